Source: an optimization exercise on an open RTL-to-GDS flow (aim: small area and a short achievable clock period). Production flows keep margins and buffers that such runs may drop.
At most, simulation tests tie the RTL to the original design; equivalence was not proved.
Order is by start time. A run may have started before the one above it ended, and the first run may already hold edits.
Not every run is shown, and edits may drop behaviour that the tests do not exercise.
Function not checked in runs 2 to 5: the RTL went through the layout flow alone.
Power is estimated from default activity; no workload was simulated.

--- design/flow/run.sh ---
#!/bin/bash
# synth_recipe.tcl (not shown) runs the flow's synth.tcl, then flattens the netlist and writes it again
# the make line also repeats each setting of config.mk as NAME=value (left out here)
make -C /OpenROAD-flow-scripts/flow DESIGN_CONFIG=/design/flow/config.mk WORK_HOME=/design/flow/orfs CLKGATE_MAP_FILE= SYNTH_SCRIPT=/design/flow/synth_recipe.tcl finish
--- design/flow/config.mk ---
export PLATFORM = sky130hd
export DESIGN_NAME = MIPS
export DESIGN_NICKNAME = MIPS
export VERILOG_FILES = /design/flow/design.v
export SDC_FILE = /design/flow/constraint.sdc
export NUM_CORES = 4
export LEC_CHECK = 0
export CAP_MARGIN = 20
export CORE_MARGIN = 2
export CORE_UTILIZATION = 40
export SLEW_MARGIN = 20
--- design/flow/constraint.sdc ---
create_clock -name core_clock -period 6.0 [get_ports {clk}]
set_input_delay 1.2000 -clock core_clock [delete_from_list [all_inputs] [get_ports {clk}]]
set_output_delay 1.2000 -clock core_clock [all_outputs]
set_load 0.01 [all_outputs]
--- design/flow/design.v ---
module MIPS (
    input  clk,
    input  rst_n,
    input  in_valid,
    input  [31:0] instruction,
    input  [19:0] output_reg,
    output reg          out_valid,
    output reg  [31:0]  out_1,
    output reg  [31:0]  out_2,
    output reg  [31:0]  out_3,
    output reg  [31:0]  out_4,
    output reg          instruction_fail
);
wire  [5:0]  Opcode;
wire  [4:0]  rs, rt, rd_w;
wire  [15:0] immd_w;
wire         Format_w;           
reg          legal;
reg          rs_legal, rt_legal, rd_legal;
wire         legalAddress;
wire         instruction_fail_w;
reg  [31:0]  instrn_reg;
reg  [19:0]  output_reg_1, output_reg_2, output_reg_3;
reg          out_valid_1, out_valid_2, out_valid_3;
reg          instruction_fail_1, instruction_fail_2;
reg  [31:0]  rf0, rf1, rf2, rf3, rf4, rf5;
reg  [31:0]  rf0_n, rf1_n, rf2_n, rf3_n, rf4_n, rf5_n;
reg  [31:0]  x_rs, x_rt;
reg  [31:0]  alu_result;
always @(posedge clk or negedge rst_n) begin
    if (!rst_n) begin
        instrn_reg    <= 32'd0;
        output_reg_1  <= 20'd0;
        out_valid_1   <= 1'b0;
    end else begin
        instrn_reg    <= (in_valid) ? instruction  : 32'd0;
        output_reg_1  <= (in_valid) ? output_reg   : 20'd0;
        out_valid_1   <=  in_valid;
    end
end
assign Opcode     = instrn_reg[31:26];
assign rs         = instrn_reg[25:21];
assign rt         = instrn_reg[20:16];
assign rd_w       = (Format_w) ? instrn_reg[15:11] : rt;  
assign immd_w     = instrn_reg[15:0];
assign Format_w   = ~Opcode[3];                         
always @* begin
    if (Opcode == 6'b000000) begin
        case (instrn_reg[5:0])
            6'b100000, 6'b100100, 6'b100101,
            6'b100111, 6'b000000, 6'b000010: legal = 1'b1;
            default :                         legal = 1'b0;
        endcase
    end
    else if (Opcode == 6'b001000) begin
        legal = 1'b1;         
    end
    else begin
        legal = 1'b0;
    end
end
always @* begin
    case (rs_q)
        5'b10001: x_rs = rf5;
        5'b10010: x_rs = rf4;
        5'b01000: x_rs = rf3;
        5'b10111: x_rs = rf2;
        5'b11111: x_rs = rf1;
        5'b10000: x_rs = rf0;
        default : x_rs = 32'd0;
    endcase
    case (rt_q)
        5'b10001: x_rt = rf5;
        5'b10010: x_rt = rf4;
        5'b01000: x_rt = rf3;
        5'b10111: x_rt = rf2;
        5'b11111: x_rt = rf1;
        5'b10000: x_rt = rf0;
        default : x_rt = 32'd0;
    endcase
end
always @* begin
    case (rs)
        5'b10001,5'b10010,5'b01000,5'b10111,5'b11111,5'b10000: rs_legal = 1'b1;
        default:                                              rs_legal = 1'b0;
    endcase
    case (rt)
        5'b10001,5'b10010,5'b01000,5'b10111,5'b11111,5'b10000: rt_legal = 1'b1;
        default:                                              rt_legal = 1'b0;
    endcase
    case (rd_w)
        5'b10001,5'b10010,5'b01000,5'b10111,5'b11111,5'b10000: rd_legal = 1'b1;
        default:                                              rd_legal = 1'b0;
    endcase
end
assign legalAddress        = rs_legal & rt_legal & rd_legal;
assign instruction_fail_w  = (out_valid_1) ? ~(legal & legalAddress) : 1'b0;
reg  [4:0] rd;
reg  [4:0] rs_q, rt_q;
reg  [15:0] immd;
reg         Format;
always @(posedge clk or negedge rst_n) begin
    if (!rst_n) begin
        output_reg_2      <= 20'd0;
        out_valid_2       <= 1'b0;
        instruction_fail_1<= 1'b0;
        rd                <= 5'd0;
        rs_q              <= 5'd0;
        rt_q              <= 5'd0;
        immd              <= 16'd0;
        Format            <= 1'b0;
    end else begin
        output_reg_2      <= output_reg_1;
        out_valid_2       <= out_valid_1;
        instruction_fail_1<= instruction_fail_w;
        rd                <= rd_w;
        rs_q              <= rs;
        rt_q              <= rt;
        immd              <= immd_w;
        Format            <= Format_w;
    end
end
always @* begin
    if (!Format) begin               
        alu_result = x_rs + {{16{immd[15]}}, immd};  
    end else begin                   
        case (immd[5:0])             
            6'b100000: alu_result = x_rs + x_rt;                
            6'b100100: alu_result = x_rs & x_rt;                
            6'b100101: alu_result = x_rs | x_rt;                
            6'b100111: alu_result = ~(x_rs | x_rt);             
            6'b000000: alu_result = x_rt << immd[10:6];         
            6'b000010: alu_result = x_rt >> immd[10:6];         
            default  : alu_result = 32'd0;
        endcase
    end
end
always @* begin
    {rf5_n, rf4_n, rf3_n, rf2_n, rf1_n, rf0_n} =
        {rf5,  rf4,  rf3,  rf2,  rf1,  rf0};       
    if (!instruction_fail_1) begin
        case (rd)
            5'b10001: rf5_n = alu_result;
            5'b10010: rf4_n = alu_result;
            5'b01000: rf3_n = alu_result;
            5'b10111: rf2_n = alu_result;
            5'b11111: rf1_n = alu_result;
            5'b10000: rf0_n = alu_result;
        endcase
    end
end
always @(posedge clk or negedge rst_n) begin
    if (!rst_n) begin
        {rf5, rf4, rf3, rf2, rf1, rf0} <= 192'd0;
        output_reg_3      <= 20'd0;
        out_valid_3       <= 1'b0;
        instruction_fail_2<= 1'b0;
    end else begin
        {rf5, rf4, rf3, rf2, rf1, rf0} <=
            {rf5_n, rf4_n, rf3_n, rf2_n, rf1_n, rf0_n};
        output_reg_3      <= output_reg_2;
        out_valid_3       <= out_valid_2;
        instruction_fail_2<= instruction_fail_1;
    end
end
always @* begin
    if (instruction_fail_2) begin
        {out_1, out_2, out_3, out_4} = 128'd0;
    end else begin
        {out_1, out_2, out_3, out_4} = 128'd0;
        case (output_reg_3[19:15])    
            5'b10001: out_4 = rf5;
            5'b10010: out_4 = rf4;
            5'b01000: out_4 = rf3;
            5'b10111: out_4 = rf2;
            5'b11111: out_4 = rf1;
            5'b10000: out_4 = rf0;
        endcase
        case (output_reg_3[14:10])    
            5'b10001: out_3 = rf5;
            5'b10010: out_3 = rf4;
            5'b01000: out_3 = rf3;
            5'b10111: out_3 = rf2;
            5'b11111: out_3 = rf1;
            5'b10000: out_3 = rf0;
        endcase
        case (output_reg_3[9:5])      
            5'b10001: out_2 = rf5;
            5'b10010: out_2 = rf4;
            5'b01000: out_2 = rf3;
            5'b10111: out_2 = rf2;
            5'b11111: out_2 = rf1;
            5'b10000: out_2 = rf0;
        endcase
        case (output_reg_3[4:0])      
            5'b10001: out_1 = rf5;
            5'b10010: out_1 = rf4;
            5'b01000: out_1 = rf3;
            5'b10111: out_1 = rf2;
            5'b11111: out_1 = rf1;
            5'b10000: out_1 = rf0;
        endcase
    end
end
always @* begin
    out_valid        = out_valid_3;
    instruction_fail = instruction_fail_2;
end
endmodule
==> results of run 1 <==
power by group through the flow:
stage               clock network (mW)  registers [mW]  logic (mW)
floorplan                            0            2.40       0.526
global placement                     0            2.50       0.927
detailed placement                   0            2.50       0.932
CTS                               2.59            2.47       0.936
global route                      2.68            2.49        1.01
finish                            2.58            2.49       0.975
Yosys cell counts (70+ instances only):
master      n  area (um^2)
a21oi_1   172          861
a222oi_1   83          831
a22oi_1   341         2560
a31oi_1   107          669
clkbuf_1  224          841
dfrtp_1   321         8030
ha_1       95         1190
inv_1      85          319
mux2_2    150         1690
mux2i_1    70          701
nand2_1   261          980
nor2_1    219          822
o21ai_0   133          666
per-stage QoR:
step,setup WS [ns],power (mW)
after floorplan,1.28,2.93
after global routing,0.0324,6.18
after CTS,0.431,6.00
after detailed placement,0.481,3.44
after global placement,0.519,3.43
final,0.168,6.04
what timing repair did:
action	in CTS	in global routing
hold buffers	0	0
endpoints found under the setup margin	0	5
gates resized for setup	0	1
setup buffers	0	0
worst max path at each step:
stage,start,endpoint,cells past startpoint
2_1_floorplan,rt_q[0],rf5[18],21
3_3_place_gp,rt_q[3],rf2[31],19
3_5_place_dp,rt_q[3],rf3[31],19
4_1_cts,rt_q[3],rf3[31],19
5_1_grt,rt_q[0],rf2[31],17
6_report,rt_q[3],rf3[31],18
final cells by class:
type / count / area [um^2]
well taps: 873 / 1090
inverters: 92 / 345
flip-flops and latches: 321 / 8040
clock buffers: 52 / 1090
multi-input cells: 2473 / 18000
clock inverters: 19 / 290
repair buffers: 368 / 3320
fillers: 6481 / 35200
diodes: 1 / 2.50
layer usage:
layer / GRT usage / vias up / wire (um)
met5: 0 / - / 27
li1: - / 12600 / -
met2: 0.671 / 3016 / 68000
met4: 0.223 / 4 / 10600
met1: 0.587 / 15300 / 60400
met3: 0.139 / 723 / 22900
worst reg2reg max path, cell delays in order, from the launching register on:
cell and delay [ns]:
dfrtp_1 0.49, buf_4 0.25, or4b_1 0.52, nor2_4 0.32, buf_4 0.31, a22o_1 0.18
a211o_1 0.24, ha_1 0.31, and3_1 0.28, and3_1 0.21, nand3_1 0.38, a211o_1 0.45
a2111oi_0 0.58, o32a_1 0.35, xnor2_1 0.14, o2111a_1 0.21, a2bb2oi_1 0.18, buf_4 0.20
o21ai_1 0.09
cells by family (layout without fill, tap and decap cells):
kind of cell	Yosys count	in the layout	synth area share
AOI/OAI and AO/OA	1220	1220	0.319
xor gates and xnor gates	77	77	0.0247
adders and majority gates	97	97	0.0450
buffers and inverters	360	531	0.0526
DFF	321	321	0.294
muxes	262	262	0.122
other	0	1	0
and+or+nand+nor	817	817	0.142
layout by cell type (no fill, tap or decap), types with 13 or more instances in the layout:
master	synthesis	layout
a211o_1	15	15
a211oi_1	30	30
a21o_1	23	23
a21oi_1	172	172
a221o_1	46	46
a221oi_1	16	16
a222oi_1	83	83
a22o_1	15	15
a22oi_1	341	341
a31oi_1	107	106
and2_1	64	62
and3_1	15	15
buf_4	9	177
clkbuf_16	0	39
clkdlybuf4s50_1	0	183
dfrtp_1	321	314
ha_1	95	95
inv_1	85	84
mux2_2	150	150
mux2i_1	70	70
mux4_2	42	42
nand2_1	261	258
nand3_1	62	62
nand4_1	19	19
nor2_1	219	212
nor2b_1	16	14
nor3_1	54	51
nor4_1	21	13
o211ai_1	19	19
o21a_1	15	15
o21ai_0	133	133
o21ai_1	37	37
o21bai_1	13	13
o22ai_1	34	34
o31ai_1	14	14
xnor2_1	55	55
xor2_1	22	22
==> impl_results.md, run 1 <==
- # DRC: 0
- Register share of total power: 0.412
- Element type at the critical path end: register
- Routability cong.: roughly 1.1
- Worst Hold Depth: 0
- Routed WL: 162000 um
- Placed instance area: 30800 um^2
- Clk_skew: ~0.036 ns
- Final period utilization: 0.972
- Worst Path Required: about 6.4 ns
- Non-filler instance count after layout: about 4200
- Hold EP: output_reg_3[7]
- Setup violators final: 0
- CP bufs+invs: 3
- Tot GR Track Use: 0.449
- Worst Hold Slack: 0.347 ns
- Synth Instances: 3154
- CP Max Fanout: 15
- Avg Cell Area, Syn: between 8 and 9 um^2
- Clock buffer count from CTS: 39
- Count of different cell masters after synthesis: 97
- Post-route antenna net violation count: 0
- Rows: 95
- Starting Density: 0.405
- Final Critical Period: roughly 5.8 ns
- Min-Delay Startpoint: output_reg_2[7]
- FFs w/ async S/R, synth: 1.00
- Die width: around 270 um
- I/O pin total: 185
- Synthesis-to-layout area growth: 17.9%
- CP delay by family, top: compound AO/OA/AOI/OAI gates
- Pin count of the biggest net entering global routing: 134
- Static leakage: 12.4 nW
- Detail Placement HPWL: between 100000 and 150000 um
- Worst VDD drop: approximately 0.00024 V
- Status: complete, no violations
- Yosys synthesis warning count: 1
- Sw frac: 0.315
- H-tree depth: 2
- Most common flop cell mapped by yosys: dfrtp_1
- Final core utilization: 0.477
- First-pass GRT wire length: ~230000 um
- EDFF count, synth: 0
- P_sw: ~1.9 mW
- Placed instance count: 4127
- Synth Cell Area: approximately 27000 um^2
- Cell Int Power: 4.14 mW
- Slowest cell delay on critical path: 0.58 ns
- Pre-antenna DRT Iters: 14
- Routed len/inst: between 30 and 40 um
- R2r startpoint: rt_q[3]
- Clock sink count: between 300 and 400
- Logic gate share of total power: 0.161
- Nets: between 3000 and 4000
- Crit path launch type: register
- Vias in the first global route: between 30000 and 40000
- Power per cell area: ~190 nW/um^2
- Clock root buffer master: clkbuf_16
- Port Buf Inserts: between 150 and 200
- Starting DRT DRC Count: slightly below 7000
- Max_slew headroom: 0.251
- CTS tree: done
- Share of cells above drive strength 1: 0.159
- Final Hold Vio Count: 0
- Core box area: about 67000 um^2
- Die Span Y: roughly 270 um
- Via count: 31600
- RSZ-0062 raised after global routing: no
- Critical path's slowest cell: a2111oi_0
- Number of cells on the worst reg-to-reg path: 18
- Critical path class: register to register
- Global route overflow: 0
- R2R Setup Slk: around 0.17 ns
- Max-cap viol count: 0
- Worst skew pair latency: around 0.58 ns
- Syn nets: between 3000 and 4000
- Total Die Area: between 70000 and 80000 um^2
- Most used cell, CP: buf_4
- Crit-path cells: buf_4 -> or4b_1 -> nor2_4 -> buf_4 -> a22o_1 -> a211o_1 -> ha_1 -> and3_1 -> and3_1 -> nand3_1 -> a211o_1 -> a2111oi_0 -> o32a_1 -> xnor2_1 -> o2111a_1 -> a2bb2oi_1 -> buf_4 -> o21ai_1
- Post-DR vias/cell: about 7.5
- Slew Limit Fails: 0
- Min-delay worst type: register to register
- Antenna violations before repair: 4
- Sequential-to-total area share from yosys stat: 0.294
- Clock slew at reported path FFs: roughly 0.07 ns
- Fmax: between 150 and 200 MHz
- Setup TNS: 0 ns
- Crit path arrival time: 6.25 ns
- Maximum clock path buffer count: 3
- Capturing point of the worst reg2reg path: rf3[31]
- Seq cells post-synth: around 320
- Post-route design area: about 32000 um^2
- Clock network fraction of design power: 0.427
- Worst-Margin Slew: approximately 1.1 ns
==> run 2, diff against run 1 <==
==> design/flow/design.v (replaced) <==
module MIPS (
    input             clk,
    input             rst_n,
    input             in_valid,
    input      [31:0] instruction,
    input      [19:0] output_reg,
    output            out_valid,
    output     [31:0] out_1,
    output     [31:0] out_2,
    output     [31:0] out_3,
    output     [31:0] out_4,
    output            instruction_fail
);
function [5:0] dec;
    input [4:0] a;
    begin
        dec[0] = (a == 5'b10000);
        dec[1] = (a == 5'b11111);
        dec[2] = (a == 5'b10111);
        dec[3] = (a == 5'b01000);
        dec[4] = (a == 5'b10010);
        dec[5] = (a == 5'b10001);
    end
endfunction
wire [5:0] op    = instruction[31:26];
wire [5:0] funct = instruction[5:0];
wire       is_r  = (op == 6'b000000);
wire       is_i  = (op == 6'b001000);
wire       f_add = is_r & (funct == 6'b100000);
wire       f_and = is_r & (funct == 6'b100100);
wire       f_or  = is_r & (funct == 6'b100101);
wire       f_nor = is_r & (funct == 6'b100111);
wire       f_sll = is_r & (funct == 6'b000000);
wire       f_srl = is_r & (funct == 6'b000010);
wire       legal = f_add | f_and | f_or | f_nor | f_sll | f_srl | is_i;
wire [5:0] rs_h  = dec(instruction[25:21]);
wire [5:0] rt_h  = dec(instruction[20:16]);
wire [5:0] rd_h  = dec(instruction[15:11]);
wire [5:0] dst_h = is_i ? rt_h : rd_h;
wire       fail  = ~(legal & (|rs_h) & (|rt_h) & (|dst_h));
reg        v1;
reg  [5:0] we1;
reg        f1;
reg  [5:0] ra1, rb1;
reg        add1, and1, or1, nor1, sll1, srl1, imm1;
reg [15:0] immd1;
reg [19:0] oreg1;
always @(posedge clk or negedge rst_n) begin
    if (!rst_n) begin
        v1  <= 1'b0;
        we1 <= 6'd0;
    end else begin
        v1  <= in_valid;
        we1 <= (in_valid & ~fail) ? dst_h : 6'd0;
    end
end
always @(posedge clk) begin
    f1    <= fail;
    ra1   <= rs_h;
    rb1   <= is_i ? 6'd0 : rt_h;
    add1  <= f_add | is_i;
    and1  <= f_and;
    or1   <= f_or;
    nor1  <= f_nor;
    sll1  <= f_sll;
    srl1  <= f_srl;
    imm1  <= is_i;
    immd1 <= instruction[15:0];
    oreg1 <= output_reg;
end
reg [31:0] rf0, rf1, rf2, rf3, rf4, rf5;
wire [31:0] a = ({32{ra1[0]}} & rf0) | ({32{ra1[1]}} & rf1) | ({32{ra1[2]}} & rf2)
              | ({32{ra1[3]}} & rf3) | ({32{ra1[4]}} & rf4) | ({32{ra1[5]}} & rf5);
wire [31:0] b = ({32{rb1[0]}} & rf0) | ({32{rb1[1]}} & rf1) | ({32{rb1[2]}} & rf2)
              | ({32{rb1[3]}} & rf3) | ({32{rb1[4]}} & rf4) | ({32{rb1[5]}} & rf5)
              | ({32{imm1}} & {{16{immd1[15]}}, immd1});
wire [4:0]  sh = immd1[10:6];
wire [31:0] sum = a + b;
wire [31:0] res = ({32{add1}} & sum)
                | ({32{and1}} & (a & b))
                | ({32{or1}}  & (a | b))
                | ({32{nor1}} & ~(a | b))
                | ({32{sll1}} & (b << sh))
                | ({32{srl1}} & (b >> sh));
always @(posedge clk or negedge rst_n) begin
    if (!rst_n) begin
        rf0 <= 32'd0; rf1 <= 32'd0; rf2 <= 32'd0;
        rf3 <= 32'd0; rf4 <= 32'd0; rf5 <= 32'd0;
    end else begin
        if (we1[0]) rf0 <= res;
        if (we1[1]) rf1 <= res;
        if (we1[2]) rf2 <= res;
        if (we1[3]) rf3 <= res;
        if (we1[4]) rf4 <= res;
        if (we1[5]) rf5 <= res;
    end
end
reg        v2;
reg        f2;
reg  [5:0] s1, s2, s3, s4;
always @(posedge clk or negedge rst_n) begin
    if (!rst_n) v2 <= 1'b0;
    else        v2 <= v1;
end
always @(posedge clk) begin
    f2 <= f1;
    s1 <= f1 ? 6'd0 : dec(oreg1[4:0]);
    s2 <= f1 ? 6'd0 : dec(oreg1[9:5]);
    s3 <= f1 ? 6'd0 : dec(oreg1[14:10]);
    s4 <= f1 ? 6'd0 : dec(oreg1[19:15]);
end
function [31:0] rd6;
    input [5:0] s;
    input [31:0] r0, r1, r2, r3, r4, r5;
    rd6 = ({32{s[0]}} & r0) | ({32{s[1]}} & r1) | ({32{s[2]}} & r2)
        | ({32{s[3]}} & r3) | ({32{s[4]}} & r4) | ({32{s[5]}} & r5);
endfunction
assign out_valid        = v2;
assign instruction_fail = f2;
assign out_1 = rd6(s1, rf0, rf1, rf2, rf3, rf4, rf5);
assign out_2 = rd6(s2, rf0, rf1, rf2, rf3, rf4, rf5);
assign out_3 = rd6(s3, rf0, rf1, rf2, rf3, rf4, rf5);
assign out_4 = rd6(s4, rf0, rf1, rf2, rf3, rf4, rf5);
endmodule
==> impl_results.md, run 2 <==
- Min-delay worst type: register to register
- Placed instance count: 3431 (-17%)
- Routed len/inst: 33.9 um (-12%)
- Count of different cell masters after synthesis: 84 (-13%)
- Pre-antenna DRT Iters: 11 (-3)
- CP startpoint: rb1[0]
- Clock sink count: 281 (-12%)
- Worst Hold Depth: 0 (unchanged)
- Pin count of the biggest net entering global routing: 113 (-16%)
- Cell Int Power: 3.08 mW (-26%)
- Port Buf Inserts: 184 (unchanged)
- Routability cong.: 0.965 (-8.9%)
- Seq cells post-synth: 281 (-12%)
- Critical path class: register to register
- Detail Placement HPWL: 81400 um (-30%)
- Commonest cells after routing, fill and taps aside: a22oi_1, nor2_1, a21oi_1
- Share of the synthesized area in the top cell type: 0.227 (-0.0673)
- Worst skew pair latency: 0.61 ns (+0.03 ns)
- Clk_skew: 0.0322 ns (-0.00376 ns)
- Core box area: 54800 um^2 (-19%)
- Final Hold Vio Count: 0 (unchanged)
- Hold Buf Count CTS: 0 (unchanged)
- Avg Cell Area, Syn: 8.16 um^2 (-5.7%)
- Maximum clock path buffer count: 3 (unchanged)
- Routed WL: 118000 um (-27%)
- Setup violators final: 0 (unchanged)
- Top cells by count, synth: a22oi_1, nor2_1, a21oi_1
- Max_slew headroom: 0.172 (-0.0792)
- Yosys synthesis warning count: 1 (unchanged)
- Via count: 26300 (-17%)
- Post-Place Worst Slack: 1.36 ns (+0.874 ns)
- R2R Setup Slk: 1.13 ns (+0.96 ns)
- Yosys top cell by area: dfrtp_1
- Crit path launch type: register
- Count leader, synth: a22oi_1
- Tot GR Track Use: 0.399 (-0.0498)
- Synth Instances: 2700 (-14%)
- Die Span Y: 239 um (-10%)
- P_sw: 1.07 mW (-44%)
- CTS tree: done
- Syn nets: 2820 (-15%)
- Clock root buffer master: clkbuf_16
- Placed instance area: 24400 um^2 (-21%)
- Total Die Area: 57000 um^2 (-19%)
- Share of cells above drive strength 1: 0.0801 (-0.0790)
- EDFF count, synth: 0 (unchanged)
- Worst VDD drop: 0.000201 V (-16%)
- Post-route antenna net violation count: 0 (unchanged)
- Final Critical Period: 4.87 ns (-0.959 ns)
- Die width: 239 um (-10%)
- Starting DRT DRC Count: 4913 (-28%)
- Most common flop cell mapped by yosys: dfrtp_1
- Register share of total power: 0.466 (+0.054)
- RSZ-0062 raised after global routing: no
- Element type at the critical path end: register
- Hold EP: v2
- Setup TNS: 0 ns (unchanged)
- Sw frac: 0.258 (-0.0561)
- Sequential-to-total area share from yosys stat: 0.301 (+0.00634)
- Vias in the first global route: 24300 (-19%)
- Post-DR vias/cell: 7.54 (+0.14%)
- I/O pin total: 185 (unchanged)
- Clock slew at reported path FFs: 0.06 ns (about the same)
- Global route overflow: 0 (unchanged)
- Power per cell area: 163 nW/um^2 (-13%)
- Slew Limit Fails: 0 (unchanged)
- Worst Hold Slack: 0.359 ns (+0.0121 ns)
- Synthesis-to-layout area growth: 15.4%
- Capturing point of the worst reg2reg path: rf2[27]
- Worst-Margin Slew: 1.24 ns (+0.121 ns)
- Rows: 86 (-9.5%)
- Antenna violations before repair: 4 (unchanged)
- Non-filler instance count after layout: 3490 (-17%)
- Fmax: 205 MHz (+20%)
- Clock network fraction of design power: 0.463 (+0.036)
- CP Max Fanout: 17 (+2)
- CTS resizes: 0 (unchanged)
- Number of cells on the worst reg-to-reg path: 12 (-6)
- H-tree depth: 1 (-1)
- Max-cap viol count: 0 (unchanged)
- Clock buffer count from CTS: 31 (-21%)
- Commonest non-fill, non-tap cell in the layout: a22oi_1
- Worst Path Required: 6.43 ns (+0.02 ns)
- Status: complete, no violations
- Logic gate share of total power: 0.071 (-0.090)
- First-pass GRT wire length: 169000 um (-26%)
- Setup slack after layout: 1.13 ns (+0.959 ns)
- FFs w/ async S/R, synth: 0.712 (-0.288)
- # DRC: 0 (unchanged)
- Min-Delay Startpoint: v1
- Starting Density: 0.402 (-0.00255)
- Nets: 2880 (-16%)
- Final period utilization: 0.812 (-0.160)
- Top cells by area, synth: dfrtp_1, a22oi_1, dfxtp_1, a21oi_1, nand3_1
- Post-route design area: 25400 um^2 (-21%)
- Synth Cell Area: 22000 um^2 (-19%)
- R2r startpoint: rb1[0]
- Postcts setup bufs: 0 (unchanged)
- Crit path arrival time: 5.30 ns (-0.95 ns)
- Static leakage: 9.84 nW (-21%)
-- run 2: worst max-delay path, cell delays in order, from the launching register on --
cell	delay [ns]
dfxtp_1	0.86
buf_4	0.40
a22oi_1	0.20
nand3_1	0.23
ha_1	0.28
a211oi_1	0.37
o211ai_1	0.24
a32o_1	0.35
or4_1	0.57
and2_1	0.17
a21oi_1	0.16
xor2_1	0.66
o211ai_1	0.19
-- run 2: cells by family (layout without fill, tap and decap cells) --
logic type / count (synthesis) / count (layout) / share of synthesized area
buffers and inverters: 313 / 398 / 0.0564
other: 0 / 1 / 0
adder cells (fa/ha/maj): 65 / 65 / 0.0373
AO/OA/AOI/OAI: 1133 / 1133 / 0.365
AND/OR/NAND/NOR: 801 / 801 / 0.177
multiplexers: 87 / 87 / 0.0555
XOR/XNOR: 20 / 20 / 0.00795
flip-flops: 281 / 281 / 0.301
-- run 2: layout make-up --
type | count | area [um^2]
antenna | 1 | 2.50
clock buffer | 46 | 935
clock inverter | 12 | 72.6
fill | 5332 | 29300
inverter | 87 | 327
multi-input combinational | 2106 | 14200
sequential | 281 | 6650
tap | 704 | 881
timing repair buffer | 253 | 2380
-- run 2: metal layers --
metal	track usage	up-vias	wire (um)
met5	0	-	56
met4	0.175	6	6160
met3	0.136	528	17600
met2	0.564	2324	48400
met1	0.549	12800	46200
li1	-	10700	-
-- run 2: how the worst max path moves through the flow --
stage | to | slack (ns)
after detailed placement | rf4[16] | 1.36
after global routing | rf0[27] | 1.01
after CTS | rf4[16] | 1.30
final | rf2[27] | 1.13
after global placement | rf4[16] | 1.43
after floorplan | rf0[28] | 2.47
-- run 2: per-stage QoR --
stage,utilization,power [mW]
2_1_floorplan,-,2.10
4_1_cts,0.464,4.15
5_1_grt,0.464,4.24
6_report,0.464,4.15
3_5_place_dp,0.446,2.25
3_3_place_gp,0.446,2.25
-- run 2: power by group through the flow --
stage               sequential, mW  combinational [mW]  clock, mW
floorplan                     1.95               0.149          0
global placement              1.97               0.285          0
detailed placement            1.97               0.284          0
CTS                           1.93               0.284       1.93
global route                  1.93               0.309       2.00
finish                        1.94               0.295       1.92
==> run 3, diff against run 2 <==
--- a/design/flow/design.v
+++ b/design/flow/design.v
@@ -38,6 +38,8 @@
 wire [5:0] rd_h  = dec(instruction[15:11]);
 wire [5:0] dst_h = is_i ? rt_h : rd_h;
 wire       fail  = ~(legal & (|rs_h) & (|rt_h) & (|dst_h));
+reg [31:0] rf0, rf1, rf2, rf3, rf4, rf5;
+reg  [5:0] rv;
 reg        v1;
 reg  [5:0] we1;
 reg        f1;
@@ -56,8 +58,8 @@
 end
 always @(posedge clk) begin
     f1    <= fail;
-    ra1   <= rs_h;
-    rb1   <= is_i ? 6'd0 : rt_h;
+    ra1   <= rs_h & (rv | we1);
+    rb1   <= is_i ? 6'd0 : (rt_h & (rv | we1));
     add1  <= f_add | is_i;
     and1  <= f_and;
     or1   <= f_or;
@@ -68,7 +70,6 @@
     immd1 <= instruction[15:0];
     oreg1 <= output_reg;
 end
-reg [31:0] rf0, rf1, rf2, rf3, rf4, rf5;
 wire [31:0] a = ({32{ra1[0]}} & rf0) | ({32{ra1[1]}} & rf1) | ({32{ra1[2]}} & rf2)
               | ({32{ra1[3]}} & rf3) | ({32{ra1[4]}} & rf4) | ({32{ra1[5]}} & rf5);
 wire [31:0] b = ({32{rb1[0]}} & rf0) | ({32{rb1[1]}} & rf1) | ({32{rb1[2]}} & rf2)
@@ -76,24 +77,29 @@
               | ({32{imm1}} & {{16{immd1[15]}}, immd1});
 wire [4:0]  sh = immd1[10:6];
 wire [31:0] sum = a + b;
+wire [4:0]  r  = srl1 ? sh : -sh;
+wire [31:0] r0 = r[0] ? {b[0], b[31:1]}      : b;
+wire [31:0] r1 = r[1] ? {r0[1:0], r0[31:2]}  : r0;
+wire [31:0] r2 = r[2] ? {r1[3:0], r1[31:4]}  : r1;
+wire [31:0] r3 = r[3] ? {r2[7:0], r2[31:8]}  : r2;
+wire [31:0] r4 = r[4] ? {r3[15:0], r3[31:16]} : r3;
+wire [31:0] msk = ({32{sll1}} & ({32{1'b1}} << sh)) | ({32{srl1}} & ({32{1'b1}} >> sh));
 wire [31:0] res = ({32{add1}} & sum)
                 | ({32{and1}} & (a & b))
                 | ({32{or1}}  & (a | b))
                 | ({32{nor1}} & ~(a | b))
-                | ({32{sll1}} & (b << sh))
-                | ({32{srl1}} & (b >> sh));
+                | (msk & r4);
 always @(posedge clk or negedge rst_n) begin
-    if (!rst_n) begin
-        rf0 <= 32'd0; rf1 <= 32'd0; rf2 <= 32'd0;
-        rf3 <= 32'd0; rf4 <= 32'd0; rf5 <= 32'd0;
-    end else begin
-        if (we1[0]) rf0 <= res;
-        if (we1[1]) rf1 <= res;
-        if (we1[2]) rf2 <= res;
-        if (we1[3]) rf3 <= res;
-        if (we1[4]) rf4 <= res;
-        if (we1[5]) rf5 <= res;
-    end
+    if (!rst_n) rv <= 6'd0;
+    else        rv <= rv | we1;
+end
+always @(posedge clk) begin
+    if (we1[0]) rf0 <= res;
+    if (we1[1]) rf1 <= res;
+    if (we1[2]) rf2 <= res;
+    if (we1[3]) rf3 <= res;
+    if (we1[4]) rf4 <= res;
+    if (we1[5]) rf5 <= res;
 end
 reg        v2;
 reg        f2;
@@ -104,10 +110,10 @@
 end
 always @(posedge clk) begin
     f2 <= f1;
-    s1 <= f1 ? 6'd0 : dec(oreg1[4:0]);
-    s2 <= f1 ? 6'd0 : dec(oreg1[9:5]);
-    s3 <= f1 ? 6'd0 : dec(oreg1[14:10]);
-    s4 <= f1 ? 6'd0 : dec(oreg1[19:15]);
+    s1 <= f1 ? 6'd0 : (dec(oreg1[4:0])   & (rv | we1));
+    s2 <= f1 ? 6'd0 : (dec(oreg1[9:5])   & (rv | we1));
+    s3 <= f1 ? 6'd0 : (dec(oreg1[14:10]) & (rv | we1));
+    s4 <= f1 ? 6'd0 : (dec(oreg1[19:15]) & (rv | we1));
 end
 function [31:0] rd6;
     input [5:0] s;
--- a/design/flow/config.mk
+++ b/design/flow/config.mk
@@ -5,7 +5,9 @@
 export SDC_FILE = /design/flow/constraint.sdc
 export NUM_CORES = 4
 export LEC_CHECK = 0
+export ABC_CLOCK_PERIOD_IN_PS = 3000
 export CAP_MARGIN = 20
 export CORE_MARGIN = 2
 export CORE_UTILIZATION = 40
+export SETUP_SLACK_MARGIN = 3.0
 export SLEW_MARGIN = 20
==> impl_results.md, run 3 <==
- Status: complete, no violations
- Static leakage: 10.7 nW (+8.6%)
- Maximum clock path buffer count: 3 (unchanged)
- Clock slew at reported path FFs: 0.06 ns (about the same)
- Share of the synthesized area in the top cell type: 0.285 (+0.0581)
- Synthesis-to-layout area growth: 43.9%
- Non-filler instance count after layout: 3167 (-9.3%)
- Tot GR Track Use: 0.436 (+0.0368)
- Core box area: 50000 um^2 (-8.8%)
- Synth Cell Area: 20200 um^2 (-8.3%)
- EDFF count, synth: 192 (+192)
- Detail Placement HPWL: 66700 um (-18%)
- Final Hold Vio Count: 0 (unchanged)
- Final Critical Period: 3.76 ns (-1.11 ns)
- CTS tree: done
- Share of cells above drive strength 1: 0.372 (+0.292)
- Seq cells post-synth: 287 (+2.1%)
- Die width: 229 um (-4.1%)
- Global route overflow: 0 (unchanged)
- Pre-antenna DRT Iters: 17 (+6)
- Commonest cells after routing, fill and taps aside: a22oi_1, edfxtp_1, buf_4
- Min-delay worst type: register to register
- Element type at the critical path end: register
- Vias in the first global route: 22900 (-5.6%)
- Worst Path Required: 6.37 ns (-0.06 ns)
- Clock sink count: 287 (+2.1%)
- Antenna violations before repair: 4 (unchanged)
- Port Buf Inserts: 184 (unchanged)
- Clock root buffer master: clkbuf_16
- Synth Instances: 2106 (-22%)
- Placed instance count: 2852 (-17%)
- Min-Delay Startpoint: v1
- Setup TNS: 0 ns (unchanged)
- Clk_skew: 0.0192 ns (-0.0130 ns)
- First-pass GRT wire length: 167000 um (-1.2%)
- Number of cells on the worst reg-to-reg path: 12 (unchanged)
- Hold Buf Count CTS: 0 (unchanged)
- I/O pin total: 185 (unchanged)
- Routed len/inst: 38.7 um (+14%)
- Most common flop cell mapped by yosys: edfxtp_1
- Capturing point of the worst reg2reg path: rf3[28]
- Post-route antenna net violation count: 0 (unchanged)
- Nets: 2593 (-10%)
- Top cells by area, synth: edfxtp_1, a22oi_1, dfxtp_1, nand3_1, ha_1
- Starting DRT DRC Count: 5743 (+17%)
- Power per cell area: 148 nW/um^2 (-9.4%)
- FFs w/ async S/R, synth: 0.0488 (-0.663)
- # DRC: 0 (unchanged)
- Max_slew headroom: 0.221 (+0.0487)
- Worst skew pair latency: 0.61 ns (about the same)
- Fill count: 4149 (-22%)
- Max-cap viol count: 0 (unchanged)
- Yosys synthesis warning count: 1 (unchanged)
- Die Span Y: 229 um (-4.1%)
- Worst VDD drop: 0.000247 V (+23%)
- Via count: 24800 (-6.0%)
- Count of different cell masters after synthesis: 65 (-23%)
- Setup violators final: 0 (unchanged)
- Hold EP: v2
- Slew Limit Fails: 0 (unchanged)
- Crit path arrival time: 4.13 ns (-1.17 ns)
- Routed WL: 122000 um (+3.4%)
- R2R Setup Slk: 2.24 ns (+1.11 ns)
- Worst Hold Depth: 0 (unchanged)
- R2r startpoint: rb1[2]
- Worst-Margin Slew: 1.17 ns (-0.0726 ns)
- CP startpoint: rb1[2]
- Rows: 82 (-4.7%)
- Yosys top cell by area: edfxtp_1
- Clock buffer count from CTS: 31 (unchanged)
- Top cells by count, synth: a22oi_1, nand3_1, edfxtp_1
- RSZ-0062 raised after global routing: yes
- Avg Cell Area, Syn: 9.60 um^2 (+18%)
- Sequential-to-total area share from yosys stat: 0.383 (+0.0821)
- Fmax: 266 MHz (+29%)
- Syn nets: 2230 (-21%)
- Commonest non-fill, non-tap cell in the layout: a22oi_1
- H-tree depth: 1 (unchanged)
- Starting Density: 0.404 (+0.00227)
- Crit path launch type: register
- Count leader, synth: a22oi_1
- Critical path class: register to register
- Post-DR vias/cell: 7.82 (+3.6%)
- Total Die Area: 52300 um^2 (-8.1%)
- Worst Hold Slack: 0.357 ns (-0.00131 ns)
- Pin count of the biggest net entering global routing: 42 (-63%)
- CP Max Fanout: 21 (+4)
- Routability cong.: 1.04 (+7.5%)
- Final period utilization: 0.627 (-0.185)
run 3: cell types whose count changed in the layout (fill, tap and decap cells not counted), moves of 57 or more:
cell	before	now
a21oi_1	251	61
a22oi_2	1	154
nand3_1	217	128
edfxtp_1	0	192
buf_2	0	77
a22oi_1	582	408
nor2_1	259	68
buf_4	68	180
buf_6	0	57
dfrtp_1	194	14
clkdlybuf4s50_1	183	56
run 3: cell families after synthesis:
kind of cell,synth area share
DFF,0.383
xor gates and xnor gates,0.0130
buffers and inverters,0.0505
and+or+nand+nor,0.123
muxes,0.0755
AOI/OAI and AO/OA,0.312
adders and majority gates,0.0431
run 3: metal layers:
metal	track usage	part of all wire	wire, um	vias up
li1	-	-	-	9311
met4	0.316	0.11	13000	6
met2	0.630	0.40	48900	2721
met5	0.00919	0.00074	91	-
met3	0.222	0.18	21400	992
met1	0.494	0.32	39000	11700
run 3: cell type report:
class | instances | area (um^2) | area share
multi-input combinational | 1558 | 13500 | 0.466
sequential | 287 | 7890 | 0.271
timing repair buffer | 502 | 5440 | 0.187
clock buffer | 45 | 858 | 0.0295
tap | 672 | 841 | 0.0289
inverter | 89 | 350 | 0.0120
clock inverter | 12 | 150 | 0.00516
antenna | 2 | 5.00 | 0.000172
run 3: what timing repair did:
| action | 4_1_cts | 5_1_grt |
|---|---|---|
| buffers inserted | 158 | 65 |
| setup endpoints to repair | 326 | 308 |
| gates resized for setup | 681 | 411 |
| pin swaps | 107 | 145 |
| gates cloned | 25 | 8 |
run 3: worst max-delay path by stage:
stage	cells past startpoint	slack, ns	endpoint
detailed placement	10	1.26	rf1[29]
global route	13	2.15	rf3[27]
global placement	10	1.27	rf1[29]
CTS	14	2.41	rf0[25]
floorplan	13	2.82	rf0[26]
finish	12	2.24	rf3[28]
run 3: report_power, final:
group	internal (mW)	leakage (nW)	switching (mW)
Combinational	0.109	7.97	0.142
Sequential	2.08	2.21	0.0188
Clock	1.12	0.493	0.832
Total	3.31	10.7	0.992
run 3: per-stage QoR:
stage	cell area [um^2]	setup slack [ns]	power, mW	util
finish	29100	2.24	4.30	0.582
global route	29100	2.15	4.38	0.582
CTS	27000	2.41	4.26	0.541
detailed placement	22900	1.26	2.37	0.458
global placement	22900	1.27	2.37	0.458
floorplan	20400	2.82	2.28	-
run 3: critical path, stage by stage (launching register included):
cell,delay (ns)
dfxtp_4,0.42
buf_12,0.18
a22oi_1,0.31
nand4_1,0.27
ha_4,0.40
nand3_2,0.14
o32a_1,0.43
a41oi_4,0.34
a31oi_4,0.18
o311ai_4,0.34
xnor2_4,0.22
o21ai_2,0.10
buf_6,0.18
==> run 4, diff against run 3 <==
==> design/flow/config.mk (replaced) <==
export PLATFORM = sky130hd
export DESIGN_NAME = MIPS
export DESIGN_NICKNAME = MIPS
export VERILOG_FILES = /design/flow/design.v
export SDC_FILE = /design/flow/constraint.sdc
export NUM_CORES = 4
export LEC_CHECK = 0
export ABC_CLOCK_PERIOD_IN_PS = 2400
export CAP_MARGIN = 20
export CORE_MARGIN = 2
export CORE_UTILIZATION = 40
export SETUP_SLACK_MARGIN = 3.6
export SLEW_MARGIN = 20
==> impl_results.md, run 4 <==
- Footprint of the multi-input gates: 14100 um^2 (+4.4%)
- Commonest cells after routing, fill and taps aside: a22oi_1, a22oi_2, buf_4
- Clk_skew: 0.0194 ns (+0.000202 ns)
- Min-Delay Startpoint: v1
- Pin count of the biggest net entering global routing: 43 (+2.4%)
- Most common flop cell mapped by yosys: edfxtp_1
- Max_slew headroom: 0.363 (+0.143)
- Nets: 2685 (+3.5%)
- Synthesis-to-layout area growth: 52.6%
- Post-route design area: 30800 um^2 (+6.0%)
- Yosys synthesis warning count: 1 (unchanged)
- FFs w/ async S/R, synth: 0.0488 (unchanged)
- Clock network fraction of design power: 0.485 (+0.032)
- Slowest cell delay on critical path: 0.59 ns (+0.16 ns)
- Rows: 82 (unchanged)
- Maximum clock path buffer count: 3 (unchanged)
- Final period utilization: 0.630 (+0.00292)
- Met3 wire len: 18200 um (-15%)
- Top cells by count, synth: a22oi_1, nand3_1, edfxtp_1
- Share of cells above drive strength 1: 0.448 (+0.0759)
- First-pass GRT wire length: 164000 um (-1.4%)
- RSZ-0062 raised after global routing: yes
- Clock slew at reported path FFs: 0.07 ns (about the same)
- Hold Buf Count CTS: 0 (unchanged)
- EDFF count, synth: 192 (unchanged)
- Most used cell, CP: o211ai_1
- Number of cells on the worst reg-to-reg path: 13 (+1)
- Clock buffer count from CTS: 31 (unchanged)
- Fill count: 3863 (-6.9%)
- Global route overflow: 0 (unchanged)
- Static leakage: 11.4 nW (+7.0%)
- Capturing point of the worst reg2reg path: rf2[27]
- Antenna violations before repair: 3 (-1)
- Commonest non-fill, non-tap cell in the layout: a22oi_1
- Post-route antenna net violation count: 0 (unchanged)
- Yosys top cell by area: edfxtp_1
- Count of different cell masters after synthesis: 65 (unchanged)
- Starting Density: 0.404 (unchanged)
- Synth Instances: 2106 (unchanged)
- Element type at the critical path end: register
- Critical path's slowest cell: a222oi_1
- R2r startpoint: rb1[0]
- Avg Cell Area, Syn: 9.60 um^2 (unchanged)
- Setup TNS: 0 ns (unchanged)
- Final core utilization: 0.617 (+0.0351)
- Hold EP: v2
- Share of the synthesized area in the top cell type: 0.285 (unchanged)
- Crit-path cells: buf_12 -> a222oi_1 -> nand3_2 -> ha_4 -> o211ai_1 -> o21ai_2 -> o211ai_1 -> buf_4 -> a211oi_4 -> o211ai_1 -> a21oi_1 -> xor2_1 -> a221o_1
- Post-DR vias/cell: 7.51 (-3.9%)
- Routed len/inst: 37.2 um (-3.8%)
- CTS tree: done
- Cell Int Power: 3.54 mW (+6.9%)
- Routability cong.: 1.02 (-1.5%)
- Worst skew pair latency: 0.63 ns (+0.02 ns)
- Post-Place Worst Slack: 1.43 ns (+0.167 ns)
- Critical path class: register to register
- Synth Cell Area: 20200 um^2 (unchanged)
- Starting DRT DRC Count: 4882 (-15%)
- Final Critical Period: 3.78 ns (+0.0175 ns)
- Logic gate share of total power: 0.057 (about the same)
- Met2 wire length: 51100 um (+4.5%)
- Wl on met1: 38700 um (-0.92%)
- Sequential-to-total area share from yosys stat: 0.383 (unchanged)
- Worst Path Required: 6.33 ns (-0.04 ns)
- Power per cell area: 149 nW/um^2 (+0.67%)
- # DRC: 0 (unchanged)
- Pre-antenna DRT Iters: 14 (-3)
- Detail Placement HPWL: 65100 um (-2.5%)
- Die width: 229 um (unchanged)
- DR top layer: met5
- P_sw: 1.05 mW (+6.3%)
- Syn nets: 2230 (unchanged)
- Clock root buffer master: clkbuf_16
- Clock sink count: 287 (unchanged)
- Placed instance area: 23000 um^2 (+0.36%)
- Min-delay worst type: register to register
- Worst VDD drop: 0.000243 V (-1.5%)
- Slew Limit Fails: 0 (unchanged)
- Max-cap viol count: 0 (unchanged)
- Sw frac: 0.230 (-0.00105)
- H-tree depth: 1 (unchanged)
- Top cells by area, synth: edfxtp_1, a22oi_1, dfxtp_1, nand3_1, ha_1
- Via count: 24500 (-1.1%)
- Final Hold Vio Count: 0 (unchanged)
- Fmax: 264 MHz (-0.46%)
- Setup slack after layout: 2.22 ns (-0.0175 ns)
- Core box area: 50000 um^2 (unchanged)
- Die Span Y: 229 um (unchanged)
- Vias in the first global route: 23000 (+0.61%)
- Worst-Margin Slew: 0.955 ns (-0.213 ns)
- Count leader, synth: a22oi_1
- R2R Setup Slk: 2.22 ns (-0.02 ns)
- Crit path arrival time: 4.12 ns (about the same)
- Port Buf Inserts: 184 (unchanged)
- Status: complete, no violations
- Total Die Area: 52300 um^2 (unchanged)
- Tot GR Track Use: 0.426 (-0.0103)
- Sequential cell area: 7880 um^2 (about the same)
- Routed WL: 121000 um (-0.98%)
- Seq cells post-synth: 287 (unchanged)
- Setup violators final: 0 (unchanged)
- Register share of total power: 0.459 (-0.029)
- Crit path launch type: register
- CP Max Fanout: 8 (-62%)
- I/O pin total: 185 (unchanged)
- Worst Hold Depth: 0 (unchanged)
-- run 4: logic make-up (layout without fill, tap and decap cells) --
family | after synthesis | count (layout) | share of synthesized area
AO/OA/AOI/OAI | 866 | 866 | 0.312
AND/OR/NAND/NOR | 490 | 491 | 0.123
flip-flops | 287 | 287 | 0.383
buffers and inverters | 261 | 740 | 0.0505
multiplexers | 103 | 103 | 0.0755
adder cells (fa/ha/maj) | 69 | 69 | 0.0431
XOR/XNOR | 30 | 30 | 0.0130
other | 0 | 1 | 0
-- run 4: timing repair --
item,in CTS,in global routing
buffers inserted,271,67
resized for setup,999,322
pin swaps,186,166
cloned,12,5
endpoints found under the setup margin,329,331
-- run 4: how the worst max path moves through the flow --
stage          startpoint       to  slack (ns)  depth (start not counted)
2_1_floorplan        imm1  rf0[26]        2.82                         13
3_3_place_gp     immd1[6]   rf4[4]        1.45                         10
3_5_place_dp     immd1[6]  rf0[29]        1.43                         10
4_1_cts           rf1[13]  rf2[26]        2.48                         10
5_1_grt            rb1[0]  rf5[27]        2.17                         13
6_report           rb1[0]  rf2[27]        2.22                         13
-- run 4: power by group through the flow --
stage          registers, mW  logic (mW)  clock network (mW)
3_5_place_dp            2.16       0.211                   0
2_1_floorplan           2.15       0.140                   0
5_1_grt                 2.10       0.275                2.30
6_report                2.11       0.261                2.23
3_3_place_gp            2.16       0.211                   0
4_1_cts                 2.10       0.248                2.20
-- run 4: area by class of cell --
cell class | instances | share of cell area
repair inverters | 1 | 0.000162
repair buffers | 592 | 0.208
flip-flops and latches | 287 | 0.256
clock buffers | 39 | 0.0295
inverters | 89 | 0.0114
diodes | 1 | 0.0000812
multi-input cells | 1559 | 0.459
clock inverters | 19 | 0.00881
well taps | 672 | 0.0273
-- run 4: worst max-delay path: cells and delay by family, from the launching register on --
kind            cells  cell delay [ns]
compound gates      8             2.15
fa+ha+maj           1             0.32
flops               1             0.38
xor+xnor            1             0.09
buf+inv             2             0.33
simple gates        1             0.22
-- run 4: stage by stage --
stage          power (mW)  hold slack [ns]  std cells
2_1_floorplan        2.29            0.331       2106
3_3_place_gp         2.37            0.344       2845
3_5_place_dp         2.37            0.337       2845
4_1_cts              4.55            0.359       3186
5_1_grt              4.68            0.373       3258
6_report             4.59            0.371       3259
-- run 4: metal layers --
metal / global-route usage / vias up
li1: - / 9481
met1: 0.475 / 11600
met2: 0.643 / 2515
met3: 0.167 / 900
met4: 0.351 / 4
met5: 0 / -
==> run 5, diff against run 4 <==
--- a/design/flow/design.v
+++ b/design/flow/design.v
@@ -46,6 +46,7 @@
 reg  [5:0] ra1, rb1;
 reg        add1, and1, or1, nor1, sll1, srl1, imm1;
 reg [15:0] immd1;
+reg  [4:0] rot1;
 reg [19:0] oreg1;
 always @(posedge clk or negedge rst_n) begin
     if (!rst_n) begin
@@ -68,6 +69,7 @@
     srl1  <= f_srl;
     imm1  <= is_i;
     immd1 <= instruction[15:0];
+    rot1  <= f_srl ? instruction[10:6] : -instruction[10:6];
     oreg1 <= output_reg;
 end
 wire [31:0] a = ({32{ra1[0]}} & rf0) | ({32{ra1[1]}} & rf1) | ({32{ra1[2]}} & rf2)
@@ -77,7 +79,7 @@
               | ({32{imm1}} & {{16{immd1[15]}}, immd1});
 wire [4:0]  sh = immd1[10:6];
 wire [31:0] sum = a + b;
-wire [4:0]  r  = srl1 ? sh : -sh;
+wire [4:0]  r  = rot1;
 wire [31:0] r0 = r[0] ? {b[0], b[31:1]}      : b;
 wire [31:0] r1 = r[1] ? {r0[1:0], r0[31:2]}  : r0;
 wire [31:0] r2 = r[2] ? {r1[3:0], r1[31:4]}  : r1;
==> design/flow/config.mk (replaced) <==
export PLATFORM = sky130hd
export DESIGN_NAME = MIPS
export DESIGN_NICKNAME = MIPS
export VERILOG_FILES = /design/flow/design.v
export SDC_FILE = /design/flow/constraint.sdc
export NUM_CORES = 4
export LEC_CHECK = 0
export CAP_MARGIN = 20
export CORE_MARGIN = 2
export CORE_UTILIZATION = 55
export SETUP_SLACK_MARGIN = 2.4
export SLEW_MARGIN = 20
==> impl_results.md, run 5 <==
- Pre-antenna DRT Iters: 17 (+3)
- Setup TNS: 0 ns (unchanged)
- EDFF count, synth: 192 (unchanged)
- Final Hold Vio Count: 0 (unchanged)
- Slowest cell delay on critical path: 0.65 ns (+0.06 ns)
- Routability cong.: 1.05 (+3.0%)
- Syn nets: 2334 (+4.7%)
- Seq cells post-synth: 291 (+1.4%)
- Worst Path Required: 6.34 ns (about the same)
- Commonest non-fill, non-tap cell in the layout: a22oi_1
- Yosys top cell by area: edfxtp_1
- Slew Limit Fails: 0 (unchanged)
- Post-route antenna net violation count: 0 (unchanged)
- Global route overflow: 0 (unchanged)
- Footprint of the multi-input gates: 12400 um^2 (-12%)
- Clock buffer count from CTS: 29 (-6.5%)
- Min-delay worst type: register to register
- Total Die Area: 38800 um^2 (-26%)
- Top cells by area, synth: edfxtp_1, a22oi_1, dfxtp_1, nand3_1, ha_1
- Count leader, synth: a22oi_1
- Max_slew headroom: 0.283 (-0.0801)
- Tot GR Track Use: 0.512 (+0.0865)
- Yosys synthesis warning count: 1 (unchanged)
- Fmax: 246 MHz (-6.9%)
- Detail Placement HPWL: 66500 um (+2.2%)
- Routed len/inst: 35.5 um (-4.6%)
- Synth Instances: 2213 (+5.1%)
- Port Buf Inserts: 184 (unchanged)
- Starting Density: 0.559 (+0.154)
- Commonest cells after routing, fill and taps aside: a22oi_1, edfxtp_1, clkdlybuf4s50_1
- Max-cap viol count: 0 (unchanged)
- Avg Cell Area, Syn: 9.26 um^2 (-3.5%)
- Crit path arrival time: 4.40 ns (+0.28 ns)
- Rows: 70 (-15%)
- Clk_skew: 0.0169 ns (-0.00251 ns)
- Most common flop cell mapped by yosys: edfxtp_1
- Routed WL: 103000 um (-15%)
- Worst VDD drop: 0.000221 V (-9.2%)
- Final Power: 4.37 mW (-4.8%)
- Static leakage: 8.64 nW (-24%)
- R2R Setup Slk: 1.94 ns (-0.28 ns)
- RSZ-0062 raised after global routing: yes
- Hold Buf Count CTS: 0 (unchanged)
- FFs w/ async S/R, synth: 0.0481 (-0.000671)
- Top cells by count, synth: a22oi_1, nand3_1, edfxtp_1
- Status: complete, no violations
- Critical path's slowest cell: dfxtp_2
- Sequential cell area: 7950 um^2 (+0.83%)
- Most used cell, CP: o211ai_1
- Die Span Y: 197 um (-14%)
- Starting DRT DRC Count: 5309 (+8.7%)
- Vias in the first global route: 22300 (-3.1%)
- CP startpoint: rot1[1]
- Fill count: 2812 (-27%)
- Critical path class: register to register
- Core box area: 36700 um^2 (-27%)
- Power per cell area: 171 nW/um^2 (+15%)
- Worst-Margin Slew: 1.07 ns (+0.119 ns)
- Antenna violations before repair: 7 (+4)
- H-tree depth: 1 (unchanged)
- Nets: 2538 (-5.5%)
- Clock root buffer master: clkbuf_16
- Pin count of the biggest net entering global routing: 41 (-4.7%)
- CTS tree: done
- Final period utilization: 0.677 (+0.0466)
- Element type at the critical path end: register
- Setup violators final: 0 (unchanged)
- Die width: 197 um (-14%)
- Crit-path cells: a21boi_4 -> nand4_1 -> nand2_1 -> a222oi_1 -> and2_1 -> o21ba_2 -> o211ai_1 -> o211ai_1 -> buf_4
- Synthesis-to-layout area growth: 24.9%
- Maximum clock path buffer count: 3 (unchanged)
- Sequential-to-total area share from yosys stat: 0.381 (-0.00154)
- Count of different cell masters after synthesis: 69 (+6.2%)
- # DRC: 0 (unchanged)
- Share of the synthesized area in the top cell type: 0.281 (-0.00406)
- Share of cells above drive strength 1: 0.170 (-0.278)
- Final Critical Period: 4.06 ns (+0.280 ns)
- Via count: 24100 (-1.4%)
- R2r startpoint: rot1[1]
- CP delay by family, top: compound AO/OA/AOI/OAI gates
- Min-Delay Startpoint: v1
- CP Max Fanout: 11 (+3)
- Clock sink count: 291 (+1.4%)
- Crit path launch type: register
- Post-DR vias/cell: 8.30 (+10%)
- CP bufs+invs: 1 (-1)
- Worst skew pair latency: 0.59 ns (-0.04 ns)
- Clock slew at reported path FFs: 0.07 ns (about the same)
- I/O pin total: 185 (unchanged)
- Synth Cell Area: 20500 um^2 (+1.4%)
- First-pass GRT wire length: 147000 um (-11%)
-- run 5: worst reg2reg max path, delay by kind of cell (launching register included) --
kind | cells | cell delay [ns]
buf+inv | 1 | 0.25
simple gates | 3 | 1.15
compound gates | 5 | 1.76
flops | 1 | 0.65
-- run 5: per-layer routing --
layer | up-vias | wire [um] | global-route usage
met5 | - | 70 | 0.0128
met4 | 10 | 11500 | 0.383
met3 | 981 | 17700 | 0.225
met2 | 2811 | 42400 | 0.756
met1 | 10900 | 31700 | 0.587
li1 | 9404 | - | -
-- run 5: worst paths after layout --
kind	end	cells past startpoint
max in group asynchronous	we1[0]	1
hold reg to reg	v2	0
min in group asynchronous	v2	1
hold / removal	v2	0
setup reg to reg	rf2[21]	9
setup / recovery	rf2[21]	9
-- run 5: logic make-up (layout without fill, tap and decap cells) --
group	Yosys count	count (layout)	share of synthesized area
compound gates	914	914	0.324
simple gates	569	569	0.140
flops	291	291	0.381
buf+inv	268	495	0.0521
mux	75	75	0.0494
fa+ha+maj	66	66	0.0406
xor+xnor	30	30	0.0128
other cells	0	2	0
-- run 5: report_power, final --
part           internal, mW  switching, mW
Combinational         0.160          0.252
Clock                  1.02          0.803
Sequential             2.11         0.0248
Total                  3.29           1.08
-- run 5: cell type report --
cell class,count,share of cell area
Antenna cell,2,0.000195
Clock buffer,41,0.0325
Clock inverter,13,0.00469
Inverter,95,0.0142
Multi-Input combinational cell,1654,0.485
Sequential cell,291,0.310
Tap cell,468,0.0229
Timing Repair Buffer,346,0.130
-- run 5: timing repair --
item / CTS / global route
gates resized for setup: 159 / 84
cloned: 3 / 1
buffers inserted: 53 / 65
setup endpoints to repair: 296 / 186
pin swaps: 47 / 65
-- run 5: per-stage QoR --
step / hold WS, ns / instance area [um^2] / cells / utilization / worst slack [ns]
6_report: 0.362 / 25600 / 2910 / 0.698 / 1.94
3_5_place_dp: 0.360 / 22500 / 2732 / 0.614 / 1.59
2_1_floorplan: 0.331 / 20500 / 2213 / - / 2.47
4_1_cts: 0.365 / 24600 / 2842 / 0.671 / 2.33
5_1_grt: 0.369 / 25600 / 2908 / 0.698 / 2.04
3_3_place_gp: 0.340 / 22500 / 2732 / 0.614 / 1.64
==> run 6, diff against run 5 <==
==> design/flow/design.v (replaced) <==
module MIPS (
    input             clk,
    input             rst_n,
    input             in_valid,
    input      [31:0] instruction,
    input      [19:0] output_reg,
    output            out_valid,
    output     [31:0] out_1,
    output     [31:0] out_2,
    output     [31:0] out_3,
    output     [31:0] out_4,
    output            instruction_fail
);
function [5:0] dec;
    input [4:0] a;
    begin
        dec[0] = (a == 5'b10000);
        dec[1] = (a == 5'b11111);
        dec[2] = (a == 5'b10111);
        dec[3] = (a == 5'b01000);
        dec[4] = (a == 5'b10010);
        dec[5] = (a == 5'b10001);
    end
endfunction
function [31:0] rd6;
    input [5:0]  s;
    input [31:0] r0, r1, r2, r3, r4, r5;
    rd6 = ({32{s[0]}} & r0) | ({32{s[1]}} & r1) | ({32{s[2]}} & r2)
        | ({32{s[3]}} & r3) | ({32{s[4]}} & r4) | ({32{s[5]}} & r5);
endfunction
reg [31:0] rf0, rf1, rf2, rf3, rf4, rf5;
reg  [5:0] rv;         
wire [31:0] res;       
wire [5:0] op    = instruction[31:26];
wire [5:0] funct = instruction[5:0];
wire       is_r  = (op == 6'b000000);
wire       is_i  = (op == 6'b001000);
wire       f_add = is_r & (funct == 6'b100000);
wire       f_and = is_r & (funct == 6'b100100);
wire       f_or  = is_r & (funct == 6'b100101);
wire       f_nor = is_r & (funct == 6'b100111);
wire       f_sll = is_r & (funct == 6'b000000);
wire       f_srl = is_r & (funct == 6'b000010);
wire       legal = f_add | f_and | f_or | f_nor | f_sll | f_srl | is_i;
wire [5:0] rs_h  = dec(instruction[25:21]);
wire [5:0] rt_h  = dec(instruction[20:16]);
wire [5:0] rd_h  = dec(instruction[15:11]);
wire [5:0] dst_h = is_i ? rt_h : rd_h;
reg         v1;
reg   [5:0] dst1;
reg         ok1;       
reg         f1n;
reg  [31:0] a1, b1;
reg         add1, and1, or1, nor1, sll1, srl1;
reg   [4:0] sh1, rot1;
reg  [19:0] oreg1;
wire        f1   = ~(ok1 & (|dst1));
wire  [5:0] we1  = (v1 & ok1) ? dst1 : 6'd0;
wire        fwd_a = |(rs_h & we1);
wire        fwd_b = ~is_i & (|(rt_h & we1));
wire [31:0] pre_a = rd6(rs_h & rv, rf0, rf1, rf2, rf3, rf4, rf5);
wire [31:0] pre_b = is_i ? {{16{instruction[15]}}, instruction[15:0]}
                         : rd6(rt_h & rv, rf0, rf1, rf2, rf3, rf4, rf5);
always @(posedge clk or negedge rst_n) begin
    if (!rst_n) v1 <= 1'b0;
    else        v1 <= in_valid;
end
always @(posedge clk) begin
    dst1  <= dst_h;
    ok1   <= legal & (|rs_h) & (|rt_h);
    a1    <= fwd_a ? res : pre_a;
    b1    <= fwd_b ? res : pre_b;
    add1  <= f_add | is_i;
    and1  <= f_and;
    or1   <= f_or;
    nor1  <= f_nor;
    sll1  <= f_sll;
    srl1  <= f_srl;
    sh1   <= instruction[10:6];
    rot1  <= f_srl ? instruction[10:6] : -instruction[10:6];
    oreg1 <= output_reg;
end
wire [31:0] sum = a1 + b1;
wire [31:0] r0 = rot1[0] ? {b1[0], b1[31:1]}    : b1;
wire [31:0] r1 = rot1[1] ? {r0[1:0], r0[31:2]}  : r0;
wire [31:0] r2 = rot1[2] ? {r1[3:0], r1[31:4]}  : r1;
wire [31:0] r3 = rot1[3] ? {r2[7:0], r2[31:8]}  : r2;
wire [31:0] r4 = rot1[4] ? {r3[15:0], r3[31:16]} : r3;
wire [31:0] msk = ({32{sll1}} & ({32{1'b1}} << sh1)) | ({32{srl1}} & ({32{1'b1}} >> sh1));
assign res = ({32{add1}} & sum)
           | ({32{and1}} & (a1 & b1))
           | ({32{or1}}  & (a1 | b1))
           | ({32{nor1}} & ~(a1 | b1))
           | (msk & r4);
always @(posedge clk or negedge rst_n) begin
    if (!rst_n) rv <= 6'd0;
    else        rv <= rv | we1;
end
always @(posedge clk) begin
    if (we1[0]) rf0 <= res;
    if (we1[1]) rf1 <= res;
    if (we1[2]) rf2 <= res;
    if (we1[3]) rf3 <= res;
    if (we1[4]) rf4 <= res;
    if (we1[5]) rf5 <= res;
end
reg        v2;
reg        f2;
reg  [5:0] s1, s2, s3, s4;
always @(posedge clk or negedge rst_n) begin
    if (!rst_n) v2 <= 1'b0;
    else        v2 <= v1;
end
always @(posedge clk) begin
    f2 <= f1;
    s1 <= f1 ? 6'd0 : (dec(oreg1[4:0])   & (rv | we1));
    s2 <= f1 ? 6'd0 : (dec(oreg1[9:5])   & (rv | we1));
    s3 <= f1 ? 6'd0 : (dec(oreg1[14:10]) & (rv | we1));
    s4 <= f1 ? 6'd0 : (dec(oreg1[19:15]) & (rv | we1));
end
assign out_valid        = v2;
assign instruction_fail = f2;
assign out_1 = rd6(s1, rf0, rf1, rf2, rf3, rf4, rf5);
assign out_2 = rd6(s2, rf0, rf1, rf2, rf3, rf4, rf5);
assign out_3 = rd6(s3, rf0, rf1, rf2, rf3, rf4, rf5);
assign out_4 = rd6(s4, rf0, rf1, rf2, rf3, rf4, rf5);
endmodule
--- a/design/flow/config.mk
+++ b/design/flow/config.mk
@@ -7,6 +7,6 @@
 export LEC_CHECK = 0
 export CAP_MARGIN = 20
 export CORE_MARGIN = 2
-export CORE_UTILIZATION = 55
-export SETUP_SLACK_MARGIN = 2.4
+export CORE_UTILIZATION = 45
+export SETUP_SLACK_MARGIN = 2.8
 export SLEW_MARGIN = 20
==> impl_results.md, run 6 <==
- Cell Int Power: 3.89 mW (+18%)
- Via count: 24900 (+3.0%)
- Max_slew headroom: 0.353 (+0.0696)
- Commonest cells after routing, fill and taps aside: a22oi_1, edfxtp_1, nand3_1
- Rows: 81 (+16%)
- Critical path class: register to primary output
- Final Hold Vio Count: 0 (unchanged)
- Non-filler instance count after layout: 3250 (+12%)
- Detail Placement HPWL: 68400 um (+2.9%)
- Global route overflow: 0 (unchanged)
- Sequential-to-total area share from yosys stat: 0.385 (+0.00336)
- Clock buffer count from CTS: 39 (+34%)
- Starting DRT DRC Count: 6126 (+15%)
- Yosys top cell by area: edfxtp_1
- Nets: 2676 (+5.4%)
- P_sw: 1.19 mW (+10%)
- Worst Path Required: 4.80 ns (-1.54 ns)
- M3 GR Usage: 0.173 (-0.0522)
- Clock root buffer master: clkbuf_16
- Routed WL: 118000 um (+14%)
- Crit path arrival time: 2.15 ns (-2.25 ns)
- Total Die Area: 51400 um^2 (+32%)
- Routed len/inst: 36.2 um (+1.9%)
- Worst VDD drop: 0.000241 V (+9.1%)
- Clock slew at reported path FFs: 0.07 ns (about the same)
- Clock network fraction of design power: 0.480 (+0.063)
- Pre-antenna DRT Iters: 13 (-4)
- EDFF count, synth: 192 (unchanged)
- Count of different cell masters after synthesis: 80 (+16%)
- I/O pin total: 185 (unchanged)
- Grt met1 use: 0.545 (-0.0423)
- Most common flop cell mapped by yosys: edfxtp_1
- Top cells by area, synth: edfxtp_1, a22oi_1, dfxtp_1, nand3_1, ha_1
- M2 GR Usage: 0.638 (-0.118)
- Synth Instances: 2329 (+5.2%)
- # DRC: 0 (unchanged)
- Slew Limit Fails: 0 (unchanged)
- Min-delay worst type: register to register
- Max-cap viol count: 0 (unchanged)
- Die width: 227 um (+15%)
- Status: complete, no violations
- Vias in the first global route: 23100 (+3.5%)
- Share of the synthesized area in the top cell type: 0.258 (-0.0230)
- FFs w/ async S/R, synth: 0.0242 (-0.0239)
- Static leakage: 11.2 nW (+29%)
- H-tree depth: 2 (+1)
- Top Usage Layer GRT: met2
- Clk_skew: 0.0283 ns (+0.0114 ns)
- Tot GR Track Use: 0.443 (-0.0690)
- Routability cong.: 0.996 (-5.4%)
- Yosys synthesis warning count: 1 (unchanged)
- First-pass GRT wire length: 164000 um (+12%)
- Element type at the critical path end: primary output
- Worst skew pair latency: 0.58 ns (about the same)
- Final Critical Period: 3.35 ns (-0.716 ns)
- Syn nets: 2450 (+5.0%)
- Crit path launch type: register
- Clock sink count: 331 (+14%)
- Starting Density: 0.456 (-0.103)
- Port Buf Inserts: 184 (unchanged)
- Logic gate share of total power: 0.045 (-0.049)
- Setup TNS: 0 ns (unchanged)
- Placed instance count: 3026 (+11%)
- Antenna violations before repair: 8 (+1)
- Setup violators final: 0 (unchanged)
- Register share of total power: 0.475 (-0.014)
- Core box area: 49000 um^2 (+33%)
- Commonest non-fill, non-tap cell in the layout: a22oi_1
- RSZ-0062 raised after global routing: yes
- Hold Buf Count CTS: 0 (unchanged)
- Count leader, synth: a22oi_1
- Fmax: 299 MHz (+21%)
- CTS tree: done
- Avg Cell Area, Syn: 9.59 um^2 (+3.5%)
- Post-DR vias/cell: 7.65 (-7.8%)
- Synth Cell Area: 22300 um^2 (+8.9%)
- Pin count of the biggest net entering global routing: 36 (-12%)
- Power per cell area: 177 nW/um^2 (+3.5%)
- CP Max Fanout: 16 (+5)
- Seq cells post-synth: 331 (+14%)
- Synthesis-to-layout area growth: 28.6%
- Post-route antenna net violation count: 0 (unchanged)
- Sw frac: 0.234 (-0.0128)
- Share of cells above drive strength 1: 0.217 (+0.0466)
- Maximum clock path buffer count: 3 (unchanged)
- Top cells by count, synth: a22oi_1, edfxtp_1, nand3_1
- Die Span Y: 227 um (+15%)
- Final period utilization: 0.558 (-0.119)
- Worst-Margin Slew: 0.971 ns (-0.103 ns)
-- run 6: cell count changes after synthesis, sizes merged, moves of 27 or more --
cell and change:
a222oi +44, mux2 +57, nand4 -42, nor2 +27, clkbuf +32, dfxtp +46
a22oi -72, o21ai +29
-- run 6: kinds of logic (layout without fill, tap and decap cells) --
kind of cell / after synthesis / after routing / synth area share
DFF: 331 / 331 / 0.385
and+or+nand+nor: 569 / 570 / 0.126
buffers and inverters: 296 / 551 / 0.0524
other: 0 / 1 / 0
muxes: 150 / 150 / 0.0943
adders and majority gates: 66 / 66 / 0.0373
xor gates and xnor gates: 18 / 18 / 0.00706
AOI/OAI and AO/OA: 899 / 899 / 0.298
-- run 6: timing repair --
item | 4_1_cts | 5_1_grt
endpoints found under the setup margin | 384 | 192
resized for setup | 235 | 157
gates cloned | 8 | 2
buffers inserted | 124 | 18
pin swaps | 14 | 25
-- run 6: metrics by stage --
stage	hold slack, ns	worst slack [ns]	cell area [um^2]	power [mW]	util
detailed placement	0.431	1.64	24600	2.67	0.503
finish	0.441	2.65	28700	5.08	0.587
floorplan	0.410	3.07	22300	2.59	-
CTS	0.435	2.68	28000	5.04	0.572
global route	0.467	2.66	28700	5.17	0.587
global placement	0.429	1.80	24600	2.67	0.503
-- run 6: path summary, 6_finish.rpt --
path / slack [ns] / to / startpoint / cells after the start
worst min register to register: 0.44 / s1[1] / oreg1[1] / 2
min in group asynchronous: 0.91 / rv[3] / rst_n / 1
max in group asynchronous: 4.79 / rv[0] / rst_n / 1
worst max-delay path: 2.65 / out_3[26] / s3[5] / 4
worst max register to register: 2.80 / b1[23] / rot1[2] / 10
worst min-delay path: 0.44 / s1[1] / oreg1[1] / 2
-- run 6: worst max-delay path: stages (launching register included) --
cell and delay, ns:
dfxtp_2 0.44, bufbuf_16 0.38, a22oi_1 0.09, nand3_1 0.10, clkdlybuf4s50_1 0.54
-- run 6: area by class of cell --
cell class / instances / area (um^2)
sequential: 331 / 8730
inverter: 100 / 378
clock buffer: 55 / 1080
fill: 4191 / 20200
timing repair buffer: 380 / 4210
antenna: 1 / 2.50
clock inverter: 16 / 185
tap: 664 / 831
multi-input combinational: 1703 / 13300
-- run 6: power by group through the flow --
stage / combinational (mW) / clock (mW) / sequential (mW)
floorplan: 0.140 / 0 / 2.45
global route: 0.240 / 2.52 / 2.41
finish: 0.228 / 2.44 / 2.41
CTS: 0.214 / 2.41 / 2.41
global placement: 0.187 / 0 / 2.48
detailed placement: 0.189 / 0 / 2.48
-- run 6: layer usage --
metal | vias to the layer above | share of wire
li1 | 9830 | -
met1 | 11700 | 0.35
met2 | 2538 | 0.41
met3 | 769 | 0.16
met4 | 6 | 0.093
met5 | - | 0.00029
==> run 7, diff against run 6 <==
--- a/design/flow/design.v
+++ b/design/flow/design.v
@@ -20,6 +20,17 @@
         dec[3] = (a == 5'b01000);
         dec[4] = (a == 5'b10010);
         dec[5] = (a == 5'b10001);
+    end
+endfunction
+function [5:0] dec_g;
+    input [4:0] a;
+    begin
+        dec_g[0] =  a[4] & ~a[3] & ~a[2] & ~a[1] & ~a[0];
+        dec_g[1] =  a[4] &  a[3] &  a[2] &  a[1] &  a[0];
+        dec_g[2] =  a[4] & ~a[3] &  a[2] &  a[1] &  a[0];
+        dec_g[3] = ~a[4] &  a[3] & ~a[2] & ~a[1] & ~a[0];
+        dec_g[4] =  a[4] & ~a[3] & ~a[2] &  a[1] & ~a[0];
+        dec_g[5] =  a[4] & ~a[3] & ~a[2] & ~a[1] &  a[0];
     end
 endfunction
 function [31:0] rd6;
@@ -106,7 +117,8 @@
 end
 reg        v2;
 reg        f2;
-reg  [5:0] s1, s2, s3, s4;
+reg  [5:0] s1, s2, s3, s4;       
+reg  [5:0] t1, t2, t3, t4;       
 always @(posedge clk or negedge rst_n) begin
     if (!rst_n) v2 <= 1'b0;
     else        v2 <= v1;
@@ -117,11 +129,23 @@
     s2 <= f1 ? 6'd0 : (dec(oreg1[9:5])   & (rv | we1));
     s3 <= f1 ? 6'd0 : (dec(oreg1[14:10]) & (rv | we1));
     s4 <= f1 ? 6'd0 : (dec(oreg1[19:15]) & (rv | we1));
+    t1 <= f1 ? 6'd0 : (dec_g(oreg1[4:0])   & (rv | we1));
+    t2 <= f1 ? 6'd0 : (dec_g(oreg1[9:5])   & (rv | we1));
+    t3 <= f1 ? 6'd0 : (dec_g(oreg1[14:10]) & (rv | we1));
+    t4 <= f1 ? 6'd0 : (dec_g(oreg1[19:15]) & (rv | we1));
 end
 assign out_valid        = v2;
 assign instruction_fail = f2;
-assign out_1 = rd6(s1, rf0, rf1, rf2, rf3, rf4, rf5);
-assign out_2 = rd6(s2, rf0, rf1, rf2, rf3, rf4, rf5);
-assign out_3 = rd6(s3, rf0, rf1, rf2, rf3, rf4, rf5);
-assign out_4 = rd6(s4, rf0, rf1, rf2, rf3, rf4, rf5);
+wire [31:0] o1l = rd6(s1, rf0, rf1, rf2, rf3, rf4, rf5);
+wire [31:0] o2l = rd6(s2, rf0, rf1, rf2, rf3, rf4, rf5);
+wire [31:0] o3l = rd6(s3, rf0, rf1, rf2, rf3, rf4, rf5);
+wire [31:0] o4l = rd6(s4, rf0, rf1, rf2, rf3, rf4, rf5);
+wire [31:0] o1h = rd6(t1, rf0, rf1, rf2, rf3, rf4, rf5);
+wire [31:0] o2h = rd6(t2, rf0, rf1, rf2, rf3, rf4, rf5);
+wire [31:0] o3h = rd6(t3, rf0, rf1, rf2, rf3, rf4, rf5);
+wire [31:0] o4h = rd6(t4, rf0, rf1, rf2, rf3, rf4, rf5);
+assign out_1 = {o1h[31:16], o1l[15:0]};
+assign out_2 = {o2h[31:16], o2l[15:0]};
+assign out_3 = {o3h[31:16], o3l[15:0]};
+assign out_4 = {o4h[31:16], o4l[15:0]};
 endmodule
==> design/flow/flow/run.sh (new file) <==
#!/bin/bash
# The standard layout, with every input and output port buffered by a
# sky130_fd_sc_hd__buf_2 instead of the cell buffer_ports picks by default.
set -euo pipefail
export BUFFER_PORTS_ARGS="-buffer_cell sky130_fd_sc_hd__buf_2"
bash standard.sh > standard_flow.log 2>&1
==> design/flow/standard.sh (new file) <==
#!/bin/bash
# synth_recipe.tcl (not shown) runs the flow's synth.tcl, then flattens the netlist and writes it again
# the make line also repeats each setting of config.mk as NAME=value (left out here)
make -C /OpenROAD-flow-scripts/flow DESIGN_CONFIG=/design/flow/config.mk WORK_HOME=/design/flow/orfs CLKGATE_MAP_FILE= SYNTH_SCRIPT=/design/flow/synth_recipe.tcl "${@:-finish}"
removed: design/flow/run.sh
==> impl_results.md, run 7 <==
- Max_slew headroom: 0.229 (-0.124)
- Via count: 24100 (-3.2%)
- # DRC: 0 (unchanged)
- Clock network fraction of design power: 0.472 (-0.008)
- Setup TNS: 0 ns (unchanged)
- Most common flop cell mapped by yosys: edfxtp_1
- Seq cells post-synth: 355 (+7.3%)
- P_sw: 1.23 mW (+3.6%)
- Starting DRT DRC Count: 4745 (-23%)
- Synth Cell Area: 22900 um^2 (+2.6%)
- Count of different cell masters after synthesis: 83 (+3.8%)
- Top cells by count, synth: a22oi_1, clkbuf_1, edfxtp_1
- RSZ-0062 raised after global routing: yes
- Critical path class: input port to register
- Clock slew at reported path FFs: 0.06 ns (about the same)
- Die width: 230 um (+1.3%)
- FFs w/ async S/R, synth: 0.0225 (-0.00163)
- Cell Int Power: 4.08 mW (+5.0%)
- Sw frac: 0.232 (-0.00239)
- Share of cells above drive strength 1: 0.209 (-0.00759)
- Post-DR vias/cell: 7.38 (-3.5%)
- Clk_skew: 0.0350 ns (+0.00673 ns)
- Capturing point of the worst reg2reg path: rf2[24]
- Yosys synthesis warning count: 1 (unchanged)
- H-tree depth: 2 (unchanged)
- Port Buf Inserts: 184 (unchanged)
- Worst VDD drop: 0.000261 V (+8.4%)
- Worst-Margin Slew: 1.16 ns (+0.186 ns)
- Antenna violations before repair: 5 (-3)
- Element type at the critical path end: register
- Crit path launch type: input port
- Static leakage: 10.1 nW (-9.5%)
- R2R Setup Slk: 2.84 ns (+0.04 ns)
- Synthesis-to-layout area growth: 14.4%
- Tot GR Track Use: 0.374 (-0.0691)
- Clock buffer count from CTS: 39 (unchanged)
- Pin count of the biggest net entering global routing: 53 (+47%)
- Post-route antenna net violation count: 0 (unchanged)
- Syn nets: 2616 (+6.8%)
- I/O pin total: 185 (unchanged)
- Starting Density: 0.457 (+0.000532)
- Final Hold Vio Count: 0 (unchanged)
- Logic gate share of total power: 0.041 (-0.004)
- Max-cap viol count: 0 (unchanged)
- Clock root buffer master: clkbuf_16
- EDFF count, synth: 192 (unchanged)
- Core box area: 50200 um^2 (+2.5%)
- Slew Limit Fails: 0 (unchanged)
- Crit path arrival time: 3.65 ns (+1.50 ns)
- Fmax: 309 MHz (+3.6%)
- Top cells by area, synth: edfxtp_1, a22oi_1, dfxtp_1, nand3_1, ha_1
- Worst skew pair latency: 0.59 ns (about the same)
- Vias in the first global route: 22100 (-4.2%)
- Global route overflow: 0 (unchanged)
- R2r startpoint: b1[13]
- CTS tree: done
- Sequential-to-total area share from yosys stat: 0.396 (+0.0112)
- Nets: 2679 (+0.11%)
- Fill count: 4554 (+8.7%)
- Detail Placement HPWL: 67800 um (-0.81%)
- Die Span Y: 230 um (+1.3%)
- Final Critical Period: 3.23 ns (-0.115 ns)
- Number of cells on the worst reg-to-reg path: 10 (unchanged)
- Synth Instances: 2495 (+7.1%)
- Avg Cell Area, Syn: 9.18 um^2 (-4.2%)
- Worst Hold Slack: 0.469 ns (+0.0279 ns)
- Routed len/inst: 31.5 um (-13%)
- Power per cell area: 203 nW/um^2 (+15%)
- Worst Hold Depth: 1 (-1)
- Min-delay worst type: register to register
- Worst Path Required: 6.42 ns (+1.62 ns)
- Min-Delay Startpoint: oreg1[13]
- Share of the synthesized area in the top cell type: 0.252 (-0.00657)
- Count leader, synth: a22oi_1
- Commonest cells after routing, fill and taps aside: a22oi_1, edfxtp_1, nand3_1, buf_2, nand2_1
- Clock sink count: 355 (+7.3%)
- Commonest non-fill, non-tap cell in the layout: a22oi_1
- Status: complete, no violations
- Setup violators final: 0 (unchanged)
- CP Max Fanout: 17 (+1)
- Final period utilization: 0.539 (-0.0192)
- Routability cong.: 1.03 (+3.1%)
- Routed WL: 103000 um (-13%)
- Hold EP: s3[2]
- Register share of total power: 0.487 (+0.012)
- Total Die Area: 52700 um^2 (+2.6%)
- First-pass GRT wire length: 149000 um (-9.4%)
- Maximum clock path buffer count: 3 (unchanged)
- Rows: 82 (+1.2%)
- Yosys top cell by area: edfxtp_1
- Pre-antenna DRT Iters: 11 (-2)
-- run 7: cell types whose count changed after synthesis, moves of 12 or more --
| cell | previous run | this run |
|---|---|---|
| a21oi_1 | 89 | 111 |
| a222oi_1 | 64 | 17 |
| a22oi_1 | 486 | 540 |
| a31oi_1 | 17 | 36 |
| a41oi_1 | 15 | 3 |
| clkbuf_1 | 178 | 197 |
| dfxtp_1 | 131 | 155 |
| mux2_2 | 60 | 28 |
| nand2_1 | 97 | 175 |
| nand4_1 | 17 | 30 |
| nor2_1 | 117 | 105 |
| o21ai_0 | 68 | 81 |
-- run 7: how the worst max path moves through the flow --
stage / from / end / slack, ns / cells past startpoint
after CTS: b1[13] / rf2[28] / 2.69 / 10
final: instruction[24] / a1[18] / 2.77 / 8
after detailed placement: instruction[19] / b1[25] / 1.80 / 9
after floorplan: instruction[26] / b1[2] / 2.95 / 7
after global placement: instruction[19] / b1[17] / 1.90 / 9
after global routing: b1[2] / rf0[16] / 2.74 / 11
-- run 7: kinds of logic after synthesis --
logic type / synth area share
XOR/XNOR: 0.00726
multiplexers: 0.0605
buffers and inverters: 0.0572
adder cells (fa/ha/maj): 0.0364
AND/OR/NAND/NOR: 0.146
AO/OA/AOI/OAI: 0.297
flip-flops: 0.396
-- run 7: metal layers --
| layer | up-vias | share of wire | global-route usage |
|---|---|---|---|
| met1 | 11500 | 0.37 | 0.495 |
| li1 | 9894 | - | - |
| met4 | 8 | 0.060 | 0.169 |
| met3 | 495 | 0.15 | 0.117 |
| met5 | - | 0.00047 | 0 |
| met2 | 2161 | 0.42 | 0.559 |
-- run 7: through the flow --
step	power, mW	util	worst slack, ns	cells	instance area, um^2
after global placement	2.83	0.481	1.90	3165	24100
final	5.31	0.522	2.77	3262	26200
after floorplan	2.76	-	2.95	2495	22900
after global routing	5.45	0.522	2.74	3260	26200
after CTS	5.32	0.514	2.69	3241	25800
after detailed placement	2.84	0.481	1.80	3165	24100
-- run 7: cell type report --
class | count | area [um^2] | area share
repair buffers | 243 | 1440 | 0.0548
diodes | 2 | 5.00 | 0.000191
well taps | 672 | 841 | 0.0321
clock buffers | 56 | 1220 | 0.0466
flip-flops and latches | 355 | 9180 | 0.350
multi-input cells | 1805 | 13000 | 0.494
inverters | 114 | 435 | 0.0166
clock inverters | 15 | 139 | 0.00530
-- run 7: repair_timing --
action,in CTS,in global routing
pin swaps,5,16
endpoints found under the setup margin,303,176
buffers inserted,4,19
hold buffers,0,0
cloned,1,0
resized for setup,91,62
-- run 7: power by group through the flow --
stage                     clock network (mW)  logic [mW]  registers [mW]
after floorplan                            0       0.146            2.61
after global placement                     0       0.183            2.65
after detailed placement                   0       0.186            2.65
after CTS                               2.53       0.198            2.59
after global routing                    2.63       0.232            2.59
final                                   2.51       0.218            2.59
-- run 7: critical path, cell delays in order --
cell and delay, ns:
buf_2 0.16, and3b_1 0.24, and3_1 0.93, buf_4 0.45, a22oi_1 0.11, nand3_1 0.11
nor2_1 0.06, a21oi_1 0.36
==> run 8, diff against run 7 <==
--- a/design/flow/design.v
+++ b/design/flow/design.v
@@ -20,17 +20,6 @@
         dec[3] = (a == 5'b01000);
         dec[4] = (a == 5'b10010);
         dec[5] = (a == 5'b10001);
-    end
-endfunction
-function [5:0] dec_g;
-    input [4:0] a;
-    begin
-        dec_g[0] =  a[4] & ~a[3] & ~a[2] & ~a[1] & ~a[0];
-        dec_g[1] =  a[4] &  a[3] &  a[2] &  a[1] &  a[0];
-        dec_g[2] =  a[4] & ~a[3] &  a[2] &  a[1] &  a[0];
-        dec_g[3] = ~a[4] &  a[3] & ~a[2] & ~a[1] & ~a[0];
-        dec_g[4] =  a[4] & ~a[3] & ~a[2] &  a[1] & ~a[0];
-        dec_g[5] =  a[4] & ~a[3] & ~a[2] & ~a[1] &  a[0];
     end
 endfunction
 function [31:0] rd6;
@@ -117,8 +106,7 @@
 end
 reg        v2;
 reg        f2;
-reg  [5:0] s1, s2, s3, s4;       
-reg  [5:0] t1, t2, t3, t4;       
+reg  [5:0] s1, s2, s3, s4;
 always @(posedge clk or negedge rst_n) begin
     if (!rst_n) v2 <= 1'b0;
     else        v2 <= v1;
@@ -129,23 +117,25 @@
     s2 <= f1 ? 6'd0 : (dec(oreg1[9:5])   & (rv | we1));
     s3 <= f1 ? 6'd0 : (dec(oreg1[14:10]) & (rv | we1));
     s4 <= f1 ? 6'd0 : (dec(oreg1[19:15]) & (rv | we1));
-    t1 <= f1 ? 6'd0 : (dec_g(oreg1[4:0])   & (rv | we1));
-    t2 <= f1 ? 6'd0 : (dec_g(oreg1[9:5])   & (rv | we1));
-    t3 <= f1 ? 6'd0 : (dec_g(oreg1[14:10]) & (rv | we1));
-    t4 <= f1 ? 6'd0 : (dec_g(oreg1[19:15]) & (rv | we1));
 end
-assign out_valid        = v2;
-assign instruction_fail = f2;
-wire [31:0] o1l = rd6(s1, rf0, rf1, rf2, rf3, rf4, rf5);
-wire [31:0] o2l = rd6(s2, rf0, rf1, rf2, rf3, rf4, rf5);
-wire [31:0] o3l = rd6(s3, rf0, rf1, rf2, rf3, rf4, rf5);
-wire [31:0] o4l = rd6(s4, rf0, rf1, rf2, rf3, rf4, rf5);
-wire [31:0] o1h = rd6(t1, rf0, rf1, rf2, rf3, rf4, rf5);
-wire [31:0] o2h = rd6(t2, rf0, rf1, rf2, rf3, rf4, rf5);
-wire [31:0] o3h = rd6(t3, rf0, rf1, rf2, rf3, rf4, rf5);
-wire [31:0] o4h = rd6(t4, rf0, rf1, rf2, rf3, rf4, rf5);
-assign out_1 = {o1h[31:16], o1l[15:0]};
-assign out_2 = {o2h[31:16], o2l[15:0]};
-assign out_3 = {o3h[31:16], o3l[15:0]};
-assign out_4 = {o4h[31:16], o4l[15:0]};
+reg         v3;
+reg         f3;
+reg  [31:0] o1, o2, o3, o4;
+always @(posedge clk or negedge rst_n) begin
+    if (!rst_n) v3 <= 1'b0;
+    else        v3 <= v2;
+end
+always @(posedge clk) begin
+    f3 <= f2;
+    o1 <= rd6(s1, rf0, rf1, rf2, rf3, rf4, rf5);
+    o2 <= rd6(s2, rf0, rf1, rf2, rf3, rf4, rf5);
+    o3 <= rd6(s3, rf0, rf1, rf2, rf3, rf4, rf5);
+    o4 <= rd6(s4, rf0, rf1, rf2, rf3, rf4, rf5);
+end
+assign out_valid        = v3;
+assign instruction_fail = f3;
+assign out_1 = o1;
+assign out_2 = o2;
+assign out_3 = o3;
+assign out_4 = o4;
 endmodule
--- a/design/flow/config.mk
+++ b/design/flow/config.mk
@@ -8,5 +8,5 @@
 export CAP_MARGIN = 20
 export CORE_MARGIN = 2
 export CORE_UTILIZATION = 45
-export SETUP_SLACK_MARGIN = 2.8
+export SETUP_SLACK_MARGIN = 3.1
 export SLEW_MARGIN = 20
==> impl_results.md, run 8 <==
- Status: complete, no violations
- CP bufs+invs: 4 (+2)
- Count of different cell masters after synthesis: 82 (-1.2%)
- H-tree depth: 2 (unchanged)
- Hold Buf Count CTS: 0 (unchanged)
- Crit path launch type: register
- Antenna violations before repair: 4 (-1)
- Worst Path Required: 6.35 ns (-0.07 ns)
- Core box area: 54000 um^2 (+7.7%)
- Final Hold Vio Count: 0 (unchanged)
- Static leakage: 11.5 nW (+14%)
- Pin count of the biggest net entering global routing: 59 (+11%)
- Synth Instances: 2477 (-0.72%)
- Share of the synthesized area in the top cell type: 0.234 (-0.0178)
- Element type at the critical path end: register
- Worst skew pair latency: 0.61 ns (+0.02 ns)
- Starting DRT DRC Count: 5017 (+5.7%)
- Commonest non-fill, non-tap cell in the layout: a22oi_1
- Clock sink count: 461 (+30%)
- Synth Cell Area: 24700 um^2 (+7.6%)
- Slew Limit Fails: 0 (unchanged)
- Crit-path cells: buf_12 -> clkbuf_16 -> mux4_2 -> nand2_1 -> nand2_1 -> mux2i_1 -> mux2i_1 -> a221oi_2 -> buf_4 -> inv_4
- Placed instance area: 26100 um^2 (+8.4%)
- I/O pin total: 185 (unchanged)
- Placed instance count: 3212 (+1.5%)
- Port Buf Inserts: 184 (unchanged)
- Number of cells on the worst reg-to-reg path: 10 (unchanged)
- Die Span Y: 238 um (+3.7%)
- Fmax: 337 MHz (+8.8%)
- Capturing point of the worst reg2reg path: rf3[23]
- # DRC: 0 (unchanged)
- CP startpoint: rot1[2]
- R2R Setup Slk: 3.03 ns (+0.19 ns)
- Post-DR vias/cell: 7.29 (-1.2%)
- FFs w/ async S/R, synth: 0.0195 (-0.00301)
- Avg Cell Area, Syn: 9.95 um^2 (+8.4%)
- Clock slew at reported path FFs: 0.06 ns (about the same)
- Routability cong.: 0.987 (-3.8%)
- Syn nets: 2598 (-0.69%)
- Count leader, synth: a22oi_1
- Total Die Area: 56700 um^2 (+7.5%)
- Top cells by count, synth: a22oi_1, dfxtp_1, nand3_1
- Post-route design area: 29400 um^2 (+12%)
- Clock root buffer master: clkbuf_16
- Starting Density: 0.456 (about the same)
- Setup violators final: 0 (unchanged)
- Via count: 24600 (+2.3%)
- Max_slew headroom: 0.146 (-0.0828)
- Routed len/inst: 31.9 um (+1.3%)
- Global route overflow: 0 (unchanged)
- Final Critical Period: 2.97 ns (-0.261 ns)
- Seq cells post-synth: 461 (+30%)
- Pre-antenna DRT Iters: 11 (unchanged)
- Vias in the first global route: 23300 (+5.3%)
- Rows: 85 (+3.7%)
- Top cells by area, synth: edfxtp_1, dfxtp_1, a22oi_1, nand3_1, ha_1
- Synthesis-to-layout area growth: 19.1%
- Setup TNS: 0 ns (unchanged)
- Nets: 2763 (+3.1%)
- Sequential-to-total area share from yosys stat: 0.454 (+0.0583)
- Yosys synthesis warning count: 1 (unchanged)
- Commonest cells after routing, fill and taps aside: a22oi_1, dfxtp_1, nand3_1
- Crit path arrival time: 3.32 ns (-0.33 ns)
- Non-filler instance count after layout: 3378 (+3.6%)
- Min-delay worst type: register to register
- Critical path class: register to register
- Power per cell area: 223 nW/um^2 (+10%)
- WP depth: 10 (+2)
- Fill count: 4692 (+3.0%)
- R2r startpoint: rot1[2]
- Die width: 238 um (+3.7%)
- Final period utilization: 0.495 (-0.0435)
- Yosys top cell by area: edfxtp_1
- CP delay by family, top: multiplexers
- Worst-Margin Slew: 1.28 ns (+0.124 ns)
- Detail Placement HPWL: 64600 um (-4.8%)
- CTS tree: done
- EDFF count, synth: 192 (unchanged)
- Tot GR Track Use: 0.362 (-0.0118)
- Post-route antenna net violation count: 0 (unchanged)
- Max-cap viol count: 0 (unchanged)
- Slowest cell delay on critical path: 0.51 ns (-0.42 ns)
- First-pass GRT wire length: 153000 um (+3.0%)
- Final Power: 6.56 mW (+23%)
- Maximum clock path buffer count: 3 (unchanged)
- Crit path to: rf3[23]
- Clock buffer count from CTS: 48 (+23%)
- Worst VDD drop: 0.000279 V (+6.8%)
- Most common flop cell mapped by yosys: dfxtp_1
- Share of cells above drive strength 1: 0.247 (+0.0375)
- Critical path's slowest cell: mux4_2
- Clk_skew: 0.0248 ns (-0.0103 ns)
- Routed WL: 108000 um (+4.9%)
- CP Max Fanout: 8 (-9)
- RSZ-0062 raised after global routing: yes
run 8: cell count changes in the layout (fill, tap and decap cells not counted), sizes merged, moves of 25 or more:
cell / previous run / this run
a21oi: 111 / 86
o21ai: 91 / 65
dfxtp: 155 / 260
a221oi: 26 / 52
nand2: 175 / 113
buf: 243 / 304
run 8: logic make-up (layout without fill, tap and decap cells):
family | after synthesis | after routing | synth area share
adder cells (fa/ha/maj) | 66 | 66 | 0.0338
buffers and inverters | 304 | 506 | 0.0479
AO/OA/AOI/OAI | 905 | 905 | 0.271
flip-flops | 461 | 461 | 0.454
AND/OR/NAND/NOR | 599 | 601 | 0.118
XOR/XNOR | 24 | 24 | 0.00853
other | 0 | 1 | 0
multiplexers | 118 | 118 | 0.0666
run 8: worst min path at each step:
stage | from | end | cells past startpoint
2_1_floorplan | f2 | f3 | 0
3_3_place_gp | f2 | f3 | 0
3_5_place_dp | f2 | f3 | 0
4_1_cts | f2 | f3 | 0
5_1_grt | f2 | f3 | 0
6_report | f2 | f3 | 0
run 8: metal layers:
layer  up-vias  wire length [um]  track usage
met5         -                79       0.0104
met4         4              7020        0.184
met3       627             16400        0.125
met2      2308             43800        0.520
met1     11600             40500        0.483
li1      10100                 -            -
run 8: metrics by stage:
step                      worst slack [ns]  hold slack [ns]   util
after global routing                  3.00            0.339  0.543
after global placement                1.95            0.312  0.484
after floorplan                       3.10            0.310      -
after detailed placement              1.92            0.319  0.484
after CTS                             3.06            0.334  0.532
final                                 3.03            0.330  0.543
run 8: cell type report:
| cell class | count | area (um^2) | area share |
|---|---|---|---|
| Clock buffer | 60 | 1350 | 0.0460 |
| Timing Repair Buffer | 307 | 2100 | 0.0716 |
| Clock inverter | 29 | 229 | 0.00780 |
| Antenna cell | 1 | 2.50 | 0.0000852 |
| Sequential cell | 461 | 11300 | 0.385 |
| Tap cell | 696 | 871 | 0.0297 |
| Timing Repair inverter | 1 | 7.51 | 0.000256 |
| Multi-Input combinational cell | 1714 | 13100 | 0.446 |
| Inverter | 109 | 420 | 0.0143 |
run 8: timing repair:
action / in CTS / in global routing
gates resized for setup: 140 / 92
buffers inserted: 43 / 28
setup endpoints to repair: 256 / 205
cloned: 3 / 2
pin swaps: 28 / 45
run 8: report_power, final:
| part | leakage [nW] | internal [mW] | total [mW] | switching (mW) |
|---|---|---|---|---|
| logic | 6.28 | 0.123 | 0.275 | 0.152 |
| registers | 4.48 | 3.25 | 3.27 | 0.0249 |
| clock network | 0.769 | 1.67 | 3.01 | 1.34 |
| total | 11.5 | 5.04 | 6.56 | 1.52 |
run 8: worst reg2reg max path, cell delays in order (launching register included):
cell and delay, ns:
dfxtp_4 0.39, buf_12 0.15, clkbuf_16 0.15, mux4_2 0.51, nand2_1 0.10, nand2_1 0.11, mux2i_1 0.37, mux2i_1 0.26
a221oi_2 0.37, buf_4 0.24, inv_4 0.07
==> run 9, diff against run 8 <==
==> design/flow/design.v: back to that of run 7 <==
==> impl_results.md, run 9 <==
- # DRC: 0 (unchanged)
- Crit path arrival time: 3.31 ns (about the same)
- Clock slew at reported path FFs: 0.06 ns (about the same)
- Worst Path Required: 6.31 ns (-0.04 ns)
- Commonest cells after routing, fill and taps aside: a22oi_1, edfxtp_1, buf_2
- Vias in the first global route: 22300 (-4.4%)
- Port Buf Inserts: 184 (unchanged)
- Detail Placement HPWL: 67800 um (+4.9%)
- FFs w/ async S/R, synth: 0.0225 (+0.00301)
- Max_slew headroom: 0.265 (+0.120)
- Final core utilization: 0.544 (about the same)
- Count leader, synth: a22oi_1
- Starting Density: 0.457 (about the same)
- Nets: 2735 (-1.0%)
- Final period utilization: 0.501 (+0.00561)
- Post-route antenna net violation count: 0 (unchanged)
- Min-delay worst type: register to register
- Slew Limit Fails: 0 (unchanged)
- Static leakage: 10.5 nW (-8.8%)
- Die width: 230 um (-3.5%)
- Capturing point of the worst reg2reg path: rf0[21]
- Fmax: 333 MHz (-1.1%)
- Worst skew pair latency: 0.57 ns (-0.04 ns)
- Fill count: 4462 (-4.9%)
- Seq cells post-synth: 355 (-23%)
- Rows: 82 (-3.5%)
- Yosys top cell by area: edfxtp_1
- R2R Setup Slk: 3.00 ns (-0.03 ns)
- Synth Instances: 2495 (+0.73%)
- Pin count of the biggest net entering global routing: 62 (+5.1%)
- Tot GR Track Use: 0.373 (+0.0108)
- Status: complete, no violations
- Total Die Area: 52700 um^2 (-7.0%)
- Setup TNS: 0 ns (unchanged)
- Routability cong.: 1.05 (+6.3%)
- Routed WL: 104000 um (-3.3%)
- Min-Delay Startpoint: oreg1[13]
- Element type at the critical path end: register
- Clk_skew: 0.0180 ns (-0.00671 ns)
- Most common flop cell mapped by yosys: edfxtp_1
- Commonest non-fill, non-tap cell in the layout: a22oi_1
- EDFF count, synth: 192 (unchanged)
- Top cells by count, synth: a22oi_1, clkbuf_1, edfxtp_1
- Global route overflow: 0 (unchanged)
- Avg Cell Area, Syn: 9.18 um^2 (-7.7%)
- Number of cells on the worst reg-to-reg path: 12 (+2)
- First-pass GRT wire length: 149000 um (-2.7%)
- CP Max Fanout: 6 (-2)
- Share of the synthesized area in the top cell type: 0.252 (+0.0178)
- Count of different cell masters after synthesis: 83 (+1.2%)
- Final Critical Period: 3.00 ns (+0.0337 ns)
- Share of cells above drive strength 1: 0.256 (+0.00960)
- Routed len/inst: 31.4 um (-1.5%)
- Max-cap viol count: 0 (unchanged)
- Hold Buf Count CTS: 0 (unchanged)
- Critical path class: register to register
- Power per cell area: 195 nW/um^2 (-13%)
- Footprint of the multi-input gates: 13400 um^2 (+2.3%)
- Die Span Y: 230 um (-3.5%)
- CTS tree: done
- Worst VDD drop: 0.000213 V (-23%)
- Worst Hold Depth: 1 (+1)
- Pre-antenna DRT Iters: 9 (-2)
- Setup violators final: 0 (unchanged)
- Synth Cell Area: 22900 um^2 (-7.1%)
- H-tree depth: 2 (unchanged)
- Starting DRT DRC Count: 4376 (-13%)
- Hold EP: s3[2]
- Top cells by area, synth: edfxtp_1, a22oi_1, dfxtp_1, nand3_1, ha_1
- Maximum clock path buffer count: 3 (unchanged)
- Via count: 24500 (-0.63%)
- Syn nets: 2616 (+0.69%)
- RSZ-0062 raised after global routing: yes
- Antenna violations before repair: 10 (+6)
- Worst-Margin Slew: 1.09 ns (-0.194 ns)
- I/O pin total: 185 (unchanged)
- Sequential cell area: 9330 um^2 (-17%)
- R2r startpoint: b1[6]
- Core box area: 50200 um^2 (-7.1%)
- Post-DR vias/cell: 7.38 (+1.2%)
- Clock buffer count from CTS: 39 (-19%)
- Clock root buffer master: clkbuf_16
- Crit path launch type: register
- Yosys synthesis warning count: 1 (unchanged)
- Sequential-to-total area share from yosys stat: 0.396 (-0.0583)
- Synthesis-to-layout area growth: 19.1% (about the same)
- Final Hold Vio Count: 0 (unchanged)
- Clock sink count: 355 (-23%)
run 9: cell types whose count changed after synthesis, moves of 13 or more:
cell	previous run	this run
a221oi_1	51	25
a222oi_1	30	17
mux2_2	42	28
a21oi_1	83	111
clkbuf_1	166	197
a22oi_1	523	540
o21ai_0	51	81
nand2_1	113	175
nand4_1	12	30
dfxtp_1	260	155
nand3_1	205	184
run 9: kinds of logic (layout without fill, tap and decap cells):
family	after synthesis	count (layout)	synth area share
compound gates	948	948	0.297
simple gates	676	677	0.146
flops	355	355	0.396
buf+inv	336	483	0.0572
mux	95	95	0.0605
fa+ha+maj	66	66	0.0364
xor+xnor	19	19	0.00726
other cells	0	2	0
run 9: repair_timing:
action	CTS	global route
cloned	0	2
buffers inserted	27	46
setup endpoints to repair	384	233
pin swaps	27	35
resized for setup	192	142
run 9: layout make-up:
class                      count  area share
multi-input combinational   1805       0.491
sequential                   355       0.342
timing repair buffer         299      0.0706
clock buffer                  55      0.0438
tap                          672      0.0308
inverter                     114      0.0162
clock inverter                15     0.00564
antenna                        2    0.000184
run 9: critical path, cell delays in order (launching register included):
cell	delay, ns
dfxtp_4	0.35
inv_2	0.04
ha_4	0.23
a21o_1	0.17
a21o_1	0.19
a2111oi_4	0.31
buf_4	0.20
a211oi_4	0.09
or3_4	0.38
a21o_1	0.17
a311oi_2	0.30
buf_4	0.25
inv_4	0.06
run 9: worst max path at each step:
stage                    startpoint       to  slack (ns)  cells past startpoint
finish                        b1[6]  rf0[21]        3.00                     12
global route                  b1[6]  rf0[21]        2.94                     12
detailed placement  instruction[19]    b1[9]        1.97                      9
global placement    instruction[19]    b1[9]        2.02                      9
floorplan           instruction[26]   b1[24]        3.10                      7
CTS                           b1[2]  rf1[16]        3.08                     12
run 9: power breakdown:
group	switching (mW)	internal (mW)	total (mW)
sequential	0.0294	2.53	2.55
clock	1.01	1.52	2.53
combinational	0.141	0.0963	0.237
total	1.18	4.14	5.32
run 9: stage by stage:
| stage | cell area, um^2 | worst slack, ns | total power [mW] | instances | hold slack (ns) |
|---|---|---|---|---|---|
| after floorplan | 22900 | 3.10 | 2.76 | 2495 | 0.415 |
| after detailed placement | 24100 | 1.97 | 2.84 | 3170 | 0.476 |
| after global routing | 27300 | 2.94 | 5.45 | 3315 | 0.498 |
| after CTS | 26300 | 3.08 | 5.33 | 3267 | 0.474 |
| after global placement | 24100 | 2.02 | 2.83 | 3170 | 0.474 |
| final | 27300 | 3.00 | 5.32 | 3317 | 0.474 |
run 9: metal layers:
metal  global-route usage  routed length (um)  vias up
li1                     -                   -    10000
met1                0.497               38200    11700
met2                0.564               44600     2245
met3                0.113               15500      499
met4                0.152                5900       14
met5                    0                  93        -
==> run 10, diff against run 9 <==
--- a/design/flow/design.v
+++ b/design/flow/design.v
@@ -20,17 +20,6 @@
         dec[3] = (a == 5'b01000);
         dec[4] = (a == 5'b10010);
         dec[5] = (a == 5'b10001);
-    end
-endfunction
-function [5:0] dec_g;
-    input [4:0] a;
-    begin
-        dec_g[0] =  a[4] & ~a[3] & ~a[2] & ~a[1] & ~a[0];
-        dec_g[1] =  a[4] &  a[3] &  a[2] &  a[1] &  a[0];
-        dec_g[2] =  a[4] & ~a[3] &  a[2] &  a[1] &  a[0];
-        dec_g[3] = ~a[4] &  a[3] & ~a[2] & ~a[1] & ~a[0];
-        dec_g[4] =  a[4] & ~a[3] & ~a[2] &  a[1] & ~a[0];
-        dec_g[5] =  a[4] & ~a[3] & ~a[2] & ~a[1] &  a[0];
     end
 endfunction
 function [31:0] rd6;
@@ -117,8 +106,7 @@
 end
 reg        v2;
 reg        f2;
-reg  [5:0] s1, s2, s3, s4;       
-reg  [5:0] t1, t2, t3, t4;       
+reg  [5:0] s1, s2, s3, s4;
 always @(posedge clk or negedge rst_n) begin
     if (!rst_n) v2 <= 1'b0;
     else        v2 <= v1;
@@ -129,23 +117,11 @@
     s2 <= f1 ? 6'd0 : (dec(oreg1[9:5])   & (rv | we1));
     s3 <= f1 ? 6'd0 : (dec(oreg1[14:10]) & (rv | we1));
     s4 <= f1 ? 6'd0 : (dec(oreg1[19:15]) & (rv | we1));
-    t1 <= f1 ? 6'd0 : (dec_g(oreg1[4:0])   & (rv | we1));
-    t2 <= f1 ? 6'd0 : (dec_g(oreg1[9:5])   & (rv | we1));
-    t3 <= f1 ? 6'd0 : (dec_g(oreg1[14:10]) & (rv | we1));
-    t4 <= f1 ? 6'd0 : (dec_g(oreg1[19:15]) & (rv | we1));
 end
 assign out_valid        = v2;
 assign instruction_fail = f2;
-wire [31:0] o1l = rd6(s1, rf0, rf1, rf2, rf3, rf4, rf5);
-wire [31:0] o2l = rd6(s2, rf0, rf1, rf2, rf3, rf4, rf5);
-wire [31:0] o3l = rd6(s3, rf0, rf1, rf2, rf3, rf4, rf5);
-wire [31:0] o4l = rd6(s4, rf0, rf1, rf2, rf3, rf4, rf5);
-wire [31:0] o1h = rd6(t1, rf0, rf1, rf2, rf3, rf4, rf5);
-wire [31:0] o2h = rd6(t2, rf0, rf1, rf2, rf3, rf4, rf5);
-wire [31:0] o3h = rd6(t3, rf0, rf1, rf2, rf3, rf4, rf5);
-wire [31:0] o4h = rd6(t4, rf0, rf1, rf2, rf3, rf4, rf5);
-assign out_1 = {o1h[31:16], o1l[15:0]};
-assign out_2 = {o2h[31:16], o2l[15:0]};
-assign out_3 = {o3h[31:16], o3l[15:0]};
-assign out_4 = {o4h[31:16], o4l[15:0]};
+assign out_1 = rd6(s1, rf0, rf1, rf2, rf3, rf4, rf5);
+assign out_2 = rd6(s2, rf0, rf1, rf2, rf3, rf4, rf5);
+assign out_3 = rd6(s3, rf0, rf1, rf2, rf3, rf4, rf5);
+assign out_4 = rd6(s4, rf0, rf1, rf2, rf3, rf4, rf5);
 endmodule
--- a/design/flow/config.mk
+++ b/design/flow/config.mk
@@ -8,5 +8,5 @@
 export CAP_MARGIN = 20
 export CORE_MARGIN = 2
 export CORE_UTILIZATION = 45
-export SETUP_SLACK_MARGIN = 3.1
+export SETUP_SLACK_MARGIN = 2.8
 export SLEW_MARGIN = 20
==> impl_results.md, run 10 <==
- Status: complete, no violations
- Placed instance count: 3041 (-4.1%)
- Cell Int Power: 3.86 mW (-6.8%)
- Logic gate share of total power: 0.039 (-0.006)
- Top cells by count, synth: a22oi_1, edfxtp_1, nand3_1
- Clock buffer count from CTS: 40 (+2.6%)
- Commonest cells after routing, fill and taps aside: a22oi_1, edfxtp_1, buf_2
- Critical path's slowest cell: a31oi_1
- Commonest non-fill, non-tap cell in the layout: a22oi_1
- Via count: 24000 (-1.9%)
- Min-delay worst type: input port to async pin
- Yosys top cell by area: edfxtp_1
- Share of the synthesized area in the top cell type: 0.258 (+0.00657)
- Final Critical Period: 3.23 ns (+0.229 ns)
- Most common flop cell mapped by yosys: edfxtp_1
- Clock root buffer master: clkbuf_16
- Worst-Margin Slew: 0.908 ns (-0.180 ns)
- Critical path class: input port to register
- Register share of total power: 0.479 (about the same)
- Detail Placement HPWL: 65400 um (-3.5%)
- Pre-antenna DRT Iters: 14 (+5)
- Tot GR Track Use: 0.407 (+0.0339)
- Vias in the first global route: 22900 (+2.7%)
- Crit path arrival time: 3.75 ns (+0.44 ns)
- Core box area: 49000 um^2 (-2.4%)
- Placed instance area: 23800 um^2 (-1.5%)
- FFs w/ async S/R, synth: 0.0242 (+0.00163)
- Post-route antenna net violation count: 0 (unchanged)
- Total Die Area: 51400 um^2 (-2.5%)
- Slew Limit Fails: 0 (unchanged)
- Synthesis-to-layout area growth: 16.2%
- Post-route design area: 25900 um^2 (-4.9%)
- Pin count of the biggest net entering global routing: 36 (-42%)
- RSZ-0062 raised after global routing: yes
- Worst Path Required: 6.52 ns (+0.21 ns)
- Fmax: 309 MHz (-7.1%)
- CTS tree: done
- Crit-path cells: buf_2 -> nor3b_1 -> and3_1 -> buf_4 -> a222oi_1 -> a31oi_1 -> a22o_1
- Final period utilization: 0.539 (+0.0381)
- P_sw: 1.20 mW (+1.8%)
- Post-Place Worst Slack: 2.05 ns (+0.0806 ns)
- # DRC: 0 (unchanged)
- Avg Cell Area, Syn: 9.59 um^2 (+4.4%)
- Global route overflow: 0 (unchanged)
- Rows: 81 (-1.2%)
- Synth Cell Area: 22300 um^2 (-2.5%)
- Routed WL: 108000 um (+3.3%)
- Top cells by area, synth: edfxtp_1, a22oi_1, dfxtp_1, nand3_1, ha_1
- Clk_skew: 0.0572 ns (+0.0392 ns)
- Share of cells above drive strength 1: 0.229 (-0.0269)
- Sequential-to-total area share from yosys stat: 0.385 (-0.0112)
- Nets: 2567 (-6.1%)
- Yosys synthesis warning count: 1 (unchanged)
- Clock network fraction of design power: 0.482 (+0.007)
- Element type at the critical path end: register
- Fill count: 4388 (-1.7%)
- EDFF count, synth: 192 (unchanged)
- Routed len/inst: 34.2 um (+8.9%)
- Static leakage: 9.61 nW (-8.6%)
- Maximum clock path buffer count: 3 (unchanged)
- Final Hold Vio Count: 0 (unchanged)
- Slowest cell delay on critical path: 0.71 ns (+0.33 ns)
- Sw frac: 0.238 (+0.0156)
- Post-DR vias/cell: 7.63 (+3.4%)
- Setup slack after layout: 2.77 ns (-0.229 ns)
- Count of different cell masters after synthesis: 80 (-3.6%)
- Worst skew pair latency: 0.60 ns (+0.03 ns)
- First-pass GRT wire length: 153000 um (+2.9%)
- Routability cong.: 0.996 (-5.1%)
- H-tree depth: 2 (unchanged)
- Non-filler instance count after layout: 3144 (-5.2%)
- Worst VDD drop: 0.000214 V (+0.32%)
- Setup violators final: 0 (unchanged)
- Power per cell area: 195 nW/um^2 (about the same)
- Antenna violations before repair: 3 (-7)
- Max_slew headroom: 0.394 (+0.129)
- Max-cap viol count: 0 (unchanged)
- R2R Setup Slk: 2.81 ns (-0.19 ns)
- Clock slew at reported path FFs: 0.06 ns (about the same)
- Syn nets: 2450 (-6.3%)
- Crit path launch type: input port
- Seq cells post-synth: 331 (-6.8%)
- I/O pin total: 185 (unchanged)
- Starting DRT DRC Count: 5728 (+31%)
- Setup TNS: 0 ns (unchanged)
- Starting Density: 0.456 (-0.000532)
- Clock sink count: 331 (-6.8%)
- Die width: 227 um (-1.3%)
- Port Buf Inserts: 184 (unchanged)
- Die Span Y: 227 um (-1.3%)
- CP Max Fanout: 32 (+26)
- Count leader, synth: a22oi_1
- Synth Instances: 2329 (-6.7%)
-- run 10: cell types whose count changed after synthesis, moves of 12 or more --
cell      before  now
nand2_1      175   97
a22oi_1      540  486
a222oi_1      17   64
mux2_2        28   60
dfxtp_1      155  131
a21oi_1      111   89
a31oi_1       36   17
clkbuf_1     197  178
nand4_1       30   17
o21ai_0       81   68
a41oi_1        3   15
nor2_1       105  117
-- run 10: power by group through the flow --
stage | clock (mW) | sequential (mW) | combinational (mW)
2_1_floorplan | 0 | 2.45 | 0.140
3_3_place_gp | 0 | 2.48 | 0.167
3_5_place_dp | 0 | 2.48 | 0.170
4_1_cts | 2.45 | 2.42 | 0.190
5_1_grt | 2.54 | 2.42 | 0.211
6_report | 2.44 | 2.42 | 0.200
-- run 10: stage by stage --
stage | total power, mW | hold slack, ns | utilization
global placement | 2.64 | 0.437 | 0.485
detailed placement | 2.65 | 0.441 | 0.486
CTS | 5.06 | 0.424 | 0.521
global route | 5.18 | 0.446 | 0.530
finish | 5.06 | 0.435 | 0.530
floorplan | 2.59 | 0.410 | -
-- run 10: per-layer routing --
metal	track usage	vias up	routed length, um	share of wire
li1	-	9625	-	-
met5	0	-	138	0.0013
met1	0.523	11400	38200	0.35
met2	0.579	2370	43900	0.41
met3	0.170	581	18400	0.17
met4	0.214	4	6970	0.065
-- run 10: kinds of logic after synthesis --
kind of cell,after synthesis,share of synthesized area
AOI/OAI and AO/OA,899,0.298
and+or+nand+nor,569,0.126
DFF,331,0.385
buffers and inverters,296,0.0524
muxes,150,0.0943
adders and majority gates,66,0.0373
xor gates and xnor gates,18,0.00706
-- run 10: what timing repair did --
item,in CTS,in global routing
resized for setup,60,87
endpoints found under the setup margin,270,180
hold buffers,0,0
pin swaps,9,13
setup buffers,16,10
gates cloned,0,1
-- run 10: worst max-delay path, delay by kind of cell --
kind	cells	cell delay, ns
AOI/OAI and AO/OA	3	1.14
buffers and inverters	2	0.66
and+or+nand+nor	2	0.72
-- run 10: path summary, 6_finish.rpt --
check	start	end	depth (start not counted)
min in group core_clock	oreg1[12]	s3[4]	1
worst max register to register	a1[6]	a1[9]	12
worst max-delay path	instruction[17]	b1[3]	7
worst min-delay path	rst_n	v2	1
max in group asynchronous	rst_n	rv[2]	1
worst min register to register	oreg1[12]	s3[4]	1
-- run 10: layout make-up --
type	count	area [um^2]	share of cell area
diodes	2	5.00	0.000193
clock buffers	47	1060	0.0408
clock inverters	27	253	0.00975
inverters	100	378	0.0146
multi-input cells	1702	13000	0.501
flip-flops and latches	331	8630	0.333
well taps	664	831	0.0320
repair buffers	271	1790	0.0688
==> run 11, diff against run 10 <==
--- a/design/flow/design.v
+++ b/design/flow/design.v
@@ -20,6 +20,17 @@
         dec[3] = (a == 5'b01000);
         dec[4] = (a == 5'b10010);
         dec[5] = (a == 5'b10001);
+    end
+endfunction
+function [5:0] dec_g;
+    input [4:0] a;
+    begin
+        dec_g[0] =  a[4] & ~a[3] & ~a[2] & ~a[1] & ~a[0];
+        dec_g[1] =  a[4] &  a[3] &  a[2] &  a[1] &  a[0];
+        dec_g[2] =  a[4] & ~a[3] &  a[2] &  a[1] &  a[0];
+        dec_g[3] = ~a[4] &  a[3] & ~a[2] & ~a[1] & ~a[0];
+        dec_g[4] =  a[4] & ~a[3] & ~a[2] &  a[1] & ~a[0];
+        dec_g[5] =  a[4] & ~a[3] & ~a[2] & ~a[1] &  a[0];
     end
 endfunction
 function [31:0] rd6;
@@ -106,7 +117,8 @@
 end
 reg        v2;
 reg        f2;
-reg  [5:0] s1, s2, s3, s4;
+reg  [5:0] s1, s2, s3, s4;       
+reg  [5:0] t1, t2, t3, t4;       
 always @(posedge clk or negedge rst_n) begin
     if (!rst_n) v2 <= 1'b0;
     else        v2 <= v1;
@@ -117,11 +129,23 @@
     s2 <= f1 ? 6'd0 : (dec(oreg1[9:5])   & (rv | we1));
     s3 <= f1 ? 6'd0 : (dec(oreg1[14:10]) & (rv | we1));
     s4 <= f1 ? 6'd0 : (dec(oreg1[19:15]) & (rv | we1));
+    t1 <= f1 ? 6'd0 : (dec_g(oreg1[4:0])   & (rv | we1));
+    t2 <= f1 ? 6'd0 : (dec_g(oreg1[9:5])   & (rv | we1));
+    t3 <= f1 ? 6'd0 : (dec_g(oreg1[14:10]) & (rv | we1));
+    t4 <= f1 ? 6'd0 : (dec_g(oreg1[19:15]) & (rv | we1));
 end
 assign out_valid        = v2;
 assign instruction_fail = f2;
-assign out_1 = rd6(s1, rf0, rf1, rf2, rf3, rf4, rf5);
-assign out_2 = rd6(s2, rf0, rf1, rf2, rf3, rf4, rf5);
-assign out_3 = rd6(s3, rf0, rf1, rf2, rf3, rf4, rf5);
-assign out_4 = rd6(s4, rf0, rf1, rf2, rf3, rf4, rf5);
+wire [31:0] o1l = rd6(s1, rf0, rf1, rf2, rf3, rf4, rf5);
+wire [31:0] o2l = rd6(s2, rf0, rf1, rf2, rf3, rf4, rf5);
+wire [31:0] o3l = rd6(s3, rf0, rf1, rf2, rf3, rf4, rf5);
+wire [31:0] o4l = rd6(s4, rf0, rf1, rf2, rf3, rf4, rf5);
+wire [31:0] o1h = rd6(t1, rf0, rf1, rf2, rf3, rf4, rf5);
+wire [31:0] o2h = rd6(t2, rf0, rf1, rf2, rf3, rf4, rf5);
+wire [31:0] o3h = rd6(t3, rf0, rf1, rf2, rf3, rf4, rf5);
+wire [31:0] o4h = rd6(t4, rf0, rf1, rf2, rf3, rf4, rf5);
+assign out_1 = {o1h[31:16], o1l[15:0]};
+assign out_2 = {o2h[31:16], o2l[15:0]};
+assign out_3 = {o3h[31:16], o3l[15:0]};
+assign out_4 = {o4h[31:16], o4l[15:0]};
 endmodule
==> design/flow/config.mk (replaced) <==
export PLATFORM = sky130hd
export DESIGN_NAME = MIPS
export DESIGN_NICKNAME = MIPS
export VERILOG_FILES = /design/flow/design.v
export SDC_FILE = /design/flow/constraint.sdc
export NUM_CORES = 4
export LEC_CHECK = 0
export CAP_MARGIN = 40
export CORE_MARGIN = 2
export CORE_UTILIZATION = 45
export SETUP_SLACK_MARGIN = 3.1
export SLEW_MARGIN = 60
==> impl_results.md, run 11 <==
- Status: complete, no violations
- Starting Density: 0.457 (+0.000532)
- Vias in the first global route: 22300 (-2.7%)
- # DRC: 0 (unchanged)
- Tot GR Track Use: 0.372 (-0.0351)
- Setup TNS: 0 ns (unchanged)
- Yosys synthesis warning count: 1 (unchanged)
- Post-Place Worst Slack: 2.43 ns (+0.383 ns)
- Pre-antenna DRT Iters: 9 (-5)
- CTS tree: done
- Register share of total power: 0.471 (-0.008)
- Non-filler instance count after layout: 3339 (+6.2%)
- Max_slew headroom: 0.569 (+0.175)
- Clock buffer count from CTS: 40 (unchanged)
- Top cells by area, synth: edfxtp_1, a22oi_1, dfxtp_1, nand3_1, ha_1
- Commonest cells after routing, fill and taps aside: a22oi_1, edfxtp_1, buf_2
- Post-DR vias/cell: 7.26 (-4.8%)
- Static leakage: 10.7 nW (+11%)
- Clock sink count: 355 (+7.3%)
- Footprint of the multi-input gates: 13400 um^2 (+2.9%)
- Cell Int Power: 4.17 mW (+8.0%)
- Logic gate share of total power: 0.045 (+0.006)
- Antenna violations before repair: 11 (+8)
- Total Die Area: 52700 um^2 (+2.6%)
- Max-cap viol count: 0 (unchanged)
- Clock root buffer master: clkbuf_16
- CP Max Fanout: 6 (-81%)
- Starting DRT DRC Count: 4587 (-20%)
- Pin count of the biggest net entering global routing: 62 (+72%)
- Crit path launch type: register
- Synth Instances: 2495 (+7.1%)
- Post-route design area: 27500 um^2 (+6.1%)
- First-pass GRT wire length: 149000 um (-2.9%)
- Synth Cell Area: 22900 um^2 (+2.6%)
- Placed instance area: 24400 um^2 (+2.6%)
- Worst VDD drop: 0.000199 V (-6.9%)
- Worst-Margin Slew: 0.643 ns (-0.265 ns)
- Yosys top cell by area: edfxtp_1
- Post-route antenna net violation count: 0 (unchanged)
- Seq cells post-synth: 355 (+7.3%)
- Fmax: 336 MHz (+8.5%)
- Routability cong.: 1.05 (+5.4%)
- Count leader, synth: a22oi_1
- Clock slew at reported path FFs: 0.06 ns (about the same)
- Die width: 230 um (+1.3%)
- Min-delay worst type: input port to async pin
- R2R Setup Slk: 3.02 ns (+0.21 ns)
- Final Power: 5.42 mW (+7.1%)
- Slew Limit Fails: 0 (unchanged)
- CP startpoint: b1[6]
- P_sw: 1.25 mW (+4.2%)
- Final period utilization: 0.497 (-0.0421)
- Rows: 82 (+1.2%)
- Routed len/inst: 31.0 um (-9.4%)
- Detail Placement HPWL: 68000 um (+4.1%)
- Worst skew pair latency: 0.59 ns (about the same)
- Nets: 2755 (+7.3%)
- Final Critical Period: 2.98 ns (-0.253 ns)
- Clk_skew: 0.0306 ns (-0.0266 ns)
- FFs w/ async S/R, synth: 0.0225 (-0.00163)
- I/O pin total: 185 (unchanged)
- Avg Cell Area, Syn: 9.18 um^2 (-4.2%)
- Number of cells on the worst reg-to-reg path: 12 (unchanged)
- Clock network fraction of design power: 0.484 (+0.002)
- EDFF count, synth: 192 (unchanged)
- Element type at the critical path end: register
- Global route overflow: 0 (unchanged)
- Power per cell area: 197 nW/um^2 (+0.92%)
- Setup slack after layout: 3.02 ns (+0.253 ns)
- Fill count: 4382 (-0.14%)
- Port Buf Inserts: 184 (unchanged)
- Share of the synthesized area in the top cell type: 0.252 (-0.00657)
- Commonest non-fill, non-tap cell in the layout: a22oi_1
- Critical path class: register to register
- Syn nets: 2616 (+6.8%)
- Sw frac: 0.231 (-0.00636)
- Worst Path Required: 6.33 ns (-0.19 ns)
- Synthesis-to-layout area growth: 20.1%
- Via count: 24200 (+1.1%)
- Maximum clock path buffer count: 3 (unchanged)
- Core box area: 50200 um^2 (+2.5%)
- Sequential-to-total area share from yosys stat: 0.396 (+0.0112)
- Final Hold Vio Count: 0 (unchanged)
- RSZ-0062 raised after global routing: yes
- Top cells by count, synth: a22oi_1, clkbuf_1, edfxtp_1
- Crit path arrival time: 3.31 ns (-0.44 ns)
- H-tree depth: 2 (unchanged)
- Sequential cell area: 9340 um^2 (+8.1%)
- Placed instance count: 3177 (+4.5%)
- Routed WL: 104000 um (-3.7%)
- R2r startpoint: b1[6]
- Setup violators final: 0 (unchanged)
- Die Span Y: 230 um (+1.3%)
- Share of cells above drive strength 1: 0.265 (+0.0361)
- Count of different cell masters after synthesis: 83 (+3.8%)
- Most common flop cell mapped by yosys: edfxtp_1
[run 11: changes by cell type in the layout (fill, tap and decap cells not counted), sizes merged, moves of 21 or more]
cell | before | now
nand2 | 97 | 175
a22oi | 486 | 540
a222oi | 64 | 17
buf | 269 | 317
mux2 | 71 | 28
dfxtp | 131 | 155
a21oi | 90 | 111
[run 11: routing by layer]
metal | track usage | up-vias | wire, um
met2 | 0.553 | 2252 | 44400
met3 | 0.127 | 443 | 15800
li1 | - | 10100 | -
met1 | 0.489 | 11500 | 37600
met4 | 0.163 | 14 | 5630
met5 | 0 | - | 86
[run 11: logic make-up (layout without fill, tap and decap cells)]
group,Yosys count,after routing,synth area share
fa+ha+maj,66,66,0.0364
mux,95,95,0.0605
buf+inv,336,506,0.0572
simple gates,676,676,0.146
other cells,0,2,0
xor+xnor,19,19,0.00726
compound gates,948,948,0.297
flops,355,355,0.396
[run 11: stage by stage]
stage | hold slack, ns | util
after global routing | 0.481 | 0.548
after CTS | 0.469 | 0.528
after detailed placement | 0.477 | 0.486
after global placement | 0.474 | 0.481
final | 0.472 | 0.548
after floorplan | 0.415 | -
[run 11: power groups by stage]
stage          Clock [mW]  Sequential (mW)  Combinational [mW]
2_1_floorplan           0             2.61               0.146
6_report             2.62             2.55               0.244
4_1_cts              2.63             2.56               0.225
3_5_place_dp            0             2.64               0.199
5_1_grt              2.73             2.55               0.258
3_3_place_gp            0             2.64               0.195
[run 11: critical path, stage by stage (launching register included)]
cell       delay (ns)
dfxtp_4          0.37
inv_2            0.05
ha_4             0.23
a21o_1           0.15
a21o_1           0.18
a2111oi_4        0.29
buf_4            0.19
a211oi_4         0.09
or3_4            0.40
a21o_1           0.17
a311oi_2         0.32
buf_4            0.25
inv_4            0.06
[run 11: layout make-up]
class	instances	area share
well taps	672	0.0306
diodes	2	0.000182
clock buffers	52	0.0429
repair buffers	319	0.0770
clock inverters	21	0.00828
flip-flops and latches	355	0.339
multi-input cells	1804	0.486
inverters	114	0.0159
[run 11: final timing paths]
kind | endpoint
min | rv[1]
min reg2reg | s3[3]
max | rf1[21]
min in group core_clock | s3[3]
max reg2reg | rf1[21]
max in group asynchronous | rv[4]
[run 11: repair_timing]
item | in CTS | in global routing
gates resized for setup | 125 | 121
hold buffers | 0 | 0
buffers inserted | 27 | 56
setup endpoints to repair | 220 | 222
gates cloned | 0 | 1
pin swaps | 20 | 28
==> run 12, diff against run 11 <==
--- a/design/flow/design.v
+++ b/design/flow/design.v
@@ -20,17 +20,6 @@
         dec[3] = (a == 5'b01000);
         dec[4] = (a == 5'b10010);
         dec[5] = (a == 5'b10001);
-    end
-endfunction
-function [5:0] dec_g;
-    input [4:0] a;
-    begin
-        dec_g[0] =  a[4] & ~a[3] & ~a[2] & ~a[1] & ~a[0];
-        dec_g[1] =  a[4] &  a[3] &  a[2] &  a[1] &  a[0];
-        dec_g[2] =  a[4] & ~a[3] &  a[2] &  a[1] &  a[0];
-        dec_g[3] = ~a[4] &  a[3] & ~a[2] & ~a[1] & ~a[0];
-        dec_g[4] =  a[4] & ~a[3] & ~a[2] &  a[1] & ~a[0];
-        dec_g[5] =  a[4] & ~a[3] & ~a[2] & ~a[1] &  a[0];
     end
 endfunction
 function [31:0] rd6;
@@ -117,8 +106,7 @@
 end
 reg        v2;
 reg        f2;
-reg  [5:0] s1, s2, s3, s4;       
-reg  [5:0] t1, t2, t3, t4;       
+reg  [5:0] s1, s2, s3, s4;
 always @(posedge clk or negedge rst_n) begin
     if (!rst_n) v2 <= 1'b0;
     else        v2 <= v1;
@@ -129,23 +117,11 @@
     s2 <= f1 ? 6'd0 : (dec(oreg1[9:5])   & (rv | we1));
     s3 <= f1 ? 6'd0 : (dec(oreg1[14:10]) & (rv | we1));
     s4 <= f1 ? 6'd0 : (dec(oreg1[19:15]) & (rv | we1));
-    t1 <= f1 ? 6'd0 : (dec_g(oreg1[4:0])   & (rv | we1));
-    t2 <= f1 ? 6'd0 : (dec_g(oreg1[9:5])   & (rv | we1));
-    t3 <= f1 ? 6'd0 : (dec_g(oreg1[14:10]) & (rv | we1));
-    t4 <= f1 ? 6'd0 : (dec_g(oreg1[19:15]) & (rv | we1));
 end
 assign out_valid        = v2;
 assign instruction_fail = f2;
-wire [31:0] o1l = rd6(s1, rf0, rf1, rf2, rf3, rf4, rf5);
-wire [31:0] o2l = rd6(s2, rf0, rf1, rf2, rf3, rf4, rf5);
-wire [31:0] o3l = rd6(s3, rf0, rf1, rf2, rf3, rf4, rf5);
-wire [31:0] o4l = rd6(s4, rf0, rf1, rf2, rf3, rf4, rf5);
-wire [31:0] o1h = rd6(t1, rf0, rf1, rf2, rf3, rf4, rf5);
-wire [31:0] o2h = rd6(t2, rf0, rf1, rf2, rf3, rf4, rf5);
-wire [31:0] o3h = rd6(t3, rf0, rf1, rf2, rf3, rf4, rf5);
-wire [31:0] o4h = rd6(t4, rf0, rf1, rf2, rf3, rf4, rf5);
-assign out_1 = {o1h[31:16], o1l[15:0]};
-assign out_2 = {o2h[31:16], o2l[15:0]};
-assign out_3 = {o3h[31:16], o3l[15:0]};
-assign out_4 = {o4h[31:16], o4l[15:0]};
+assign out_1 = rd6(s1, rf0, rf1, rf2, rf3, rf4, rf5);
+assign out_2 = rd6(s2, rf0, rf1, rf2, rf3, rf4, rf5);
+assign out_3 = rd6(s3, rf0, rf1, rf2, rf3, rf4, rf5);
+assign out_4 = rd6(s4, rf0, rf1, rf2, rf3, rf4, rf5);
 endmodule
==> design/flow/config.mk (replaced) <==
export PLATFORM = sky130hd
export DESIGN_NAME = MIPS
export DESIGN_NICKNAME = MIPS
export VERILOG_FILES = /design/flow/design.v
export SDC_FILE = /design/flow/constraint.sdc
export NUM_CORES = 4
export LEC_CHECK = 0
export CAP_MARGIN = 20
export CORE_MARGIN = 2
export CORE_UTILIZATION = 45
export SETUP_SLACK_MARGIN = 3.1
export SLEW_MARGIN = 20
==> impl_results.md, run 12 <==
- Crit-path cells: buf_2 -> and3_1 -> and3_4 -> buf_4 -> a222oi_1 -> a31oi_1 -> a22o_1
- Final Power: 5.22 mW (-3.6%)
- Clock root buffer master: clkbuf_16
- Footprint of the multi-input gates: 14300 um^2 (+7.2%)
- Starting Density: 0.456 (-0.000532)
- Number of cells on the worst reg-to-reg path: 9 (-3)
- Non-filler instance count after layout: 3208 (-3.9%)
- Final core utilization: 0.587 (+0.0384)
- Fmax: 332 MHz (-1.1%)
- Clock slew at reported path FFs: 0.06 ns (about the same)
- CP bufs+invs: 2 (-2)
- Detail Placement HPWL: 65100 um (-4.3%)
- Routed len/inst: 35.3 um (+14%)
- Maximum clock path buffer count: 3 (unchanged)
- Worst Path Required: 6.45 ns (+0.12 ns)
- FFs w/ async S/R, synth: 0.0242 (+0.00163)
- CTS tree: done
- Vias in the first global route: 22700 (+2.0%)
- Seq cells post-synth: 331 (-6.8%)
- Routed WL: 113000 um (+9.3%)
- Synthesis-to-layout area growth: 28.7%
- Final period utilization: 0.502 (+0.00562)
- I/O pin total: 185 (unchanged)
- Count of different cell masters after synthesis: 80 (-3.6%)
- Die Span Y: 227 um (-1.3%)
- Pre-antenna DRT Iters: 12 (+3)
- Post-DR vias/cell: 7.68 (+5.7%)
- Starting DRT DRC Count: 6060 (+32%)
- First-pass GRT wire length: 151000 um (+1.3%)
- Port Buf Inserts: 184 (unchanged)
- Synth Cell Area: 22300 um^2 (-2.5%)
- Global route overflow: 0 (unchanged)
- Worst Hold Depth: 1
- Most common flop cell mapped by yosys: edfxtp_1
- Power per cell area: 182 nW/um^2 (-7.7%)
- Total Die Area: 51400 um^2 (-2.5%)
- Sequential-to-total area share from yosys stat: 0.385 (-0.0112)
- Share of the synthesized area in the top cell type: 0.258 (+0.00657)
- Antenna violations before repair: 3 (-8)
- WP depth: 7 (-5)
- Slowest cell delay on critical path: 0.76 ns (+0.36 ns)
- Count leader, synth: a22oi_1
- EDFF count, synth: 192 (unchanged)
- Share of cells above drive strength 1: 0.345 (+0.0800)
- Placed instance count: 3042 (-4.2%)
- Commonest non-fill, non-tap cell in the layout: a22oi_1
- Rows: 81 (-1.2%)
- Clk_skew: 0.0334 ns (+0.00278 ns)
- Slew Limit Fails: 0 (unchanged)
- Sequential cell area: 8740 um^2 (-6.4%)
- Crit path launch type: input port
- Post-route antenna net violation count: 0 (unchanged)
- Routability cong.: 0.977 (-6.9%)
- Max_slew headroom: 0.297 (-0.272)
- Commonest cells after routing, fill and taps aside: a22oi_1, edfxtp_1, buf_2
- Clock buffer count from CTS: 39 (-2.5%)
- Clock sink count: 331 (-6.8%)
- Final Critical Period: 3.01 ns (+0.0337 ns)
- Final Hold Vio Count: 0 (unchanged)
- Core box area: 49000 um^2 (-2.4%)
- Status: complete, no violations
- Yosys top cell by area: edfxtp_1
- Worst skew pair latency: 0.59 ns (about the same)
- Yosys synthesis warning count: 1 (unchanged)
- Tot GR Track Use: 0.400 (+0.0285)
- Static leakage: 10.5 nW (-2.0%)
- Min-delay worst type: register to register
- Max-cap viol count: 0 (unchanged)
- Crit path arrival time: 3.47 ns (+0.16 ns)
- Worst-Margin Slew: 1.05 ns (+0.412 ns)
- CP delay by family, top: compound AO/OA/AOI/OAI gates
- Via count: 24600 (+1.6%)
- Hold Buf Count CTS: 0 (unchanged)
- Critical path's slowest cell: a222oi_1
- Element type at the critical path end: register
- Setup violators final: 0 (unchanged)
- Nets: 2634 (-4.4%)
- Top cells by area, synth: edfxtp_1, a22oi_1, dfxtp_1, nand3_1, ha_1
- Die width: 227 um (-1.3%)
- Top cells by count, synth: a22oi_1, edfxtp_1, nand3_1
- Critical path class: input port to register
- H-tree depth: 2 (unchanged)
- Syn nets: 2450 (-6.3%)
- Worst Hold Slack: 0.433 ns (-0.0393 ns)
- Fill count: 4107 (-6.3%)
- Synth Instances: 2329 (-6.7%)
- CP Max Fanout: 14 (+8)
- RSZ-0062 raised after global routing: yes
- Avg Cell Area, Syn: 9.59 um^2 (+4.4%)
- Setup TNS: 0 ns (unchanged)
- # DRC: 0 (unchanged)
- Worst VDD drop: 0.000245 V (+23%)
- Pin count of the biggest net entering global routing: 36 (-42%)
-- run 12: changes by cell type after synthesis, sizes merged, moves of 12 or more --
cell / previous run / this run
nand2: 175 / 97
a22oi: 540 / 486
a222oi: 17 / 64
mux2: 28 / 71
dfxtp: 155 / 131
a21oi: 111 / 90
a31oi: 36 / 17
clkbuf: 197 / 178
o21ai: 90 / 76
nand4: 30 / 17
a41oi: 3 / 15
nor2: 105 / 117
-- run 12: cell type report --
class,instances,share of cell area
multi-input combinational,1704,0.499
inverter,100,0.0135
clock buffer,58,0.0409
tap,664,0.0289
timing repair buffer,337,0.107
antenna,1,0.0000871
clock inverter,13,0.00671
sequential,331,0.304
-- run 12: repair_timing --
item / CTS / global route
pin swaps: 32 / 87
endpoints found under the setup margin: 384 / 245
buffers inserted: 40 / 33
gates cloned: 3 / 17
gates resized for setup: 253 / 301
-- run 12: worst paths after layout --
check                                 from      end  slack [ns]
max                        instruction[17]    b1[3]        2.99
min in group asynchronous            rst_n       v2        0.46
min                              oreg1[12]    s3[4]        0.43
min reg2reg                      oreg1[12]    s3[4]        0.43
max reg2reg                        rot1[2]  rf0[19]        3.03
max in group asynchronous            rst_n       v1        5.35
-- run 12: power breakdown --
part	internal, mW	switching (mW)
Combinational	0.114	0.127
Sequential	2.38	0.0270
Clock	1.54	1.04
Total	4.03	1.19
-- run 12: cell families after synthesis --
family	count (synthesis)	synth area share
AOI/OAI and AO/OA	899	0.298
xor gates and xnor gates	18	0.00706
adders and majority gates	66	0.0373
buffers and inverters	296	0.0524
DFF	331	0.385
muxes	150	0.0943
and+or+nand+nor	569	0.126
-- run 12: metrics by stage --
stage               setup WS (ns)  area, um^2
floorplan                    3.10       22300
global placement             1.94       23800
detailed placement           1.98       23800
CTS                          3.06       26700
global route                 3.02       28700
finish                       2.99       28700
-- run 12: metal layers --
| layer | GRT usage | wire length, um |
|---|---|---|
| met4 | 0.208 | 9050 |
| met3 | 0.144 | 18300 |
| met1 | 0.517 | 39500 |
| met5 | 0 | 158 |
| met2 | 0.587 | 46100 |
==> run 13, diff against run 12 <==
--- a/design/flow/design.v
+++ b/design/flow/design.v
@@ -22,6 +22,17 @@
         dec[5] = (a == 5'b10001);
     end
 endfunction
+function [5:0] dec_g;
+    input [4:0] a;
+    begin
+        dec_g[0] =  a[4] & ~a[3] & ~a[2] & ~a[1] & ~a[0];
+        dec_g[1] =  a[4] &  a[3] &  a[2] &  a[1] &  a[0];
+        dec_g[2] =  a[4] & ~a[3] &  a[2] &  a[1] &  a[0];
+        dec_g[3] = ~a[4] &  a[3] & ~a[2] & ~a[1] & ~a[0];
+        dec_g[4] =  a[4] & ~a[3] & ~a[2] &  a[1] & ~a[0];
+        dec_g[5] =  a[4] & ~a[3] & ~a[2] & ~a[1] &  a[0];
+    end
+endfunction
 function [31:0] rd6;
     input [5:0]  s;
     input [31:0] r0, r1, r2, r3, r4, r5;
@@ -31,8 +42,19 @@
 reg [31:0] rf0, rf1, rf2, rf3, rf4, rf5;
 reg  [5:0] rv;         
 wire [31:0] res;       
-wire [5:0] op    = instruction[31:26];
-wire [5:0] funct = instruction[5:0];
+reg         v0;
+reg  [31:0] ins0;
+reg  [19:0] oreg0;
+always @(posedge clk or negedge rst_n) begin
+    if (!rst_n) v0 <= 1'b0;
+    else        v0 <= in_valid;
+end
+always @(posedge clk) begin
+    ins0  <= instruction;
+    oreg0 <= output_reg;
+end
+wire [5:0] op    = ins0[31:26];
+wire [5:0] funct = ins0[5:0];
 wire       is_r  = (op == 6'b000000);
 wire       is_i  = (op == 6'b001000);
 wire       f_add = is_r & (funct == 6'b100000);
@@ -42,9 +64,9 @@
 wire       f_sll = is_r & (funct == 6'b000000);
 wire       f_srl = is_r & (funct == 6'b000010);
 wire       legal = f_add | f_and | f_or | f_nor | f_sll | f_srl | is_i;
-wire [5:0] rs_h  = dec(instruction[25:21]);
-wire [5:0] rt_h  = dec(instruction[20:16]);
-wire [5:0] rd_h  = dec(instruction[15:11]);
+wire [5:0] rs_h  = dec(ins0[25:21]);
+wire [5:0] rt_h  = dec(ins0[20:16]);
+wire [5:0] rd_h  = dec(ins0[15:11]);
 wire [5:0] dst_h = is_i ? rt_h : rd_h;
 reg         v1;
 reg   [5:0] dst1;
@@ -59,11 +81,11 @@
 wire        fwd_a = |(rs_h & we1);
 wire        fwd_b = ~is_i & (|(rt_h & we1));
 wire [31:0] pre_a = rd6(rs_h & rv, rf0, rf1, rf2, rf3, rf4, rf5);
-wire [31:0] pre_b = is_i ? {{16{instruction[15]}}, instruction[15:0]}
+wire [31:0] pre_b = is_i ? {{16{ins0[15]}}, ins0[15:0]}
                          : rd6(rt_h & rv, rf0, rf1, rf2, rf3, rf4, rf5);
 always @(posedge clk or negedge rst_n) begin
     if (!rst_n) v1 <= 1'b0;
-    else        v1 <= in_valid;
+    else        v1 <= v0;
 end
 always @(posedge clk) begin
     dst1  <= dst_h;
@@ -76,9 +98,9 @@
     nor1  <= f_nor;
     sll1  <= f_sll;
     srl1  <= f_srl;
-    sh1   <= instruction[10:6];
-    rot1  <= f_srl ? instruction[10:6] : -instruction[10:6];
-    oreg1 <= output_reg;
+    sh1   <= ins0[10:6];
+    rot1  <= f_srl ? ins0[10:6] : -ins0[10:6];
+    oreg1 <= oreg0;
 end
 wire [31:0] sum = a1 + b1;
 wire [31:0] r0 = rot1[0] ? {b1[0], b1[31:1]}    : b1;
@@ -106,7 +128,8 @@
 end
 reg        v2;
 reg        f2;
-reg  [5:0] s1, s2, s3, s4;
+reg  [5:0] s1, s2, s3, s4;       
+reg  [5:0] t1, t2, t3, t4;       
 always @(posedge clk or negedge rst_n) begin
     if (!rst_n) v2 <= 1'b0;
     else        v2 <= v1;
@@ -117,11 +140,23 @@
     s2 <= f1 ? 6'd0 : (dec(oreg1[9:5])   & (rv | we1));
     s3 <= f1 ? 6'd0 : (dec(oreg1[14:10]) & (rv | we1));
     s4 <= f1 ? 6'd0 : (dec(oreg1[19:15]) & (rv | we1));
+    t1 <= f1 ? 6'd0 : (dec_g(oreg1[4:0])   & (rv | we1));
+    t2 <= f1 ? 6'd0 : (dec_g(oreg1[9:5])   & (rv | we1));
+    t3 <= f1 ? 6'd0 : (dec_g(oreg1[14:10]) & (rv | we1));
+    t4 <= f1 ? 6'd0 : (dec_g(oreg1[19:15]) & (rv | we1));
 end
 assign out_valid        = v2;
 assign instruction_fail = f2;
-assign out_1 = rd6(s1, rf0, rf1, rf2, rf3, rf4, rf5);
-assign out_2 = rd6(s2, rf0, rf1, rf2, rf3, rf4, rf5);
-assign out_3 = rd6(s3, rf0, rf1, rf2, rf3, rf4, rf5);
-assign out_4 = rd6(s4, rf0, rf1, rf2, rf3, rf4, rf5);
+wire [31:0] o1l = rd6(s1, rf0, rf1, rf2, rf3, rf4, rf5);
+wire [31:0] o2l = rd6(s2, rf0, rf1, rf2, rf3, rf4, rf5);
+wire [31:0] o3l = rd6(s3, rf0, rf1, rf2, rf3, rf4, rf5);
+wire [31:0] o4l = rd6(s4, rf0, rf1, rf2, rf3, rf4, rf5);
+wire [31:0] o1h = rd6(t1, rf0, rf1, rf2, rf3, rf4, rf5);
+wire [31:0] o2h = rd6(t2, rf0, rf1, rf2, rf3, rf4, rf5);
+wire [31:0] o3h = rd6(t3, rf0, rf1, rf2, rf3, rf4, rf5);
+wire [31:0] o4h = rd6(t4, rf0, rf1, rf2, rf3, rf4, rf5);
+assign out_1 = {o1h[31:16], o1l[15:0]};
+assign out_2 = {o2h[31:16], o2l[15:0]};
+assign out_3 = {o3h[31:16], o3l[15:0]};
+assign out_4 = {o4h[31:16], o4l[15:0]};
 endmodule
==> impl_results.md, run 13 <==
- Post-route design area: 28600 um^2 (-0.42%)
- Starting DRT DRC Count: 4591 (-24%)
- Slowest cell delay on critical path: 0.50 ns (-0.26 ns)
- Critical path's slowest cell: edfxtp_1
- Static leakage: 11.1 nW (+5.4%)
- Post-route antenna net violation count: 0 (unchanged)
- Die width: 235 um (+3.7%)
- Count leader, synth: a22oi_1
- Hold Buf Count CTS: 0 (unchanged)
- CP Max Fanout: 5 (-9)
- WP depth: 3 (-4)
- Max-cap viol count: 0 (unchanged)
- Core box area: 52700 um^2 (+7.6%)
- Final Power: 5.76 mW (+10%)
- Sequential-to-total area share from yosys stat: 0.422 (+0.0369)
- Routed WL: 104000 um (-8.1%)
- Global route overflow: 0 (unchanged)
- Crit path to: out_4[29]
- Seq cells post-synth: 408 (+23%)
- Cell Int Power: 4.44 mW (+10%)
- Clock sink count: 408 (+23%)
- Final Critical Period: 2.94 ns (-0.0730 ns)
- Synthesis-to-layout area growth: 19.0%
- R2R Setup Slk: 3.12 ns (+0.09 ns)
- Port Buf Inserts: 184 (unchanged)
- CP startpoint: rf3[29]
- Rows: 84 (+3.7%)
- EDFF count, synth: 192 (unchanged)
- Pin count of the biggest net entering global routing: 60 (+67%)
- Yosys top cell by area: edfxtp_1
- Worst Path Required: 4.80 ns (-1.65 ns)
- Sequential cell area: 10400 um^2 (+19%)
- Fill count: 4520 (+10%)
- Commonest cells after routing, fill and taps aside: a22oi_1, edfxtp_1, buf_2
- CP bufs+invs: 1 (-1)
- Post-DR vias/cell: 7.37 (-3.9%)
- Capturing point of the worst reg2reg path: rf1[26]
- Worst Hold Slack: 0.320 ns (-0.113 ns)
- Share of the synthesized area in the top cell type: 0.240 (-0.0184)
- CTS tree: done
- Clock network fraction of design power: 0.453 (-0.040)
- First-pass GRT wire length: 150000 um (-0.74%)
- Worst VDD drop: 0.000265 V (+8.3%)
- RSZ-0062 raised after global routing: yes
- Final period utilization: 0.490 (-0.0122)
- Clk_skew: 0.0470 ns (+0.0136 ns)
- Total Die Area: 55300 um^2 (+7.5%)
- Detail Placement HPWL: 66000 um (+1.4%)
- CP delay by family, top: flip-flops
- Number of cells on the worst reg-to-reg path: 9 (unchanged)
- Power per cell area: 201 nW/um^2 (+11%)
- Clock buffer count from CTS: 43 (+10%)
- Most common flop cell mapped by yosys: dfxtp_1
- Worst skew pair latency: 0.61 ns (+0.02 ns)
- Logic gate share of total power: 0.034 (-0.012)
- Final Hold Vio Count: 0 (unchanged)
- Routability cong.: 0.960 (-1.8%)
- Tot GR Track Use: 0.353 (-0.0474)
- Worst-Margin Slew: 1.08 ns (+0.0217 ns)
- # DRC: 0 (unchanged)
- Antenna violations before repair: 3 (unchanged)
- Setup TNS: 0 ns (unchanged)
- FFs w/ async S/R, synth: 0.0221 (-0.00211)
- H-tree depth: 2 (unchanged)
- Via count: 24600 (-0.12%)
- Critical path class: register to primary output
- Share of cells above drive strength 1: 0.279 (-0.0661)
- Placed instance area: 25200 um^2 (+5.8%)
- I/O pin total: 185 (unchanged)
- Fmax: 340 MHz (+2.5%)
- Clock slew at reported path FFs: 0.08 ns (+0.02 ns)
- Clock root buffer master: clkbuf_16
- Pre-antenna DRT Iters: 8 (-4)
- Routed len/inst: 31.2 um (-12%)
- Register share of total power: 0.513 (+0.052)
- Max_slew headroom: 0.275 (-0.0223)
- Footprint of the multi-input gates: 13600 um^2 (-5.0%)
- Crit-path cells: a22oi_1 -> nand3_2 -> buf_2
- Setup violators final: 0 (unchanged)
- Synth Cell Area: 24000 um^2 (+7.7%)
- Crit path launch type: register
- Top cells by count, synth: a22oi_1, dfxtp_1, edfxtp_1
- Crit path arrival time: 1.74 ns (-1.73 ns)
- Count of different cell masters after synthesis: 87 (+8.8%)
- ANT cells: 0 (-1)
- P_sw: 1.32 mW (+11%)
- Maximum clock path buffer count: 3 (unchanged)
- Sw frac: 0.229 (+0.00104)
- Slew Limit Fails: 0 (unchanged)
- Syn nets: 2609 (+6.5%)
- Avg Cell Area, Syn: 9.66 um^2 (+0.80%)
- Yosys synthesis warning count: 1 (unchanged)
- Vias in the first global route: 23000 (+1.4%)
- Top cells by area, synth: edfxtp_1, dfxtp_1, a22oi_1, nand3_1, ha_1
- Element type at the critical path end: primary output
- R2r startpoint: rot1[2]
- Status: complete, no violations
- Final core utilization: 0.543 (-0.0436)
- Starting Density: 0.457 (+0.000465)
- Nets: 2734 (+3.8%)
- Min-delay worst type: register to register
- Die Span Y: 235 um (+3.7%)
- Commonest non-fill, non-tap cell in the layout: a22oi_1
- Synth Instances: 2488 (+6.8%)
-- run 13: cell count changes after synthesis, sizes merged, moves of 11 or more --
cell / change
dfxtp: +76
clkbuf: +12
nor2: -16
o21ai: +11
inv: +12
a222oi: -47
mux2: -22
a21oi: +21
a41oi: -11
a22oi: +56
mux2i: +27
buf: +18
-- run 13: worst min path at each step --
stage | slack [ns] | cells past startpoint | startpoint | endpoint
3_3_place_gp | 0.31 | 0 | oreg0[2] | oreg1[2]
2_1_floorplan | 0.31 | 0 | oreg0[0] | oreg1[0]
6_report | 0.32 | 0 | oreg0[18] | oreg1[18]
3_5_place_dp | 0.31 | 0 | oreg0[6] | oreg1[6]
4_1_cts | 0.32 | 0 | oreg0[18] | oreg1[18]
5_1_grt | 0.33 | 0 | oreg0[4] | oreg1[4]
-- run 13: power by group through the flow --
stage | Sequential (mW) | Clock (mW) | Combinational, mW
floorplan | 3.00 | 0 | 0.149
global placement | 3.06 | 0 | 0.145
detailed placement | 3.06 | 0 | 0.147
CTS | 2.96 | 2.62 | 0.182
global route | 2.96 | 2.74 | 0.209
finish | 2.95 | 2.61 | 0.197
-- run 13: metal layers --
layer	track usage	vias to the layer above	routed length [um]
li1	-	10000	-
met1	0.480	11800	38500
met2	0.521	2213	44700
met3	0.0945	520	15000
met4	0.170	6	5760
met5	0.00173	-	29
-- run 13: stage by stage --
stage	worst slack [ns]	cells
floorplan	3.17	2488
global placement	2.44	3161
detailed placement	2.41	3161
CTS	3.07	3277
global route	3.03	3335
finish	3.06	3335
-- run 13: worst reg2reg max path, delay by kind of cell, from the launching register on --
| kind | cells | cell delay [ns] |
|---|---|---|
| multiplexers | 3 | 1.00 |
| buffers and inverters | 2 | 0.34 |
| AO/OA/AOI/OAI | 3 | 0.85 |
| AND/OR/NAND/NOR | 1 | 0.06 |
| flip-flops | 1 | 0.39 |
-- run 13: logic make-up after synthesis --
| group | Yosys count | synth area share |
|---|---|---|
| AO/OA/AOI/OAI | 927 | 0.279 |
| AND/OR/NAND/NOR | 578 | 0.121 |
| flip-flops | 408 | 0.422 |
| buffers and inverters | 339 | 0.0555 |
| multiplexers | 147 | 0.0800 |
| adder cells (fa/ha/maj) | 66 | 0.0347 |
| XOR/XNOR | 23 | 0.00838 |
-- run 13: final cells by class --
| cell class | instances | share of cell area |
|---|---|---|
| inverters | 113 | 0.0149 |
| repair buffers | 306 | 0.0670 |
| clock inverters | 15 | 0.00516 |
| multi-input cells | 1741 | 0.476 |
| flip-flops and latches | 408 | 0.364 |
| well taps | 688 | 0.0301 |
| clock buffers | 64 | 0.0429 |
-- run 13: repair_timing --
action	in CTS	in global routing
buffers inserted	37	58
pin swaps	30	42
gates resized for setup	223	141
endpoints found under the setup margin	384	233
gates cloned	0	0
==> run 14, diff against run 13 <==
--- a/design/flow/design.v
+++ b/design/flow/design.v
@@ -42,19 +42,8 @@
 reg [31:0] rf0, rf1, rf2, rf3, rf4, rf5;
 reg  [5:0] rv;         
 wire [31:0] res;       
-reg         v0;
-reg  [31:0] ins0;
-reg  [19:0] oreg0;
-always @(posedge clk or negedge rst_n) begin
-    if (!rst_n) v0 <= 1'b0;
-    else        v0 <= in_valid;
-end
-always @(posedge clk) begin
-    ins0  <= instruction;
-    oreg0 <= output_reg;
-end
-wire [5:0] op    = ins0[31:26];
-wire [5:0] funct = ins0[5:0];
+wire [5:0] op    = instruction[31:26];
+wire [5:0] funct = instruction[5:0];
 wire       is_r  = (op == 6'b000000);
 wire       is_i  = (op == 6'b001000);
 wire       f_add = is_r & (funct == 6'b100000);
@@ -64,9 +53,9 @@
 wire       f_sll = is_r & (funct == 6'b000000);
 wire       f_srl = is_r & (funct == 6'b000010);
 wire       legal = f_add | f_and | f_or | f_nor | f_sll | f_srl | is_i;
-wire [5:0] rs_h  = dec(ins0[25:21]);
-wire [5:0] rt_h  = dec(ins0[20:16]);
-wire [5:0] rd_h  = dec(ins0[15:11]);
+wire [5:0] rs_h  = dec(instruction[25:21]);
+wire [5:0] rt_h  = dec(instruction[20:16]);
+wire [5:0] rd_h  = dec(instruction[15:11]);
 wire [5:0] dst_h = is_i ? rt_h : rd_h;
 reg         v1;
 reg   [5:0] dst1;
@@ -81,11 +70,11 @@
 wire        fwd_a = |(rs_h & we1);
 wire        fwd_b = ~is_i & (|(rt_h & we1));
 wire [31:0] pre_a = rd6(rs_h & rv, rf0, rf1, rf2, rf3, rf4, rf5);
-wire [31:0] pre_b = is_i ? {{16{ins0[15]}}, ins0[15:0]}
+wire [31:0] pre_b = is_i ? {{16{instruction[15]}}, instruction[15:0]}
                          : rd6(rt_h & rv, rf0, rf1, rf2, rf3, rf4, rf5);
 always @(posedge clk or negedge rst_n) begin
     if (!rst_n) v1 <= 1'b0;
-    else        v1 <= v0;
+    else        v1 <= in_valid;
 end
 always @(posedge clk) begin
     dst1  <= dst_h;
@@ -98,9 +87,9 @@
     nor1  <= f_nor;
     sll1  <= f_sll;
     srl1  <= f_srl;
-    sh1   <= ins0[10:6];
-    rot1  <= f_srl ? ins0[10:6] : -ins0[10:6];
-    oreg1 <= oreg0;
+    sh1   <= instruction[10:6];
+    rot1  <= f_srl ? instruction[10:6] : -instruction[10:6];
+    oreg1 <= output_reg;
 end
 wire [31:0] sum = a1 + b1;
 wire [31:0] r0 = rot1[0] ? {b1[0], b1[31:1]}    : b1;
--- a/design/flow/config.mk
+++ b/design/flow/config.mk
@@ -8,5 +8,6 @@
 export CAP_MARGIN = 20
 export CORE_MARGIN = 2
 export CORE_UTILIZATION = 45
+export CTS_BUF_LIST = sky130_fd_sc_hd__clkbuf_8
 export SETUP_SLACK_MARGIN = 3.1
 export SLEW_MARGIN = 20
==> impl_results.md, run 14 <==
- Share of cells above drive strength 1: 0.359 (+0.0794)
- Post-route antenna net violation count: 0 (unchanged)
- Sw frac: 0.242 (+0.0125)
- CP Max Fanout: 5 (unchanged)
- Register share of total power: 0.511 (-0.002)
- # DRC: 0 (unchanged)
- Die Span Y: 230 um (-2.3%)
- Worst-Margin Slew: 1.06 ns (-0.0160 ns)
- FFs w/ async S/R, synth: 0.0225 (+0.000476)
- First-pass GRT wire length: 151000 um (+0.71%)
- Rows: 82 (-2.4%)
- Count leader, synth: a22oi_1
- Global route overflow: 0 (unchanged)
- Final period utilization: 0.505 (+0.0152)
- Clk_skew: 0.0424 ns (-0.00458 ns)
- Via count: 25200 (+2.6%)
- Total Die Area: 52700 um^2 (-4.6%)
- Share of the synthesized area in the top cell type: 0.252 (+0.0118)
- EDFF count, synth: 192 (unchanged)
- Maximum clock path buffer count: 3 (unchanged)
- Antenna violations before repair: 10 (+7)
- Commonest non-fill, non-tap cell in the layout: a22oi_1
- Post-route design area: 29100 um^2 (+1.8%)
- Vias in the first global route: 22900 (-0.71%)
- Max-cap viol count: 0 (unchanged)
- H-tree depth: 2 (unchanged)
- Synthesis-to-layout area growth: 27.2%
- Slew Limit Fails: 0 (unchanged)
- Setup TNS: 0 ns (unchanged)
- Seq cells post-synth: 355 (-13%)
- Starting Density: 0.457 (about the same)
- Setup violators final: 0 (unchanged)
- Clock slew at reported path FFs: 0.07 ns (about the same)
- RSZ-0062 raised after global routing: yes
- Clock sink count: 355 (-13%)
- Die width: 230 um (-2.3%)
- Starting DRT DRC Count: 4243 (-7.6%)
- Power per cell area: 171 nW/um^2 (-15%)
- Element type at the critical path end: primary output
- Pre-antenna DRT Iters: 10 (+2)
- Nets: 2887 (+5.6%)
- Critical path class: register to primary output
- Max_slew headroom: 0.284 (+0.00926)
- Syn nets: 2616 (+0.27%)
- Cell Int Power: 3.79 mW (-15%)
- Status: complete, no violations
- Placed instance area: 24100 um^2 (-4.1%)
- Worst VDD drop: 0.000182 V (-31%)
- Top cells by count, synth: a22oi_1, clkbuf_1, edfxtp_1
- Routed WL: 106000 um (+1.9%)
- Final Critical Period: 3.03 ns (+0.0915 ns)
- Routed len/inst: 30.4 um (-2.6%)
- CTS tree: done
- Clock root buffer master: clkbuf_8
- Most common flop cell mapped by yosys: edfxtp_1
- Synth Instances: 2495 (+0.28%)
- Final Hold Vio Count: 0 (unchanged)
- Avg Cell Area, Syn: 9.18 um^2 (-5.0%)
- Non-filler instance count after layout: 3489 (+4.6%)
- Synth Cell Area: 22900 um^2 (-4.7%)
- Clock buffer count from CTS: 58 (+35%)
- Detail Placement HPWL: 67800 um (+2.7%)
- Hold Buf Count CTS: 0 (unchanged)
- Crit path launch type: register
- Post-DR vias/cell: 7.23 (-1.9%)
- Clock network fraction of design power: 0.442 (-0.011)
- Top cells by area, synth: edfxtp_1, a22oi_1, dfxtp_1, nand3_1, ha_1
- Count of different cell masters after synthesis: 83 (-4.6%)
- Static leakage: 11.5 nW (+4.2%)
- Commonest cells after routing, fill and taps aside: a22oi_1, buf_4, edfxtp_1
- Fmax: 330 MHz (-3.0%)
- Pin count of the biggest net entering global routing: 62 (+3.3%)
- Sequential-to-total area share from yosys stat: 0.396 (-0.0257)
- Core box area: 50200 um^2 (-4.7%)
- P_sw: 1.21 mW (-8.5%)
- Crit path arrival time: 1.83 ns (+0.09 ns)
- Placed instance count: 3170 (+0.28%)
- Yosys top cell by area: edfxtp_1
- I/O pin total: 185 (unchanged)
- Yosys synthesis warning count: 1 (unchanged)
- Logic gate share of total power: 0.047 (+0.013)
- Worst Path Required: 4.80 ns (about the same)
- Routability cong.: 1.05 (+9.3%)
- Min-delay worst type: input port to async pin
- Worst skew pair latency: 0.69 ns (+0.08 ns)
- Port Buf Inserts: 184 (unchanged)
- Tot GR Track Use: 0.377 (+0.0240)
-- run 14: power groups by stage --
stage | Sequential, mW | Clock (mW) | Combinational (mW)
finish | 2.55 | 2.21 | 0.237
global route | 2.55 | 2.33 | 0.252
CTS | 2.55 | 2.22 | 0.224
detailed placement | 2.64 | 0 | 0.196
global placement | 2.64 | 0 | 0.195
floorplan | 2.61 | 0 | 0.146
-- run 14: per-layer routing --
metal  GRT usage  vias up  wire length [um]
met4       0.156       16              5860
met1       0.490    12200             38500
met5           0        -               111
met3       0.136      488             15600
met2       0.567     2256             45900
li1            -    10300                 -
-- run 14: timing repair --
item                                    4_1_cts  5_1_grt
resized for setup                           252      281
pin swaps                                    86      109
buffers inserted                             98      110
hold endpoints to repair                      0        0
endpoints found under the setup margin      384      294
-- run 14: stage by stage --
step	hold WS, ns	total power, mW	setup slack [ns]	util
floorplan	0.415	2.76	3.10	-
global placement	0.474	2.83	2.02	0.481
detailed placement	0.476	2.84	1.97	0.481
CTS	0.342	5.00	3.04	0.537
global route	0.378	5.14	2.95	0.581
finish	0.373	5.00	2.97	0.581
-- run 14: path summary, 6_finish.rpt --
| path | from | to | slack [ns] | cells past startpoint |
|---|---|---|---|---|
| setup / recovery | rf3[26] | out_2[26] | 2.97 | 3 |
| hold / removal | rst_n | rv[4] | 0.37 | 1 |
| setup reg to reg | b1[6] | rf1[30] | 3.07 | 12 |
| hold reg to reg | oreg1[13] | s3[2] | 0.48 | 1 |
| max in group asynchronous | rst_n | rv[2] | 5.41 | 1 |
| min in group core_clock | oreg1[13] | s3[2] | 0.48 | 1 |
-- run 14: cell families after synthesis --
family          Yosys count  synth area share
xor+xnor                 19           0.00726
fa+ha+maj                66            0.0364
buf+inv                 336            0.0572
flops                   355             0.396
mux                      95            0.0605
simple gates            676             0.146
compound gates          948             0.297
-- run 14: worst max-delay path, stage by stage, from the launching register on --
cell	delay [ns]
edfxtp_1	0.49
a22oi_2	0.25
nand3_1	0.20
buf_2	0.21
-- run 14: area by class of cell --
type                       count  area, um^2
inverter                     114         438
multi-input combinational   1804       14300
tap                          672         841
sequential                   355        9340
clock buffer                  68         936
clock inverter                40         263
timing repair buffer         433        3060
antenna                        3        7.51
fill                        4336       21000
==> run 15, diff against run 14 <==
--- a/design/flow/config.mk
+++ b/design/flow/config.mk
@@ -8,6 +8,5 @@
 export CAP_MARGIN = 20
 export CORE_MARGIN = 2
 export CORE_UTILIZATION = 45
-export CTS_BUF_LIST = sky130_fd_sc_hd__clkbuf_8
-export SETUP_SLACK_MARGIN = 3.1
+export SETUP_SLACK_MARGIN = 3.0
 export SLEW_MARGIN = 20
==> impl_results.md, run 15 <==
- Fmax: 320 MHz (-3.0%)
- Min-Delay Startpoint: oreg1[13]
- Share of cells above drive strength 1: 0.236 (-0.123)
- First-pass GRT wire length: 151000 um (+0.39%)
- Worst VDD drop: 0.000292 V (+60%)
- FFs w/ async S/R, synth: 0.0225 (unchanged)
- Setup TNS: 0 ns (unchanged)
- RSZ-0062 raised after global routing: yes
- Synth Cell Area: 22900 um^2 (unchanged)
- Hold Buf Count CTS: 0 (unchanged)
- Post-DR vias/cell: 7.37 (+1.8%)
- Crit-path cells: inv_2 -> ha_4 -> a21o_1 -> a21o_1 -> a2111oi_4 -> buf_4 -> a21oi_4 -> buf_12 -> a211oi_4 -> o21a_2 -> buf_12 -> mux2i_4 -> nand2_4
- Critical path class: register to register
- Max-cap viol count: 0 (unchanged)
- Worst Hold Slack: 0.464 ns (+0.0907 ns)
- Max_slew headroom: 0.207 (-0.0768)
- Top cells by count, synth: a22oi_1, clkbuf_1, edfxtp_1
- Pin count of the biggest net entering global routing: 53 (-15%)
- Crit path arrival time: 3.41 ns (+1.58 ns)
- Synth Instances: 2495 (unchanged)
- Rows: 82 (unchanged)
- Synthesis-to-layout area growth: 16.6%
- Slew Limit Fails: 0 (unchanged)
- Commonest non-fill, non-tap cell in the layout: a22oi_1
- CP Max Fanout: 6 (+1)
- Footprint of the multi-input gates: 13200 um^2 (-7.5%)
- Status: complete, no violations
- Core box area: 50200 um^2 (unchanged)
- Routed WL: 105000 um (-0.54%)
- Routed len/inst: 32.0 um (+5.4%)
- Commonest cells after routing, fill and taps aside: a22oi_1, edfxtp_1, nand3_1, buf_2, nand2_1
- Clk_skew: 0.0260 ns (-0.0164 ns)
- Simple-Gate Fraction of Synth Area: 0.146 (unchanged)
- Clock root buffer master: clkbuf_16
- CP startpoint: a1[6]
- Nets: 2708 (-6.2%)
- Die width: 230 um (unchanged)
- Detail Placement HPWL: 68300 um (+0.72%)
- Yosys synthesis warning count: 1 (unchanged)
- Routability cong.: 1.02 (-2.6%)
- Port Buf Inserts: 184 (unchanged)
- Starting DRT DRC Count: 4780 (+13%)
- Avg Cell Area, Syn: 9.18 um^2 (unchanged)
- I/O pin total: 185 (unchanged)
- Count leader, synth: a22oi_1
- Worst-Margin Slew: 1.19 ns (+0.128 ns)
- R2r startpoint: a1[6]
- Die Span Y: 230 um (unchanged)
- Final Critical Period: 3.13 ns (+0.0949 ns)
- Critical path's slowest cell: dfxtp_2
- H-tree depth: 2 (unchanged)
- Total Die Area: 52700 um^2 (unchanged)
- Setup violators final: 0 (unchanged)
- Top cells by area, synth: edfxtp_1, a22oi_1, dfxtp_1, nand3_1, ha_1
- Vias in the first global route: 22900 (-0.057%)
- Antenna violations before repair: 7 (-3)
- Synthesized-area fraction occupied by adder cells: 0.0364 (unchanged)
- Crit path launch type: register
- Pre-antenna DRT Iters: 10 (unchanged)
- CTS tree: done
- Element type at the critical path end: register
- Sequential cell area: 9280 um^2 (-0.66%)
- Most common flop cell mapped by yosys: edfxtp_1
- Final Hold Vio Count: 0 (unchanged)
- Maximum clock path buffer count: 3 (unchanged)
- Largest family of logic cells by synthesized area: compound AO/OA/AOI/OAI gates
- Slowest cell delay on critical path: 0.34 ns (-0.15 ns)
- CP bufs+invs: 4 (+3)
- Power per cell area: 196 nW/um^2 (+14%)
- Share of the synthesized area in the top cell type: 0.252 (unchanged)
- Fill count: 4488 (+3.5%)
- Clock sink count: 355 (unchanged)
- Min-delay worst type: register to register
- # DRC: 0 (unchanged)
- Count of different cell masters after synthesis: 83 (unchanged)
- Clock slew at reported path FFs: 0.06 ns (about the same)
- Tot GR Track Use: 0.383 (+0.00585)
- Sequential-to-total area share from yosys stat: 0.396 (unchanged)
- Post-route antenna net violation count: 0 (unchanged)
- Seq cells post-synth: 355 (unchanged)
- Mux cell area share after synthesis: 0.0605 (unchanged)
- Static leakage: 10.2 nW (-11%)
- Global route overflow: 0 (unchanged)
- Syn nets: 2616 (unchanged)
- EDFF count, synth: 192 (unchanged)
- Final period utilization: 0.521 (+0.0158)
- Worst Path Required: 6.28 ns (+1.48 ns)
- Synth Area in Compound Gates: 0.297 (unchanged)
- Starting Density: 0.457 (unchanged)
- XOR/XNOR Fraction of Synth Area: 0.00726 (unchanged)
- Via count: 24300 (-3.9%)
- CP delay by family, top: compound AO/OA/AOI/OAI gates
- Yosys top cell by area: edfxtp_1
- Clock buffer count from CTS: 39 (-33%)
- Worst skew pair latency: 0.58 ns (-0.11 ns)
-- run 15: cell types whose count changed in the layout (fill, tap and decap cells not counted), sizes merged --
| cell | change |
|---|---|
| o21ai | +1 |
| clkbuf | -17 |
| buf | -161 |
| inv | -13 |
| clkinvlp | +1 |
| clkinv | -5 |
| diode | -1 |
| bufinv | -2 |
-- run 15: path summary, 6_finish.rpt --
check	slack, ns	end	depth (start not counted)
worst min register to register	0.46	t3[2]	1
worst max register to register	2.87	rf1[27]	13
worst max-delay path	2.87	rf1[27]	13
worst min-delay path	0.46	t3[2]	1
max in group asynchronous	5.31	rv[4]	1
min in group asynchronous	0.48	rv[1]	1
-- run 15: cells by family after synthesis --
group / count (synthesis)
compound gates: 948
simple gates: 676
mux: 95
fa+ha+maj: 66
flops: 355
buf+inv: 336
xor+xnor: 19
-- run 15: worst reg2reg max path, delay by kind of cell, from the launching register on --
family	cells	cell delay, ns
AO/OA/AOI/OAI	6	1.31
buffers and inverters	4	0.51
flip-flops	1	0.34
multiplexers	1	0.32
adder cells (fa/ha/maj)	1	0.23
AND/OR/NAND/NOR	1	0.13
-- run 15: routing by layer --
layer / GRT usage / part of all wire / vias to the layer above
met5: 0 / 0.00040 / -
met4: 0.192 / 0.063 / 6
met3: 0.116 / 0.15 / 540
met2: 0.554 / 0.42 / 2165
met1: 0.517 / 0.37 / 11600
li1: - / - / 9965
-- run 15: power breakdown --
part / internal, mW / total, mW / switching [mW]
Combinational: 0.0924 / 0.235 / 0.143
Clock: 1.38 / 2.42 / 1.05
Sequential: 2.53 / 2.57 / 0.0318
-- run 15: stage by stage --
step           setup slack (ns)  instance area [um^2]   util  power, mW  cells
3_5_place_dp               1.82                 24100  0.480       2.84   3166
5_1_grt                    2.84                 26700  0.532       5.36   3291
2_1_floorplan              3.01                 22900      -       2.76   2495
6_report                   2.87                 26700  0.533       5.23   3292
4_1_cts                    2.95                 26200  0.522       5.24   3266
3_3_place_gp               1.88                 24100  0.480       2.84   3166
-- run 15: cell type report --
| cell class | count | share of cell area |
|---|---|---|
| multi-input cells | 1805 | 0.494 |
| flip-flops and latches | 355 | 0.347 |
| repair buffers | 272 | 0.0625 |
| clock buffers | 51 | 0.0418 |
| well taps | 672 | 0.0315 |
| inverters | 114 | 0.0164 |
| clock inverters | 21 | 0.00665 |
| diodes | 2 | 0.000187 |
-- run 15: timing repair --
item,4_1_cts,5_1_grt
endpoints found under the hold margin,0,0
endpoints found under the setup margin,383,204
buffers inserted,27,24
gates resized for setup,164,96
pin swaps,17,28
gates cloned,1,0
==> run 16, diff against run 15 <==
--- a/design/flow/config.mk
+++ b/design/flow/config.mk
@@ -8,5 +8,5 @@
 export CAP_MARGIN = 20
 export CORE_MARGIN = 2
 export CORE_UTILIZATION = 45
-export SETUP_SLACK_MARGIN = 3.0
+export SETUP_SLACK_MARGIN = 3.2
 export SLEW_MARGIN = 20
==> impl_results.md, run 16 <==
- Core box area: 50200 um^2 (unchanged)
- Share of cells above drive strength 1: 0.384 (+0.148)
- Clock slew at reported path FFs: 0.06 ns (about the same)
- Critical path class: register to primary output
- Vias in the first global route: 23000 (+0.56%)
- Sequential-to-total area share from yosys stat: 0.396 (unchanged)
- Max_slew headroom: 0.257 (+0.0499)
- Crit-path cells: a22oi_1 -> nand3_1 -> buf_2
- Via count: 25400 (+4.9%)
- I/O pin total: 185 (unchanged)
- Commonest cells after routing, fill and taps aside: a22oi_1, buf_4, edfxtp_1
- Rows: 82 (unchanged)
- Footprint of the multi-input gates: 14700 um^2 (+11%)
- Worst VDD drop: 0.000266 V (-8.8%)
- Global route overflow: 0 (unchanged)
- Worst skew pair latency: 0.57 ns (about the same)
- Routed len/inst: 31.0 um (-3.0%)
- Number of cells on the worst reg-to-reg path: 11 (-2)
- Max-cap viol count: 0 (unchanged)
- Detail Placement HPWL: 68100 um (-0.23%)
- CP bufs+invs: 1 (-3)
- # DRC: 0 (unchanged)
- CTS tree: done
- RSZ-0062 raised after global routing: yes
- Final period utilization: 0.490 (-0.0307)
- Crit path arrival time: 1.74 ns (-1.67 ns)
- Maximum clock path buffer count: 3 (unchanged)
- EDFF count, synth: 192 (unchanged)
- Clock buffer count from CTS: 39 (unchanged)
- Tot GR Track Use: 0.381 (-0.00213)
- Synth Instances: 2495 (unchanged)
- Starting Density: 0.457 (unchanged)
- Top cells by count, synth: a22oi_1, clkbuf_1, edfxtp_1
- Synth Cell Area: 22900 um^2 (unchanged)
- H-tree depth: 2 (unchanged)
- Seq cells post-synth: 355 (unchanged)
- First-pass GRT wire length: 151000 um (about the same)
- Static leakage: 11.7 nW (+14%)
- CP delay by family, top: flip-flops
- Sequential cell area: 9360 um^2 (+0.88%)
- Most common flop cell mapped by yosys: edfxtp_1
- Yosys synthesis warning count: 1 (unchanged)
- Status: complete, no violations
- Setup slack after layout: 3.06 ns (+0.184 ns)
- WP depth: 3 (-10)
- Nets: 2899 (+7.1%)
- CP Max Fanout: 6 (unchanged)
- Setup TNS: 0 ns (unchanged)
- Fmax: 340 MHz (+6.3%)
- Syn nets: 2616 (unchanged)
- Post-route antenna net violation count: 0 (unchanged)
- Share of the synthesized area in the top cell type: 0.252 (unchanged)
- Power per cell area: 175 nW/um^2 (-11%)
- Worst-Margin Slew: 1.11 ns (-0.0748 ns)
- Clock sink count: 355 (unchanged)
- Post-DR vias/cell: 7.31 (-0.79%)
- Pre-antenna DRT Iters: 13 (+3)
- Port Buf Inserts: 184 (unchanged)
- Post-Place Worst Slack: 1.91 ns (+0.0896 ns)
- Setup violators final: 0 (unchanged)
- Clk_skew: 0.0319 ns (+0.00589 ns)
- Slew Limit Fails: 0 (unchanged)
- Critical path's slowest cell: edfxtp_1
- Pin count of the biggest net entering global routing: 44 (-17%)
- Routability cong.: 1.01 (-0.85%)
- Post-route design area: 30000 um^2 (+12%)
- Routed WL: 108000 um (+2.6%)
- Element type at the critical path end: primary output
- Starting DRT DRC Count: 4816 (+0.75%)
- Final Hold Vio Count: 0 (unchanged)
- Worst Path Required: 4.80 ns (-1.48 ns)
- Worst Hold Depth: 1 (unchanged)
- Slowest cell delay on critical path: 0.56 ns (+0.22 ns)
- Top cells by area, synth: edfxtp_1, a22oi_1, dfxtp_1, nand3_1, ha_1
- Crit path launch type: register
- Placed instance area: 24200 um^2 (+0.24%)
- FFs w/ async S/R, synth: 0.0225 (unchanged)
- Die width: 230 um (unchanged)
- Fill count: 4183 (-6.8%)
- Synthesis-to-layout area growth: 31.1%
- Count of different cell masters after synthesis: 83 (unchanged)
- Count leader, synth: a22oi_1
- Hold Buf Count CTS: 0 (unchanged)
- Yosys top cell by area: edfxtp_1
- Avg Cell Area, Syn: 9.18 um^2 (unchanged)
- Clock root buffer master: clkbuf_16
- Commonest non-fill, non-tap cell in the layout: a22oi_1
- Total Die Area: 52700 um^2 (unchanged)
- Antenna violations before repair: 4 (-3)
- Final Critical Period: 2.94 ns (-0.184 ns)
- Min-delay worst type: register to register
- Die Span Y: 230 um (unchanged)
run 16: cell counts after synthesis:
No cell type changed its count.
run 16: layout make-up:
type | instances | area share
diodes | 1 | 0.0000833
clock buffers | 55 | 0.0379
clock inverters | 17 | 0.00554
inverters | 114 | 0.0153
multi-input cells | 1806 | 0.489
flip-flops and latches | 355 | 0.312
well taps | 672 | 0.0280
repair buffers | 462 | 0.113
run 16: logic make-up after synthesis:
kind of cell | after synthesis | share of synthesized area
AOI/OAI and AO/OA | 948 | 0.297
xor gates and xnor gates | 19 | 0.00726
adders and majority gates | 66 | 0.0364
buffers and inverters | 336 | 0.0572
DFF | 355 | 0.396
muxes | 95 | 0.0605
and+or+nand+nor | 676 | 0.146
run 16: metrics by stage:
step | power (mW) | hold slack, ns | std cells | util
after CTS | 5.23 | 0.472 | 3343 | 0.545
after global placement | 2.84 | 0.475 | 3169 | 0.482
after floorplan | 2.76 | 0.415 | 2495 | -
final | 5.26 | 0.481 | 3482 | 0.599
after detailed placement | 2.84 | 0.473 | 3169 | 0.482
after global routing | 5.38 | 0.491 | 3481 | 0.599
run 16: worst register-to-register path: cells and delay by family (launching register included):
family                   cells  cell delay (ns)
flip-flops                   1             0.37
adder cells (fa/ha/maj)      1             0.28
buffers and inverters        3             0.36
AO/OA/AOI/OAI                3             0.79
AND/OR/NAND/NOR              4             0.88
run 16: repair_timing:
action / in CTS / in global routing
gates cloned: 2 / 2
endpoints found under the setup margin: 384 / 335
setup buffers: 100 / 136
resized for setup: 314 / 344
pin swaps: 92 / 139
run 16: worst paths after layout:
| check | from | endpoint | slack (ns) |
|---|---|---|---|
| hold reg to reg | oreg1[9] | s2[3] | 0.48 |
| hold / removal | oreg1[9] | s2[3] | 0.48 |
| setup / recovery | rf1[24] | out_4[24] | 3.06 |
| setup reg to reg | a1[10] | rf4[22] | 3.08 |
| min in group asynchronous | rst_n | rv[1] | 0.49 |
| max in group asynchronous | rst_n | rv[2] | 5.28 |
run 16: metal layers:
layer,up-vias,global-route usage,wire length [um]
li1,10300,-,-
met1,12100,0.504,38300
met2,2351,0.573,46100
met3,647,0.109,16100
met4,6,0.179,7490
met5,-,0,34
run 16: power by group:
group / internal [mW] / switching, mW
Clock: 1.42 / 1.02
Sequential: 2.52 / 0.0271
Combinational: 0.109 / 0.155
==> run 17, diff against run 16 <==
--- a/design/flow/config.mk
+++ b/design/flow/config.mk
@@ -8,5 +8,6 @@
 export CAP_MARGIN = 20
 export CORE_MARGIN = 2
 export CORE_UTILIZATION = 45
-export SETUP_SLACK_MARGIN = 3.2
+export SETUP_SLACK_MARGIN = 3.1
 export SLEW_MARGIN = 20
+export TNS_END_PERCENT = 30
==> impl_results.md, run 17 <==
- Final period utilization: 0.511 (+0.0205)
- I/O pin total: 185 (unchanged)
- Seq cells post-synth: 355 (unchanged)
- Pin count of the biggest net entering global routing: 62 (+41%)
- Slew Limit Fails: 0 (unchanged)
- Crit path arrival time: 1.87 ns (+0.13 ns)
- Hold Buf Count CTS: 0 (unchanged)
- Setup violators final: 0 (unchanged)
- Status: complete, no violations
- Final Hold Vio Count: 0 (unchanged)
- Avg Cell Area, Syn: 9.18 um^2 (unchanged)
- Routed len/inst: 31.9 um (+2.8%)
- Maximum clock path buffer count: 3 (unchanged)
- Total Die Area: 52700 um^2 (unchanged)
- Met3 wire len: 15400 um (-4.8%)
- Post-DR vias/cell: 7.33 (+0.36%)
- Share of the synthesized area in the top cell type: 0.252 (unchanged)
- Min-delay worst type: register to register
- Commonest cells after routing, fill and taps aside: a22oi_1, edfxtp_1, buf_2
- RSZ-0062 raised after global routing: yes
- Final Power: 5.43 mW (+3.4%)
- Synth Instances: 2495 (unchanged)
- Die width: 230 um (unchanged)
- Pre-antenna DRT Iters: 10 (-3)
- FFs w/ async S/R, synth: 0.0225 (unchanged)
- DR top layer: met5
- Met2 wire length: 44900 um (-2.7%)
- Core box area: 50200 um^2 (unchanged)
- Starting DRT DRC Count: 4781 (-0.73%)
- Clock sink count: 355 (unchanged)
- Routability cong.: 0.997 (-1.5%)
- CP Max Fanout: 16 (+10)
- Die Span Y: 230 um (unchanged)
- Worst Path Required: 4.80 ns (about the same)
- Yosys top cell by area: edfxtp_1
- Tot GR Track Use: 0.379 (-0.00146)
- Crit path launch type: register
- Detail Placement HPWL: 67800 um (-0.40%)
- Count leader, synth: a22oi_1
- Clk_skew: 0.0272 ns (-0.00474 ns)
- Fmax: 326 MHz (-4.0%)
- Fill count: 4407 (+5.4%)
- Clock slew at reported path FFs: 0.06 ns (about the same)
- Crit-path cells: a22oi_1 -> nand3_1 -> buf_2
- Routed WL: 106000 um (-1.9%)
- Max_slew headroom: 0.253 (-0.00449)
- Syn nets: 2616 (unchanged)
- EDFF count, synth: 192 (unchanged)
- Max-cap viol count: 0 (unchanged)
- Top cells by area, synth: edfxtp_1, a22oi_1, dfxtp_1, nand3_1, ha_1
- Sequential-to-total area share from yosys stat: 0.396 (unchanged)
- Most common flop cell mapped by yosys: edfxtp_1
- Worst skew pair latency: 0.58 ns (about the same)
- Setup TNS: 0 ns (unchanged)
- CP delay by family, top: flip-flops
- CP bufs+invs: 1 (unchanged)
- Slowest cell delay on critical path: 0.67 ns (+0.11 ns)
- Rows: 82 (unchanged)
- # DRC: 0 (unchanged)
- Element type at the critical path end: primary output
- Synthesis-to-layout area growth: 19.3%
- Share of cells above drive strength 1: 0.259 (-0.125)
- First-pass GRT wire length: 150000 um (-0.72%)
- Port Buf Inserts: 184 (unchanged)
- Nets: 2737 (-5.6%)
- Worst-Margin Slew: 1.12 ns (+0.00673 ns)
- Count of different cell masters after synthesis: 83 (unchanged)
- Synth Cell Area: 22900 um^2 (unchanged)
- Wl on met1: 39000 um (+1.8%)
- Commonest non-fill, non-tap cell in the layout: a22oi_1
- Yosys synthesis warning count: 1 (unchanged)
- H-tree depth: 2 (unchanged)
- Worst VDD drop: 0.000254 V (-4.4%)
- Antenna violations before repair: 3 (-1)
- CTS tree: done
- Via count: 24400 (-4.3%)
- Critical path class: register to primary output
- Clock root buffer master: clkbuf_16
- Vias in the first global route: 22400 (-2.5%)
- Power per cell area: 199 nW/um^2 (+14%)
- Starting Density: 0.457 (unchanged)
- Post-route antenna net violation count: 0 (unchanged)
- Global route overflow: 0 (unchanged)
- Critical path's slowest cell: dfxtp_2
- Clock buffer count from CTS: 40 (+2.6%)
- Top cells by count, synth: a22oi_1, clkbuf_1, edfxtp_1
- Final Critical Period: 3.07 ns (+0.123 ns)
- Static leakage: 10.6 nW (-9.9%)
- Final core utilization: 0.545 (-0.0539)
[run 17: cell types whose count changed in the layout (fill, tap and decap cells not counted), moves of 32 or more]
cell     before  now
a22oi_1     363  527
nand3_1     139  174
buf_4       234  105
buf_6        34    2
nand3_2      43   10
a22oi_2     177   13
[run 17: area by class of cell]
cell class,instances,area [um^2],area share
timing repair buffer,301,1940,0.0709
antenna,1,2.50,0.0000916
clock inverter,19,205,0.00751
tap,672,841,0.0308
clock buffer,55,1200,0.0440
inverter,114,448,0.0164
sequential,355,9310,0.341
multi-input combinational,1804,13400,0.490
[run 17: per-layer routing]
layer | track usage | vias up
met1 | 0.501 | 11600
li1 | - | 10000
met3 | 0.122 | 537
met5 | 0 | -
met2 | 0.556 | 2197
met4 | 0.193 | 4
[run 17: repair_timing]
| item | in CTS | in global routing |
|---|---|---|
| endpoints found under the setup margin | 384 | 331 |
| setup buffers | 41 | 36 |
| gates cloned | 0 | 2 |
| pin swaps | 33 | 20 |
| resized for setup | 186 | 130 |
[run 17: path summary, 6_finish.rpt]
path                                  end  cells past startpoint     start  slack (ns)
worst max register to register    rf4[22]                      6    sh1[2]        2.96
min in group asynchronous              v1                      1     rst_n        0.48
max in group asynchronous           rv[1]                      1     rst_n        5.29
worst min register to register      s2[2]                      1  oreg1[8]        0.46
worst max-delay path            out_4[25]                      3     t4[3]        2.93
worst min-delay path                s2[2]                      1  oreg1[8]        0.46
[run 17: logic make-up after synthesis]
| group | count (synthesis) | share of synthesized area |
|---|---|---|
| flops | 355 | 0.396 |
| simple gates | 676 | 0.146 |
| mux | 95 | 0.0605 |
| buf+inv | 336 | 0.0572 |
| xor+xnor | 19 | 0.00726 |
| compound gates | 948 | 0.297 |
| fa+ha+maj | 66 | 0.0364 |
[run 17: power breakdown]
part	internal, mW	switching (mW)	leakage [nW]
logic	0.0942	0.141	6.21
clock network	1.55	1.08	0.702
registers	2.53	0.0355	3.65
total	4.17	1.26	10.6
[run 17: per-stage QoR]
stage	std cells	setup slack [ns]	hold slack (ns)	area (um^2)
finish	3321	2.93	0.461	27300
detailed placement	3167	1.98	0.473	24100
floorplan	2495	3.10	0.415	22900
global placement	3167	2.03	0.473	24100
global route	3320	2.96	0.484	27300
CTS	3282	2.99	0.473	26500

port drivers added, routing unchanged:
How much do the figures lean on ideal ports? The routed layouts below were timed once more, with nothing changed but the port constraints. Step 1 sets driving cells, clkbuf_16 on the clock port and buf_2 on the other inputs (assumed; they add their load-dependent delay and slew). Step 2 also shifts input and output timing later by t, the mid clock arrival at the registers, as if the neighbouring blocks saw the same clock. Slacks: ideal ports / drivers / drivers and shift; pairs: ideal ports / drivers.
| run | t (ns) | setup slack, ns | slew at the worst register clock pin (ns) | worst data-port slew with drivers (ns) | cell pins on the clock port's net |
|---|---|---|---|---|---|
| run 1 | 0.635 | 0.168 / 0.168 / 0.168 | 0.07 / 0.07 | 0.08 | 1 |
| run 2 | 0.655 | 1.127 / 1.127 / 1.127 | 0.08 / 0.08 | 0.07 | 1 |
| run 3 | 0.657 | 2.235 / 2.235 / 2.235 | 0.07 / 0.07 | 0.05 | 1 |
| run 4 | 0.675 | 2.218 / 2.218 / 2.218 | 0.07 / 0.07 | 0.06 | 1 |
| run 5 | 0.637 | 1.938 / 1.938 / 1.938 | 0.07 / 0.07 | 0.06 | 1 |
| run 6 | 0.631 | 2.654 / 2.593 / 2.076 | 0.07 / 0.07 | 0.04 | 1 |
| run 7 | 0.629 | 2.769 / 2.771 / 2.141 | 0.07 / 0.07 | 0.09 | 1 |
| run 8 | 0.655 | 3.030 / 3.030 / 2.475 | 0.07 / 0.07 | 0.06 | 1 |
| run 9 | 0.621 | 2.996 / 2.996 / 2.456 | 0.07 / 0.07 | 0.14 | 1 |
| run 10 | 0.633 | 2.768 / 2.743 / 2.172 | 0.07 / 0.07 | 0.04 | 1 |
| run 11 | 0.630 | 3.020 / 3.014 / 2.467 | 0.07 / 0.07 | 0.14 | 1 |
| run 12 | 0.632 | 2.987 / 2.968 / 2.394 | 0.07 / 0.07 | 0.04 | 1 |
| run 13 | 0.646 | 3.060 / 2.999 / 3.119 | 0.08 / 0.08 | 0.04 | 1 |
| run 14 | 0.731 | 2.968 / 2.901 / 2.248 | 0.07 / 0.07 | 0.13 | 1 |
| run 15 | 0.632 | 2.873 / 2.873 / 2.418 | 0.07 / 0.07 | 0.09 | 1 |
| run 16 | 0.617 | 3.058 / 2.998 / 2.559 | 0.07 / 0.07 | 0.14 | 1 |
| run 17 | 0.637 | 2.935 / 2.865 / 2.409 | 0.08 / 0.08 | 0.14 | 1 |
After both steps every run listed still meets setup and hold. For run 14, which loses most, drivers alone change the setup slack by -0.067 ns; drivers and shift together by -0.720 ns.
